This design comes from an exercise in tuning for small area and a short achievable clock period on the open sky130 flow, not from production work. Only simulation tests tie the RTL to the original design; equivalence was not proved. Order is by start time. A run may have started before the one above it ended, and the first run may already hold edits. Some runs may be left out. An edit can pass the tests and still lose a function that they never use. Power and IR drop assume default switching activity.

### flow/run.sh
#!/bin/bash
# synth_recipe.tcl (not shown) runs the flow's synth.tcl, then flattens the netlist and writes it again
# the make line also repeats each setting of config.mk as NAME=value (left out here)
make -C /OpenROAD-flow-scripts/flow DESIGN_CONFIG=/design/flow/config.mk WORK_HOME=/design/flow/orfs CLKGATE_MAP_FILE= SYNTH_SCRIPT=/design/flow/synth_recipe.tcl finish
### flow/config.mk
export PLATFORM = sky130hd
export DESIGN_NAME = mips32_top
export DESIGN_NICKNAME = mips32_top
export VERILOG_FILES = /design/flow/design.v
export SDC_FILE = /design/flow/constraint.sdc
export NUM_CORES = 4
export LEC_CHECK = 0
export CAP_MARGIN = 20
export CORE_MARGIN = 2
export CORE_UTILIZATION = 40
export SLEW_MARGIN = 20
### flow/constraint.sdc
create_clock -name core_clock -period 18.0 [get_ports {clk}]
set_input_delay 3.6000 -clock core_clock [delete_from_list [all_inputs] [get_ports {clk}]]
set_output_delay 3.6000 -clock core_clock [all_outputs]
set_load 0.01 [all_outputs]
### flow/design.v
`timescale 1ns / 1ps
module sign_extend(input [15:0]in, output [31:0]out);
    assign out = {{16{in[15]}},in};
endmodule
`timescale 1ns / 1ps
module l_shift(in,out);
input [31:0]in;
output [31:0]out;
assign out = in << 2;
endmodule
`timescale 1ns / 1ps
module mux_32(a,b,sel,o);
    input [31:0]a,b;
    input sel;
    output reg [31:0]o;
    always@ (*)
        begin
            case (sel)
                0 : o = a;
                1 : o = b;
                default : o = a;
            endcase
        end
endmodule           
`timescale 1ns / 1ps
module p_mux(a,b,sel,o);
    input [4:0]a,b;
    input sel;
    output reg [4:0]o;
    always@ (*)
        begin
            case (sel)
                0 : o = a;
                1 : o = b;
                default : o = a;
            endcase
        end
endmodule
module operandmux(
    input [31:0]a,b,c,
    input [1:0]sel,
    output reg [31:0]o
);
    always@(*)
    begin
        case (sel)
            0 : o = a;
            1 : o = b;
            2 : o = c;
            default : o = a;
        endcase
    end    
endmodule
`timescale 1ns / 1ps
module alu_behaviour(a,b,o,op,zf,of);
input [31:0]a;
input [31:0]b;
input [2:0]op;
output reg zf,of;
output reg [31:0]o;
always@ (*)
begin
    o = 8'h00000000;
    case (op)
        0 : o = a + b;
        1 : o = a - b;
        2 : o = a * b;
        4 : o = a & b;
        5 : o = a | b;
        6 : o = a ^ b;
        7 : o = ~a & ~b;
    endcase
end
always@ (*)
begin
    zf = 1'b0;
    if (o == 32'h00000000)
        zf = 1'b1;
    else
        zf = 1'b0;
end
always@ (*)
begin
    of = 1'b0;
    if (o > 32)
        of = 1'b1;
    else
        of = 1'b0;
end
endmodule
`timescale 1ns / 1ps
module alu_decoder(funct,op,alc);
input [5:0]funct;
input [2:0]op;
output reg [2:0]alc;
always@ (*)
begin
    alc = 3'b000;
    case (op)
        3'b000 : alc = 3'b000;
        3'b001 : alc = 3'b001;
        3'b010 : begin
                    alc = 3'b000;
                    case (funct)
                        2 : alc = 3'b010;
                        32 : alc = 3'b000;
                        34 : alc = 3'b001;
                        36 : alc = 3'b100;
                        35 : alc = 3'b101;
                    endcase
                end
        3'b011 : alc = 3'b010;
        3'b100 : alc = 3'b100;
        3'b101 : alc = 3'b101;
        3'b110 : alc = 3'b110;
    endcase
end
endmodule
`timescale 1ns / 1ps
module main_decoder(opcode,sel1,sel2,sel3,we,we3,bre,brn,op,j,ofs,mrd,rst);
input rst;
input [5:0]opcode;
output reg sel1,sel2,sel3,we,we3,bre,brn,j,ofs,mrd;
output reg [2:0]op;
always@ (*)
begin
if (rst == 1'b1) begin
        sel1 = 1'b0;
sel2 = 1'b0;
sel3 = 1'b0;
we = 1'b0;
we3 = 1'b0;
bre = 1'b0;
brn = 1'b0;
j = 1'b0;
ofs = 1'b0;
op = 3'b000;
mrd = 1'b0;
end
else begin
        sel1 = 1'b0;
        sel2 = 1'b0;
        sel3 = 1'b0;
        we = 1'b0;
        we3 = 1'b0;
        bre = 1'b0;
        brn = 1'b0;
        j = 1'b0;
        ofs = 1'b0;
        op = 3'b000;
        mrd = 1'b0;
        case (opcode)
        0 : begin
                we3 = 1'b1;
                sel3 = 1'b1;
                sel1 = 1'b0;
                bre = 1'b0;
                brn = 1'b0;
                we = 1'b0;
                sel2 = 1'b0;
                op = 3'b010;
                j = 1'b0;
                ofs = 1'b0;
        end
        2 : begin
                we3 = 1'b0;
                sel3 = 1'b0;
                sel1 = 1'b0;
                bre = 1'b0;
                brn = 1'b0;
                we = 1'b0;
                sel2 = 1'b0;
                op = 3'b000;
                j = 1'b1;
                ofs = 1'b0;
        end
        4 : begin
                we3 = 1'b0;
                sel3 = 1'b0;
                sel1 = 1'b0;
                bre = 1'b1;
                brn = 1'b0;
                we = 1'b0;
                sel2 = 1'b0;
                op = 3'b001;
                j = 1'b0;
                ofs = 1'b0;
        end
        5 : begin
                we3 = 1'b0;
                sel3 = 1'b0;
                sel1 = 1'b0;
                bre = 1'b0;
                brn = 1'b1;
                we = 1'b0;
                sel2 = 1'b0;
                op = 3'b001;
                j = 1'b0;
                ofs = 1'b0;
        end
        8 : begin
                we3 = 1'b1;
                sel3 = 1'b0;
                sel1 = 1'b1;
                bre = 1'b0;
                brn = 1'b0;
                we = 1'b0;
                sel2 = 1'b0;
                op = 3'b000;
                j = 1'b0;
                ofs = 1'b1;
        end
        9 : begin
                we3 = 1'b1;
                sel3 = 1'b0;
                sel1 = 1'b1;
                bre = 1'b0;
                brn = 1'b0;
                we = 1'b0;
                sel2 = 1'b0;
                op = 3'b000;
                j = 1'b0;
                ofs = 1'b0;
        end
        12 : begin
                we3 = 1'b1;
                sel3 = 1'b0;
                sel1 = 1'b1;
                bre = 1'b0;
                brn = 1'b0;
                we = 1'b0;
                sel2 = 1'b0;
                op = 3'b100;
                j = 1'b0;
                ofs = 1'b0;
        end
        13 : begin
                we3 = 1'b1;
                sel3 = 1'b0;
                sel1 = 1'b1;
                bre = 1'b0;
                brn = 1'b0;
                we = 1'b0;
                sel2 = 1'b0;
                op = 3'b101;
                j = 1'b0;
                ofs = 1'b0;
        end
        14 : begin
                we3 = 1'b1;
                sel3 = 1'b0;
                sel1 = 1'b1;
                bre = 1'b0;
                brn = 1'b0;
                we = 1'b0;
                sel2 = 1'b0;
                op = 3'b110;
                j = 1'b0;
                ofs = 1'b0;
        end
        28 : begin
                we3 = 1'b1;
                sel3 = 1'b1;
                sel1 = 1'b0;
                bre = 1'b0;
                brn = 1'b0;
                we = 1'b0;
                sel2 = 1'b0;
                op = 3'b010;
                j = 1'b0;
                ofs = 1'b0;
        end
        35 : begin
                we3 = 1'b1;
                sel3 = 1'b0;
                sel1 = 1'b1;
                bre = 1'b0;
                brn = 1'b0;
                we = 1'b0;
                sel2 = 1'b1;
                op = 2'b000;
                j = 1'b0;
                ofs = 1'b0;
                mrd = 1'b1;
        end
        43 : begin
                we3 = 1'b0;
                sel3 = 1'b0;
                sel1 = 1'b1;
                bre = 1'b0;
                brn = 1'b0;
                we = 1'b1;
                sel2 = 1'b0;
                op = 2'b000;
                j = 1'b0;
                ofs = 1'b0;
        end
        endcase
end
end
endmodule
`timescale 1ns / 1ps
module control_unit(opcode,funct,we,we3,sel1,sel2,sel3,j,beq,bne,alc,ofs,mrd,rst);
input [5:0]opcode,funct;
input rst;
output we,we3,sel1,sel2,sel3,j,beq,bne,ofs,mrd;
output [2:0]alc;
wire [2:0]t1;
main_decoder M1 (.opcode(opcode),.sel1(sel1),.sel2(sel2),.sel3(sel3),.we(we),.we3(we3),
.bre(beq),.j(j),.op(t1),.ofs(ofs),.mrd(mrd),.brn(bne),.rst(rst));
alu_decoder A1 (.funct(funct),.op(t1),.alc(alc));
endmodule
`timescale 1ns / 1ps
module prog_counter(pci,pco,clk,stl,rst);
input [31:0]pci;
input clk,stl,rst;
output reg [31:0]pco;
always@ (posedge clk)
    begin
        if (rst == 1'b1) begin
            pco <= 32'b0;
        end
        else begin
            if (stl != 1'b1) begin
                pco <= pci;
            end
        end
    end
endmodule
`timescale 1ns / 1ps
module reg_file(a1,a2,a3,wd3,rd1,rd2,clk,we3,rst);
input [4:0]a1,a2,a3;
input [31:0]wd3;
input clk,we3,rst;
output reg [31:0]rd1;
output reg [31:0]rd2;
reg [31:0] mem [0:31];
integer i;
always@ (negedge clk)
    begin
        if (rst == 1'b1) begin
            for (i=0; i<32; i = i + 1) begin
                mem[i] <= 32'b0;
            end
            end
        else begin
            if (we3)
                mem[a3] <= wd3;
    end
    end
always @(*) begin
    if (a1 == 5'd0)
        rd1 = 32'b0;
    else
        rd1 = mem[a1];
    if (a2 == 5'd0)
        rd2 = 32'b0;
    else
        rd2 = mem[a2];
end
endmodule
module if_id(ar1,ar2,clk,ao1,ao2,flush,stall,nop,ar3,ao3,rst);
    input [31:0]ar1,ar2;
    input clk,nop,stall,flush,ar3,rst;
    output reg [31:0]ao1,ao2;
    output reg ao3;
    always@ (posedge clk)
    begin
        if (rst == 1'b1)begin
            ao1 <= 32'b0;
            ao2 <= 32'b0;
            ao3 <= 32'b0;
        end
        else begin
            if (flush == 1'b1) begin
            ao1 <= 32'b0;
            ao2 <= 32'b0;
            end
            else if (stall == 1'b0) begin
            ao1 <= ar1;
            ao2 <= ar2;
            ao3 <= ar3;
            end
        end
    end
endmodule
module id_ex(
    input [31:0]br1,br2,br3,br4,
    input [2:0]br5,
    input br6,br7,br8,br9,br10,br11,br15,br16,
    input clk,nop,rst,
    input [4:0]br12,br13,br14,
    output reg [31:0]bo1,bo2,bo3,bo4,
    output reg [2:0]bo5,
    output reg bo6,bo7,bo8,bo9,bo10,bo11,bo15,bo16,
    output reg [4:0]bo12,bo13,bo14
    );
    always@ (posedge clk)
    begin
        if (rst == 1'b1) begin
            bo1 <= 32'b0;
            bo2 <= 32'b0;
            bo3 <= 32'b0;
            bo4 <= 32'b0;
            bo5 <= 3'b0;
            bo6 <= 1'b0;
            bo7 <= 1'b0;
            bo8 <= 1'b0;
            bo9 <= 1'b0;
            bo10 <= 1'b0;
            bo11 <= 1'b0;
            bo12 <= 5'b0;
            bo13 <= 5'b0;
            bo14 <= 5'b0;
            bo15 <= 1'b0;
            bo16 <= 1'b0;
        end
        else begin
            if (nop == 1'b1) begin
            bo5 <= 2'b00;
            bo6 <= 1'b0;
            bo7 <= 1'b0;
            bo8 <= 1'b0;
            bo9 <= 1'b0;
            bo10 <= 1'b0;
            bo11 <= 1'b0;
            bo15 <= 1'b0;
            bo16 <= 1'b0;
        end
        else begin
            bo1 <= br1;
            bo2 <= br2;
            bo3 <= br3;
            bo4 <= br4;
            bo5 <= br5;
            bo6 <= br6;
            bo7 <= br7;
            bo8 <= br8;
            bo9 <= br9;
            bo10 <= br10;
            bo11 <= br11;
            bo12 <= br12;
            bo13 <= br13;
            bo14 <= br14;
            bo15 <= br15;
            bo16 <= br16;
        end
        end
    end
endmodule
module ex_mem(
    input [31:0]cr1,cr2,cr3,
    input [4:0]cr4,
    input cr5,cr6,cr7,
    input clk,rst,
    output reg [31:0]co1,co2,co3,
    output reg [4:0]co4,
    output reg co5,co6,co7
);
    always @(posedge clk) begin
        if (rst == 1'b1) begin
            co1 <= 32'b0;
            co2 <= 32'b0;
            co3 <= 32'b0;
            co4 <= 5'b0;
            co5 <= 1'b0;
            co6 <= 1'b0;
            co7 <= 1'b0;
        end
        else begin
            co1 <= cr1;
        co2 <= cr2;
        co3 <= cr3;
        co4 <= cr4;
        co5 <= cr5;
        co6 <= cr6;
        co7 <= cr7;
        end
    end
endmodule
module mem_wb(
    input [31:0]dr1,dr2,
    input [4:0]dr3,
    input dr4,dr5,
    input clk,rst,
    output reg [31:0]do1,do2,
    output reg [4:0]do3,
    output reg do4,do5
);
  always @(posedge clk) begin
    if (rst == 1'b1) begin
      do1 <= 32'b0;
      do2 <= 32'b0;
      do3 <= 5'b0;
      do4 <= 1'b0;
      do5 <= 1'b0;
    end
    else begin
      do1 <= dr1;
    do2 <= dr2;
    do3 <= dr3;
    do4 <= dr4;
    do5 <= dr5;
    end
  end  
endmodule
module stall_unit(
    input memr, clk,
    input [4:0]rs,rt,rtn,
    output reg nop,stall
);
    always @(posedge clk) begin
       if ((memr == 1'b1) && (rtn == rs || rtn == rt)) begin
        nop <= 1'b1;
        stall <= 1'b1;
        end 
        else begin
            nop <= 1'b0;
            stall <= 1'b0;
        end
    end
endmodule
module fwd_unit(
    input [4:0]rd1,rd2,rs,rt,
    input regw,clk,
    output reg [1:0]sel1mf,sel2mf
);
    always @(posedge clk) begin
        sel1mf <= 2'b00;
        sel2mf <= 2'b00;
        if ((regw == 1'b1) && (rd1 != 5'b00000 && rd1 == rs)) begin
            sel1mf <= 2'b10;
        end
        else if ((regw == 1'b1) && (rd2 != 5'b00000 && rd2 == rs)) begin
            sel1mf <= 2'b01;
        end
        if ((regw == 1'b1) && (rd1 != 5'b00000 && rd1 == rt)) begin
            sel2mf <= 2'b01;
        end
        else if ((regw == 1'b1) && (rd2 != 5'b00000 && rd2 == rt)) begin
            sel2mf <= 2'b10;
        end
    end
endmodule
module sbr_unit(
    input clk,bres,
    output reg flush
);
    always @(posedge clk) begin
        if (bres == 1'b1) begin
            flush <= 1'b1;
        end
        else begin
            flush <= 1'b0;
        end
    end
endmodule
module bht(
    input [3:0]ind,
    input [31:0]bta,
    input val,clk,br,rst,
    output reg taken,
    output [31:0]btp
);
reg [1:0] stat [0:15];
reg [31:0] btb [0:15];
assign btp = btb[ind];
always @(*) begin
    if (stat[ind] == 2'b10 || stat[ind] == 2'b11) begin
        taken = 1'b1;
    end
    else begin
        taken = 1'b0;
    end
end
integer i;
always @(posedge clk) begin
    if (rst == 1'b1) begin
        for (i = 0; i < 16; i = i + 1) begin
            stat[i] <= 2'b00;
            btb[i] <= 32'b0;
        end
    end
    else if (br == 1'b1) begin
        case (stat[ind])
                0 : begin
                        if (val == 1'b1) begin
                            stat[ind] <= 2'b01;
                        end
                        else begin
                            stat[ind] <= 2'b00;
                        end
                    end
                1 : begin
                        if (val == 1'b1) begin
                            stat[ind] <= 2'b10;
                        end
                        else begin
                            stat[ind] <= 2'b00;
                        end
                    end
                2 : begin
                        if (val == 1'b1) begin
                            stat[ind] <= 2'b11;
                            btb[ind] <= bta;
                        end
                        else begin
                            stat[ind] <= 2'b01;
                        end
                    end
                3 : begin
                        if (val != 1'b1) begin
                            stat[ind] <= 2'b10;
                        end
                        else begin
                            stat[ind] <= 2'b11;
                            btb[ind] <= bta;
                        end
                    end
        endcase
    end
end
endmodule
`timescale 1ns / 1ps
module mips32_top(clk,rst,imem_addr,imem_rdata,dmem_addr,dmem_wdata,dmem_we,dmem_rdata,
wb_we,wb_addr,wb_data,of);
input clk,rst;
output of;
output [31:0]imem_addr;
input [31:0]imem_rdata;
output [31:0]dmem_addr,dmem_wdata;
output dmem_we;
input [31:0]dmem_rdata;
output wb_we;
output [4:0]wb_addr;
output [31:0]wb_data;
wire we3,we,sel1,sel2,sel3,j,beq,bne,ofs,br6,br7,br8,br9,brval,taken,
br10,br11,cr5,cr6,cr7,cr8,dr4,dr5,memrd,flush,flush_id,flush_if,br15,zf,
selm,t1,stall,nop,ar3,br16,mispredict;
wire [2:0]op,br5;
wire [31:0]pc,instr,rdreg1,rdreg2,sim,alres1,alres2,alres3,d_out,m1r,m2r,m3r,
m4r,m5r,pro1,ar1,ar2,br1,br2,br3,br4,cr1,cr2,cr3,dr1,dr2,btp,opra,oprb;
wire [4:0]mr,br12,br13,br14,cr4,dr3;
wire [1:0]sel1mf,sel2mf;
wire [25:0] pro2;
assign brval = beq | bne;
assign pro2 = instr[25:0] << 2;
assign  of = ofs & t1;
assign imem_addr = pc;
assign instr = imem_rdata;
assign dmem_addr = cr1;
assign dmem_wdata = m2r;
assign dmem_we = cr7;
assign d_out = dmem_rdata;
assign wb_we = dr4;
assign wb_addr = dr3;
assign wb_data = m2r;
assign selm = ((~zf & br15)|(zf & br11));
assign mispredict = br16 ^ selm;
assign flush_id = nop | flush | mispredict;
assign flush_if = j | flush | mispredict;
prog_counter pc1 (.pco(pc),.clk(clk),.pci(m5r),.stl(stall),.rst(rst));
alu_behaviour a2 (.a(pc),.b(32'h00000004),.op(3'b000),.o(alres2));
l_shift l1 (.in(sim),.out(pro1));
alu_behaviour a3 (.a(pro1),.b(ar2),.op(3'b000),.o(alres3));
mux_32 m3 (.a(alres2),.b(btp),.sel(taken),.o(m3r));
mux_32 m4 (.a(m3r),.b(br4),.sel(mispredict),.o(m4r));
mux_32 m5 (.a(m4r),.b({alres2[31:28],pro2,2'b00}),.sel(j),.o(m5r));
p_mux p1 (.a(br12),.b(br13),.sel(br7),.o(mr));
reg_file rf1 (.a1(ar1[25:21]),.a2(ar1[20:16]),.a3(dr3),.rd1(rdreg1),
.rd2(rdreg2),.wd3(m2r),.clk(clk),.we3(dr4),.rst(rst));
sign_extend se1 (.in(ar1[15:0]),.out(sim));
mux_32 m1 (.a(br2),.b(br3),.sel(br6),.o(m1r));
alu_behaviour a1 (.a(opra),.b(oprb),.op(br5),.o(alres1),.zf(zf),.of(t1));
mux_32 m2 (.a(dr1),.b(dr2),.sel(dr5),.o(m2r));
control_unit c1 (.opcode(ar1[31:26]),.funct(ar1[5:0]),.we(we),.we3(we3),.rst(rst),
.sel1(sel1),.sel2(sel2),.sel3(sel3),.j(j),.alc(op),.beq(beq),.bne(bne),.ofs(ofs),.mrd(memrd));
if_id i1 (.ar1(instr),.ar2(alres2),.clk(clk),.ao1(ar1),.ao2(ar2),.flush(flush_if),.stall(stall),
.ar3(taken),.ao3(ar3),.rst(rst));
id_ex i2 (.br1(rdreg1),.br2(rdreg2),.br3(sim),.br4(alres3),.br5(op),.br6(sel1),.br7(sel3),
.br8(we3),.br9(sel2),.br10(we),.br11(beq),.br12(ar1[20:16]),.br13(ar1[15:11]),
.br14(ar1[25:21]),.br15(bne),.nop(flush_id),.clk(clk),.bo1(br1),.bo2(br2),.bo3(br3),.bo4(br4),
.bo5(br5),.bo6(br6),.bo7(br7),.bo8(br8),.bo9(br9),.bo10(br10),.bo11(br11),.bo12(br12),
.bo13(br13),.bo14(br14),.bo15(br15),.br16(ar3),.bo16(br16),.rst(rst));
ex_mem i3 (.cr1(alres1),.cr2(br2),.cr3(alres3),.cr4(mr),.cr5(br8),.cr6(br9),.cr7(br10),
.clk(clk),.co1(cr1),.co2(cr2),.co3(cr3),.co4(cr4),.co5(cr5),.co6(cr6),.co7(cr7),.rst(rst));
mem_wb i4 (.dr1(cr1),.dr2(d_out),.dr3(mr),.dr4(cr5),.dr5(cr6),.clk(clk),.do1(dr1),.do2(dr2),
.do3(dr3),.do4(dr4),.do5(dr5),.rst(rst));
stall_unit s1 (.rtn(br12),.rs(ar1[25:21]),.rt(ar1[20:16]),.nop(nop),.stall(stall),
.clk(clk),.memr(memrd));
fwd_unit f1 (.rd1(cr4),.rd2(dr3),.regw(dr4),.clk(clk),.rs(br14),.rt(br12),.sel1mf(sel1mf),
.sel2mf(sel2mf));
operandmux o1 (.a(br1),.b(m2r),.c(cr1),.sel(sel1mf),.o(opra));
operandmux o2 (.a(m1r),.b(cr1),.c(m2r),.sel(sel2mf),.o(oprb));
sbr_unit su1 (.clk(clk),.bres(selm),.flush(flush));
bht b1 (.ind(pc[3:0]),.clk(clk),.rst(rst),.val(selm),.br(brval),.bta(alres3),.taken(taken),.btp(btp));
endmodule
==> results of run 1 <==
[cells by family after synthesis]
kind of cell / Yosys count / share of synthesized area (%)
multiplexers: 1065 / 18.7
adder cells (fa/ha/maj): 659 / 10.2
AO/OA/AOI/OAI: 667 / 3.62
XOR/XNOR: 207 / 1.66
flip-flops: 1912 / 48.5
buffers and inverters: 1301 / 4.53
AND/OR/NAND/NOR: 3374 / 12.8
[layout make-up]
class | count | area [um2] | area share, %
clock buffer | 249 | 5810 | 4.54
sequential | 1912 | 54000 | 42.2
clock inverter | 1170 | 5240 | 4.09
inverter | 524 | 1970 | 1.54
timing repair buffer | 365 | 3320 | 2.59
multi-input combinational | 5972 | 53100 | 41.5
tap | 3705 | 4640 | 3.62
antenna | 5 | 12.5 | 0.00976
[placed cells by master (no fill, tap or decap), types with 133 or more instances in the layout]
cell type        count
edfxtp_1          1568
dfxtp_1            322
nor2_1            1986
clkbuf_16          226
mux2i_1            176
and3_1             133
o21ai_0            160
nand2_1            666
clkdlybuf4s50_1    200
inv_1             1553
xnor2_1            141
fa_1               410
buf_4              158
mux4_2             810
a21oi_1            261
ha_1               241
[through the flow]
| step | power [mW] | hold slack [ns] | cells | worst slack (ns) | util [%] |
|---|---|---|---|---|---|
| global route | 16.6 | 0.465 | 13898 | 1.55 | 46.3 |
| finish | 15.8 | 0.448 | 13902 | 2.03 | 46.3 |
| CTS | 15.8 | 0.450 | 13897 | 2.12 | 46.3 |
| global placement | 10.6 | 0.438 | 12479 | 1.97 | 42.3 |
| detailed placement | 10.7 | 0.442 | 12479 | 1.94 | 42.3 |
| floorplan | 8.83 | 0.414 | 9185 | 3.33 | - |
[routing by layer]
metal / track usage [%] / routed length, um
met5: 0 / 91
met4: 11.7 / 16000
met3: 5.89 / 38700
met2: 40.5 / 174000
met1: 34.1 / 143000
[tightest hold or removal path, cell delays in order (launching register included)]
cell and delay (ns):
dfxtp_1 0.31, nand2_1 0.05, a21oi_1 0.05
[power by group through the flow]
stage          registers (mW)  clock network [mW]  logic, mW
2_1_floorplan            5.30               0.336       3.20
3_3_place_gp             5.53               0.336       4.78
3_5_place_dp             5.54               0.336       4.82
4_1_cts                  5.47                5.49       4.86
5_1_grt                  5.50                5.84       5.23
6_report                 5.47                5.42       4.91
[registers in the layout, indices dropped and copies added, names as in the netlist, 3 cells and up, named ones only]
register	count
rf1.mem	1024
b1.btb	512
b1.stat	32
i1.ao1	32
i1.ao2	32
i2.bo1	32
i2.bo2	32
i2.bo4	32
i3.co1	32
i4.do1	32
i4.do2	32
pc1.pco	32
i2.bo3	16
i2.bo12	5
i2.bo14	5
i3.co4	5
i2.bo5	3
[final timing paths]
path / from / endpoint / slack, ns / depth (start not counted)
max: f1.sel1mf[1] / of / 2.03 / 31
min: i2.bo1[16] / i2.bo1[16] / 0.45 / 2
max reg2reg: f1.sel1mf[1] / b1.btb[3][5] / 3.49 / 37
min reg2reg: i2.bo1[16] / i2.bo1[16] / 0.45 / 2
==> run notes, run 1 <==
- Hold-fix buffer count after cts: 0
- Final number of hold-violating endpoints: 0
- CP max-delay cell: dfxtp_2
- Worst Max-Slew Pin Slew: 1.19 ns
- Mapped Area: 0.111 mm2
- Min Tclk post-route: 15.97 ns
- Synth unique cells: 89
- Final setup fails: 0
- Yosys warns: 16
- Startpoint Class: flip-flop
- CP max stage delay: 0.93 ns
- Remaining DRCs: 0
- Area contributors post-synth: edfxtp_1, mux4_2, fa_1
- Vias in the first global route: 82,187
- Core Box Area: 0.277 mm2
- Maxcap violations: 0
- Crit path max-delay family: adder cells
- Slew Limit Fails: 0
- Deepest clock path buffer count: 4
- CTS buffer count: 219
- DR iter-0 viols: 9,921
- Wire length of the first global-routing pass: 540 mm
- Pin count of the biggest net entering global routing: 163
- Synth top cells by count: nor2_1, edfxtp_1, mux4_2, nand2_1, clkbuf_1
- Worst VDD drop: 90.0 uV
- Postcts setup bufs: 0
- Async S/R FF share, synth: 0%
- Mapped Cells: 9,185
- CTS clk-pin slew, worst paths: 0.06 ns
- Initial core utilization: 40.2%
- Clock power share: 34.3%
- CP arrival: 12.37 ns
- Period utilization: 88.7%
- Worst path bufs/invs: 7
- CTS tree: done
- PostCTS Resize Cnt: 0
- Sequential share of the synthesized area: 48.5%
- Worst rel slew slack: 20.5%
- Setup crit end kind: output port
- Drt via density: 5.78
- TritonRoute pass-1 iters: 6
- Skew final: 0.157 ns
- Top-count cell post-synth: nor2_1
- Switching power: 5.88 mW
- Placer Congestion: 0.939
- Sequential Power Share: 34.6%
- FILL cells: 25,086
- WL per Instance: 26.7 um
- Fmax: 0.0626 GHz
- Outcome: timing/DRC/antenna clean
- H-tree depth: 4
- CP Max Fanout: 32
- ANT nets after route: 0
- Design Area, Final: 0.128 mm2
- Pint: 9.93 mW
- Cell mode on critical path: fa_1
- Post-synth top area cell: edfxtp_1
- Seq cells post-synth: 1,912
- Final wirelength: 371 mm
- Die area: 0.283 mm2
- CTS Root Buffer Type: clkbuf_16
- PortBufs: 201
- Prevailing post-synth register cell: edfxtp_1
- Initial antenna violation count: 24
- Die H: 532 um
- GR Overflow Total: 0
- Hpwl dp: 245 mm
- Cell Pwr Density: 123 mW/mm2
- Vias: 80,357
- Number of I/O pins: 202
- Yosys top cell area share: 42.3%
- CP required: 14.40 ns
- Net Sw Frac: 37.2%
- Cell row count: 193
- GR Util All Layers: 25.8%
- Post-layout nets: 10,739
- Crit path kind: flip-flop to output port
- Syn-to-layout area delta: 15.0%
- Placed inst area: 0.117 mm2
- Num Clock Sinks: 1,912
- Lkg Pwr: 49.6 nW
- Worst-Skew Late Latency: 0.94 ns
- RSZ-0062 raised after global routing: false
- Die X: 532 um
- Min-delay worst type: flip-flop to flip-flop
- Share of layout cells above drive strength 1: 15.2%
- Logic pwr share: 31.1%
- Setup TNS: 0 ns
- Number of flops mapped to enable cells by yosys: 1,568
- Syn Area/Cell: 12.1 um2
==> inputs of run 2 (changes only) <==
==> flow/design.v (replaced) <==
`timescale 1ns / 1ps
module mips32_top(clk,rst,imem_addr,imem_rdata,dmem_addr,dmem_wdata,dmem_we,dmem_rdata,
wb_we,wb_addr,wb_data,of);
input clk,rst;
output of;
output [31:0]imem_addr;
input [31:0]imem_rdata;
output [31:0]dmem_addr,dmem_wdata;
output dmem_we;
input [31:0]dmem_rdata;
output wb_we;
output [4:0]wb_addr;
output [31:0]wb_data;
reg [31:2] pc;                  
reg [31:0] ar1;                 
reg [31:2] ar2;                 
reg        ar3;                 
reg [31:0] br1, br2;            
reg [15:0] br3;                 
reg [31:2] br4;                 
reg        bsub, bmul, band, bor, bxor;  
reg        br6, br7, br8, br9, br10, br11, br15, br16;
reg [4:0]  br12, br13, br14;
reg        f1, f2;              
reg        stall;               
reg        flush;               
reg [31:0] cr1;                 
reg [4:0]  cr4;                 
reg        cr5, cr6, cr7;
reg [31:0] dr1, dr2;            
reg        dr4, dr5;
wire [5:0] opc = ar1[31:26];
wire [5:0] fn  = ar1[5:0];
wire d_r    = (opc == 6'd0) | (opc == 6'd28);
wire d_j    = (opc == 6'd2);
wire d_beq  = (opc == 6'd4);
wire d_bne  = (opc == 6'd5);
wire d_addi = (opc == 6'd8);
wire d_ld   = (opc == 6'd35);
wire d_st   = (opc == 6'd43);
wire d_andi = (opc == 6'd12);
wire d_ori  = (opc == 6'd13);
wire d_xori = (opc == 6'd14);
wire d_ii   = d_addi | (opc == 6'd9) | d_andi | d_ori | d_xori | d_ld;
wire d_sel1 = d_ii | d_st;
wire d_we3  = d_r | d_ii;
wire d_sub  = d_beq | d_bne | (d_r & (fn == 6'd34));
wire d_mul  = d_r & (fn == 6'd2);
wire d_and  = d_andi | (d_r & (fn == 6'd36));
wire d_or   = d_ori  | (d_r & (fn == 6'd35));
wire d_xor  = d_xori;
wire brval  = d_beq | d_bne;
wire memrd  = ~rst & d_ld;
wire ofs    = ~rst & d_addi;
wire [31:2] sim30 = {{14{ar1[15]}}, ar1[15:0]};
wire [31:2] alres3 = ar2 + sim30;           
reg [31:0] rf [1:31];
reg [31:1] rv;                  
wire [31:0] m2r = dr5 ? dr2 : dr1;
wire [4:0] a1 = ar1[25:21];
wire [4:0] a2 = ar1[20:16];
always @(posedge clk) begin
    if (dr4 && cr4 != 5'd0) rf[cr4] <= m2r;
end
integer k;
always @(posedge clk) begin
    if (rst) rv <= 31'b0;
    else if (dr4 && cr4 != 5'd0) rv[cr4] <= 1'b1;
end
reg [31:0] rdreg1, rdreg2;
always @(*) begin
    rdreg1 = 32'b0;
    rdreg2 = 32'b0;
    for (k = 1; k < 32; k = k + 1) begin
        if (a1 == k && rv[k]) rdreg1 = rdreg1 | rf[k];
        if (a2 == k && rv[k]) rdreg2 = rdreg2 | rf[k];
    end
    if (dr4 && cr4 != 5'd0 && cr4 == a1) rdreg1 = m2r;
    if (dr4 && cr4 != 5'd0 && cr4 == a2) rdreg2 = m2r;
end
reg [1:0]  st [0:3];
reg [31:2] btb [0:3];
reg [3:0]  bv;                  
wire [1:0] bi = pc[3:2];
wire taken = st[bi][1];
wire [31:2] btp = bv[bi] ? btb[bi] : 30'b0;
wire [31:0] opra = f1 ? cr1 : br1;
wire [31:0] m1r  = br6 ? {{16{br3[15]}}, br3} : br2;
wire [31:0] oprb = f2 ? cr1 : m1r;
wire [63:0] mrows;
mul_rows2 mu (.x(opra), .y(oprb), .r(mrows));
wire [31:0] addb = bmul ? mrows[63:32] : (bsub ? ~oprb : oprb);
wire [31:0] adda = bmul ? mrows[31:0] : opra;
wire [31:0] sum  = adda + addb + {31'b0, bsub};
wire [31:0] alres1 = band ? (opra & oprb) :
                     bor  ? (opra | oprb) :
                     bxor ? (opra ^ oprb) : sum;
wire eq = (opra == oprb);
wire selm = (br11 & eq) | (br15 & ~eq);
wire mispredict = br16 ^ selm;
wire t1 = (alres1 > 32'd32);
assign of = ofs & t1;
wire flush_id = stall | flush | mispredict;
wire flush_if = d_j | flush | mispredict;
wire [31:2] pc4 = pc + 30'd1;
wire [31:2] m3r = taken ? btp : pc4;
wire [31:2] m4r = mispredict ? br4 : m3r;
wire [31:2] m5r = d_j ? {pc4[31:28], imem_rdata[23:0], 2'b00} : m4r;
always @(posedge clk) begin
    if (rst) pc <= 30'b0;
    else if (!stall) pc <= m5r;
    if (rst) begin
        ar1 <= 32'b0; ar2 <= 30'b0; ar3 <= 1'b0;
    end else if (flush_if) begin
        ar1 <= 32'b0; ar2 <= 30'b0;
    end else if (!stall) begin
        ar1 <= imem_rdata; ar2 <= pc4; ar3 <= taken;
    end
    br3 <= ar1[15:0];
    br4 <= alres3;
    br13 <= ar1[15:11];
    if (rst) begin
        br1 <= 32'b0; br2 <= 32'b0;
        br12 <= 5'b0; br14 <= 5'b0;
    end else if (!flush_id) begin
        br1 <= rdreg1; br2 <= rdreg2;
        br12 <= a2; br14 <= a1;
    end
    if (rst || flush_id) begin
        bsub <= 1'b0; bmul <= 1'b0; band <= 1'b0; bor <= 1'b0; bxor <= 1'b0;
        br6 <= 1'b0; br7 <= 1'b0; br8 <= 1'b0; br9 <= 1'b0; br10 <= 1'b0;
        br11 <= 1'b0; br15 <= 1'b0; br16 <= 1'b0;
    end else begin
        bsub <= d_sub; bmul <= d_mul; band <= d_and; bor <= d_or; bxor <= d_xor;
        br6 <= d_sel1; br7 <= d_r; br8 <= d_we3; br9 <= d_ld; br10 <= d_st;
        br11 <= d_beq; br15 <= d_bne; br16 <= ar3;
    end
    stall <= memrd & ((br12 == a1) | (br12 == a2));
    f1 <= dr4 & (cr4 != 5'd0) & (cr4 == br14);
    f2 <= dr4 & (cr4 != 5'd0) & (cr4 == br12);
    flush <= selm;
    cr4 <= br7 ? br13 : br12;
    if (rst) begin
        cr1 <= 32'b0; cr5 <= 1'b0; cr6 <= 1'b0; cr7 <= 1'b0;
    end else begin
        cr1 <= alres1; cr5 <= br8; cr6 <= br9; cr7 <= br10;
    end
    dr1 <= cr1;
    dr2 <= dmem_rdata;
    if (rst) begin
        dr4 <= 1'b0; dr5 <= 1'b0;
    end else begin
        dr4 <= cr5; dr5 <= cr6;
    end
end
always @(posedge clk) begin
    if (rst) begin
        st[0] <= 2'b00; st[1] <= 2'b00; st[2] <= 2'b00; st[3] <= 2'b00;
        bv <= 4'b0;
    end else if (brval) begin
        case (st[bi])
            2'b00: st[bi] <= selm ? 2'b01 : 2'b00;
            2'b01: st[bi] <= selm ? 2'b10 : 2'b00;
            2'b10: st[bi] <= selm ? 2'b11 : 2'b01;
            2'b11: st[bi] <= selm ? 2'b11 : 2'b10;
        endcase
        if (st[bi][1] && selm) bv[bi] <= 1'b1;
    end
end
always @(posedge clk) begin
    if (brval && st[bi][1] && selm) btb[bi] <= alres3;
end
assign imem_addr = {pc, 2'b00};
assign dmem_addr = cr1;
assign dmem_wdata = m2r;
assign dmem_we = cr7;
assign wb_we = dr4;
assign wb_addr = cr4;
assign wb_data = m2r;
endmodule
module mul_rows2(input [31:0] x, input [31:0] y, output [63:0] r);
  wire one0 = y[0] ^ 1'b0;
  wire two0 = (y[1] & ~y[0] & ~1'b0) | (~y[1] & y[0] & 1'b0);
  wire neg0 = y[1];
  wire pp0_0 = ((one0 & x[0]) | (two0 & 1'b0)) ^ neg0;
  wire pp0_1 = ((one0 & x[1]) | (two0 & x[0])) ^ neg0;
  wire pp0_2 = ((one0 & x[2]) | (two0 & x[1])) ^ neg0;
  wire pp0_3 = ((one0 & x[3]) | (two0 & x[2])) ^ neg0;
  wire pp0_4 = ((one0 & x[4]) | (two0 & x[3])) ^ neg0;
  wire pp0_5 = ((one0 & x[5]) | (two0 & x[4])) ^ neg0;
  wire pp0_6 = ((one0 & x[6]) | (two0 & x[5])) ^ neg0;
  wire pp0_7 = ((one0 & x[7]) | (two0 & x[6])) ^ neg0;
  wire pp0_8 = ((one0 & x[8]) | (two0 & x[7])) ^ neg0;
  wire pp0_9 = ((one0 & x[9]) | (two0 & x[8])) ^ neg0;
  wire pp0_10 = ((one0 & x[10]) | (two0 & x[9])) ^ neg0;
  wire pp0_11 = ((one0 & x[11]) | (two0 & x[10])) ^ neg0;
  wire pp0_12 = ((one0 & x[12]) | (two0 & x[11])) ^ neg0;
  wire pp0_13 = ((one0 & x[13]) | (two0 & x[12])) ^ neg0;
  wire pp0_14 = ((one0 & x[14]) | (two0 & x[13])) ^ neg0;
  wire pp0_15 = ((one0 & x[15]) | (two0 & x[14])) ^ neg0;
  wire pp0_16 = ((one0 & x[16]) | (two0 & x[15])) ^ neg0;
  wire pp0_17 = ((one0 & x[17]) | (two0 & x[16])) ^ neg0;
  wire pp0_18 = ((one0 & x[18]) | (two0 & x[17])) ^ neg0;
  wire pp0_19 = ((one0 & x[19]) | (two0 & x[18])) ^ neg0;
  wire pp0_20 = ((one0 & x[20]) | (two0 & x[19])) ^ neg0;
  wire pp0_21 = ((one0 & x[21]) | (two0 & x[20])) ^ neg0;
  wire pp0_22 = ((one0 & x[22]) | (two0 & x[21])) ^ neg0;
  wire pp0_23 = ((one0 & x[23]) | (two0 & x[22])) ^ neg0;
  wire pp0_24 = ((one0 & x[24]) | (two0 & x[23])) ^ neg0;
  wire pp0_25 = ((one0 & x[25]) | (two0 & x[24])) ^ neg0;
  wire pp0_26 = ((one0 & x[26]) | (two0 & x[25])) ^ neg0;
  wire pp0_27 = ((one0 & x[27]) | (two0 & x[26])) ^ neg0;
  wire pp0_28 = ((one0 & x[28]) | (two0 & x[27])) ^ neg0;
  wire pp0_29 = ((one0 & x[29]) | (two0 & x[28])) ^ neg0;
  wire pp0_30 = ((one0 & x[30]) | (two0 & x[29])) ^ neg0;
  wire pp0_31 = ((one0 & x[31]) | (two0 & x[30])) ^ neg0;
  wire one1 = y[2] ^ y[1];
  wire two1 = (y[3] & ~y[2] & ~y[1]) | (~y[3] & y[2] & y[1]);
  wire neg1 = y[3];
  wire pp1_0 = ((one1 & x[0]) | (two1 & 1'b0)) ^ neg1;
  wire pp1_1 = ((one1 & x[1]) | (two1 & x[0])) ^ neg1;
  wire pp1_2 = ((one1 & x[2]) | (two1 & x[1])) ^ neg1;
  wire pp1_3 = ((one1 & x[3]) | (two1 & x[2])) ^ neg1;
  wire pp1_4 = ((one1 & x[4]) | (two1 & x[3])) ^ neg1;
  wire pp1_5 = ((one1 & x[5]) | (two1 & x[4])) ^ neg1;
  wire pp1_6 = ((one1 & x[6]) | (two1 & x[5])) ^ neg1;
  wire pp1_7 = ((one1 & x[7]) | (two1 & x[6])) ^ neg1;
  wire pp1_8 = ((one1 & x[8]) | (two1 & x[7])) ^ neg1;
  wire pp1_9 = ((one1 & x[9]) | (two1 & x[8])) ^ neg1;
  wire pp1_10 = ((one1 & x[10]) | (two1 & x[9])) ^ neg1;
  wire pp1_11 = ((one1 & x[11]) | (two1 & x[10])) ^ neg1;
  wire pp1_12 = ((one1 & x[12]) | (two1 & x[11])) ^ neg1;
  wire pp1_13 = ((one1 & x[13]) | (two1 & x[12])) ^ neg1;
  wire pp1_14 = ((one1 & x[14]) | (two1 & x[13])) ^ neg1;
  wire pp1_15 = ((one1 & x[15]) | (two1 & x[14])) ^ neg1;
  wire pp1_16 = ((one1 & x[16]) | (two1 & x[15])) ^ neg1;
  wire pp1_17 = ((one1 & x[17]) | (two1 & x[16])) ^ neg1;
  wire pp1_18 = ((one1 & x[18]) | (two1 & x[17])) ^ neg1;
  wire pp1_19 = ((one1 & x[19]) | (two1 & x[18])) ^ neg1;
  wire pp1_20 = ((one1 & x[20]) | (two1 & x[19])) ^ neg1;
  wire pp1_21 = ((one1 & x[21]) | (two1 & x[20])) ^ neg1;
  wire pp1_22 = ((one1 & x[22]) | (two1 & x[21])) ^ neg1;
  wire pp1_23 = ((one1 & x[23]) | (two1 & x[22])) ^ neg1;
  wire pp1_24 = ((one1 & x[24]) | (two1 & x[23])) ^ neg1;
  wire pp1_25 = ((one1 & x[25]) | (two1 & x[24])) ^ neg1;
  wire pp1_26 = ((one1 & x[26]) | (two1 & x[25])) ^ neg1;
  wire pp1_27 = ((one1 & x[27]) | (two1 & x[26])) ^ neg1;
  wire pp1_28 = ((one1 & x[28]) | (two1 & x[27])) ^ neg1;
  wire pp1_29 = ((one1 & x[29]) | (two1 & x[28])) ^ neg1;
  wire one2 = y[4] ^ y[3];
  wire two2 = (y[5] & ~y[4] & ~y[3]) | (~y[5] & y[4] & y[3]);
  wire neg2 = y[5];
  wire pp2_0 = ((one2 & x[0]) | (two2 & 1'b0)) ^ neg2;
  wire pp2_1 = ((one2 & x[1]) | (two2 & x[0])) ^ neg2;
  wire pp2_2 = ((one2 & x[2]) | (two2 & x[1])) ^ neg2;
  wire pp2_3 = ((one2 & x[3]) | (two2 & x[2])) ^ neg2;
  wire pp2_4 = ((one2 & x[4]) | (two2 & x[3])) ^ neg2;
  wire pp2_5 = ((one2 & x[5]) | (two2 & x[4])) ^ neg2;
  wire pp2_6 = ((one2 & x[6]) | (two2 & x[5])) ^ neg2;
  wire pp2_7 = ((one2 & x[7]) | (two2 & x[6])) ^ neg2;
  wire pp2_8 = ((one2 & x[8]) | (two2 & x[7])) ^ neg2;
  wire pp2_9 = ((one2 & x[9]) | (two2 & x[8])) ^ neg2;
  wire pp2_10 = ((one2 & x[10]) | (two2 & x[9])) ^ neg2;
  wire pp2_11 = ((one2 & x[11]) | (two2 & x[10])) ^ neg2;
  wire pp2_12 = ((one2 & x[12]) | (two2 & x[11])) ^ neg2;
  wire pp2_13 = ((one2 & x[13]) | (two2 & x[12])) ^ neg2;
  wire pp2_14 = ((one2 & x[14]) | (two2 & x[13])) ^ neg2;
  wire pp2_15 = ((one2 & x[15]) | (two2 & x[14])) ^ neg2;
  wire pp2_16 = ((one2 & x[16]) | (two2 & x[15])) ^ neg2;
  wire pp2_17 = ((one2 & x[17]) | (two2 & x[16])) ^ neg2;
  wire pp2_18 = ((one2 & x[18]) | (two2 & x[17])) ^ neg2;
  wire pp2_19 = ((one2 & x[19]) | (two2 & x[18])) ^ neg2;
  wire pp2_20 = ((one2 & x[20]) | (two2 & x[19])) ^ neg2;
  wire pp2_21 = ((one2 & x[21]) | (two2 & x[20])) ^ neg2;
  wire pp2_22 = ((one2 & x[22]) | (two2 & x[21])) ^ neg2;
  wire pp2_23 = ((one2 & x[23]) | (two2 & x[22])) ^ neg2;
  wire pp2_24 = ((one2 & x[24]) | (two2 & x[23])) ^ neg2;
  wire pp2_25 = ((one2 & x[25]) | (two2 & x[24])) ^ neg2;
  wire pp2_26 = ((one2 & x[26]) | (two2 & x[25])) ^ neg2;
  wire pp2_27 = ((one2 & x[27]) | (two2 & x[26])) ^ neg2;
  wire one3 = y[6] ^ y[5];
  wire two3 = (y[7] & ~y[6] & ~y[5]) | (~y[7] & y[6] & y[5]);
  wire neg3 = y[7];
  wire pp3_0 = ((one3 & x[0]) | (two3 & 1'b0)) ^ neg3;
  wire pp3_1 = ((one3 & x[1]) | (two3 & x[0])) ^ neg3;
  wire pp3_2 = ((one3 & x[2]) | (two3 & x[1])) ^ neg3;
  wire pp3_3 = ((one3 & x[3]) | (two3 & x[2])) ^ neg3;
  wire pp3_4 = ((one3 & x[4]) | (two3 & x[3])) ^ neg3;
  wire pp3_5 = ((one3 & x[5]) | (two3 & x[4])) ^ neg3;
  wire pp3_6 = ((one3 & x[6]) | (two3 & x[5])) ^ neg3;
  wire pp3_7 = ((one3 & x[7]) | (two3 & x[6])) ^ neg3;
  wire pp3_8 = ((one3 & x[8]) | (two3 & x[7])) ^ neg3;
  wire pp3_9 = ((one3 & x[9]) | (two3 & x[8])) ^ neg3;
  wire pp3_10 = ((one3 & x[10]) | (two3 & x[9])) ^ neg3;
  wire pp3_11 = ((one3 & x[11]) | (two3 & x[10])) ^ neg3;
  wire pp3_12 = ((one3 & x[12]) | (two3 & x[11])) ^ neg3;
  wire pp3_13 = ((one3 & x[13]) | (two3 & x[12])) ^ neg3;
  wire pp3_14 = ((one3 & x[14]) | (two3 & x[13])) ^ neg3;
  wire pp3_15 = ((one3 & x[15]) | (two3 & x[14])) ^ neg3;
  wire pp3_16 = ((one3 & x[16]) | (two3 & x[15])) ^ neg3;
  wire pp3_17 = ((one3 & x[17]) | (two3 & x[16])) ^ neg3;
  wire pp3_18 = ((one3 & x[18]) | (two3 & x[17])) ^ neg3;
  wire pp3_19 = ((one3 & x[19]) | (two3 & x[18])) ^ neg3;
  wire pp3_20 = ((one3 & x[20]) | (two3 & x[19])) ^ neg3;
  wire pp3_21 = ((one3 & x[21]) | (two3 & x[20])) ^ neg3;
  wire pp3_22 = ((one3 & x[22]) | (two3 & x[21])) ^ neg3;
  wire pp3_23 = ((one3 & x[23]) | (two3 & x[22])) ^ neg3;
  wire pp3_24 = ((one3 & x[24]) | (two3 & x[23])) ^ neg3;
  wire pp3_25 = ((one3 & x[25]) | (two3 & x[24])) ^ neg3;
  wire one4 = y[8] ^ y[7];
  wire two4 = (y[9] & ~y[8] & ~y[7]) | (~y[9] & y[8] & y[7]);
  wire neg4 = y[9];
  wire pp4_0 = ((one4 & x[0]) | (two4 & 1'b0)) ^ neg4;
  wire pp4_1 = ((one4 & x[1]) | (two4 & x[0])) ^ neg4;
  wire pp4_2 = ((one4 & x[2]) | (two4 & x[1])) ^ neg4;
  wire pp4_3 = ((one4 & x[3]) | (two4 & x[2])) ^ neg4;
  wire pp4_4 = ((one4 & x[4]) | (two4 & x[3])) ^ neg4;
  wire pp4_5 = ((one4 & x[5]) | (two4 & x[4])) ^ neg4;
  wire pp4_6 = ((one4 & x[6]) | (two4 & x[5])) ^ neg4;
  wire pp4_7 = ((one4 & x[7]) | (two4 & x[6])) ^ neg4;
  wire pp4_8 = ((one4 & x[8]) | (two4 & x[7])) ^ neg4;
  wire pp4_9 = ((one4 & x[9]) | (two4 & x[8])) ^ neg4;
  wire pp4_10 = ((one4 & x[10]) | (two4 & x[9])) ^ neg4;
  wire pp4_11 = ((one4 & x[11]) | (two4 & x[10])) ^ neg4;
  wire pp4_12 = ((one4 & x[12]) | (two4 & x[11])) ^ neg4;
  wire pp4_13 = ((one4 & x[13]) | (two4 & x[12])) ^ neg4;
  wire pp4_14 = ((one4 & x[14]) | (two4 & x[13])) ^ neg4;
  wire pp4_15 = ((one4 & x[15]) | (two4 & x[14])) ^ neg4;
  wire pp4_16 = ((one4 & x[16]) | (two4 & x[15])) ^ neg4;
  wire pp4_17 = ((one4 & x[17]) | (two4 & x[16])) ^ neg4;
  wire pp4_18 = ((one4 & x[18]) | (two4 & x[17])) ^ neg4;
  wire pp4_19 = ((one4 & x[19]) | (two4 & x[18])) ^ neg4;
  wire pp4_20 = ((one4 & x[20]) | (two4 & x[19])) ^ neg4;
  wire pp4_21 = ((one4 & x[21]) | (two4 & x[20])) ^ neg4;
  wire pp4_22 = ((one4 & x[22]) | (two4 & x[21])) ^ neg4;
  wire pp4_23 = ((one4 & x[23]) | (two4 & x[22])) ^ neg4;
  wire one5 = y[10] ^ y[9];
  wire two5 = (y[11] & ~y[10] & ~y[9]) | (~y[11] & y[10] & y[9]);
  wire neg5 = y[11];
  wire pp5_0 = ((one5 & x[0]) | (two5 & 1'b0)) ^ neg5;
  wire pp5_1 = ((one5 & x[1]) | (two5 & x[0])) ^ neg5;
  wire pp5_2 = ((one5 & x[2]) | (two5 & x[1])) ^ neg5;
  wire pp5_3 = ((one5 & x[3]) | (two5 & x[2])) ^ neg5;
  wire pp5_4 = ((one5 & x[4]) | (two5 & x[3])) ^ neg5;
  wire pp5_5 = ((one5 & x[5]) | (two5 & x[4])) ^ neg5;
  wire pp5_6 = ((one5 & x[6]) | (two5 & x[5])) ^ neg5;
  wire pp5_7 = ((one5 & x[7]) | (two5 & x[6])) ^ neg5;
  wire pp5_8 = ((one5 & x[8]) | (two5 & x[7])) ^ neg5;
  wire pp5_9 = ((one5 & x[9]) | (two5 & x[8])) ^ neg5;
  wire pp5_10 = ((one5 & x[10]) | (two5 & x[9])) ^ neg5;
  wire pp5_11 = ((one5 & x[11]) | (two5 & x[10])) ^ neg5;
  wire pp5_12 = ((one5 & x[12]) | (two5 & x[11])) ^ neg5;
  wire pp5_13 = ((one5 & x[13]) | (two5 & x[12])) ^ neg5;
  wire pp5_14 = ((one5 & x[14]) | (two5 & x[13])) ^ neg5;
  wire pp5_15 = ((one5 & x[15]) | (two5 & x[14])) ^ neg5;
  wire pp5_16 = ((one5 & x[16]) | (two5 & x[15])) ^ neg5;
  wire pp5_17 = ((one5 & x[17]) | (two5 & x[16])) ^ neg5;
  wire pp5_18 = ((one5 & x[18]) | (two5 & x[17])) ^ neg5;
  wire pp5_19 = ((one5 & x[19]) | (two5 & x[18])) ^ neg5;
  wire pp5_20 = ((one5 & x[20]) | (two5 & x[19])) ^ neg5;
  wire pp5_21 = ((one5 & x[21]) | (two5 & x[20])) ^ neg5;
  wire one6 = y[12] ^ y[11];
  wire two6 = (y[13] & ~y[12] & ~y[11]) | (~y[13] & y[12] & y[11]);
  wire neg6 = y[13];
  wire pp6_0 = ((one6 & x[0]) | (two6 & 1'b0)) ^ neg6;
  wire pp6_1 = ((one6 & x[1]) | (two6 & x[0])) ^ neg6;
  wire pp6_2 = ((one6 & x[2]) | (two6 & x[1])) ^ neg6;
  wire pp6_3 = ((one6 & x[3]) | (two6 & x[2])) ^ neg6;
  wire pp6_4 = ((one6 & x[4]) | (two6 & x[3])) ^ neg6;
  wire pp6_5 = ((one6 & x[5]) | (two6 & x[4])) ^ neg6;
  wire pp6_6 = ((one6 & x[6]) | (two6 & x[5])) ^ neg6;
  wire pp6_7 = ((one6 & x[7]) | (two6 & x[6])) ^ neg6;
  wire pp6_8 = ((one6 & x[8]) | (two6 & x[7])) ^ neg6;
  wire pp6_9 = ((one6 & x[9]) | (two6 & x[8])) ^ neg6;
  wire pp6_10 = ((one6 & x[10]) | (two6 & x[9])) ^ neg6;
  wire pp6_11 = ((one6 & x[11]) | (two6 & x[10])) ^ neg6;
  wire pp6_12 = ((one6 & x[12]) | (two6 & x[11])) ^ neg6;
  wire pp6_13 = ((one6 & x[13]) | (two6 & x[12])) ^ neg6;
  wire pp6_14 = ((one6 & x[14]) | (two6 & x[13])) ^ neg6;
  wire pp6_15 = ((one6 & x[15]) | (two6 & x[14])) ^ neg6;
  wire pp6_16 = ((one6 & x[16]) | (two6 & x[15])) ^ neg6;
  wire pp6_17 = ((one6 & x[17]) | (two6 & x[16])) ^ neg6;
  wire pp6_18 = ((one6 & x[18]) | (two6 & x[17])) ^ neg6;
  wire pp6_19 = ((one6 & x[19]) | (two6 & x[18])) ^ neg6;
  wire one7 = y[14] ^ y[13];
  wire two7 = (y[15] & ~y[14] & ~y[13]) | (~y[15] & y[14] & y[13]);
  wire neg7 = y[15];
  wire pp7_0 = ((one7 & x[0]) | (two7 & 1'b0)) ^ neg7;
  wire pp7_1 = ((one7 & x[1]) | (two7 & x[0])) ^ neg7;
  wire pp7_2 = ((one7 & x[2]) | (two7 & x[1])) ^ neg7;
  wire pp7_3 = ((one7 & x[3]) | (two7 & x[2])) ^ neg7;
  wire pp7_4 = ((one7 & x[4]) | (two7 & x[3])) ^ neg7;
  wire pp7_5 = ((one7 & x[5]) | (two7 & x[4])) ^ neg7;
  wire pp7_6 = ((one7 & x[6]) | (two7 & x[5])) ^ neg7;
  wire pp7_7 = ((one7 & x[7]) | (two7 & x[6])) ^ neg7;
  wire pp7_8 = ((one7 & x[8]) | (two7 & x[7])) ^ neg7;
  wire pp7_9 = ((one7 & x[9]) | (two7 & x[8])) ^ neg7;
  wire pp7_10 = ((one7 & x[10]) | (two7 & x[9])) ^ neg7;
  wire pp7_11 = ((one7 & x[11]) | (two7 & x[10])) ^ neg7;
  wire pp7_12 = ((one7 & x[12]) | (two7 & x[11])) ^ neg7;
  wire pp7_13 = ((one7 & x[13]) | (two7 & x[12])) ^ neg7;
  wire pp7_14 = ((one7 & x[14]) | (two7 & x[13])) ^ neg7;
  wire pp7_15 = ((one7 & x[15]) | (two7 & x[14])) ^ neg7;
  wire pp7_16 = ((one7 & x[16]) | (two7 & x[15])) ^ neg7;
  wire pp7_17 = ((one7 & x[17]) | (two7 & x[16])) ^ neg7;
  wire one8 = y[16] ^ y[15];
  wire two8 = (y[17] & ~y[16] & ~y[15]) | (~y[17] & y[16] & y[15]);
  wire neg8 = y[17];
  wire pp8_0 = ((one8 & x[0]) | (two8 & 1'b0)) ^ neg8;
  wire pp8_1 = ((one8 & x[1]) | (two8 & x[0])) ^ neg8;
  wire pp8_2 = ((one8 & x[2]) | (two8 & x[1])) ^ neg8;
  wire pp8_3 = ((one8 & x[3]) | (two8 & x[2])) ^ neg8;
  wire pp8_4 = ((one8 & x[4]) | (two8 & x[3])) ^ neg8;
  wire pp8_5 = ((one8 & x[5]) | (two8 & x[4])) ^ neg8;
  wire pp8_6 = ((one8 & x[6]) | (two8 & x[5])) ^ neg8;
  wire pp8_7 = ((one8 & x[7]) | (two8 & x[6])) ^ neg8;
  wire pp8_8 = ((one8 & x[8]) | (two8 & x[7])) ^ neg8;
  wire pp8_9 = ((one8 & x[9]) | (two8 & x[8])) ^ neg8;
  wire pp8_10 = ((one8 & x[10]) | (two8 & x[9])) ^ neg8;
  wire pp8_11 = ((one8 & x[11]) | (two8 & x[10])) ^ neg8;
  wire pp8_12 = ((one8 & x[12]) | (two8 & x[11])) ^ neg8;
  wire pp8_13 = ((one8 & x[13]) | (two8 & x[12])) ^ neg8;
  wire pp8_14 = ((one8 & x[14]) | (two8 & x[13])) ^ neg8;
  wire pp8_15 = ((one8 & x[15]) | (two8 & x[14])) ^ neg8;
  wire one9 = y[18] ^ y[17];
  wire two9 = (y[19] & ~y[18] & ~y[17]) | (~y[19] & y[18] & y[17]);
  wire neg9 = y[19];
  wire pp9_0 = ((one9 & x[0]) | (two9 & 1'b0)) ^ neg9;
  wire pp9_1 = ((one9 & x[1]) | (two9 & x[0])) ^ neg9;
  wire pp9_2 = ((one9 & x[2]) | (two9 & x[1])) ^ neg9;
  wire pp9_3 = ((one9 & x[3]) | (two9 & x[2])) ^ neg9;
  wire pp9_4 = ((one9 & x[4]) | (two9 & x[3])) ^ neg9;
  wire pp9_5 = ((one9 & x[5]) | (two9 & x[4])) ^ neg9;
  wire pp9_6 = ((one9 & x[6]) | (two9 & x[5])) ^ neg9;
  wire pp9_7 = ((one9 & x[7]) | (two9 & x[6])) ^ neg9;
  wire pp9_8 = ((one9 & x[8]) | (two9 & x[7])) ^ neg9;
  wire pp9_9 = ((one9 & x[9]) | (two9 & x[8])) ^ neg9;
  wire pp9_10 = ((one9 & x[10]) | (two9 & x[9])) ^ neg9;
  wire pp9_11 = ((one9 & x[11]) | (two9 & x[10])) ^ neg9;
  wire pp9_12 = ((one9 & x[12]) | (two9 & x[11])) ^ neg9;
  wire pp9_13 = ((one9 & x[13]) | (two9 & x[12])) ^ neg9;
  wire one10 = y[20] ^ y[19];
  wire two10 = (y[21] & ~y[20] & ~y[19]) | (~y[21] & y[20] & y[19]);
  wire neg10 = y[21];
  wire pp10_0 = ((one10 & x[0]) | (two10 & 1'b0)) ^ neg10;
  wire pp10_1 = ((one10 & x[1]) | (two10 & x[0])) ^ neg10;
  wire pp10_2 = ((one10 & x[2]) | (two10 & x[1])) ^ neg10;
  wire pp10_3 = ((one10 & x[3]) | (two10 & x[2])) ^ neg10;
  wire pp10_4 = ((one10 & x[4]) | (two10 & x[3])) ^ neg10;
  wire pp10_5 = ((one10 & x[5]) | (two10 & x[4])) ^ neg10;
  wire pp10_6 = ((one10 & x[6]) | (two10 & x[5])) ^ neg10;
  wire pp10_7 = ((one10 & x[7]) | (two10 & x[6])) ^ neg10;
  wire pp10_8 = ((one10 & x[8]) | (two10 & x[7])) ^ neg10;
  wire pp10_9 = ((one10 & x[9]) | (two10 & x[8])) ^ neg10;
  wire pp10_10 = ((one10 & x[10]) | (two10 & x[9])) ^ neg10;
  wire pp10_11 = ((one10 & x[11]) | (two10 & x[10])) ^ neg10;
  wire one11 = y[22] ^ y[21];
  wire two11 = (y[23] & ~y[22] & ~y[21]) | (~y[23] & y[22] & y[21]);
  wire neg11 = y[23];
  wire pp11_0 = ((one11 & x[0]) | (two11 & 1'b0)) ^ neg11;
  wire pp11_1 = ((one11 & x[1]) | (two11 & x[0])) ^ neg11;
  wire pp11_2 = ((one11 & x[2]) | (two11 & x[1])) ^ neg11;
  wire pp11_3 = ((one11 & x[3]) | (two11 & x[2])) ^ neg11;
  wire pp11_4 = ((one11 & x[4]) | (two11 & x[3])) ^ neg11;
  wire pp11_5 = ((one11 & x[5]) | (two11 & x[4])) ^ neg11;
  wire pp11_6 = ((one11 & x[6]) | (two11 & x[5])) ^ neg11;
  wire pp11_7 = ((one11 & x[7]) | (two11 & x[6])) ^ neg11;
  wire pp11_8 = ((one11 & x[8]) | (two11 & x[7])) ^ neg11;
  wire pp11_9 = ((one11 & x[9]) | (two11 & x[8])) ^ neg11;
  wire one12 = y[24] ^ y[23];
  wire two12 = (y[25] & ~y[24] & ~y[23]) | (~y[25] & y[24] & y[23]);
  wire neg12 = y[25];
  wire pp12_0 = ((one12 & x[0]) | (two12 & 1'b0)) ^ neg12;
  wire pp12_1 = ((one12 & x[1]) | (two12 & x[0])) ^ neg12;
  wire pp12_2 = ((one12 & x[2]) | (two12 & x[1])) ^ neg12;
  wire pp12_3 = ((one12 & x[3]) | (two12 & x[2])) ^ neg12;
  wire pp12_4 = ((one12 & x[4]) | (two12 & x[3])) ^ neg12;
  wire pp12_5 = ((one12 & x[5]) | (two12 & x[4])) ^ neg12;
  wire pp12_6 = ((one12 & x[6]) | (two12 & x[5])) ^ neg12;
  wire pp12_7 = ((one12 & x[7]) | (two12 & x[6])) ^ neg12;
  wire one13 = y[26] ^ y[25];
  wire two13 = (y[27] & ~y[26] & ~y[25]) | (~y[27] & y[26] & y[25]);
  wire neg13 = y[27];
  wire pp13_0 = ((one13 & x[0]) | (two13 & 1'b0)) ^ neg13;
  wire pp13_1 = ((one13 & x[1]) | (two13 & x[0])) ^ neg13;
  wire pp13_2 = ((one13 & x[2]) | (two13 & x[1])) ^ neg13;
  wire pp13_3 = ((one13 & x[3]) | (two13 & x[2])) ^ neg13;
  wire pp13_4 = ((one13 & x[4]) | (two13 & x[3])) ^ neg13;
  wire pp13_5 = ((one13 & x[5]) | (two13 & x[4])) ^ neg13;
  wire one14 = y[28] ^ y[27];
  wire two14 = (y[29] & ~y[28] & ~y[27]) | (~y[29] & y[28] & y[27]);
  wire neg14 = y[29];
  wire pp14_0 = ((one14 & x[0]) | (two14 & 1'b0)) ^ neg14;
  wire pp14_1 = ((one14 & x[1]) | (two14 & x[0])) ^ neg14;
  wire pp14_2 = ((one14 & x[2]) | (two14 & x[1])) ^ neg14;
  wire pp14_3 = ((one14 & x[3]) | (two14 & x[2])) ^ neg14;
  wire one15 = y[30] ^ y[29];
  wire two15 = (y[31] & ~y[30] & ~y[29]) | (~y[31] & y[30] & y[29]);
  wire neg15 = y[31];
  wire pp15_0 = ((one15 & x[0]) | (two15 & 1'b0)) ^ neg15;
  wire pp15_1 = ((one15 & x[1]) | (two15 & x[0])) ^ neg15;
  wire s1 = neg12 ^ pp0_24;
  wire c2 = neg12 & pp0_24;
  wire s3 = pp0_25 ^ pp10_5;
  wire c4 = pp0_25 & pp10_5;
  wire s5 = neg13 ^ pp0_26 ^ pp10_6;
  wire c6 = (neg13 & pp0_26) | (neg13 & pp10_6) | (pp0_26 & pp10_6);
  wire s7 = pp11_4 ^ pp12_2;
  wire c8 = pp11_4 & pp12_2;
  wire s9 = pp0_27 ^ pp10_7 ^ pp11_5;
  wire c10 = (pp0_27 & pp10_7) | (pp0_27 & pp11_5) | (pp10_7 & pp11_5);
  wire s11 = pp12_3 ^ pp13_1;
  wire c12 = pp12_3 & pp13_1;
  wire s13 = neg14 ^ pp0_28 ^ pp10_8;
  wire c14 = (neg14 & pp0_28) | (neg14 & pp10_8) | (pp0_28 & pp10_8);
  wire s15 = pp11_6 ^ pp12_4 ^ pp13_2;
  wire c16 = (pp11_6 & pp12_4) | (pp11_6 & pp13_2) | (pp12_4 & pp13_2);
  wire s17 = pp14_0 ^ pp1_26;
  wire c18 = pp14_0 & pp1_26;
  wire s19 = pp0_29 ^ pp10_9 ^ pp11_7;
  wire c20 = (pp0_29 & pp10_9) | (pp0_29 & pp11_7) | (pp10_9 & pp11_7);
  wire s21 = pp12_5 ^ pp13_3 ^ pp14_1;
  wire c22 = (pp12_5 & pp13_3) | (pp12_5 & pp14_1) | (pp13_3 & pp14_1);
  wire s23 = pp1_27 ^ pp2_25;
  wire c24 = pp1_27 & pp2_25;
  wire s25 = neg15 ^ pp0_30 ^ pp10_10;
  wire c26 = (neg15 & pp0_30) | (neg15 & pp10_10) | (pp0_30 & pp10_10);
  wire s27 = pp11_8 ^ pp12_6 ^ pp13_4;
  wire c28 = (pp11_8 & pp12_6) | (pp11_8 & pp13_4) | (pp12_6 & pp13_4);
  wire s29 = pp14_2 ^ pp15_0 ^ pp1_28;
  wire c30 = (pp14_2 & pp15_0) | (pp14_2 & pp1_28) | (pp15_0 & pp1_28);
  wire s31 = pp2_26 ^ pp3_24;
  wire c32 = pp2_26 & pp3_24;
  wire s33 = pp0_31 ^ pp10_11 ^ pp11_9;
  wire s34 = pp12_7 ^ pp13_5 ^ pp14_3;
  wire s35 = pp15_1 ^ pp1_29 ^ pp2_27;
  wire s36 = pp3_25 ^ pp4_23;
  wire s37 = neg8 ^ pp0_16;
  wire c38 = neg8 & pp0_16;
  wire s39 = pp0_17 ^ pp1_15;
  wire c40 = pp0_17 & pp1_15;
  wire s41 = neg9 ^ pp0_18 ^ pp1_16;
  wire c42 = (neg9 & pp0_18) | (neg9 & pp1_16) | (pp0_18 & pp1_16);
  wire s43 = pp2_14 ^ pp3_12;
  wire c44 = pp2_14 & pp3_12;
  wire s45 = pp0_19 ^ pp1_17 ^ pp2_15;
  wire c46 = (pp0_19 & pp1_17) | (pp0_19 & pp2_15) | (pp1_17 & pp2_15);
  wire s47 = pp3_13 ^ pp4_11;
  wire c48 = pp3_13 & pp4_11;
  wire s49 = neg10 ^ pp0_20 ^ pp10_0;
  wire c50 = (neg10 & pp0_20) | (neg10 & pp10_0) | (pp0_20 & pp10_0);
  wire s51 = pp1_18 ^ pp2_16 ^ pp3_14;
  wire c52 = (pp1_18 & pp2_16) | (pp1_18 & pp3_14) | (pp2_16 & pp3_14);
  wire s53 = pp4_12 ^ pp5_10;
  wire c54 = pp4_12 & pp5_10;
  wire s55 = pp0_21 ^ pp10_1 ^ pp1_19;
  wire c56 = (pp0_21 & pp10_1) | (pp0_21 & pp1_19) | (pp10_1 & pp1_19);
  wire s57 = pp2_17 ^ pp3_15 ^ pp4_13;
  wire c58 = (pp2_17 & pp3_15) | (pp2_17 & pp4_13) | (pp3_15 & pp4_13);
  wire s59 = pp5_11 ^ pp6_9;
  wire c60 = pp5_11 & pp6_9;
  wire s61 = neg11 ^ pp0_22 ^ pp10_2;
  wire c62 = (neg11 & pp0_22) | (neg11 & pp10_2) | (pp0_22 & pp10_2);
  wire s63 = pp11_0 ^ pp1_20 ^ pp2_18;
  wire c64 = (pp11_0 & pp1_20) | (pp11_0 & pp2_18) | (pp1_20 & pp2_18);
  wire s65 = pp3_16 ^ pp4_14 ^ pp5_12;
  wire c66 = (pp3_16 & pp4_14) | (pp3_16 & pp5_12) | (pp4_14 & pp5_12);
  wire s67 = pp6_10 ^ pp7_8;
  wire c68 = pp6_10 & pp7_8;
  wire s69 = pp0_23 ^ pp10_3 ^ pp11_1;
  wire c70 = (pp0_23 & pp10_3) | (pp0_23 & pp11_1) | (pp10_3 & pp11_1);
  wire s71 = pp1_21 ^ pp2_19 ^ pp3_17;
  wire c72 = (pp1_21 & pp2_19) | (pp1_21 & pp3_17) | (pp2_19 & pp3_17);
  wire s73 = pp4_15 ^ pp5_13 ^ pp6_11;
  wire c74 = (pp4_15 & pp5_13) | (pp4_15 & pp6_11) | (pp5_13 & pp6_11);
  wire s75 = pp7_9 ^ pp8_7;
  wire c76 = pp7_9 & pp8_7;
  wire s77 = pp10_4 ^ pp11_2 ^ pp12_0;
  wire c78 = (pp10_4 & pp11_2) | (pp10_4 & pp12_0) | (pp11_2 & pp12_0);
  wire s79 = pp1_22 ^ pp2_20 ^ pp3_18;
  wire c80 = (pp1_22 & pp2_20) | (pp1_22 & pp3_18) | (pp2_20 & pp3_18);
  wire s81 = pp4_16 ^ pp5_14 ^ pp6_12;
  wire c82 = (pp4_16 & pp5_14) | (pp4_16 & pp6_12) | (pp5_14 & pp6_12);
  wire s83 = pp7_10 ^ pp8_8 ^ pp9_6;
  wire c84 = (pp7_10 & pp8_8) | (pp7_10 & pp9_6) | (pp8_8 & pp9_6);
  wire s85 = pp11_3 ^ pp12_1 ^ pp1_23;
  wire c86 = (pp11_3 & pp12_1) | (pp11_3 & pp1_23) | (pp12_1 & pp1_23);
  wire s87 = pp2_21 ^ pp3_19 ^ pp4_17;
  wire c88 = (pp2_21 & pp3_19) | (pp2_21 & pp4_17) | (pp3_19 & pp4_17);
  wire s89 = pp5_15 ^ pp6_13 ^ pp7_11;
  wire c90 = (pp5_15 & pp6_13) | (pp5_15 & pp7_11) | (pp6_13 & pp7_11);
  wire s91 = pp8_9 ^ pp9_7 ^ c2;
  wire c92 = (pp8_9 & pp9_7) | (pp8_9 & c2) | (pp9_7 & c2);
  wire s93 = pp13_0 ^ pp1_24 ^ pp2_22;
  wire c94 = (pp13_0 & pp1_24) | (pp13_0 & pp2_22) | (pp1_24 & pp2_22);
  wire s95 = pp3_20 ^ pp4_18 ^ pp5_16;
  wire c96 = (pp3_20 & pp4_18) | (pp3_20 & pp5_16) | (pp4_18 & pp5_16);
  wire s97 = pp6_14 ^ pp7_12 ^ pp8_10;
  wire c98 = (pp6_14 & pp7_12) | (pp6_14 & pp8_10) | (pp7_12 & pp8_10);
  wire s99 = pp9_8 ^ c4 ^ s5;
  wire c100 = (pp9_8 & c4) | (pp9_8 & s5) | (c4 & s5);
  wire s101 = pp1_25 ^ pp2_23 ^ pp3_21;
  wire c102 = (pp1_25 & pp2_23) | (pp1_25 & pp3_21) | (pp2_23 & pp3_21);
  wire s103 = pp4_19 ^ pp5_17 ^ pp6_15;
  wire c104 = (pp4_19 & pp5_17) | (pp4_19 & pp6_15) | (pp5_17 & pp6_15);
  wire s105 = pp7_13 ^ pp8_11 ^ pp9_9;
  wire c106 = (pp7_13 & pp8_11) | (pp7_13 & pp9_9) | (pp8_11 & pp9_9);
  wire s107 = c6 ^ c8 ^ s11;
  wire c108 = (c6 & c8) | (c6 & s11) | (c8 & s11);
  wire s109 = pp2_24 ^ pp3_22 ^ pp4_20;
  wire c110 = (pp2_24 & pp3_22) | (pp2_24 & pp4_20) | (pp3_22 & pp4_20);
  wire s111 = pp5_18 ^ pp6_16 ^ pp7_14;
  wire c112 = (pp5_18 & pp6_16) | (pp5_18 & pp7_14) | (pp6_16 & pp7_14);
  wire s113 = pp8_12 ^ pp9_10 ^ c10;
  wire c114 = (pp8_12 & pp9_10) | (pp8_12 & c10) | (pp9_10 & c10);
  wire s115 = c12 ^ s13 ^ s15;
  wire c116 = (c12 & s13) | (c12 & s15) | (s13 & s15);
  wire s117 = pp3_23 ^ pp4_21 ^ pp5_19;
  wire c118 = (pp3_23 & pp4_21) | (pp3_23 & pp5_19) | (pp4_21 & pp5_19);
  wire s119 = pp6_17 ^ pp7_15 ^ pp8_13;
  wire c120 = (pp6_17 & pp7_15) | (pp6_17 & pp8_13) | (pp7_15 & pp8_13);
  wire s121 = pp9_11 ^ c14 ^ c16;
  wire c122 = (pp9_11 & c14) | (pp9_11 & c16) | (c14 & c16);
  wire s123 = c18 ^ s19 ^ s21;
  wire c124 = (c18 & s19) | (c18 & s21) | (s19 & s21);
  wire s125 = pp4_22 ^ pp5_20 ^ pp6_18;
  wire c126 = (pp4_22 & pp5_20) | (pp4_22 & pp6_18) | (pp5_20 & pp6_18);
  wire s127 = pp7_16 ^ pp8_14 ^ pp9_12;
  wire c128 = (pp7_16 & pp8_14) | (pp7_16 & pp9_12) | (pp8_14 & pp9_12);
  wire s129 = c20 ^ c22 ^ c24;
  wire c130 = (c20 & c22) | (c20 & c24) | (c22 & c24);
  wire s131 = s25 ^ s27 ^ s29;
  wire c132 = (s25 & s27) | (s25 & s29) | (s27 & s29);
  wire s133 = pp5_21 ^ pp6_19 ^ pp7_17;
  wire s134 = pp8_15 ^ pp9_13 ^ c26;
  wire s135 = c28 ^ c30 ^ c32;
  wire s136 = s33 ^ s34 ^ s35;
  wire s137 = neg5 ^ pp0_10;
  wire c138 = neg5 & pp0_10;
  wire s139 = pp0_11 ^ pp1_9;
  wire c140 = pp0_11 & pp1_9;
  wire s141 = neg6 ^ pp0_12 ^ pp1_10;
  wire c142 = (neg6 & pp0_12) | (neg6 & pp1_10) | (pp0_12 & pp1_10);
  wire s143 = pp2_8 ^ pp3_6;
  wire c144 = pp2_8 & pp3_6;
  wire s145 = pp0_13 ^ pp1_11 ^ pp2_9;
  wire c146 = (pp0_13 & pp1_11) | (pp0_13 & pp2_9) | (pp1_11 & pp2_9);
  wire s147 = pp3_7 ^ pp4_5;
  wire c148 = pp3_7 & pp4_5;
  wire s149 = neg7 ^ pp0_14 ^ pp1_12;
  wire c150 = (neg7 & pp0_14) | (neg7 & pp1_12) | (pp0_14 & pp1_12);
  wire s151 = pp2_10 ^ pp3_8 ^ pp4_6;
  wire c152 = (pp2_10 & pp3_8) | (pp2_10 & pp4_6) | (pp3_8 & pp4_6);
  wire s153 = pp5_4 ^ pp6_2;
  wire c154 = pp5_4 & pp6_2;
  wire s155 = pp0_15 ^ pp1_13 ^ pp2_11;
  wire c156 = (pp0_15 & pp1_13) | (pp0_15 & pp2_11) | (pp1_13 & pp2_11);
  wire s157 = pp3_9 ^ pp4_7 ^ pp5_5;
  wire c158 = (pp3_9 & pp4_7) | (pp3_9 & pp5_5) | (pp4_7 & pp5_5);
  wire s159 = pp6_3 ^ pp7_1;
  wire c160 = pp6_3 & pp7_1;
  wire s161 = pp1_14 ^ pp2_12 ^ pp3_10;
  wire c162 = (pp1_14 & pp2_12) | (pp1_14 & pp3_10) | (pp2_12 & pp3_10);
  wire s163 = pp4_8 ^ pp5_6 ^ pp6_4;
  wire c164 = (pp4_8 & pp5_6) | (pp4_8 & pp6_4) | (pp5_6 & pp6_4);
  wire s165 = pp7_2 ^ pp8_0 ^ s37;
  wire c166 = (pp7_2 & pp8_0) | (pp7_2 & s37) | (pp8_0 & s37);
  wire s167 = pp2_13 ^ pp3_11 ^ pp4_9;
  wire c168 = (pp2_13 & pp3_11) | (pp2_13 & pp4_9) | (pp3_11 & pp4_9);
  wire s169 = pp5_7 ^ pp6_5 ^ pp7_3;
  wire c170 = (pp5_7 & pp6_5) | (pp5_7 & pp7_3) | (pp6_5 & pp7_3);
  wire s171 = pp8_1 ^ c38 ^ s39;
  wire c172 = (pp8_1 & c38) | (pp8_1 & s39) | (c38 & s39);
  wire s173 = pp4_10 ^ pp5_8 ^ pp6_6;
  wire c174 = (pp4_10 & pp5_8) | (pp4_10 & pp6_6) | (pp5_8 & pp6_6);
  wire s175 = pp7_4 ^ pp8_2 ^ pp9_0;
  wire c176 = (pp7_4 & pp8_2) | (pp7_4 & pp9_0) | (pp8_2 & pp9_0);
  wire s177 = c40 ^ s41 ^ s43;
  wire c178 = (c40 & s41) | (c40 & s43) | (s41 & s43);
  wire s179 = pp5_9 ^ pp6_7 ^ pp7_5;
  wire c180 = (pp5_9 & pp6_7) | (pp5_9 & pp7_5) | (pp6_7 & pp7_5);
  wire s181 = pp8_3 ^ pp9_1 ^ c42;
  wire c182 = (pp8_3 & pp9_1) | (pp8_3 & c42) | (pp9_1 & c42);
  wire s183 = c44 ^ s45 ^ s47;
  wire c184 = (c44 & s45) | (c44 & s47) | (s45 & s47);
  wire s185 = pp6_8 ^ pp7_6 ^ pp8_4;
  wire c186 = (pp6_8 & pp7_6) | (pp6_8 & pp8_4) | (pp7_6 & pp8_4);
  wire s187 = pp9_2 ^ c46 ^ c48;
  wire c188 = (pp9_2 & c46) | (pp9_2 & c48) | (c46 & c48);
  wire s189 = s49 ^ s51 ^ s53;
  wire c190 = (s49 & s51) | (s49 & s53) | (s51 & s53);
  wire s191 = pp7_7 ^ pp8_5 ^ pp9_3;
  wire c192 = (pp7_7 & pp8_5) | (pp7_7 & pp9_3) | (pp8_5 & pp9_3);
  wire s193 = c50 ^ c52 ^ c54;
  wire c194 = (c50 & c52) | (c50 & c54) | (c52 & c54);
  wire s195 = s55 ^ s57 ^ s59;
  wire c196 = (s55 & s57) | (s55 & s59) | (s57 & s59);
  wire s197 = pp8_6 ^ pp9_4 ^ c56;
  wire c198 = (pp8_6 & pp9_4) | (pp8_6 & c56) | (pp9_4 & c56);
  wire s199 = c58 ^ c60 ^ s61;
  wire c200 = (c58 & c60) | (c58 & s61) | (c60 & s61);
  wire s201 = s63 ^ s65 ^ s67;
  wire c202 = (s63 & s65) | (s63 & s67) | (s65 & s67);
  wire s203 = pp9_5 ^ c62 ^ c64;
  wire c204 = (pp9_5 & c62) | (pp9_5 & c64) | (c62 & c64);
  wire s205 = c66 ^ c68 ^ s69;
  wire c206 = (c66 & c68) | (c66 & s69) | (c68 & s69);
  wire s207 = s71 ^ s73 ^ s75;
  wire c208 = (s71 & s73) | (s71 & s75) | (s73 & s75);
  wire s209 = c70 ^ c72 ^ c74;
  wire c210 = (c70 & c72) | (c70 & c74) | (c72 & c74);
  wire s211 = c76 ^ s1 ^ s77;
  wire c212 = (c76 & s1) | (c76 & s77) | (s1 & s77);
  wire s213 = s79 ^ s81 ^ s83;
  wire c214 = (s79 & s81) | (s79 & s83) | (s81 & s83);
  wire s215 = c78 ^ c80 ^ c82;
  wire c216 = (c78 & c80) | (c78 & c82) | (c80 & c82);
  wire s217 = c84 ^ s3 ^ s85;
  wire c218 = (c84 & s3) | (c84 & s85) | (s3 & s85);
  wire s219 = s87 ^ s89 ^ s91;
  wire c220 = (s87 & s89) | (s87 & s91) | (s89 & s91);
  wire s221 = c86 ^ c88 ^ c90;
  wire c222 = (c86 & c88) | (c86 & c90) | (c88 & c90);
  wire s223 = s7 ^ s93 ^ s95;
  wire c224 = (s7 & s93) | (s7 & s95) | (s93 & s95);
  wire s225 = s97 ^ c92 ^ s99;
  wire c226 = (s97 & c92) | (s97 & s99) | (c92 & s99);
  wire s227 = c94 ^ c96 ^ c98;
  wire c228 = (c94 & c96) | (c94 & c98) | (c96 & c98);
  wire s229 = s101 ^ s103 ^ s105;
  wire c230 = (s101 & s103) | (s101 & s105) | (s103 & s105);
  wire s231 = s9 ^ c100 ^ s107;
  wire c232 = (s9 & c100) | (s9 & s107) | (c100 & s107);
  wire s233 = c102 ^ c104 ^ c106;
  wire c234 = (c102 & c104) | (c102 & c106) | (c104 & c106);
  wire s235 = s109 ^ s111 ^ s17;
  wire c236 = (s109 & s111) | (s109 & s17) | (s111 & s17);
  wire s237 = c108 ^ s113 ^ s115;
  wire c238 = (c108 & s113) | (c108 & s115) | (s113 & s115);
  wire s239 = c110 ^ c112 ^ s117;
  wire c240 = (c110 & c112) | (c110 & s117) | (c112 & s117);
  wire s241 = s119 ^ s23 ^ c114;
  wire c242 = (s119 & s23) | (s119 & c114) | (s23 & c114);
  wire s243 = c116 ^ s121 ^ s123;
  wire c244 = (c116 & s121) | (c116 & s123) | (s121 & s123);
  wire s245 = c118 ^ c120 ^ s125;
  wire c246 = (c118 & c120) | (c118 & s125) | (c120 & s125);
  wire s247 = s127 ^ s31 ^ c122;
  wire c248 = (s127 & s31) | (s127 & c122) | (s31 & c122);
  wire s249 = c124 ^ s129 ^ s131;
  wire c250 = (c124 & s129) | (c124 & s131) | (s129 & s131);
  wire s251 = c126 ^ c128 ^ s133;
  wire s252 = s36 ^ c130 ^ c132;
  wire s253 = s134 ^ s135 ^ s136;
  wire s254 = neg3 ^ pp0_6;
  wire c255 = neg3 & pp0_6;
  wire s256 = pp0_7 ^ pp1_5;
  wire c257 = pp0_7 & pp1_5;
  wire s258 = neg4 ^ pp0_8 ^ pp1_6;
  wire c259 = (neg4 & pp0_8) | (neg4 & pp1_6) | (pp0_8 & pp1_6);
  wire s260 = pp2_4 ^ pp3_2;
  wire c261 = pp2_4 & pp3_2;
  wire s262 = pp0_9 ^ pp1_7 ^ pp2_5;
  wire c263 = (pp0_9 & pp1_7) | (pp0_9 & pp2_5) | (pp1_7 & pp2_5);
  wire s264 = pp3_3 ^ pp4_1;
  wire c265 = pp3_3 & pp4_1;
  wire s266 = pp1_8 ^ pp2_6 ^ pp3_4;
  wire c267 = (pp1_8 & pp2_6) | (pp1_8 & pp3_4) | (pp2_6 & pp3_4);
  wire s268 = pp4_2 ^ pp5_0 ^ s137;
  wire c269 = (pp4_2 & pp5_0) | (pp4_2 & s137) | (pp5_0 & s137);
  wire s270 = pp2_7 ^ pp3_5 ^ pp4_3;
  wire c271 = (pp2_7 & pp3_5) | (pp2_7 & pp4_3) | (pp3_5 & pp4_3);
  wire s272 = pp5_1 ^ c138 ^ s139;
  wire c273 = (pp5_1 & c138) | (pp5_1 & s139) | (c138 & s139);
  wire s274 = pp4_4 ^ pp5_2 ^ pp6_0;
  wire c275 = (pp4_4 & pp5_2) | (pp4_4 & pp6_0) | (pp5_2 & pp6_0);
  wire s276 = c140 ^ s141 ^ s143;
  wire c277 = (c140 & s141) | (c140 & s143) | (s141 & s143);
  wire s278 = pp5_3 ^ pp6_1 ^ c142;
  wire c279 = (pp5_3 & pp6_1) | (pp5_3 & c142) | (pp6_1 & c142);
  wire s280 = c144 ^ s145 ^ s147;
  wire c281 = (c144 & s145) | (c144 & s147) | (s145 & s147);
  wire s282 = pp7_0 ^ c146 ^ c148;
  wire c283 = (pp7_0 & c146) | (pp7_0 & c148) | (c146 & c148);
  wire s284 = s149 ^ s151 ^ s153;
  wire c285 = (s149 & s151) | (s149 & s153) | (s151 & s153);
  wire s286 = c150 ^ c152 ^ c154;
  wire c287 = (c150 & c152) | (c150 & c154) | (c152 & c154);
  wire s288 = s155 ^ s157 ^ s159;
  wire c289 = (s155 & s157) | (s155 & s159) | (s157 & s159);
  wire s290 = c156 ^ c158 ^ c160;
  wire c291 = (c156 & c158) | (c156 & c160) | (c158 & c160);
  wire s292 = s161 ^ s163 ^ s165;
  wire c293 = (s161 & s163) | (s161 & s165) | (s163 & s165);
  wire s294 = c162 ^ c164 ^ s167;
  wire c295 = (c162 & c164) | (c162 & s167) | (c164 & s167);
  wire s296 = s169 ^ c166 ^ s171;
  wire c297 = (s169 & c166) | (s169 & s171) | (c166 & s171);
  wire s298 = c168 ^ c170 ^ s173;
  wire c299 = (c168 & c170) | (c168 & s173) | (c170 & s173);
  wire s300 = s175 ^ c172 ^ s177;
  wire c301 = (s175 & c172) | (s175 & s177) | (c172 & s177);
  wire s302 = c174 ^ c176 ^ s179;
  wire c303 = (c174 & c176) | (c174 & s179) | (c176 & s179);
  wire s304 = c178 ^ s181 ^ s183;
  wire c305 = (c178 & s181) | (c178 & s183) | (s181 & s183);
  wire s306 = c180 ^ s185 ^ c182;
  wire c307 = (c180 & s185) | (c180 & c182) | (s185 & c182);
  wire s308 = c184 ^ s187 ^ s189;
  wire c309 = (c184 & s187) | (c184 & s189) | (s187 & s189);
  wire s310 = c186 ^ s191 ^ c188;
  wire c311 = (c186 & s191) | (c186 & c188) | (s191 & c188);
  wire s312 = c190 ^ s193 ^ s195;
  wire c313 = (c190 & s193) | (c190 & s195) | (s193 & s195);
  wire s314 = c192 ^ c194 ^ c196;
  wire c315 = (c192 & c194) | (c192 & c196) | (c194 & c196);
  wire s316 = s197 ^ s199 ^ s201;
  wire c317 = (s197 & s199) | (s197 & s201) | (s199 & s201);
  wire s318 = c198 ^ c200 ^ c202;
  wire c319 = (c198 & c200) | (c198 & c202) | (c200 & c202);
  wire s320 = s203 ^ s205 ^ s207;
  wire c321 = (s203 & s205) | (s203 & s207) | (s205 & s207);
  wire s322 = c204 ^ c206 ^ c208;
  wire c323 = (c204 & c206) | (c204 & c208) | (c206 & c208);
  wire s324 = s209 ^ s211 ^ s213;
  wire c325 = (s209 & s211) | (s209 & s213) | (s211 & s213);
  wire s326 = c210 ^ c212 ^ c214;
  wire c327 = (c210 & c212) | (c210 & c214) | (c212 & c214);
  wire s328 = s215 ^ s217 ^ s219;
  wire c329 = (s215 & s217) | (s215 & s219) | (s217 & s219);
  wire s330 = c216 ^ c218 ^ s221;
  wire c331 = (c216 & c218) | (c216 & s221) | (c218 & s221);
  wire s332 = s223 ^ c220 ^ s225;
  wire c333 = (s223 & c220) | (s223 & s225) | (c220 & s225);
  wire s334 = c222 ^ c224 ^ s227;
  wire c335 = (c222 & c224) | (c222 & s227) | (c224 & s227);
  wire s336 = s229 ^ c226 ^ s231;
  wire c337 = (s229 & c226) | (s229 & s231) | (c226 & s231);
  wire s338 = c228 ^ c230 ^ s233;
  wire c339 = (c228 & c230) | (c228 & s233) | (c230 & s233);
  wire s340 = s235 ^ c232 ^ s237;
  wire c341 = (s235 & c232) | (s235 & s237) | (c232 & s237);
  wire s342 = c234 ^ c236 ^ s239;
  wire c343 = (c234 & c236) | (c234 & s239) | (c236 & s239);
  wire s344 = c238 ^ s241 ^ s243;
  wire c345 = (c238 & s241) | (c238 & s243) | (s241 & s243);
  wire s346 = c240 ^ s245 ^ c242;
  wire c347 = (c240 & s245) | (c240 & c242) | (s245 & c242);
  wire s348 = c244 ^ s247 ^ s249;
  wire c349 = (c244 & s247) | (c244 & s249) | (s247 & s249);
  wire s350 = c246 ^ s251 ^ c248;
  wire s351 = c250 ^ s252 ^ s253;
  wire s352 = neg2 ^ pp0_4;
  wire c353 = neg2 & pp0_4;
  wire s354 = pp0_5 ^ pp1_3;
  wire c355 = pp0_5 & pp1_3;
  wire s356 = pp1_4 ^ pp2_2 ^ pp3_0;
  wire c357 = (pp1_4 & pp2_2) | (pp1_4 & pp3_0) | (pp2_2 & pp3_0);
  wire s358 = pp2_3 ^ pp3_1 ^ c255;
  wire c359 = (pp2_3 & pp3_1) | (pp2_3 & c255) | (pp3_1 & c255);
  wire s360 = pp4_0 ^ c257 ^ s258;
  wire c361 = (pp4_0 & c257) | (pp4_0 & s258) | (c257 & s258);
  wire s362 = c259 ^ c261 ^ s262;
  wire c363 = (c259 & c261) | (c259 & s262) | (c261 & s262);
  wire s364 = c263 ^ c265 ^ s266;
  wire c365 = (c263 & c265) | (c263 & s266) | (c265 & s266);
  wire s366 = c267 ^ s270 ^ c269;
  wire c367 = (c267 & s270) | (c267 & c269) | (s270 & c269);
  wire s368 = c271 ^ s274 ^ c273;
  wire c369 = (c271 & s274) | (c271 & c273) | (s274 & c273);
  wire s370 = c275 ^ c277 ^ s278;
  wire c371 = (c275 & c277) | (c275 & s278) | (c277 & s278);
  wire s372 = c279 ^ c281 ^ s282;
  wire c373 = (c279 & c281) | (c279 & s282) | (c281 & s282);
  wire s374 = c283 ^ c285 ^ s286;
  wire c375 = (c283 & c285) | (c283 & s286) | (c285 & s286);
  wire s376 = c287 ^ c289 ^ s290;
  wire c377 = (c287 & c289) | (c287 & s290) | (c289 & s290);
  wire s378 = c291 ^ s294 ^ c293;
  wire c379 = (c291 & s294) | (c291 & c293) | (s294 & c293);
  wire s380 = c295 ^ s298 ^ c297;
  wire c381 = (c295 & s298) | (c295 & c297) | (s298 & c297);
  wire s382 = c299 ^ s302 ^ c301;
  wire c383 = (c299 & s302) | (c299 & c301) | (s302 & c301);
  wire s384 = c303 ^ c305 ^ s306;
  wire c385 = (c303 & c305) | (c303 & s306) | (c305 & s306);
  wire s386 = c307 ^ c309 ^ s310;
  wire c387 = (c307 & c309) | (c307 & s310) | (c309 & s310);
  wire s388 = c311 ^ c313 ^ s314;
  wire c389 = (c311 & c313) | (c311 & s314) | (c313 & s314);
  wire s390 = c315 ^ c317 ^ s318;
  wire c391 = (c315 & c317) | (c315 & s318) | (c317 & s318);
  wire s392 = c319 ^ c321 ^ s322;
  wire c393 = (c319 & c321) | (c319 & s322) | (c321 & s322);
  wire s394 = c323 ^ c325 ^ s326;
  wire c395 = (c323 & c325) | (c323 & s326) | (c325 & s326);
  wire s396 = c327 ^ s330 ^ c329;
  wire c397 = (c327 & s330) | (c327 & c329) | (s330 & c329);
  wire s398 = c331 ^ s334 ^ c333;
  wire c399 = (c331 & s334) | (c331 & c333) | (s334 & c333);
  wire s400 = c335 ^ s338 ^ c337;
  wire c401 = (c335 & s338) | (c335 & c337) | (s338 & c337);
  wire s402 = c339 ^ s342 ^ c341;
  wire c403 = (c339 & s342) | (c339 & c341) | (s342 & c341);
  wire s404 = c343 ^ c345 ^ s346;
  wire c405 = (c343 & c345) | (c343 & s346) | (c345 & s346);
  wire s406 = c347 ^ c349 ^ s350;
  wire s407 = neg1 ^ pp0_2;
  wire c408 = neg1 & pp0_2;
  wire s409 = pp0_3 ^ pp1_1;
  wire c410 = pp0_3 & pp1_1;
  wire s411 = pp1_2 ^ pp2_0 ^ s352;
  wire c412 = (pp1_2 & pp2_0) | (pp1_2 & s352) | (pp2_0 & s352);
  wire s413 = pp2_1 ^ c353 ^ s354;
  wire c414 = (pp2_1 & c353) | (pp2_1 & s354) | (c353 & s354);
  wire s415 = c355 ^ s254 ^ s356;
  wire c416 = (c355 & s254) | (c355 & s356) | (s254 & s356);
  wire s417 = c357 ^ s256 ^ s358;
  wire c418 = (c357 & s256) | (c357 & s358) | (s256 & s358);
  wire s419 = s260 ^ c359 ^ s360;
  wire c420 = (s260 & c359) | (s260 & s360) | (c359 & s360);
  wire s421 = s264 ^ c361 ^ s362;
  wire c422 = (s264 & c361) | (s264 & s362) | (c361 & s362);
  wire s423 = c363 ^ s268 ^ s364;
  wire c424 = (c363 & s268) | (c363 & s364) | (s268 & s364);
  wire s425 = c365 ^ s272 ^ s366;
  wire c426 = (c365 & s272) | (c365 & s366) | (s272 & s366);
  wire s427 = s276 ^ c367 ^ s368;
  wire c428 = (s276 & c367) | (s276 & s368) | (c367 & s368);
  wire s429 = s280 ^ c369 ^ s370;
  wire c430 = (s280 & c369) | (s280 & s370) | (c369 & s370);
  wire s431 = s284 ^ c371 ^ s372;
  wire c432 = (s284 & c371) | (s284 & s372) | (c371 & s372);
  wire s433 = s288 ^ c373 ^ s374;
  wire c434 = (s288 & c373) | (s288 & s374) | (c373 & s374);
  wire s435 = c375 ^ s292 ^ s376;
  wire c436 = (c375 & s292) | (c375 & s376) | (s292 & s376);
  wire s437 = c377 ^ s296 ^ s378;
  wire c438 = (c377 & s296) | (c377 & s378) | (s296 & s378);
  wire s439 = s300 ^ c379 ^ s380;
  wire c440 = (s300 & c379) | (s300 & s380) | (c379 & s380);
  wire s441 = s304 ^ c381 ^ s382;
  wire c442 = (s304 & c381) | (s304 & s382) | (c381 & s382);
  wire s443 = s308 ^ c383 ^ s384;
  wire c444 = (s308 & c383) | (s308 & s384) | (c383 & s384);
  wire s445 = s312 ^ c385 ^ s386;
  wire c446 = (s312 & c385) | (s312 & s386) | (c385 & s386);
  wire s447 = s316 ^ c387 ^ s388;
  wire c448 = (s316 & c387) | (s316 & s388) | (c387 & s388);
  wire s449 = s320 ^ c389 ^ s390;
  wire c450 = (s320 & c389) | (s320 & s390) | (c389 & s390);
  wire s451 = s324 ^ c391 ^ s392;
  wire c452 = (s324 & c391) | (s324 & s392) | (c391 & s392);
  wire s453 = c393 ^ s328 ^ s394;
  wire c454 = (c393 & s328) | (c393 & s394) | (s328 & s394);
  wire s455 = c395 ^ s332 ^ s396;
  wire c456 = (c395 & s332) | (c395 & s396) | (s332 & s396);
  wire s457 = s336 ^ c397 ^ s398;
  wire c458 = (s336 & c397) | (s336 & s398) | (c397 & s398);
  wire s459 = s340 ^ c399 ^ s400;
  wire c460 = (s340 & c399) | (s340 & s400) | (c399 & s400);
  wire s461 = s344 ^ c401 ^ s402;
  wire c462 = (s344 & c401) | (s344 & s402) | (c401 & s402);
  wire s463 = s348 ^ c403 ^ s404;
  wire c464 = (s348 & c403) | (s348 & s404) | (c403 & s404);
  wire s465 = s351 ^ c405 ^ s406;
  assign r[0] = neg0;
  assign r[1] = pp0_1;
  assign r[2] = s407;
  assign r[3] = c408;
  assign r[4] = c410;
  assign r[5] = c412;
  assign r[6] = c414;
  assign r[7] = c416;
  assign r[8] = c418;
  assign r[9] = c420;
  assign r[10] = c422;
  assign r[11] = c424;
  assign r[12] = c426;
  assign r[13] = c428;
  assign r[14] = c430;
  assign r[15] = c432;
  assign r[16] = c434;
  assign r[17] = c436;
  assign r[18] = c438;
  assign r[19] = c440;
  assign r[20] = c442;
  assign r[21] = c444;
  assign r[22] = c446;
  assign r[23] = c448;
  assign r[24] = c450;
  assign r[25] = c452;
  assign r[26] = c454;
  assign r[27] = c456;
  assign r[28] = c458;
  assign r[29] = c460;
  assign r[30] = c462;
  assign r[31] = c464;
  assign r[32] = pp0_0;
  assign r[33] = 1'b0;
  assign r[34] = pp1_0;
  assign r[35] = s409;
  assign r[36] = s411;
  assign r[37] = s413;
  assign r[38] = s415;
  assign r[39] = s417;
  assign r[40] = s419;
  assign r[41] = s421;
  assign r[42] = s423;
  assign r[43] = s425;
  assign r[44] = s427;
  assign r[45] = s429;
  assign r[46] = s431;
  assign r[47] = s433;
  assign r[48] = s435;
  assign r[49] = s437;
  assign r[50] = s439;
  assign r[51] = s441;
  assign r[52] = s443;
  assign r[53] = s445;
  assign r[54] = s447;
  assign r[55] = s449;
  assign r[56] = s451;
  assign r[57] = s453;
  assign r[58] = s455;
  assign r[59] = s457;
  assign r[60] = s459;
  assign r[61] = s461;
  assign r[62] = s463;
  assign r[63] = s465;
endmodule
==> run notes, run 2 <==
- CP required: 14.40 ns
- CP max stage delay: 0.72 ns
- Placed inst area: 0.0852 mm2
- Mapped Cells: 7,266
- Sequential share of the synthesized area: 51.0%
- Num Clock Sinks: 1,493
- Commonest cells after routing, fill and taps aside: edfxtp_1, a21oi_1, a221oi_1
- TritonRoute pass-1 iters: 11
- Vias in the first global route: 66,669
- Min-delay worst type: flip-flop to flip-flop
- Prevailing post-synth register cell: edfxtp_1
- Placer Congestion: 1.01
- Drt via density: 7.30
- Top reg by flops: rf
- Setup crit end kind: output port
- Syn Area/Cell: 11.1 um2
- GR Util All Layers: 37.1%
- Cell mode on critical path: fa_1
- CTS Root Buffer Type: clkbuf_16
- Pre-CTS setup slack: 4.75 ns
- Lkg Pwr: 30.8 nW
- Synth unique cells: 84
- Slack of the worst reg-to-reg path: 8.85 ns
- Share of layout cells above drive strength 1: 9.85%
- Post-layout nets: 7,548
- Initial core utilization: 40.3%
- Crit path max-delay family: buffers and inverters
- R2R depth: 29
- Setup ws final: 3.64 ns
- Yosys warns: 1
- Area contributors post-synth: edfxtp_1, dfxtp_1, a221oi_1
- Slew Limit Fails: 0
- Hold-fix buffer count after cts: 0
- Final number of hold-violating endpoints: 0
- Skew final: 0.0867 ns
- Worst rel slew slack: 12.1%
- Worst-Skew Late Latency: 0.86 ns
- Hold Path Stages: 0
- Die X: 453 um
- Most common cell after layout, fill and taps aside: edfxtp_1
- PostCTS Resize Cnt: 0
- Worst path bufs/invs: 7
- Vias: 72,412
- Remaining DRCs: 0
- Seq cells post-synth: 1,493
- Cell Pwr Density: 97.4 mW/mm2
- CTS tree: done
- Synth top cells by count: edfxtp_1, clkbuf_1, a21oi_1, a221oi_1, nor2_1
- Fmax: 0.0696 GHz
- CP max-delay cell: nand2_1
- Yosys top cell area share: 41.7%
- Pin count of the biggest net entering global routing: 94
- RSZ-0062 raised after global routing: false
- Hpwl dp: 226 mm
- Largest register FFs: 992
- Postcts setup bufs: 0
- PnR Total Power: 8.82 mW
- Layout Utilization: 45.2%
- FF-to-FF Start: br6
- Hold path endpoint: dr1[1]
- PortBufs: 199
- Mapped Area: 0.0806 mm2
- Worst Max-Slew Pin Slew: 1.30 ns
- Largest registers: rf: 992 flops, btb: 120 flops
- Deepest clock path buffer count: 3
- CTS buffer count: 153
- CTS clk-pin slew, worst paths: 0.06 ns
- Crit path kind: flip-flop to output port
- Core Box Area: 0.200 mm2
- Top-count cell post-synth: edfxtp_1
- Min Tclk post-route: 14.36 ns
- Wire length of the first global-routing pass: 535 mm
- Post-synth top area cell: edfxtp_1
- Number of I/O pins: 202
- Startpoint Class: flip-flop
- Initial antenna violation count: 19
- H-tree depth: 4
- Async S/R FF share, synth: 0%
- CP arrival: 10.76 ns
- Period utilization: 79.8%
- Worst VDD drop: 99.5 uV
- GR Overflow Total: 0
- Setup TNS: 0 ns
- Design Area, Final: 0.0905 mm2
- DR iter-0 viols: 16,065
- WL per Instance: 39.6 um
- Outcome: timing/DRC/antenna clean
- Final setup fails: 0
- Final wirelength: 393 mm
- Die area: 0.205 mm2
- Syn-to-layout area delta: 12.3%
- CP Max Fanout: 68
- Number of flops mapped to enable cells by yosys: 1,120
- Cell row count: 164
- RR Endpoint: cr1[30]
- Maxcap violations: 0
- Hold Startpoint: cr1[1]
- ANT nets after route: 0
- Die H: 453 um
-- run 2: cell count changes after synthesis, sizes merged, moves of 188 or more --
cell | before | now
a21oi | 261 | 567
a221oi | 8 | 538
a22o | 2 | 448
edfxtp | 1568 | 1120
fa | 410 | 198
inv | 507 | 299
mux4 | 810 | 32
nand2 | 698 | 395
nor2 | 1990 | 470
o22ai | 0 | 188
-- run 2: power by group --
group / internal (mW) / total (mW) / switching (mW)
sequential: 3.87 / 4.03 / 0.159
clock: 1.88 / 3.35 / 1.47
combinational: 0.506 / 1.44 / 0.936
-- run 2: layout make-up --
cell class              count  area (um2)
clock inverters            87        1090
flip-flops and latches   1493       41100
clock buffers             199        4170
fillers                 18158      110000
inverters                 308        1160
repair buffers            423        3680
well taps                2656        3320
multi-input cells        4737       35900
diodes                     15        37.5
-- run 2: metrics by stage --
step	instances	hold slack, ns
2_1_floorplan	7267	0.355
3_3_place_gp	9617	0.375
3_5_place_dp	9617	0.382
4_1_cts	9903	0.392
5_1_grt	9904	0.405
6_report	9918	0.393
-- run 2: worst max-delay path by stage --
stage          startpoint  to  slack, ns  cells after the start
2_1_floorplan         br6  of       7.17                     31
3_3_place_gp          br6  of       4.82                     30
3_5_place_dp          br6  of       4.75                     32
4_1_cts               br6  of       3.86                     32
5_1_grt               br6  of       3.27                     32
6_report              br6  of       3.64                     32
-- run 2: kinds of logic after synthesis --
logic type	share of synthesized area (%)
AOI/OAI and AO/OA	22.7
xor gates and xnor gates	2.61
adders and majority gates	7.54
buffers and inverters	5.15
DFF	51.0
muxes	2.98
other	0.00465
and+or+nand+nor	8.01
-- run 2: per-layer routing --
| metal | GRT usage (%) | routed length [um] | vias up |
|---|---|---|---|
| li1 | - | - | 27954 |
| met1 | 46.8 | 136000 | 34995 |
| met2 | 52.0 | 158000 | 7358 |
| met3 | 15.0 | 64000 | 2077 |
| met4 | 24.2 | 34800 | 28 |
| met5 | 0.863 | 450 | - |
==> inputs of run 3 (changes only) <==
==> flow/design.v (replaced) <==
`timescale 1ns / 1ps
module mips32_top(clk,rst,imem_addr,imem_rdata,dmem_addr,dmem_wdata,dmem_we,dmem_rdata,
wb_we,wb_addr,wb_data,of);
input clk,rst;
output of;
output [31:0]imem_addr;
input [31:0]imem_rdata;
output [31:0]dmem_addr,dmem_wdata;
output dmem_we;
input [31:0]dmem_rdata;
output wb_we;
output [4:0]wb_addr;
output [31:0]wb_data;
reg [31:2] pc;                  
reg [31:0] ar1;                 
reg [31:2] ar2;                 
reg        ar3;                 
reg [31:0] br1, br2;            
reg [31:2] br4;                 
reg        br7, br8, br9, br10, br11, br15, br16;
reg [4:0]  br12, br13, br14;
reg [31:0] xr0, xr1;            
reg        xci;                 
reg [7:0]  xtp;                 
reg        xeq;                 
reg        stall;               
reg        pf1, pf2;            
reg        flush;               
reg [31:0] cr1;                 
reg [4:0]  cr4;                 
reg        cr5, cr6, cr7;
reg [31:0] wbq;                 
reg        dr4;
wire [5:0] opc = ar1[31:26];
wire [5:0] fn  = ar1[5:0];
wire d_r    = (opc == 6'd0) | (opc == 6'd28);
wire d_j    = (opc == 6'd2);
wire d_beq  = (opc == 6'd4);
wire d_bne  = (opc == 6'd5);
wire d_addi = (opc == 6'd8);
wire d_ld   = (opc == 6'd35);
wire d_st   = (opc == 6'd43);
wire d_andi = (opc == 6'd12);
wire d_ori  = (opc == 6'd13);
wire d_xori = (opc == 6'd14);
wire d_ii   = d_addi | (opc == 6'd9) | d_andi | d_ori | d_xori | d_ld;
wire d_sel1 = d_ii | d_st;
wire d_we3  = d_r | d_ii;
wire d_sub  = d_beq | d_bne | (d_r & (fn == 6'd34));
wire d_mul  = d_r & (fn == 6'd2);
wire d_and  = d_andi | (d_r & (fn == 6'd36));
wire d_or   = d_ori  | (d_r & (fn == 6'd35));
wire d_xor  = d_xori;
wire brval  = d_beq | d_bne;
wire memrd  = ~rst & d_ld;
wire ofs    = ~rst & d_addi;
wire [31:2] sim30 = {{14{ar1[15]}}, ar1[15:0]};
wire [31:2] alres3 = ar2 + sim30;           
reg [31:0] rf [1:31];
reg [31:1] rv;                  
wire [31:0] m2r = wbq;
wire [4:0] a1 = ar1[25:21];
wire [4:0] a2 = ar1[20:16];
always @(posedge clk) begin
    if (dr4 && cr4 != 5'd0) rf[cr4] <= m2r;
end
integer k;
always @(posedge clk) begin
    if (rst) rv <= 31'b0;
    else if (dr4 && cr4 != 5'd0) rv[cr4] <= 1'b1;
end
reg [31:0] rdreg1, rdreg2;
always @(*) begin
    rdreg1 = 32'b0;
    rdreg2 = 32'b0;
    for (k = 1; k < 32; k = k + 1) begin
        if (a1 == k && rv[k]) rdreg1 = rdreg1 | rf[k];
        if (a2 == k && rv[k]) rdreg2 = rdreg2 | rf[k];
    end
    if (dr4 && cr4 != 5'd0 && cr4 == a1) rdreg1 = m2r;
    if (dr4 && cr4 != 5'd0 && cr4 == a2) rdreg2 = m2r;
end
reg [1:0]  st [0:3];
reg [31:2] btb [0:3];
reg [3:0]  bv;                  
wire [1:0] bi = pc[3:2];
wire taken = st[bi][1];
wire [31:2] btp = bv[bi] ? btb[bi] : 30'b0;
wire [32:0] s33 = {xr0, xci} + {xr1, xci};
wire [31:0] alres1 = {s33[32] ^ (^xtp), s33[31:1]};
wire eq = xeq;
wire selm = (br11 & eq) | (br15 & ~eq);
wire mispredict = br16 ^ selm;
wire        tpar = ^xtp;
wire [6:0]  lo7 = {1'b0, xr0[5:0]} + {1'b0, xr1[5:0]} + {6'b0, xci};
wire [25:0] ux = xr0[31:6] ^ xr1[31:6] ^ {tpar, 25'b0};
wire [25:1] ug = xr0[30:6] | xr1[30:6];
wire        uz = (&(~(ux[25:1] ^ ug[25:1]))) & ~(ux[0] ^ lo7[6]);
wire t1 = ~uz | (lo7[5] & (|lo7[4:0]));
assign of = ofs & t1;
wire flush_id = stall | flush | mispredict;
wire flush_if = d_j | flush | mispredict;
wire [31:2] pc4 = pc + 30'd1;
wire [31:2] m3r = taken ? btp : pc4;
wire [31:2] m4r = mispredict ? br4 : m3r;
wire [31:2] m5r = d_j ? {pc4[31:28], imem_rdata[23:0], 2'b00} : m4r;
wire n_live = ~flush_id;
wire [31:0] n_br1 = flush_id ? br1 : rdreg1;
wire [31:0] n_br2 = flush_id ? br2 : rdreg2;
wire n_br6 = n_live & d_sel1;
wire n_sub = n_live & d_sub;
wire n_mul = n_live & d_mul;
wire n_and = n_live & d_and;
wire n_or  = n_live & d_or;
wire n_xor = n_live & d_xor;
wire n_f1 = pf1;
wire n_f2 = pf2;
wire [31:0] n_opra = n_f1 ? alres1 : n_br1;
wire [31:0] n_ma   = n_f1 ? alres1 : rdreg1;
wire [31:0] n_mb   = n_f2 ? alres1 : rdreg2;
wire [31:0] n_oprb = n_f2 ? alres1 : (n_br6 ? {{16{ar1[15]}}, ar1[15:0]} : n_br2);
wire [63:0] mrows;
wire [7:0] mtop;
mul_rows2t mu (.x(n_ma), .y(n_mb), .r(mrows), .t(mtop));
wire n_log = n_and | n_or | n_xor;
wire [31:0] n_lres = n_and ? (n_opra & n_oprb) : n_or ? (n_opra | n_oprb) : (n_opra ^ n_oprb);
wire [31:0] n_r0 = n_mul ? mrows[31:0]  : (n_log ? n_lres : n_opra);
wire [31:0] n_r1 = n_mul ? mrows[63:32] : (n_log ? 32'b0 : (n_sub ? ~n_oprb : n_oprb));
always @(posedge clk) begin
    if (rst) pc <= 30'b0;
    else if (!stall) pc <= m5r;
    if (rst) begin
        ar1 <= 32'b0; ar2 <= 30'b0; ar3 <= 1'b0;
    end else if (flush_if) begin
        ar1 <= 32'b0; ar2 <= 30'b0;
    end else if (!stall) begin
        ar1 <= imem_rdata; ar2 <= pc4; ar3 <= taken;
    end
    br4 <= alres3;
    br13 <= ar1[15:11];
    xeq <= (n_opra == n_oprb);
    br1 <= n_br1; br2 <= n_br2;
    if (rst) begin
        xr0 <= 32'b0; xr1 <= 32'b0; xci <= 1'b0; xtp <= 8'b0;
    end else begin
        xtp <= n_mul ? mtop : 8'b0;
        xr0 <= n_r0; xr1 <= n_r1; xci <= n_sub & ~n_mul & ~n_log;
    end
    if (rst) begin
        br12 <= 5'b0; br14 <= 5'b0;
    end else if (!flush_id) begin
        br12 <= a2; br14 <= a1;
    end
    if (rst || flush_id) begin
        br7 <= 1'b0; br8 <= 1'b0; br9 <= 1'b0; br10 <= 1'b0;
        br11 <= 1'b0; br15 <= 1'b0; br16 <= 1'b0;
    end else begin
        br7 <= d_r; br8 <= d_we3; br9 <= d_ld; br10 <= d_st;
        br11 <= d_beq; br15 <= d_bne; br16 <= ar3;
    end
    stall <= memrd & ((br12 == a1) | (br12 == a2));
    flush <= selm;
    pf1 <= ~rst & cr5 & ((br7 ? br13 : br12) != 5'd0) & ((br7 ? br13 : br12) == (flush_id ? br14 : a1));
    pf2 <= ~rst & cr5 & ((br7 ? br13 : br12) != 5'd0) & ((br7 ? br13 : br12) == (flush_id ? br12 : a2));
    cr4 <= br7 ? br13 : br12;
    if (rst) begin
        cr1 <= 32'b0; cr5 <= 1'b0; cr6 <= 1'b0; cr7 <= 1'b0;
    end else begin
        cr1 <= alres1; cr5 <= br8; cr6 <= br9; cr7 <= br10;
    end
    wbq <= cr6 ? dmem_rdata : cr1;
    if (rst) dr4 <= 1'b0;
    else dr4 <= cr5;
end
always @(posedge clk) begin
    if (rst) begin
        st[0] <= 2'b00; st[1] <= 2'b00; st[2] <= 2'b00; st[3] <= 2'b00;
        bv <= 4'b0;
    end else if (brval) begin
        case (st[bi])
            2'b00: st[bi] <= selm ? 2'b01 : 2'b00;
            2'b01: st[bi] <= selm ? 2'b10 : 2'b00;
            2'b10: st[bi] <= selm ? 2'b11 : 2'b01;
            2'b11: st[bi] <= selm ? 2'b11 : 2'b10;
        endcase
        if (st[bi][1] && selm) bv[bi] <= 1'b1;
    end
end
always @(posedge clk) begin
    if (brval && st[bi][1] && selm) btb[bi] <= alres3;
end
assign imem_addr = {pc, 2'b00};
assign dmem_addr = cr1;
assign dmem_wdata = m2r;
assign dmem_we = cr7;
assign wb_we = dr4;
assign wb_addr = cr4;
assign wb_data = m2r;
endmodule
module mul_rows2t(input [31:0] x, input [31:0] y, output [63:0] r, output [7:0] t);
  wire one0 = y[0] ^ 1'b0;
  wire two0 = (y[1] & ~y[0] & ~1'b0) | (~y[1] & y[0] & 1'b0);
  wire neg0 = y[1];
  wire pp0_0 = ((one0 & x[0]) | (two0 & 1'b0)) ^ neg0;
  wire pp0_1 = ((one0 & x[1]) | (two0 & x[0])) ^ neg0;
  wire pp0_2 = ((one0 & x[2]) | (two0 & x[1])) ^ neg0;
  wire pp0_3 = ((one0 & x[3]) | (two0 & x[2])) ^ neg0;
  wire pp0_4 = ((one0 & x[4]) | (two0 & x[3])) ^ neg0;
  wire pp0_5 = ((one0 & x[5]) | (two0 & x[4])) ^ neg0;
  wire pp0_6 = ((one0 & x[6]) | (two0 & x[5])) ^ neg0;
  wire pp0_7 = ((one0 & x[7]) | (two0 & x[6])) ^ neg0;
  wire pp0_8 = ((one0 & x[8]) | (two0 & x[7])) ^ neg0;
  wire pp0_9 = ((one0 & x[9]) | (two0 & x[8])) ^ neg0;
  wire pp0_10 = ((one0 & x[10]) | (two0 & x[9])) ^ neg0;
  wire pp0_11 = ((one0 & x[11]) | (two0 & x[10])) ^ neg0;
  wire pp0_12 = ((one0 & x[12]) | (two0 & x[11])) ^ neg0;
  wire pp0_13 = ((one0 & x[13]) | (two0 & x[12])) ^ neg0;
  wire pp0_14 = ((one0 & x[14]) | (two0 & x[13])) ^ neg0;
  wire pp0_15 = ((one0 & x[15]) | (two0 & x[14])) ^ neg0;
  wire pp0_16 = ((one0 & x[16]) | (two0 & x[15])) ^ neg0;
  wire pp0_17 = ((one0 & x[17]) | (two0 & x[16])) ^ neg0;
  wire pp0_18 = ((one0 & x[18]) | (two0 & x[17])) ^ neg0;
  wire pp0_19 = ((one0 & x[19]) | (two0 & x[18])) ^ neg0;
  wire pp0_20 = ((one0 & x[20]) | (two0 & x[19])) ^ neg0;
  wire pp0_21 = ((one0 & x[21]) | (two0 & x[20])) ^ neg0;
  wire pp0_22 = ((one0 & x[22]) | (two0 & x[21])) ^ neg0;
  wire pp0_23 = ((one0 & x[23]) | (two0 & x[22])) ^ neg0;
  wire pp0_24 = ((one0 & x[24]) | (two0 & x[23])) ^ neg0;
  wire pp0_25 = ((one0 & x[25]) | (two0 & x[24])) ^ neg0;
  wire pp0_26 = ((one0 & x[26]) | (two0 & x[25])) ^ neg0;
  wire pp0_27 = ((one0 & x[27]) | (two0 & x[26])) ^ neg0;
  wire pp0_28 = ((one0 & x[28]) | (two0 & x[27])) ^ neg0;
  wire pp0_29 = ((one0 & x[29]) | (two0 & x[28])) ^ neg0;
  wire pp0_30 = ((one0 & x[30]) | (two0 & x[29])) ^ neg0;
  wire pp0_31 = ((one0 & x[31]) | (two0 & x[30])) ^ neg0;
  wire one1 = y[2] ^ y[1];
  wire two1 = (y[3] & ~y[2] & ~y[1]) | (~y[3] & y[2] & y[1]);
  wire neg1 = y[3];
  wire pp1_0 = ((one1 & x[0]) | (two1 & 1'b0)) ^ neg1;
  wire pp1_1 = ((one1 & x[1]) | (two1 & x[0])) ^ neg1;
  wire pp1_2 = ((one1 & x[2]) | (two1 & x[1])) ^ neg1;
  wire pp1_3 = ((one1 & x[3]) | (two1 & x[2])) ^ neg1;
  wire pp1_4 = ((one1 & x[4]) | (two1 & x[3])) ^ neg1;
  wire pp1_5 = ((one1 & x[5]) | (two1 & x[4])) ^ neg1;
  wire pp1_6 = ((one1 & x[6]) | (two1 & x[5])) ^ neg1;
  wire pp1_7 = ((one1 & x[7]) | (two1 & x[6])) ^ neg1;
  wire pp1_8 = ((one1 & x[8]) | (two1 & x[7])) ^ neg1;
  wire pp1_9 = ((one1 & x[9]) | (two1 & x[8])) ^ neg1;
  wire pp1_10 = ((one1 & x[10]) | (two1 & x[9])) ^ neg1;
  wire pp1_11 = ((one1 & x[11]) | (two1 & x[10])) ^ neg1;
  wire pp1_12 = ((one1 & x[12]) | (two1 & x[11])) ^ neg1;
  wire pp1_13 = ((one1 & x[13]) | (two1 & x[12])) ^ neg1;
  wire pp1_14 = ((one1 & x[14]) | (two1 & x[13])) ^ neg1;
  wire pp1_15 = ((one1 & x[15]) | (two1 & x[14])) ^ neg1;
  wire pp1_16 = ((one1 & x[16]) | (two1 & x[15])) ^ neg1;
  wire pp1_17 = ((one1 & x[17]) | (two1 & x[16])) ^ neg1;
  wire pp1_18 = ((one1 & x[18]) | (two1 & x[17])) ^ neg1;
  wire pp1_19 = ((one1 & x[19]) | (two1 & x[18])) ^ neg1;
  wire pp1_20 = ((one1 & x[20]) | (two1 & x[19])) ^ neg1;
  wire pp1_21 = ((one1 & x[21]) | (two1 & x[20])) ^ neg1;
  wire pp1_22 = ((one1 & x[22]) | (two1 & x[21])) ^ neg1;
  wire pp1_23 = ((one1 & x[23]) | (two1 & x[22])) ^ neg1;
  wire pp1_24 = ((one1 & x[24]) | (two1 & x[23])) ^ neg1;
  wire pp1_25 = ((one1 & x[25]) | (two1 & x[24])) ^ neg1;
  wire pp1_26 = ((one1 & x[26]) | (two1 & x[25])) ^ neg1;
  wire pp1_27 = ((one1 & x[27]) | (two1 & x[26])) ^ neg1;
  wire pp1_28 = ((one1 & x[28]) | (two1 & x[27])) ^ neg1;
  wire pp1_29 = ((one1 & x[29]) | (two1 & x[28])) ^ neg1;
  wire one2 = y[4] ^ y[3];
  wire two2 = (y[5] & ~y[4] & ~y[3]) | (~y[5] & y[4] & y[3]);
  wire neg2 = y[5];
  wire pp2_0 = ((one2 & x[0]) | (two2 & 1'b0)) ^ neg2;
  wire pp2_1 = ((one2 & x[1]) | (two2 & x[0])) ^ neg2;
  wire pp2_2 = ((one2 & x[2]) | (two2 & x[1])) ^ neg2;
  wire pp2_3 = ((one2 & x[3]) | (two2 & x[2])) ^ neg2;
  wire pp2_4 = ((one2 & x[4]) | (two2 & x[3])) ^ neg2;
  wire pp2_5 = ((one2 & x[5]) | (two2 & x[4])) ^ neg2;
  wire pp2_6 = ((one2 & x[6]) | (two2 & x[5])) ^ neg2;
  wire pp2_7 = ((one2 & x[7]) | (two2 & x[6])) ^ neg2;
  wire pp2_8 = ((one2 & x[8]) | (two2 & x[7])) ^ neg2;
  wire pp2_9 = ((one2 & x[9]) | (two2 & x[8])) ^ neg2;
  wire pp2_10 = ((one2 & x[10]) | (two2 & x[9])) ^ neg2;
  wire pp2_11 = ((one2 & x[11]) | (two2 & x[10])) ^ neg2;
  wire pp2_12 = ((one2 & x[12]) | (two2 & x[11])) ^ neg2;
  wire pp2_13 = ((one2 & x[13]) | (two2 & x[12])) ^ neg2;
  wire pp2_14 = ((one2 & x[14]) | (two2 & x[13])) ^ neg2;
  wire pp2_15 = ((one2 & x[15]) | (two2 & x[14])) ^ neg2;
  wire pp2_16 = ((one2 & x[16]) | (two2 & x[15])) ^ neg2;
  wire pp2_17 = ((one2 & x[17]) | (two2 & x[16])) ^ neg2;
  wire pp2_18 = ((one2 & x[18]) | (two2 & x[17])) ^ neg2;
  wire pp2_19 = ((one2 & x[19]) | (two2 & x[18])) ^ neg2;
  wire pp2_20 = ((one2 & x[20]) | (two2 & x[19])) ^ neg2;
  wire pp2_21 = ((one2 & x[21]) | (two2 & x[20])) ^ neg2;
  wire pp2_22 = ((one2 & x[22]) | (two2 & x[21])) ^ neg2;
  wire pp2_23 = ((one2 & x[23]) | (two2 & x[22])) ^ neg2;
  wire pp2_24 = ((one2 & x[24]) | (two2 & x[23])) ^ neg2;
  wire pp2_25 = ((one2 & x[25]) | (two2 & x[24])) ^ neg2;
  wire pp2_26 = ((one2 & x[26]) | (two2 & x[25])) ^ neg2;
  wire pp2_27 = ((one2 & x[27]) | (two2 & x[26])) ^ neg2;
  wire one3 = y[6] ^ y[5];
  wire two3 = (y[7] & ~y[6] & ~y[5]) | (~y[7] & y[6] & y[5]);
  wire neg3 = y[7];
  wire pp3_0 = ((one3 & x[0]) | (two3 & 1'b0)) ^ neg3;
  wire pp3_1 = ((one3 & x[1]) | (two3 & x[0])) ^ neg3;
  wire pp3_2 = ((one3 & x[2]) | (two3 & x[1])) ^ neg3;
  wire pp3_3 = ((one3 & x[3]) | (two3 & x[2])) ^ neg3;
  wire pp3_4 = ((one3 & x[4]) | (two3 & x[3])) ^ neg3;
  wire pp3_5 = ((one3 & x[5]) | (two3 & x[4])) ^ neg3;
  wire pp3_6 = ((one3 & x[6]) | (two3 & x[5])) ^ neg3;
  wire pp3_7 = ((one3 & x[7]) | (two3 & x[6])) ^ neg3;
  wire pp3_8 = ((one3 & x[8]) | (two3 & x[7])) ^ neg3;
  wire pp3_9 = ((one3 & x[9]) | (two3 & x[8])) ^ neg3;
  wire pp3_10 = ((one3 & x[10]) | (two3 & x[9])) ^ neg3;
  wire pp3_11 = ((one3 & x[11]) | (two3 & x[10])) ^ neg3;
  wire pp3_12 = ((one3 & x[12]) | (two3 & x[11])) ^ neg3;
  wire pp3_13 = ((one3 & x[13]) | (two3 & x[12])) ^ neg3;
  wire pp3_14 = ((one3 & x[14]) | (two3 & x[13])) ^ neg3;
  wire pp3_15 = ((one3 & x[15]) | (two3 & x[14])) ^ neg3;
  wire pp3_16 = ((one3 & x[16]) | (two3 & x[15])) ^ neg3;
  wire pp3_17 = ((one3 & x[17]) | (two3 & x[16])) ^ neg3;
  wire pp3_18 = ((one3 & x[18]) | (two3 & x[17])) ^ neg3;
  wire pp3_19 = ((one3 & x[19]) | (two3 & x[18])) ^ neg3;
  wire pp3_20 = ((one3 & x[20]) | (two3 & x[19])) ^ neg3;
  wire pp3_21 = ((one3 & x[21]) | (two3 & x[20])) ^ neg3;
  wire pp3_22 = ((one3 & x[22]) | (two3 & x[21])) ^ neg3;
  wire pp3_23 = ((one3 & x[23]) | (two3 & x[22])) ^ neg3;
  wire pp3_24 = ((one3 & x[24]) | (two3 & x[23])) ^ neg3;
  wire pp3_25 = ((one3 & x[25]) | (two3 & x[24])) ^ neg3;
  wire one4 = y[8] ^ y[7];
  wire two4 = (y[9] & ~y[8] & ~y[7]) | (~y[9] & y[8] & y[7]);
  wire neg4 = y[9];
  wire pp4_0 = ((one4 & x[0]) | (two4 & 1'b0)) ^ neg4;
  wire pp4_1 = ((one4 & x[1]) | (two4 & x[0])) ^ neg4;
  wire pp4_2 = ((one4 & x[2]) | (two4 & x[1])) ^ neg4;
  wire pp4_3 = ((one4 & x[3]) | (two4 & x[2])) ^ neg4;
  wire pp4_4 = ((one4 & x[4]) | (two4 & x[3])) ^ neg4;
  wire pp4_5 = ((one4 & x[5]) | (two4 & x[4])) ^ neg4;
  wire pp4_6 = ((one4 & x[6]) | (two4 & x[5])) ^ neg4;
  wire pp4_7 = ((one4 & x[7]) | (two4 & x[6])) ^ neg4;
  wire pp4_8 = ((one4 & x[8]) | (two4 & x[7])) ^ neg4;
  wire pp4_9 = ((one4 & x[9]) | (two4 & x[8])) ^ neg4;
  wire pp4_10 = ((one4 & x[10]) | (two4 & x[9])) ^ neg4;
  wire pp4_11 = ((one4 & x[11]) | (two4 & x[10])) ^ neg4;
  wire pp4_12 = ((one4 & x[12]) | (two4 & x[11])) ^ neg4;
  wire pp4_13 = ((one4 & x[13]) | (two4 & x[12])) ^ neg4;
  wire pp4_14 = ((one4 & x[14]) | (two4 & x[13])) ^ neg4;
  wire pp4_15 = ((one4 & x[15]) | (two4 & x[14])) ^ neg4;
  wire pp4_16 = ((one4 & x[16]) | (two4 & x[15])) ^ neg4;
  wire pp4_17 = ((one4 & x[17]) | (two4 & x[16])) ^ neg4;
  wire pp4_18 = ((one4 & x[18]) | (two4 & x[17])) ^ neg4;
  wire pp4_19 = ((one4 & x[19]) | (two4 & x[18])) ^ neg4;
  wire pp4_20 = ((one4 & x[20]) | (two4 & x[19])) ^ neg4;
  wire pp4_21 = ((one4 & x[21]) | (two4 & x[20])) ^ neg4;
  wire pp4_22 = ((one4 & x[22]) | (two4 & x[21])) ^ neg4;
  wire pp4_23 = ((one4 & x[23]) | (two4 & x[22])) ^ neg4;
  wire one5 = y[10] ^ y[9];
  wire two5 = (y[11] & ~y[10] & ~y[9]) | (~y[11] & y[10] & y[9]);
  wire neg5 = y[11];
  wire pp5_0 = ((one5 & x[0]) | (two5 & 1'b0)) ^ neg5;
  wire pp5_1 = ((one5 & x[1]) | (two5 & x[0])) ^ neg5;
  wire pp5_2 = ((one5 & x[2]) | (two5 & x[1])) ^ neg5;
  wire pp5_3 = ((one5 & x[3]) | (two5 & x[2])) ^ neg5;
  wire pp5_4 = ((one5 & x[4]) | (two5 & x[3])) ^ neg5;
  wire pp5_5 = ((one5 & x[5]) | (two5 & x[4])) ^ neg5;
  wire pp5_6 = ((one5 & x[6]) | (two5 & x[5])) ^ neg5;
  wire pp5_7 = ((one5 & x[7]) | (two5 & x[6])) ^ neg5;
  wire pp5_8 = ((one5 & x[8]) | (two5 & x[7])) ^ neg5;
  wire pp5_9 = ((one5 & x[9]) | (two5 & x[8])) ^ neg5;
  wire pp5_10 = ((one5 & x[10]) | (two5 & x[9])) ^ neg5;
  wire pp5_11 = ((one5 & x[11]) | (two5 & x[10])) ^ neg5;
  wire pp5_12 = ((one5 & x[12]) | (two5 & x[11])) ^ neg5;
  wire pp5_13 = ((one5 & x[13]) | (two5 & x[12])) ^ neg5;
  wire pp5_14 = ((one5 & x[14]) | (two5 & x[13])) ^ neg5;
  wire pp5_15 = ((one5 & x[15]) | (two5 & x[14])) ^ neg5;
  wire pp5_16 = ((one5 & x[16]) | (two5 & x[15])) ^ neg5;
  wire pp5_17 = ((one5 & x[17]) | (two5 & x[16])) ^ neg5;
  wire pp5_18 = ((one5 & x[18]) | (two5 & x[17])) ^ neg5;
  wire pp5_19 = ((one5 & x[19]) | (two5 & x[18])) ^ neg5;
  wire pp5_20 = ((one5 & x[20]) | (two5 & x[19])) ^ neg5;
  wire pp5_21 = ((one5 & x[21]) | (two5 & x[20])) ^ neg5;
  wire one6 = y[12] ^ y[11];
  wire two6 = (y[13] & ~y[12] & ~y[11]) | (~y[13] & y[12] & y[11]);
  wire neg6 = y[13];
  wire pp6_0 = ((one6 & x[0]) | (two6 & 1'b0)) ^ neg6;
  wire pp6_1 = ((one6 & x[1]) | (two6 & x[0])) ^ neg6;
  wire pp6_2 = ((one6 & x[2]) | (two6 & x[1])) ^ neg6;
  wire pp6_3 = ((one6 & x[3]) | (two6 & x[2])) ^ neg6;
  wire pp6_4 = ((one6 & x[4]) | (two6 & x[3])) ^ neg6;
  wire pp6_5 = ((one6 & x[5]) | (two6 & x[4])) ^ neg6;
  wire pp6_6 = ((one6 & x[6]) | (two6 & x[5])) ^ neg6;
  wire pp6_7 = ((one6 & x[7]) | (two6 & x[6])) ^ neg6;
  wire pp6_8 = ((one6 & x[8]) | (two6 & x[7])) ^ neg6;
  wire pp6_9 = ((one6 & x[9]) | (two6 & x[8])) ^ neg6;
  wire pp6_10 = ((one6 & x[10]) | (two6 & x[9])) ^ neg6;
  wire pp6_11 = ((one6 & x[11]) | (two6 & x[10])) ^ neg6;
  wire pp6_12 = ((one6 & x[12]) | (two6 & x[11])) ^ neg6;
  wire pp6_13 = ((one6 & x[13]) | (two6 & x[12])) ^ neg6;
  wire pp6_14 = ((one6 & x[14]) | (two6 & x[13])) ^ neg6;
  wire pp6_15 = ((one6 & x[15]) | (two6 & x[14])) ^ neg6;
  wire pp6_16 = ((one6 & x[16]) | (two6 & x[15])) ^ neg6;
  wire pp6_17 = ((one6 & x[17]) | (two6 & x[16])) ^ neg6;
  wire pp6_18 = ((one6 & x[18]) | (two6 & x[17])) ^ neg6;
  wire pp6_19 = ((one6 & x[19]) | (two6 & x[18])) ^ neg6;
  wire one7 = y[14] ^ y[13];
  wire two7 = (y[15] & ~y[14] & ~y[13]) | (~y[15] & y[14] & y[13]);
  wire neg7 = y[15];
  wire pp7_0 = ((one7 & x[0]) | (two7 & 1'b0)) ^ neg7;
  wire pp7_1 = ((one7 & x[1]) | (two7 & x[0])) ^ neg7;
  wire pp7_2 = ((one7 & x[2]) | (two7 & x[1])) ^ neg7;
  wire pp7_3 = ((one7 & x[3]) | (two7 & x[2])) ^ neg7;
  wire pp7_4 = ((one7 & x[4]) | (two7 & x[3])) ^ neg7;
  wire pp7_5 = ((one7 & x[5]) | (two7 & x[4])) ^ neg7;
  wire pp7_6 = ((one7 & x[6]) | (two7 & x[5])) ^ neg7;
  wire pp7_7 = ((one7 & x[7]) | (two7 & x[6])) ^ neg7;
  wire pp7_8 = ((one7 & x[8]) | (two7 & x[7])) ^ neg7;
  wire pp7_9 = ((one7 & x[9]) | (two7 & x[8])) ^ neg7;
  wire pp7_10 = ((one7 & x[10]) | (two7 & x[9])) ^ neg7;
  wire pp7_11 = ((one7 & x[11]) | (two7 & x[10])) ^ neg7;
  wire pp7_12 = ((one7 & x[12]) | (two7 & x[11])) ^ neg7;
  wire pp7_13 = ((one7 & x[13]) | (two7 & x[12])) ^ neg7;
  wire pp7_14 = ((one7 & x[14]) | (two7 & x[13])) ^ neg7;
  wire pp7_15 = ((one7 & x[15]) | (two7 & x[14])) ^ neg7;
  wire pp7_16 = ((one7 & x[16]) | (two7 & x[15])) ^ neg7;
  wire pp7_17 = ((one7 & x[17]) | (two7 & x[16])) ^ neg7;
  wire one8 = y[16] ^ y[15];
  wire two8 = (y[17] & ~y[16] & ~y[15]) | (~y[17] & y[16] & y[15]);
  wire neg8 = y[17];
  wire pp8_0 = ((one8 & x[0]) | (two8 & 1'b0)) ^ neg8;
  wire pp8_1 = ((one8 & x[1]) | (two8 & x[0])) ^ neg8;
  wire pp8_2 = ((one8 & x[2]) | (two8 & x[1])) ^ neg8;
  wire pp8_3 = ((one8 & x[3]) | (two8 & x[2])) ^ neg8;
  wire pp8_4 = ((one8 & x[4]) | (two8 & x[3])) ^ neg8;
  wire pp8_5 = ((one8 & x[5]) | (two8 & x[4])) ^ neg8;
  wire pp8_6 = ((one8 & x[6]) | (two8 & x[5])) ^ neg8;
  wire pp8_7 = ((one8 & x[7]) | (two8 & x[6])) ^ neg8;
  wire pp8_8 = ((one8 & x[8]) | (two8 & x[7])) ^ neg8;
  wire pp8_9 = ((one8 & x[9]) | (two8 & x[8])) ^ neg8;
  wire pp8_10 = ((one8 & x[10]) | (two8 & x[9])) ^ neg8;
  wire pp8_11 = ((one8 & x[11]) | (two8 & x[10])) ^ neg8;
  wire pp8_12 = ((one8 & x[12]) | (two8 & x[11])) ^ neg8;
  wire pp8_13 = ((one8 & x[13]) | (two8 & x[12])) ^ neg8;
  wire pp8_14 = ((one8 & x[14]) | (two8 & x[13])) ^ neg8;
  wire pp8_15 = ((one8 & x[15]) | (two8 & x[14])) ^ neg8;
  wire one9 = y[18] ^ y[17];
  wire two9 = (y[19] & ~y[18] & ~y[17]) | (~y[19] & y[18] & y[17]);
  wire neg9 = y[19];
  wire pp9_0 = ((one9 & x[0]) | (two9 & 1'b0)) ^ neg9;
  wire pp9_1 = ((one9 & x[1]) | (two9 & x[0])) ^ neg9;
  wire pp9_2 = ((one9 & x[2]) | (two9 & x[1])) ^ neg9;
  wire pp9_3 = ((one9 & x[3]) | (two9 & x[2])) ^ neg9;
  wire pp9_4 = ((one9 & x[4]) | (two9 & x[3])) ^ neg9;
  wire pp9_5 = ((one9 & x[5]) | (two9 & x[4])) ^ neg9;
  wire pp9_6 = ((one9 & x[6]) | (two9 & x[5])) ^ neg9;
  wire pp9_7 = ((one9 & x[7]) | (two9 & x[6])) ^ neg9;
  wire pp9_8 = ((one9 & x[8]) | (two9 & x[7])) ^ neg9;
  wire pp9_9 = ((one9 & x[9]) | (two9 & x[8])) ^ neg9;
  wire pp9_10 = ((one9 & x[10]) | (two9 & x[9])) ^ neg9;
  wire pp9_11 = ((one9 & x[11]) | (two9 & x[10])) ^ neg9;
  wire pp9_12 = ((one9 & x[12]) | (two9 & x[11])) ^ neg9;
  wire pp9_13 = ((one9 & x[13]) | (two9 & x[12])) ^ neg9;
  wire one10 = y[20] ^ y[19];
  wire two10 = (y[21] & ~y[20] & ~y[19]) | (~y[21] & y[20] & y[19]);
  wire neg10 = y[21];
  wire pp10_0 = ((one10 & x[0]) | (two10 & 1'b0)) ^ neg10;
  wire pp10_1 = ((one10 & x[1]) | (two10 & x[0])) ^ neg10;
  wire pp10_2 = ((one10 & x[2]) | (two10 & x[1])) ^ neg10;
  wire pp10_3 = ((one10 & x[3]) | (two10 & x[2])) ^ neg10;
  wire pp10_4 = ((one10 & x[4]) | (two10 & x[3])) ^ neg10;
  wire pp10_5 = ((one10 & x[5]) | (two10 & x[4])) ^ neg10;
  wire pp10_6 = ((one10 & x[6]) | (two10 & x[5])) ^ neg10;
  wire pp10_7 = ((one10 & x[7]) | (two10 & x[6])) ^ neg10;
  wire pp10_8 = ((one10 & x[8]) | (two10 & x[7])) ^ neg10;
  wire pp10_9 = ((one10 & x[9]) | (two10 & x[8])) ^ neg10;
  wire pp10_10 = ((one10 & x[10]) | (two10 & x[9])) ^ neg10;
  wire pp10_11 = ((one10 & x[11]) | (two10 & x[10])) ^ neg10;
  wire one11 = y[22] ^ y[21];
  wire two11 = (y[23] & ~y[22] & ~y[21]) | (~y[23] & y[22] & y[21]);
  wire neg11 = y[23];
  wire pp11_0 = ((one11 & x[0]) | (two11 & 1'b0)) ^ neg11;
  wire pp11_1 = ((one11 & x[1]) | (two11 & x[0])) ^ neg11;
  wire pp11_2 = ((one11 & x[2]) | (two11 & x[1])) ^ neg11;
  wire pp11_3 = ((one11 & x[3]) | (two11 & x[2])) ^ neg11;
  wire pp11_4 = ((one11 & x[4]) | (two11 & x[3])) ^ neg11;
  wire pp11_5 = ((one11 & x[5]) | (two11 & x[4])) ^ neg11;
  wire pp11_6 = ((one11 & x[6]) | (two11 & x[5])) ^ neg11;
  wire pp11_7 = ((one11 & x[7]) | (two11 & x[6])) ^ neg11;
  wire pp11_8 = ((one11 & x[8]) | (two11 & x[7])) ^ neg11;
  wire pp11_9 = ((one11 & x[9]) | (two11 & x[8])) ^ neg11;
  wire one12 = y[24] ^ y[23];
  wire two12 = (y[25] & ~y[24] & ~y[23]) | (~y[25] & y[24] & y[23]);
  wire neg12 = y[25];
  wire pp12_0 = ((one12 & x[0]) | (two12 & 1'b0)) ^ neg12;
  wire pp12_1 = ((one12 & x[1]) | (two12 & x[0])) ^ neg12;
  wire pp12_2 = ((one12 & x[2]) | (two12 & x[1])) ^ neg12;
  wire pp12_3 = ((one12 & x[3]) | (two12 & x[2])) ^ neg12;
  wire pp12_4 = ((one12 & x[4]) | (two12 & x[3])) ^ neg12;
  wire pp12_5 = ((one12 & x[5]) | (two12 & x[4])) ^ neg12;
  wire pp12_6 = ((one12 & x[6]) | (two12 & x[5])) ^ neg12;
  wire pp12_7 = ((one12 & x[7]) | (two12 & x[6])) ^ neg12;
  wire one13 = y[26] ^ y[25];
  wire two13 = (y[27] & ~y[26] & ~y[25]) | (~y[27] & y[26] & y[25]);
  wire neg13 = y[27];
  wire pp13_0 = ((one13 & x[0]) | (two13 & 1'b0)) ^ neg13;
  wire pp13_1 = ((one13 & x[1]) | (two13 & x[0])) ^ neg13;
  wire pp13_2 = ((one13 & x[2]) | (two13 & x[1])) ^ neg13;
  wire pp13_3 = ((one13 & x[3]) | (two13 & x[2])) ^ neg13;
  wire pp13_4 = ((one13 & x[4]) | (two13 & x[3])) ^ neg13;
  wire pp13_5 = ((one13 & x[5]) | (two13 & x[4])) ^ neg13;
  wire one14 = y[28] ^ y[27];
  wire two14 = (y[29] & ~y[28] & ~y[27]) | (~y[29] & y[28] & y[27]);
  wire neg14 = y[29];
  wire pp14_0 = ((one14 & x[0]) | (two14 & 1'b0)) ^ neg14;
  wire pp14_1 = ((one14 & x[1]) | (two14 & x[0])) ^ neg14;
  wire pp14_2 = ((one14 & x[2]) | (two14 & x[1])) ^ neg14;
  wire pp14_3 = ((one14 & x[3]) | (two14 & x[2])) ^ neg14;
  wire one15 = y[30] ^ y[29];
  wire two15 = (y[31] & ~y[30] & ~y[29]) | (~y[31] & y[30] & y[29]);
  wire neg15 = y[31];
  wire pp15_0 = ((one15 & x[0]) | (two15 & 1'b0)) ^ neg15;
  wire pp15_1 = ((one15 & x[1]) | (two15 & x[0])) ^ neg15;
  wire s1 = neg12 ^ pp0_24;
  wire c2 = neg12 & pp0_24;
  wire s3 = pp0_25 ^ pp10_5;
  wire c4 = pp0_25 & pp10_5;
  wire s5 = neg13 ^ pp0_26 ^ pp10_6;
  wire c6 = (neg13 & pp0_26) | (neg13 & pp10_6) | (pp0_26 & pp10_6);
  wire s7 = pp11_4 ^ pp12_2;
  wire c8 = pp11_4 & pp12_2;
  wire s9 = pp0_27 ^ pp10_7 ^ pp11_5;
  wire c10 = (pp0_27 & pp10_7) | (pp0_27 & pp11_5) | (pp10_7 & pp11_5);
  wire s11 = pp12_3 ^ pp13_1;
  wire c12 = pp12_3 & pp13_1;
  wire s13 = neg14 ^ pp0_28 ^ pp10_8;
  wire c14 = (neg14 & pp0_28) | (neg14 & pp10_8) | (pp0_28 & pp10_8);
  wire s15 = pp11_6 ^ pp12_4 ^ pp13_2;
  wire c16 = (pp11_6 & pp12_4) | (pp11_6 & pp13_2) | (pp12_4 & pp13_2);
  wire s17 = pp14_0 ^ pp1_26;
  wire c18 = pp14_0 & pp1_26;
  wire s19 = pp0_29 ^ pp10_9 ^ pp11_7;
  wire c20 = (pp0_29 & pp10_9) | (pp0_29 & pp11_7) | (pp10_9 & pp11_7);
  wire s21 = pp12_5 ^ pp13_3 ^ pp14_1;
  wire c22 = (pp12_5 & pp13_3) | (pp12_5 & pp14_1) | (pp13_3 & pp14_1);
  wire s23 = pp1_27 ^ pp2_25;
  wire c24 = pp1_27 & pp2_25;
  wire s25 = neg15 ^ pp0_30 ^ pp10_10;
  wire c26 = (neg15 & pp0_30) | (neg15 & pp10_10) | (pp0_30 & pp10_10);
  wire s27 = pp11_8 ^ pp12_6 ^ pp13_4;
  wire c28 = (pp11_8 & pp12_6) | (pp11_8 & pp13_4) | (pp12_6 & pp13_4);
  wire s29 = pp14_2 ^ pp15_0 ^ pp1_28;
  wire c30 = (pp14_2 & pp15_0) | (pp14_2 & pp1_28) | (pp15_0 & pp1_28);
  wire s31 = pp2_26 ^ pp3_24;
  wire c32 = pp2_26 & pp3_24;
  wire s33 = neg8 ^ pp0_16;
  wire c34 = neg8 & pp0_16;
  wire s35 = pp0_17 ^ pp1_15;
  wire c36 = pp0_17 & pp1_15;
  wire s37 = neg9 ^ pp0_18 ^ pp1_16;
  wire c38 = (neg9 & pp0_18) | (neg9 & pp1_16) | (pp0_18 & pp1_16);
  wire s39 = pp2_14 ^ pp3_12;
  wire c40 = pp2_14 & pp3_12;
  wire s41 = pp0_19 ^ pp1_17 ^ pp2_15;
  wire c42 = (pp0_19 & pp1_17) | (pp0_19 & pp2_15) | (pp1_17 & pp2_15);
  wire s43 = pp3_13 ^ pp4_11;
  wire c44 = pp3_13 & pp4_11;
  wire s45 = neg10 ^ pp0_20 ^ pp10_0;
  wire c46 = (neg10 & pp0_20) | (neg10 & pp10_0) | (pp0_20 & pp10_0);
  wire s47 = pp1_18 ^ pp2_16 ^ pp3_14;
  wire c48 = (pp1_18 & pp2_16) | (pp1_18 & pp3_14) | (pp2_16 & pp3_14);
  wire s49 = pp4_12 ^ pp5_10;
  wire c50 = pp4_12 & pp5_10;
  wire s51 = pp0_21 ^ pp10_1 ^ pp1_19;
  wire c52 = (pp0_21 & pp10_1) | (pp0_21 & pp1_19) | (pp10_1 & pp1_19);
  wire s53 = pp2_17 ^ pp3_15 ^ pp4_13;
  wire c54 = (pp2_17 & pp3_15) | (pp2_17 & pp4_13) | (pp3_15 & pp4_13);
  wire s55 = pp5_11 ^ pp6_9;
  wire c56 = pp5_11 & pp6_9;
  wire s57 = neg11 ^ pp0_22 ^ pp10_2;
  wire c58 = (neg11 & pp0_22) | (neg11 & pp10_2) | (pp0_22 & pp10_2);
  wire s59 = pp11_0 ^ pp1_20 ^ pp2_18;
  wire c60 = (pp11_0 & pp1_20) | (pp11_0 & pp2_18) | (pp1_20 & pp2_18);
  wire s61 = pp3_16 ^ pp4_14 ^ pp5_12;
  wire c62 = (pp3_16 & pp4_14) | (pp3_16 & pp5_12) | (pp4_14 & pp5_12);
  wire s63 = pp6_10 ^ pp7_8;
  wire c64 = pp6_10 & pp7_8;
  wire s65 = pp0_23 ^ pp10_3 ^ pp11_1;
  wire c66 = (pp0_23 & pp10_3) | (pp0_23 & pp11_1) | (pp10_3 & pp11_1);
  wire s67 = pp1_21 ^ pp2_19 ^ pp3_17;
  wire c68 = (pp1_21 & pp2_19) | (pp1_21 & pp3_17) | (pp2_19 & pp3_17);
  wire s69 = pp4_15 ^ pp5_13 ^ pp6_11;
  wire c70 = (pp4_15 & pp5_13) | (pp4_15 & pp6_11) | (pp5_13 & pp6_11);
  wire s71 = pp7_9 ^ pp8_7;
  wire c72 = pp7_9 & pp8_7;
  wire s73 = pp10_4 ^ pp11_2 ^ pp12_0;
  wire c74 = (pp10_4 & pp11_2) | (pp10_4 & pp12_0) | (pp11_2 & pp12_0);
  wire s75 = pp1_22 ^ pp2_20 ^ pp3_18;
  wire c76 = (pp1_22 & pp2_20) | (pp1_22 & pp3_18) | (pp2_20 & pp3_18);
  wire s77 = pp4_16 ^ pp5_14 ^ pp6_12;
  wire c78 = (pp4_16 & pp5_14) | (pp4_16 & pp6_12) | (pp5_14 & pp6_12);
  wire s79 = pp7_10 ^ pp8_8 ^ pp9_6;
  wire c80 = (pp7_10 & pp8_8) | (pp7_10 & pp9_6) | (pp8_8 & pp9_6);
  wire s81 = pp11_3 ^ pp12_1 ^ pp1_23;
  wire c82 = (pp11_3 & pp12_1) | (pp11_3 & pp1_23) | (pp12_1 & pp1_23);
  wire s83 = pp2_21 ^ pp3_19 ^ pp4_17;
  wire c84 = (pp2_21 & pp3_19) | (pp2_21 & pp4_17) | (pp3_19 & pp4_17);
  wire s85 = pp5_15 ^ pp6_13 ^ pp7_11;
  wire c86 = (pp5_15 & pp6_13) | (pp5_15 & pp7_11) | (pp6_13 & pp7_11);
  wire s87 = pp8_9 ^ pp9_7 ^ c2;
  wire c88 = (pp8_9 & pp9_7) | (pp8_9 & c2) | (pp9_7 & c2);
  wire s89 = pp13_0 ^ pp1_24 ^ pp2_22;
  wire c90 = (pp13_0 & pp1_24) | (pp13_0 & pp2_22) | (pp1_24 & pp2_22);
  wire s91 = pp3_20 ^ pp4_18 ^ pp5_16;
  wire c92 = (pp3_20 & pp4_18) | (pp3_20 & pp5_16) | (pp4_18 & pp5_16);
  wire s93 = pp6_14 ^ pp7_12 ^ pp8_10;
  wire c94 = (pp6_14 & pp7_12) | (pp6_14 & pp8_10) | (pp7_12 & pp8_10);
  wire s95 = pp9_8 ^ c4 ^ s5;
  wire c96 = (pp9_8 & c4) | (pp9_8 & s5) | (c4 & s5);
  wire s97 = pp1_25 ^ pp2_23 ^ pp3_21;
  wire c98 = (pp1_25 & pp2_23) | (pp1_25 & pp3_21) | (pp2_23 & pp3_21);
  wire s99 = pp4_19 ^ pp5_17 ^ pp6_15;
  wire c100 = (pp4_19 & pp5_17) | (pp4_19 & pp6_15) | (pp5_17 & pp6_15);
  wire s101 = pp7_13 ^ pp8_11 ^ pp9_9;
  wire c102 = (pp7_13 & pp8_11) | (pp7_13 & pp9_9) | (pp8_11 & pp9_9);
  wire s103 = c6 ^ c8 ^ s11;
  wire c104 = (c6 & c8) | (c6 & s11) | (c8 & s11);
  wire s105 = pp2_24 ^ pp3_22 ^ pp4_20;
  wire c106 = (pp2_24 & pp3_22) | (pp2_24 & pp4_20) | (pp3_22 & pp4_20);
  wire s107 = pp5_18 ^ pp6_16 ^ pp7_14;
  wire c108 = (pp5_18 & pp6_16) | (pp5_18 & pp7_14) | (pp6_16 & pp7_14);
  wire s109 = pp8_12 ^ pp9_10 ^ c10;
  wire c110 = (pp8_12 & pp9_10) | (pp8_12 & c10) | (pp9_10 & c10);
  wire s111 = c12 ^ s13 ^ s15;
  wire c112 = (c12 & s13) | (c12 & s15) | (s13 & s15);
  wire s113 = pp3_23 ^ pp4_21 ^ pp5_19;
  wire c114 = (pp3_23 & pp4_21) | (pp3_23 & pp5_19) | (pp4_21 & pp5_19);
  wire s115 = pp6_17 ^ pp7_15 ^ pp8_13;
  wire c116 = (pp6_17 & pp7_15) | (pp6_17 & pp8_13) | (pp7_15 & pp8_13);
  wire s117 = pp9_11 ^ c14 ^ c16;
  wire c118 = (pp9_11 & c14) | (pp9_11 & c16) | (c14 & c16);
  wire s119 = c18 ^ s19 ^ s21;
  wire c120 = (c18 & s19) | (c18 & s21) | (s19 & s21);
  wire s121 = pp4_22 ^ pp5_20 ^ pp6_18;
  wire c122 = (pp4_22 & pp5_20) | (pp4_22 & pp6_18) | (pp5_20 & pp6_18);
  wire s123 = pp7_16 ^ pp8_14 ^ pp9_12;
  wire c124 = (pp7_16 & pp8_14) | (pp7_16 & pp9_12) | (pp8_14 & pp9_12);
  wire s125 = c20 ^ c22 ^ c24;
  wire c126 = (c20 & c22) | (c20 & c24) | (c22 & c24);
  wire s127 = s25 ^ s27 ^ s29;
  wire c128 = (s25 & s27) | (s25 & s29) | (s27 & s29);
  wire s129 = neg5 ^ pp0_10;
  wire c130 = neg5 & pp0_10;
  wire s131 = pp0_11 ^ pp1_9;
  wire c132 = pp0_11 & pp1_9;
  wire s133 = neg6 ^ pp0_12 ^ pp1_10;
  wire c134 = (neg6 & pp0_12) | (neg6 & pp1_10) | (pp0_12 & pp1_10);
  wire s135 = pp2_8 ^ pp3_6;
  wire c136 = pp2_8 & pp3_6;
  wire s137 = pp0_13 ^ pp1_11 ^ pp2_9;
  wire c138 = (pp0_13 & pp1_11) | (pp0_13 & pp2_9) | (pp1_11 & pp2_9);
  wire s139 = pp3_7 ^ pp4_5;
  wire c140 = pp3_7 & pp4_5;
  wire s141 = neg7 ^ pp0_14 ^ pp1_12;
  wire c142 = (neg7 & pp0_14) | (neg7 & pp1_12) | (pp0_14 & pp1_12);
  wire s143 = pp2_10 ^ pp3_8 ^ pp4_6;
  wire c144 = (pp2_10 & pp3_8) | (pp2_10 & pp4_6) | (pp3_8 & pp4_6);
  wire s145 = pp5_4 ^ pp6_2;
  wire c146 = pp5_4 & pp6_2;
  wire s147 = pp0_15 ^ pp1_13 ^ pp2_11;
  wire c148 = (pp0_15 & pp1_13) | (pp0_15 & pp2_11) | (pp1_13 & pp2_11);
  wire s149 = pp3_9 ^ pp4_7 ^ pp5_5;
  wire c150 = (pp3_9 & pp4_7) | (pp3_9 & pp5_5) | (pp4_7 & pp5_5);
  wire s151 = pp6_3 ^ pp7_1;
  wire c152 = pp6_3 & pp7_1;
  wire s153 = pp1_14 ^ pp2_12 ^ pp3_10;
  wire c154 = (pp1_14 & pp2_12) | (pp1_14 & pp3_10) | (pp2_12 & pp3_10);
  wire s155 = pp4_8 ^ pp5_6 ^ pp6_4;
  wire c156 = (pp4_8 & pp5_6) | (pp4_8 & pp6_4) | (pp5_6 & pp6_4);
  wire s157 = pp7_2 ^ pp8_0 ^ s33;
  wire c158 = (pp7_2 & pp8_0) | (pp7_2 & s33) | (pp8_0 & s33);
  wire s159 = pp2_13 ^ pp3_11 ^ pp4_9;
  wire c160 = (pp2_13 & pp3_11) | (pp2_13 & pp4_9) | (pp3_11 & pp4_9);
  wire s161 = pp5_7 ^ pp6_5 ^ pp7_3;
  wire c162 = (pp5_7 & pp6_5) | (pp5_7 & pp7_3) | (pp6_5 & pp7_3);
  wire s163 = pp8_1 ^ c34 ^ s35;
  wire c164 = (pp8_1 & c34) | (pp8_1 & s35) | (c34 & s35);
  wire s165 = pp4_10 ^ pp5_8 ^ pp6_6;
  wire c166 = (pp4_10 & pp5_8) | (pp4_10 & pp6_6) | (pp5_8 & pp6_6);
  wire s167 = pp7_4 ^ pp8_2 ^ pp9_0;
  wire c168 = (pp7_4 & pp8_2) | (pp7_4 & pp9_0) | (pp8_2 & pp9_0);
  wire s169 = c36 ^ s37 ^ s39;
  wire c170 = (c36 & s37) | (c36 & s39) | (s37 & s39);
  wire s171 = pp5_9 ^ pp6_7 ^ pp7_5;
  wire c172 = (pp5_9 & pp6_7) | (pp5_9 & pp7_5) | (pp6_7 & pp7_5);
  wire s173 = pp8_3 ^ pp9_1 ^ c38;
  wire c174 = (pp8_3 & pp9_1) | (pp8_3 & c38) | (pp9_1 & c38);
  wire s175 = c40 ^ s41 ^ s43;
  wire c176 = (c40 & s41) | (c40 & s43) | (s41 & s43);
  wire s177 = pp6_8 ^ pp7_6 ^ pp8_4;
  wire c178 = (pp6_8 & pp7_6) | (pp6_8 & pp8_4) | (pp7_6 & pp8_4);
  wire s179 = pp9_2 ^ c42 ^ c44;
  wire c180 = (pp9_2 & c42) | (pp9_2 & c44) | (c42 & c44);
  wire s181 = s45 ^ s47 ^ s49;
  wire c182 = (s45 & s47) | (s45 & s49) | (s47 & s49);
  wire s183 = pp7_7 ^ pp8_5 ^ pp9_3;
  wire c184 = (pp7_7 & pp8_5) | (pp7_7 & pp9_3) | (pp8_5 & pp9_3);
  wire s185 = c46 ^ c48 ^ c50;
  wire c186 = (c46 & c48) | (c46 & c50) | (c48 & c50);
  wire s187 = s51 ^ s53 ^ s55;
  wire c188 = (s51 & s53) | (s51 & s55) | (s53 & s55);
  wire s189 = pp8_6 ^ pp9_4 ^ c52;
  wire c190 = (pp8_6 & pp9_4) | (pp8_6 & c52) | (pp9_4 & c52);
  wire s191 = c54 ^ c56 ^ s57;
  wire c192 = (c54 & c56) | (c54 & s57) | (c56 & s57);
  wire s193 = s59 ^ s61 ^ s63;
  wire c194 = (s59 & s61) | (s59 & s63) | (s61 & s63);
  wire s195 = pp9_5 ^ c58 ^ c60;
  wire c196 = (pp9_5 & c58) | (pp9_5 & c60) | (c58 & c60);
  wire s197 = c62 ^ c64 ^ s65;
  wire c198 = (c62 & c64) | (c62 & s65) | (c64 & s65);
  wire s199 = s67 ^ s69 ^ s71;
  wire c200 = (s67 & s69) | (s67 & s71) | (s69 & s71);
  wire s201 = c66 ^ c68 ^ c70;
  wire c202 = (c66 & c68) | (c66 & c70) | (c68 & c70);
  wire s203 = c72 ^ s1 ^ s73;
  wire c204 = (c72 & s1) | (c72 & s73) | (s1 & s73);
  wire s205 = s75 ^ s77 ^ s79;
  wire c206 = (s75 & s77) | (s75 & s79) | (s77 & s79);
  wire s207 = c74 ^ c76 ^ c78;
  wire c208 = (c74 & c76) | (c74 & c78) | (c76 & c78);
  wire s209 = c80 ^ s3 ^ s81;
  wire c210 = (c80 & s3) | (c80 & s81) | (s3 & s81);
  wire s211 = s83 ^ s85 ^ s87;
  wire c212 = (s83 & s85) | (s83 & s87) | (s85 & s87);
  wire s213 = c82 ^ c84 ^ c86;
  wire c214 = (c82 & c84) | (c82 & c86) | (c84 & c86);
  wire s215 = s7 ^ s89 ^ s91;
  wire c216 = (s7 & s89) | (s7 & s91) | (s89 & s91);
  wire s217 = s93 ^ c88 ^ s95;
  wire c218 = (s93 & c88) | (s93 & s95) | (c88 & s95);
  wire s219 = c90 ^ c92 ^ c94;
  wire c220 = (c90 & c92) | (c90 & c94) | (c92 & c94);
  wire s221 = s101 ^ s9 ^ s97;
  wire c222 = (s101 & s9) | (s101 & s97) | (s9 & s97);
  wire s223 = s99 ^ c96 ^ s103;
  wire c224 = (s99 & c96) | (s99 & s103) | (c96 & s103);
  wire s225 = c100 ^ c102 ^ c98;
  wire c226 = (c100 & c102) | (c100 & c98) | (c102 & c98);
  wire s227 = s105 ^ s107 ^ s17;
  wire c228 = (s105 & s107) | (s105 & s17) | (s107 & s17);
  wire s229 = c104 ^ s109 ^ s111;
  wire c230 = (c104 & s109) | (c104 & s111) | (s109 & s111);
  wire s231 = c106 ^ c108 ^ s113;
  wire c232 = (c106 & c108) | (c106 & s113) | (c108 & s113);
  wire s233 = s115 ^ s23 ^ c110;
  wire c234 = (s115 & s23) | (s115 & c110) | (s23 & c110);
  wire s235 = c112 ^ s117 ^ s119;
  wire c236 = (c112 & s117) | (c112 & s119) | (s117 & s119);
  wire s237 = c114 ^ c116 ^ s121;
  wire c238 = (c114 & c116) | (c114 & s121) | (c116 & s121);
  wire s239 = s123 ^ s31 ^ c118;
  wire c240 = (s123 & s31) | (s123 & c118) | (s31 & c118);
  wire s241 = c120 ^ s125 ^ s127;
  wire c242 = (c120 & s125) | (c120 & s127) | (s125 & s127);
  wire s243 = neg3 ^ pp0_6;
  wire c244 = neg3 & pp0_6;
  wire s245 = pp0_7 ^ pp1_5;
  wire c246 = pp0_7 & pp1_5;
  wire s247 = neg4 ^ pp0_8 ^ pp1_6;
  wire c248 = (neg4 & pp0_8) | (neg4 & pp1_6) | (pp0_8 & pp1_6);
  wire s249 = pp2_4 ^ pp3_2;
  wire c250 = pp2_4 & pp3_2;
  wire s251 = pp0_9 ^ pp1_7 ^ pp2_5;
  wire c252 = (pp0_9 & pp1_7) | (pp0_9 & pp2_5) | (pp1_7 & pp2_5);
  wire s253 = pp3_3 ^ pp4_1;
  wire c254 = pp3_3 & pp4_1;
  wire s255 = pp1_8 ^ pp2_6 ^ pp3_4;
  wire c256 = (pp1_8 & pp2_6) | (pp1_8 & pp3_4) | (pp2_6 & pp3_4);
  wire s257 = pp4_2 ^ pp5_0 ^ s129;
  wire c258 = (pp4_2 & pp5_0) | (pp4_2 & s129) | (pp5_0 & s129);
  wire s259 = pp2_7 ^ pp3_5 ^ pp4_3;
  wire c260 = (pp2_7 & pp3_5) | (pp2_7 & pp4_3) | (pp3_5 & pp4_3);
  wire s261 = pp5_1 ^ c130 ^ s131;
  wire c262 = (pp5_1 & c130) | (pp5_1 & s131) | (c130 & s131);
  wire s263 = pp4_4 ^ pp5_2 ^ pp6_0;
  wire c264 = (pp4_4 & pp5_2) | (pp4_4 & pp6_0) | (pp5_2 & pp6_0);
  wire s265 = c132 ^ s133 ^ s135;
  wire c266 = (c132 & s133) | (c132 & s135) | (s133 & s135);
  wire s267 = pp5_3 ^ pp6_1 ^ c134;
  wire c268 = (pp5_3 & pp6_1) | (pp5_3 & c134) | (pp6_1 & c134);
  wire s269 = c136 ^ s137 ^ s139;
  wire c270 = (c136 & s137) | (c136 & s139) | (s137 & s139);
  wire s271 = pp7_0 ^ c138 ^ c140;
  wire c272 = (pp7_0 & c138) | (pp7_0 & c140) | (c138 & c140);
  wire s273 = s141 ^ s143 ^ s145;
  wire c274 = (s141 & s143) | (s141 & s145) | (s143 & s145);
  wire s275 = c142 ^ c144 ^ c146;
  wire c276 = (c142 & c144) | (c142 & c146) | (c144 & c146);
  wire s277 = s147 ^ s149 ^ s151;
  wire c278 = (s147 & s149) | (s147 & s151) | (s149 & s151);
  wire s279 = c148 ^ c150 ^ c152;
  wire c280 = (c148 & c150) | (c148 & c152) | (c150 & c152);
  wire s281 = s153 ^ s155 ^ s157;
  wire c282 = (s153 & s155) | (s153 & s157) | (s155 & s157);
  wire s283 = c154 ^ c156 ^ s159;
  wire c284 = (c154 & c156) | (c154 & s159) | (c156 & s159);
  wire s285 = s161 ^ c158 ^ s163;
  wire c286 = (s161 & c158) | (s161 & s163) | (c158 & s163);
  wire s287 = c160 ^ c162 ^ s165;
  wire c288 = (c160 & c162) | (c160 & s165) | (c162 & s165);
  wire s289 = s167 ^ c164 ^ s169;
  wire c290 = (s167 & c164) | (s167 & s169) | (c164 & s169);
  wire s291 = c166 ^ c168 ^ s171;
  wire c292 = (c166 & c168) | (c166 & s171) | (c168 & s171);
  wire s293 = c170 ^ s173 ^ s175;
  wire c294 = (c170 & s173) | (c170 & s175) | (s173 & s175);
  wire s295 = c172 ^ s177 ^ c174;
  wire c296 = (c172 & s177) | (c172 & c174) | (s177 & c174);
  wire s297 = c176 ^ s179 ^ s181;
  wire c298 = (c176 & s179) | (c176 & s181) | (s179 & s181);
  wire s299 = c178 ^ s183 ^ c180;
  wire c300 = (c178 & s183) | (c178 & c180) | (s183 & c180);
  wire s301 = c182 ^ s185 ^ s187;
  wire c302 = (c182 & s185) | (c182 & s187) | (s185 & s187);
  wire s303 = c184 ^ c186 ^ c188;
  wire c304 = (c184 & c186) | (c184 & c188) | (c186 & c188);
  wire s305 = s189 ^ s191 ^ s193;
  wire c306 = (s189 & s191) | (s189 & s193) | (s191 & s193);
  wire s307 = c190 ^ c192 ^ c194;
  wire c308 = (c190 & c192) | (c190 & c194) | (c192 & c194);
  wire s309 = s195 ^ s197 ^ s199;
  wire c310 = (s195 & s197) | (s195 & s199) | (s197 & s199);
  wire s311 = c196 ^ c198 ^ c200;
  wire c312 = (c196 & c198) | (c196 & c200) | (c198 & c200);
  wire s313 = s201 ^ s203 ^ s205;
  wire c314 = (s201 & s203) | (s201 & s205) | (s203 & s205);
  wire s315 = c202 ^ c204 ^ c206;
  wire c316 = (c202 & c204) | (c202 & c206) | (c204 & c206);
  wire s317 = s207 ^ s209 ^ s211;
  wire c318 = (s207 & s209) | (s207 & s211) | (s209 & s211);
  wire s319 = c208 ^ c210 ^ s213;
  wire c320 = (c208 & c210) | (c208 & s213) | (c210 & s213);
  wire s321 = s215 ^ c212 ^ s217;
  wire c322 = (s215 & c212) | (s215 & s217) | (c212 & s217);
  wire s323 = c214 ^ c216 ^ s219;
  wire c324 = (c214 & c216) | (c214 & s219) | (c216 & s219);
  wire s325 = s221 ^ c218 ^ s223;
  wire c326 = (s221 & c218) | (s221 & s223) | (c218 & s223);
  wire s327 = c220 ^ c222 ^ s225;
  wire c328 = (c220 & c222) | (c220 & s225) | (c222 & s225);
  wire s329 = s227 ^ c224 ^ s229;
  wire c330 = (s227 & c224) | (s227 & s229) | (c224 & s229);
  wire s331 = c226 ^ c228 ^ s231;
  wire c332 = (c226 & c228) | (c226 & s231) | (c228 & s231);
  wire s333 = c230 ^ s233 ^ s235;
  wire c334 = (c230 & s233) | (c230 & s235) | (s233 & s235);
  wire s335 = c232 ^ s237 ^ c234;
  wire c336 = (c232 & s237) | (c232 & c234) | (s237 & c234);
  wire s337 = c236 ^ s239 ^ s241;
  wire c338 = (c236 & s239) | (c236 & s241) | (s239 & s241);
  wire s339 = neg2 ^ pp0_4;
  wire c340 = neg2 & pp0_4;
  wire s341 = pp0_5 ^ pp1_3;
  wire c342 = pp0_5 & pp1_3;
  wire s343 = pp1_4 ^ pp2_2 ^ pp3_0;
  wire c344 = (pp1_4 & pp2_2) | (pp1_4 & pp3_0) | (pp2_2 & pp3_0);
  wire s345 = pp2_3 ^ pp3_1 ^ c244;
  wire c346 = (pp2_3 & pp3_1) | (pp2_3 & c244) | (pp3_1 & c244);
  wire s347 = pp4_0 ^ c246 ^ s247;
  wire c348 = (pp4_0 & c246) | (pp4_0 & s247) | (c246 & s247);
  wire s349 = c248 ^ c250 ^ s251;
  wire c350 = (c248 & c250) | (c248 & s251) | (c250 & s251);
  wire s351 = c252 ^ c254 ^ s255;
  wire c352 = (c252 & c254) | (c252 & s255) | (c254 & s255);
  wire s353 = c256 ^ s259 ^ c258;
  wire c354 = (c256 & s259) | (c256 & c258) | (s259 & c258);
  wire s355 = c260 ^ s263 ^ c262;
  wire c356 = (c260 & s263) | (c260 & c262) | (s263 & c262);
  wire s357 = c264 ^ c266 ^ s267;
  wire c358 = (c264 & c266) | (c264 & s267) | (c266 & s267);
  wire s359 = c268 ^ c270 ^ s271;
  wire c360 = (c268 & c270) | (c268 & s271) | (c270 & s271);
  wire s361 = c272 ^ c274 ^ s275;
  wire c362 = (c272 & c274) | (c272 & s275) | (c274 & s275);
  wire s363 = c276 ^ c278 ^ s279;
  wire c364 = (c276 & c278) | (c276 & s279) | (c278 & s279);
  wire s365 = c280 ^ s283 ^ c282;
  wire c366 = (c280 & s283) | (c280 & c282) | (s283 & c282);
  wire s367 = c284 ^ s287 ^ c286;
  wire c368 = (c284 & s287) | (c284 & c286) | (s287 & c286);
  wire s369 = c288 ^ s291 ^ c290;
  wire c370 = (c288 & s291) | (c288 & c290) | (s291 & c290);
  wire s371 = c292 ^ c294 ^ s295;
  wire c372 = (c292 & c294) | (c292 & s295) | (c294 & s295);
  wire s373 = c296 ^ c298 ^ s299;
  wire c374 = (c296 & c298) | (c296 & s299) | (c298 & s299);
  wire s375 = c300 ^ c302 ^ s303;
  wire c376 = (c300 & c302) | (c300 & s303) | (c302 & s303);
  wire s377 = c304 ^ c306 ^ s307;
  wire c378 = (c304 & c306) | (c304 & s307) | (c306 & s307);
  wire s379 = c308 ^ c310 ^ s311;
  wire c380 = (c308 & c310) | (c308 & s311) | (c310 & s311);
  wire s381 = c312 ^ c314 ^ s315;
  wire c382 = (c312 & c314) | (c312 & s315) | (c314 & s315);
  wire s383 = c316 ^ s319 ^ c318;
  wire c384 = (c316 & s319) | (c316 & c318) | (s319 & c318);
  wire s385 = c320 ^ s323 ^ c322;
  wire c386 = (c320 & s323) | (c320 & c322) | (s323 & c322);
  wire s387 = c324 ^ s327 ^ c326;
  wire c388 = (c324 & s327) | (c324 & c326) | (s327 & c326);
  wire s389 = c328 ^ s331 ^ c330;
  wire c390 = (c328 & s331) | (c328 & c330) | (s331 & c330);
  wire s391 = c332 ^ c334 ^ s335;
  wire c392 = (c332 & c334) | (c332 & s335) | (c334 & s335);
  wire s393 = neg1 ^ pp0_2;
  wire c394 = neg1 & pp0_2;
  wire s395 = pp0_3 ^ pp1_1;
  wire c396 = pp0_3 & pp1_1;
  wire s397 = pp1_2 ^ pp2_0 ^ s339;
  wire c398 = (pp1_2 & pp2_0) | (pp1_2 & s339) | (pp2_0 & s339);
  wire s399 = pp2_1 ^ c340 ^ s341;
  wire c400 = (pp2_1 & c340) | (pp2_1 & s341) | (c340 & s341);
  wire s401 = c342 ^ s243 ^ s343;
  wire c402 = (c342 & s243) | (c342 & s343) | (s243 & s343);
  wire s403 = c344 ^ s245 ^ s345;
  wire c404 = (c344 & s245) | (c344 & s345) | (s245 & s345);
  wire s405 = s249 ^ c346 ^ s347;
  wire c406 = (s249 & c346) | (s249 & s347) | (c346 & s347);
  wire s407 = s253 ^ c348 ^ s349;
  wire c408 = (s253 & c348) | (s253 & s349) | (c348 & s349);
  wire s409 = c350 ^ s257 ^ s351;
  wire c410 = (c350 & s257) | (c350 & s351) | (s257 & s351);
  wire s411 = c352 ^ s261 ^ s353;
  wire c412 = (c352 & s261) | (c352 & s353) | (s261 & s353);
  wire s413 = s265 ^ c354 ^ s355;
  wire c414 = (s265 & c354) | (s265 & s355) | (c354 & s355);
  wire s415 = s269 ^ c356 ^ s357;
  wire c416 = (s269 & c356) | (s269 & s357) | (c356 & s357);
  wire s417 = s273 ^ c358 ^ s359;
  wire c418 = (s273 & c358) | (s273 & s359) | (c358 & s359);
  wire s419 = s277 ^ c360 ^ s361;
  wire c420 = (s277 & c360) | (s277 & s361) | (c360 & s361);
  wire s421 = c362 ^ s281 ^ s363;
  wire c422 = (c362 & s281) | (c362 & s363) | (s281 & s363);
  wire s423 = c364 ^ s285 ^ s365;
  wire c424 = (c364 & s285) | (c364 & s365) | (s285 & s365);
  wire s425 = s289 ^ c366 ^ s367;
  wire c426 = (s289 & c366) | (s289 & s367) | (c366 & s367);
  wire s427 = s293 ^ c368 ^ s369;
  wire c428 = (s293 & c368) | (s293 & s369) | (c368 & s369);
  wire s429 = s297 ^ c370 ^ s371;
  wire c430 = (s297 & c370) | (s297 & s371) | (c370 & s371);
  wire s431 = s301 ^ c372 ^ s373;
  wire c432 = (s301 & c372) | (s301 & s373) | (c372 & s373);
  wire s433 = s305 ^ c374 ^ s375;
  wire c434 = (s305 & c374) | (s305 & s375) | (c374 & s375);
  wire s435 = s309 ^ c376 ^ s377;
  wire c436 = (s309 & c376) | (s309 & s377) | (c376 & s377);
  wire s437 = s313 ^ c378 ^ s379;
  wire c438 = (s313 & c378) | (s313 & s379) | (c378 & s379);
  wire s439 = c380 ^ s317 ^ s381;
  wire c440 = (c380 & s317) | (c380 & s381) | (s317 & s381);
  wire s441 = c382 ^ s321 ^ s383;
  wire c442 = (c382 & s321) | (c382 & s383) | (s321 & s383);
  wire s443 = s325 ^ c384 ^ s385;
  wire c444 = (s325 & c384) | (s325 & s385) | (c384 & s385);
  wire s445 = s329 ^ c386 ^ s387;
  wire c446 = (s329 & c386) | (s329 & s387) | (c386 & s387);
  wire s447 = s333 ^ c388 ^ s389;
  wire c448 = (s333 & c388) | (s333 & s389) | (c388 & s389);
  wire s449 = s337 ^ c390 ^ s391;
  wire c450 = (s337 & c390) | (s337 & s391) | (c390 & s391);
  wire ppx31 = pp0_31 ^ pp1_29 ^ pp2_27 ^ pp3_25 ^ pp4_23 ^ pp5_21 ^ pp6_19 ^ pp7_17 ^ pp8_15 ^ pp9_13 ^ pp10_11 ^ pp11_9 ^ pp12_7 ^ pp13_5 ^ pp14_3 ^ pp15_1;
  assign t[0] = c450 ^ c392;
  assign t[1] = c336 ^ c338;
  assign t[2] = c238 ^ c240;
  assign t[3] = c242 ^ c122;
  assign t[4] = c124 ^ c126;
  assign t[5] = c128 ^ c26;
  assign t[6] = c28 ^ c30;
  assign t[7] = c32;
  assign r[0] = neg0;
  assign r[1] = pp0_1;
  assign r[2] = s393;
  assign r[3] = c394;
  assign r[4] = c396;
  assign r[5] = c398;
  assign r[6] = c400;
  assign r[7] = c402;
  assign r[8] = c404;
  assign r[9] = c406;
  assign r[10] = c408;
  assign r[11] = c410;
  assign r[12] = c412;
  assign r[13] = c414;
  assign r[14] = c416;
  assign r[15] = c418;
  assign r[16] = c420;
  assign r[17] = c422;
  assign r[18] = c424;
  assign r[19] = c426;
  assign r[20] = c428;
  assign r[21] = c430;
  assign r[22] = c432;
  assign r[23] = c434;
  assign r[24] = c436;
  assign r[25] = c438;
  assign r[26] = c440;
  assign r[27] = c442;
  assign r[28] = c444;
  assign r[29] = c446;
  assign r[30] = c448;
  assign r[31] = ppx31;
  assign r[32] = pp0_0;
  assign r[33] = 1'b0;
  assign r[34] = pp1_0;
  assign r[35] = s395;
  assign r[36] = s397;
  assign r[37] = s399;
  assign r[38] = s401;
  assign r[39] = s403;
  assign r[40] = s405;
  assign r[41] = s407;
  assign r[42] = s409;
  assign r[43] = s411;
  assign r[44] = s413;
  assign r[45] = s415;
  assign r[46] = s417;
  assign r[47] = s419;
  assign r[48] = s421;
  assign r[49] = s423;
  assign r[50] = s425;
  assign r[51] = s427;
  assign r[52] = s429;
  assign r[53] = s431;
  assign r[54] = s433;
  assign r[55] = s435;
  assign r[56] = s437;
  assign r[57] = s439;
  assign r[58] = s441;
  assign r[59] = s443;
  assign r[60] = s445;
  assign r[61] = s447;
  assign r[62] = s449;
  assign r[63] = 1'b0;
endmodule
==> flow/flow/run.sh (new file) <==
#!/bin/bash
# The standard layout (standard.sh), with repair_timing aiming 10.5 ns
# below the design's clock period; the SDC and every other step are unchanged.
export SETUP_SLACK_MARGIN=10.5
bash standard.sh > standard_run.log 2>&1
==> flow/standard.sh (new file) <==
#!/bin/bash
# synth_recipe.tcl (not shown) runs the flow's synth.tcl, then flattens the netlist and writes it again
# the make line also repeats each setting of config.mk as NAME=value (left out here)
make -C /OpenROAD-flow-scripts/flow DESIGN_CONFIG=/design/flow/config.mk WORK_HOME=/design/flow/orfs CLKGATE_MAP_FILE= SYNTH_SCRIPT=/design/flow/synth_recipe.tcl "${@:-finish}"
--- a/flow/config.mk
+++ b/flow/config.mk
@@ -5,7 +5,9 @@
 export SDC_FILE = /design/flow/constraint.sdc
 export NUM_CORES = 4
 export LEC_CHECK = 0
+export ABC_AREA = 1
 export CAP_MARGIN = 20
 export CORE_MARGIN = 2
-export CORE_UTILIZATION = 40
+export CORE_UTILIZATION = 30
+export PLACE_DENSITY = 0.5
 export SLEW_MARGIN = 20
removed: flow/run.sh
==> run notes, run 3 <==
- Syn Area/Cell: 8.79 um2
- Initial antenna violation count: 58
- CP required: 14.40 ns
- Largest registers: rf: 992 flops, btb: 120 flops
- FF-to-FF Start: ar1[23]
- Die H: 537 um
- Mapped Area: 0.0851 mm2
- Setup crit end kind: output port
- Prevailing post-synth register cell: edfxtp_1
- Sequential share of the synthesized area: 48.8%
- Min Tclk post-route: 7.76 ns
- Share of layout cells above drive strength 1: 9.78%
- Placer Congestion: 1.01
- Core Box Area: 0.282 mm2
- Num Clock Sinks: 1,517
- ANT nets after route: 0
- DR iter-0 viols: 14,056
- Number of flops mapped to enable cells by yosys: 1,120
- Seq cells post-synth: 1,517
- Min-delay worst type: flip-flop to flip-flop
- TritonRoute pass-1 iters: 9
- Commonest cells after routing, fill and taps aside: nand2_1, edfxtp_1, inv_1
- Skew final: 0.108 ns
- Vias: 80,601
- GR Overflow Total: 0
- Largest register FFs: 992
- Worst Max-Slew Pin Slew: 1.24 ns
- Critical Path Source: rst
- Remaining DRCs: 0
- Area occupied by multi-input gates: 0.0375 mm2
- CP Max Fanout: 2
- Async S/R FF share, synth: 0%
- Die area: 0.288 mm2
- Synth unique cells: 71
- GR Util All Layers: 32.3%
- Crit path kind: input port to output port
- Layout Utilization: 35.4%
- RR Endpoint: xr1[22]
- RSZ-0062 raised after global routing: true
- Mapped Cells: 9,683
- Final number of hold-violating endpoints: 0
- Vias in the first global route: 75,091
- H-tree depth: 4
- PortBufs: 199
- Period utilization: 43.1%
- Yosys top cell area share: 39.5%
- Worst-Skew Late Latency: 0.94 ns
- Top-count cell post-synth: nand2_1
- CTS clk-pin slew, worst paths: 0.05 ns
- Post-synth top area cell: edfxtp_1
- Wire length of the first global-routing pass: 639 mm
- FILL cells: 28,920
- Slew Limit Fails: 0
- Crit path to: of
- Most common cell after layout, fill and taps aside: nand2_1
- Drt via density: 5.80
- Synth top cells by count: nand2_1, inv_1, edfxtp_1, nor2_1, nand3_1
- CP arrival: 4.16 ns
- Worst rel slew slack: 17.2%
- Final wirelength: 480 mm
- Worst VDD drop: 89.4 uV
- CTS tree: done
- Yosys warns: 1
- Pin count of the biggest net entering global routing: 72
- Maxcap violations: 0
- CTS Root Buffer Type: clkbuf_16
- Area contributors post-synth: edfxtp_1, nand2_1, dfxtp_1
- Post-layout nets: 10,419
- Outcome: timing/DRC/antenna clean
- Number of I/O pins: 202
- Deepest clock path buffer count: 4
- CTS buffer count: 185
- Initial core utilization: 30.2%
- Cell Pwr Density: 104 mW/mm2
- Syn-to-layout area delta: 17.4%
- Slack of the worst reg-to-reg path: 10.58 ns
- R2R depth: 27
- Design Area, Final: 0.0999 mm2
- Setup TNS: 0 ns
- Register area: 0.0416 mm2
- Hpwl dp: 317 mm
- Fmax: 0.129 GHz
- Lkg Pwr: 40.6 nW
- Placed inst area: 0.0921 mm2
- Startpoint Class: input port
- WL per Instance: 34.6 um
- Final setup fails: 0
- Top reg by flops: rf
- Die X: 537 um
- Hold-fix buffer count after cts: 0
- Cell row count: 195
[run 3: changes by cell type after synthesis, sizes merged, moves of 371 or more]
cell and delta:
nand3 +556, clkbuf -371, nor2 +492, nand2 +1961, inv +884, a22o -410, a221oi -533
[run 3: how the worst min path moves through the flow]
stage / start / slack (ns) / to / cells after the start
after floorplan: ar1[11] / 0.37 / br13[0] / 0
after global placement: br9 / 0.39 / cr6 / 2
after detailed placement: br9 / 0.39 / cr6 / 2
after CTS: br9 / 0.40 / cr6 / 2
after global routing: br9 / 0.41 / cr6 / 2
final: br9 / 0.40 / cr6 / 2
[run 3: per-layer routing]
metal / GRT usage [%] / vias to the layer above / part of all wire [%]
li1: - / 33129 / -
met1: 43.3 / 39474 / 39
met2: 45.1 / 6477 / 40
met3: 9.85 / 1495 / 13
met4: 20.3 / 26 / 7.5
met5: 0 / - / 0.077
[run 3: layout make-up]
cell class              instances  share of cell area (%)
clock buffers                 230                    5.00
inverters                    1204                    4.70
multi-input cells            6503                    37.5
diodes                         31                  0.0776
flip-flops and latches       1517                    41.7
clock inverters               109                    1.10
repair buffers                550                    5.24
well taps                    3743                    4.69
[run 3: critical path, cell delays in order]
cell    delay [ns]
buf_16        0.12
nor4_4        0.25
buf_6         0.18
[run 3: repair_timing]
| item | 4_1_cts | 5_1_grt |
|---|---|---|
| endpoints found under the setup margin | 40 | 28 |
| resized for setup | 120 | 172 |
| gates cloned | 1 | 1 |
| pin swaps | 11 | 9 |
| buffers inserted | 31 | 37 |
[run 3: where the power goes]
group | total (mW) | switching (mW) | internal [mW]
Sequential | 4.28 | 0.252 | 4.03
Clock | 3.88 | 1.64 | 2.23
Combinational | 2.29 | 1.62 | 0.667
[run 3: per-stage QoR]
| step | setup slack, ns | hold WS, ns | total power [mW] | instances |
|---|---|---|---|---|
| 6_report | 10.24 | 0.398 | 10.4 | 13887 |
| 5_1_grt | 10.21 | 0.406 | 10.8 | 13862 |
| 4_1_cts | 10.21 | 0.398 | 10.4 | 13815 |
| 3_5_place_dp | 9.16 | 0.390 | 6.53 | 13444 |
| 3_3_place_gp | 9.10 | 0.389 | 6.50 | 13441 |
| 2_1_floorplan | 10.23 | 0.368 | 5.50 | 9684 |
[run 3: cells by family (layout without fill, tap and decap cells)]
logic type	after synthesis	in the layout	share of synthesized area (%)
xor gates and xnor gates	373	373	3.85
other	1	33	0.00441
muxes	32	32	0.423
DFF	1517	1517	48.8
adders and majority gates	392	392	7.51
buffers and inverters	1665	2093	7.97
AOI/OAI and AO/OA	1490	1490	10.7
and+or+nand+nor	4213	4214	20.7
==> inputs of run 4 (changes only) <==
--- a/flow/design.v
+++ b/flow/design.v
@@ -23,8 +23,11 @@
 reg        xci;                 
 reg [7:0]  xtp;                 
 reg        xeq;                 
+reg        rj;                  
 reg        stall;               
 reg        pf1, pf2;            
+reg        ofs_q;               
+reg        byp1, byp2;          
 reg        flush;               
 reg [31:0] cr1;                 
 reg [4:0]  cr4;                 
@@ -53,7 +56,7 @@
 wire d_xor  = d_xori;
 wire brval  = d_beq | d_bne;
 wire memrd  = ~rst & d_ld;
-wire ofs    = ~rst & d_addi;
+wire ofs    = ~rst & ofs_q;
 wire [31:2] sim30 = {{14{ar1[15]}}, ar1[15:0]};
 wire [31:2] alres3 = ar2 + sim30;           
 reg [31:0] rf [1:31];
@@ -77,8 +80,8 @@
         if (a1 == k && rv[k]) rdreg1 = rdreg1 | rf[k];
         if (a2 == k && rv[k]) rdreg2 = rdreg2 | rf[k];
     end
-    if (dr4 && cr4 != 5'd0 && cr4 == a1) rdreg1 = m2r;
-    if (dr4 && cr4 != 5'd0 && cr4 == a2) rdreg2 = m2r;
+    if (byp1) rdreg1 = m2r;
+    if (byp2) rdreg2 = m2r;
 end
 reg [1:0]  st [0:3];
 reg [31:2] btb [0:3];
@@ -101,6 +104,8 @@
 wire flush_id = stall | flush | mispredict;
 wire flush_if = d_j | flush | mispredict;
 wire [31:2] pc4 = pc + 30'd1;
+wire [31:0] n_ar1 = (rst | flush_if) ? 32'b0 : (stall ? ar1 : imem_rdata);
+wire [4:0]  n_cr4 = br7 ? br13 : br12;
 wire [31:2] m3r = taken ? btp : pc4;
 wire [31:2] m4r = mispredict ? br4 : m3r;
 wire [31:2] m5r = d_j ? {pc4[31:28], imem_rdata[23:0], 2'b00} : m4r;
@@ -140,12 +145,9 @@
     br13 <= ar1[15:11];
     xeq <= (n_opra == n_oprb);
     br1 <= n_br1; br2 <= n_br2;
-    if (rst) begin
-        xr0 <= 32'b0; xr1 <= 32'b0; xci <= 1'b0; xtp <= 8'b0;
-    end else begin
-        xtp <= n_mul ? mtop : 8'b0;
-        xr0 <= n_r0; xr1 <= n_r1; xci <= n_sub & ~n_mul & ~n_log;
-    end
+    rj <= rst;
+    xtp <= n_mul ? mtop : 8'b0;
+    xr0 <= n_r0; xr1 <= n_r1; xci <= n_sub & ~n_mul & ~n_log;
     if (rst) begin
         br12 <= 5'b0; br14 <= 5'b0;
     end else if (!flush_id) begin
@@ -160,14 +162,19 @@
     end
     stall <= memrd & ((br12 == a1) | (br12 == a2));
     flush <= selm;
+    ofs_q <= (n_ar1[31:26] == 6'd8);
+    byp1 <= ~rst & cr5 & (n_cr4 != 5'd0) & (n_cr4 == n_ar1[25:21]);
+    byp2 <= ~rst & cr5 & (n_cr4 != 5'd0) & (n_cr4 == n_ar1[20:16]);
     pf1 <= ~rst & cr5 & ((br7 ? br13 : br12) != 5'd0) & ((br7 ? br13 : br12) == (flush_id ? br14 : a1));
     pf2 <= ~rst & cr5 & ((br7 ? br13 : br12) != 5'd0) & ((br7 ? br13 : br12) == (flush_id ? br12 : a2));
     cr4 <= br7 ? br13 : br12;
     if (rst) begin
-        cr1 <= 32'b0; cr5 <= 1'b0; cr6 <= 1'b0; cr7 <= 1'b0;
+        cr5 <= 1'b0; cr6 <= 1'b0; cr7 <= 1'b0;
     end else begin
-        cr1 <= alres1; cr5 <= br8; cr6 <= br9; cr7 <= br10;
+        cr5 <= br8; cr6 <= br9; cr7 <= br10;
     end
+    if (rst || rj) cr1 <= 32'b0;
+    else cr1 <= alres1;
     wbq <= cr6 ? dmem_rdata : cr1;
     if (rst) dr4 <= 1'b0;
     else dr4 <= cr5;
--- a/flow/config.mk
+++ b/flow/config.mk
@@ -7,7 +7,9 @@
 export LEC_CHECK = 0
 export ABC_AREA = 1
 export CAP_MARGIN = 20
+export CELL_PAD_IN_SITES_DETAIL_PLACEMENT = 1
+export CELL_PAD_IN_SITES_GLOBAL_PLACEMENT = 2
 export CORE_MARGIN = 2
-export CORE_UTILIZATION = 30
-export PLACE_DENSITY = 0.5
+export CORE_UTILIZATION = 25
+export PLACE_DENSITY = 0.55
 export SLEW_MARGIN = 20
==> run notes, run 4 <==
- GR Overflow Total: 0
- Logic pwr share: 24.7%
- Seq cells post-synth: 1,521
- CTS Root Buffer Type: clkbuf_16
- Hold-fix buffer count after cts: 0
- Yosys warns: 1
- Slew Limit Fails: 0
- Top-count cell post-synth: nand2_1
- Initial antenna violation count: 77
- GR Layer Usage met3: 7.21%
- Synth unique cells: 72
- Startpoint Class: input port
- Die area: 0.345 mm2
- Min Tclk post-route: 7.85 ns
- Pint: 7.08 mW
- FILL cells: 39,160
- Mapped Cells: 9,645
- Net Sw Frac: 35.8%
- Largest registers: rf: 992 flops, btb: 120 flops
- Min-delay worst type: flip-flop to flip-flop
- Switching power: 3.95 mW
- Setup TNS: 0 ns
- Cell row count: 214
- Post-layout nets: 10,408
- Vias in the first global route: 79,017
- PnR Total Power: 11.0 mW
- Setup crit end kind: output port
- CTS clk-pin slew, worst paths: 0.06 ns
- ANT nets after route: 0
- Vias: 80,517
- Commonest cells after routing, fill and taps aside: nand2_1, inv_1, edfxtp_1
- Yosys top cell area share: 39.6%
- Remaining DRCs: 0
- Hpwl dp: 370 mm
- GR peak layer: met2
- Mapped Area: 0.0850 mm2
- Async S/R FF share, synth: 0%
- Maxcap violations: 0
- CP required: 14.40 ns
- Final wirelength: 557 mm
- Synth top cells by count: nand2_1, inv_1, edfxtp_1, nor2_1, o22ai_1
- RSZ-0062 raised after global routing: true
- CTS buffer count: 193
- Pin count of the biggest net entering global routing: 65
- Top reg by flops: rf
- CP arrival: 4.25 ns
- Number of I/O pins: 202
- DR iter-0 viols: 12,615
- Lkg Pwr: 41.7 nW
- Deepest clock path buffer count: 4
- Outcome: timing/DRC/antenna clean
- Met2 Usage GRT: 44.8%
- TritonRoute pass-1 iters: 6
- H-tree depth: 4
- GR Util All Layers: 31.2%
- WL per Instance: 38.0 um
- Num Clock Sinks: 1,521
- Sequential Power Share: 39.0%
- Final number of hold-violating endpoints: 0
- Area contributors post-synth: edfxtp_1, dfxtp_1, nand2_1
- Number of flops mapped to enable cells by yosys: 1,120
- CTS tree: done
- Worst-Skew Late Latency: 0.95 ns
- Initial core utilization: 25.1%
- Period utilization: 43.6%
- Die X: 587 um
- Final setup fails: 0
- Crit path kind: input port to output port
- Placer Congestion: 0.929
- Clock power share: 36.3%
- Worst Max-Slew Pin Slew: 1.24 ns
- Post-synth top area cell: edfxtp_1
- Die H: 587 um
- Most common cell after layout, fill and taps aside: nand2_1
- Skew final: 0.101 ns
- GR Layer Usage met1: 44.4%
- Drt via density: 5.49
- Sequential share of the synthesized area: 49.0%
- PortBufs: 199
- Fmax: 0.127 GHz
- Syn Area/Cell: 8.81 um2
- Prevailing post-synth register cell: edfxtp_1
- Worst VDD drop: 84.1 uV
- CP Max Fanout: 3
- Worst rel slew slack: 17.2%
- Core Box Area: 0.339 mm2
- Cell Pwr Density: 109 mW/mm2
- Largest register FFs: 992
- Wire length of the first global-routing pass: 731 mm
- Share of layout cells above drive strength 1: 10.1%
- Syn-to-layout area delta: 19.6%
-- run 4: cell types whose count changed in the layout (fill, tap and decap cells not counted), sizes merged, moves of 42 or more --
cell   delta
a21oi    +42
nand2   -383
o22ai   +185
o21ai   +145
inv     +165
-- run 4: cells by family (layout without fill, tap and decap cells) --
kind of cell    Yosys count  count (layout)  share of synthesized area, %
mux                      34              34                         0.448
xor+xnor                381             381                          3.93
buf+inv                1834            2295                          8.61
simple gates           3721            3721                          18.2
fa+ha+maj               392             392                          7.52
other cells               1              22                       0.00441
compound gates         1761            1761                          12.2
flops                  1521            1521                          49.0
-- run 4: per-layer routing --
metal  share of wire [%]  up-vias
met3                  10     1063
met4                 5.4       13
li1                    -    33020
met5               0.045        -
met2                  41     4883
met1                  43    41538
-- run 4: path summary, 6_finish.rpt --
check           from       to  slack, ns  cells past startpoint
max              rst       of      10.15                      5
min              br9      cr6       0.40                      2
max reg2reg  ar1[24]  xr0[27]      10.52                     24
min reg2reg      br9      cr6       0.40                      2
-- run 4: timing repair --
item                                    in CTS  in global routing
gates cloned                                 3                  1
pin swaps                                    5                 10
buffers inserted                            36                 39
endpoints found under the setup margin      52                 24
gates resized for setup                    242                160
-- run 4: layout make-up --
| cell class | instances | area, um2 | share of cell area [%] |
|---|---|---|---|
| Multi-Input combinational cell | 6291 | 37000 | 36.4 |
| Antenna cell | 20 | 50.0 | 0.0492 |
| Sequential cell | 1521 | 41700 | 41.0 |
| Timing Repair inverter | 1 | 8.76 | 0.00862 |
| Tap cell | 4536 | 5680 | 5.58 |
| Clock buffer | 252 | 5280 | 5.19 |
| Inverter | 1371 | 5330 | 5.25 |
| Clock inverter | 100 | 941 | 0.926 |
| Timing Repair Buffer | 571 | 5690 | 5.60 |
-- run 4: stage by stage --
| stage | instances | setup slack [ns] | utilization [%] | hold slack (ns) | cell area, um2 |
|---|---|---|---|---|---|
| after global placement | 14208 | 8.75 | 27.4 | 0.401 | 93000 |
| final | 14663 | 10.15 | 30.0 | 0.403 | 102000 |
| after CTS | 14603 | 10.16 | 29.7 | 0.404 | 101000 |
| after global routing | 14646 | 10.14 | 30.0 | 0.424 | 102000 |
| after floorplan | 9646 | 10.28 | - | 0.368 | 85000 |
| after detailed placement | 14212 | 8.74 | 27.5 | 0.399 | 93200 |
-- run 4: power groups by stage --
| stage | sequential (mW) | combinational, mW | clock, mW |
|---|---|---|---|
| 6_report | 4.30 | 2.73 | 4.00 |
| 5_1_grt | 4.33 | 2.91 | 4.18 |
| 4_1_cts | 4.30 | 2.69 | 4.06 |
| 3_5_place_dp | 4.37 | 2.66 | 0 |
| 3_3_place_gp | 4.37 | 2.63 | 0 |
| 2_1_floorplan | 4.29 | 1.38 | 0 |
-- run 4: critical path: stages --
cell	delay, ns
buf_16	0.12
inv_16	0.06
nand2_8	0.10
a31oi_4	0.20
buf_6	0.13

afterwards: timing with drivers on the ports:
In the flow no input, the clock included, has a driving cell. The finished layouts below were timed again as built, in two steps. Step 1 assumes that a clkbuf_16 drives the clock port and a buf_2 every other input. Step 2 times the ports against the registers' clock, not the clock port: input delays grow and output delays shrink by t, the midpoint of the rising clock arrivals with the driver on. a / b / c = no drivers / after step 1 / after step 2; a / b = the first two.
| run | t (ns) | slack for setup (ns) | slew at the worst register clock pin (ns) | pins driven straight from the clock port |
|---|---|---|---|---|
| run 2 | 0.915 | 3.639 / 3.540 / 4.455 | 0.07 / 0.07 | 1 |
| run 3 | 0.983 | 10.243 / 10.122 / 10.122 | 0.07 / 0.07 | 1 |
| run 4 | 1.012 | 10.152 / 10.003 / 10.003 | 0.07 / 0.07 | 1 |
After both steps every run listed still meets setup and hold. The setup slack of run 4, which loses most, moves by -0.149 ns with the drivers and by -0.149 ns with both steps.
